Context: an optimization exercise on an open-source flow, tuned for a short achievable clock period and few clock cycles. The choices shown serve that exercise and are no tape-out recipe. Where RTL was checked, it was by simulation tests only, not by an equivalence proof against the original. Order is by start time. A run may have started before the one above it ended, and the first run may already hold edits. The series may have gaps, and a smaller design here may also do less where the tests do not look. Only the layout flow was run in runs 2 to 4, 7, 9 and 11; the RTL was not checked for function there. Power and IR drop assume default switching activity.

===== run.sh =====
#!/bin/bash
# synth_recipe.tcl (not shown) runs the flow's synth.tcl, then flattens the netlist and writes it again
# the make line also repeats each setting of config.mk as NAME=value (left out here)
make -C /OpenROAD-flow-scripts/flow DESIGN_CONFIG=/design/flow/config.mk WORK_HOME=/design/flow/orfs CLKGATE_MAP_FILE= SYNTH_SCRIPT=/design/flow/synth_recipe.tcl finish

===== config.mk =====
export PLATFORM = sky130hd
export DESIGN_NAME = cpu
export DESIGN_NICKNAME = cpu
export VERILOG_FILES = /design/flow/design.v
export SDC_FILE = /design/flow/constraint.sdc
export NUM_CORES = 4
export LEC_CHECK = 0
export CAP_MARGIN = 20
export CORE_MARGIN = 2
export CORE_UTILIZATION = 40
export SLEW_MARGIN = 20

===== constraint.sdc =====
create_clock -name core_clock -period 4.0 [get_ports {clk}]
set_input_delay 0.8000 -clock core_clock [delete_from_list [all_inputs] [get_ports {clk}]]
set_output_delay 0.8000 -clock core_clock [all_outputs]
set_load 0.01 [all_outputs]

===== design.v =====
`timescale 1ns / 1ps
module cpu
#(
    parameter ADDR_WIDTH = 16,
    parameter DATA_WIDTH = 16
)
(
    input clk,
    input reset_n,
    input [DATA_WIDTH-1:0] data_in,
    output [ADDR_WIDTH-1:0] addr,
    output [DATA_WIDTH-1:0] data_out,
    output we_n
);
reg [15:0] AR, DR, IR, PC, AC;
reg I, E, r_we_n;
reg [7:0] D;
reg [3:0] SC;
reg [15:0] r_data_out;
assign we_n = r_we_n;
assign addr = AR; 
assign data_out = r_data_out;
always @(posedge clk or negedge reset_n)begin
if(!reset_n)begin
    AR <= 16'd0;
    DR <= 16'd0;
    IR <= 16'd0;
    PC <= 16'd0;
    AC <= 16'd0;
    I <= 1'b0;
    E <= 1'b0;
    D <= 4'd0;
    SC <= 4'd0;
    r_we_n <= 1'b1;  
end
else begin
    if(SC == 4'b0000)begin  
        r_we_n <= 1'b1;  
        AR <= PC;
        SC <= SC + 1;
    end
    if(SC == 4'b0001)begin  
        IR <= data_in;
        PC <= PC + 1;
        SC <= SC + 1;
    end
    if(SC == 4'b0010)begin  
        I <= IR[15];
        AR <= IR[11:0];
        case(IR[14:12])  
            3'b000 : D <= 8'b00000001;
            3'b001 : D <= 8'b00000010;
            3'b010 : D <= 8'b00000100;
            3'b011 : D <= 8'b00001000;
            3'b100 : D <= 8'b00010000;
            3'b101 : D <= 8'b00100000;
            3'b110 : D <= 8'b01000000;
            3'b111 : D <= 8'b10000000;
            default : D <= 8'b00000000;
        endcase
        SC <= SC + 1;   
    end
    if(SC == 4'b0011)begin  
        if(D[7] == 1'b0)begin  
            if(I == 1'b0)begin  
                SC <= SC + 1;
            end 
            else if(I == 1'b1)begin
                AR <= data_in;
                SC <= SC + 1;
            end
        end
        else if(D[7] == 1'b1)begin  
            if(I == 1'b0)begin
                case(AR)
                    16'h800 : AC <= 16'd0;         
                    16'h400 : E <= 1'b0;           
                    16'h200 : AC <= ~AC;           
                    16'h100 : E <= ~E;             
                    16'h080 : begin AC <= {E,AC[15:1]}; E <= AC[0]; end   
                    16'h040 : begin AC <= {AC[14:0],E}; E <= AC[15]; end  
                    16'h020 : AC <= AC + 1;        
                    16'h010 : if(AC[15] == 1'b0) PC <= PC + 1;  
                    16'h008 : if(AC[15] == 1'b1) PC <= PC + 1;  
                    16'h004 : if(AC == 16'd0) PC <= PC + 1;     
                    16'h002 : if(E == 1'b0) PC <= PC + 1;       
                endcase
                if(AR != 16'h001)begin  
                    SC <= 0;
                end
            end
            else if(I == 1'b1)begin
            end
        end
    end
    if(SC == 4'b0100)begin  
        if(D[0] == 1'b1)begin  
            DR <= data_in;
            SC <= SC + 1;
        end
        else if(D[1] == 1'b1)begin  
            DR <= data_in;
            SC <= SC + 1;
        end
        else if(D[2] == 1'b1)begin  
            DR <= data_in;
            SC <= SC + 1;
        end
        else if(D[3] == 1'b1)begin  
            r_we_n <= 1'b0;  
            r_data_out <= AC;
            SC <= 0;
        end
        else if(D[4] == 1'b1)begin  
            PC <= AR;
            SC <= 0;
        end
        else if(D[5] == 1'b1)begin  
            r_we_n <= 1'b0;  
            r_data_out <= PC;
            SC <= SC + 1;
        end
        else if(D[6] == 1'b1)begin  
            DR <= data_in;
            SC <= SC + 1;
        end
    end
    if(SC == 4'b0101)begin  
        if(D[0] == 1'b1)begin  
            AC <= AC & DR;
            SC <= 0;
        end
        if(D[1] == 1'b1)begin  
            {E, AC} <= AC + DR;  
            SC <= 0;
        end
        if(D[2] == 1'b1)begin  
            AC <= DR;
            SC <= 0;
        end
        if(D[5] == 1'b1)begin  
            r_we_n <= 1'b1;  
            PC <= AR + 1;
            SC <= 0;
        end
        if(D[6] == 1'b1)begin  
            DR <= DR + 1;
            SC <= SC + 1;
        end
    end
    if(SC == 4'b0110)begin  
        if(D[6] == 1'b1)begin  
            r_we_n <= 1'b0;  
            r_data_out <= DR;
            if(DR == 0)begin
                PC <= PC + 1;
            end
            SC <= 0;
        end
    end
end  
end  
endmodule

==> out/results.tsv, run 1 <==
stage	metric	value	unit
finish	drive_gt1_frac	0.0587	
finish	final_common_cell	nand2_1	
cts	cts_tree	yes	
global_route	grt_overflow	0	
placed_design	portBuffers	50	
placed_design	hpwl	25.4	mm
global_route	grt_antenna_before_repair	0	
detailed_routing	wl_met1	15.1	mm
die	rows	55	
power_and_ir_drop	ir_drop	0.000338	V
setup_path	crit_type	reg2reg	
timing	tns	0	ns
flow_run	drv_cap	0	
setup_path	cp_max_fo	13	
cts	clk_pin_slew	0.08	ns
detailed_routing	vias_per_cell	6.45	
detailed_routing	wl_met3	3.07	mm
synth	synth_area	9130	sq um
run_status	status	finished clean	
finish	syn_to_final_growth	11.1	%
cts	cts_resized	0	
synth	syn_nets	1270	
power_and_ir_drop	leakage	3.81	nW
synth	synth-seq-cells	111	
detailed_routing	vias	9755	
finish	layout_common_cells	nand2_1 (180), nor2_1 (126), o21ai_0 (113)	
detailed_routing	routed-wl-met2	15.1	mm
timing	rsz0062_at_grt	no	
die	num_io_pins	51	
synth	ys_warn_count	1	
timing	fin_skew	0.0101	ns
timing	slew_violations	0	
synth	synth_edf_count	16	
die	die_area	24000	sq um
cts	htree_levels	3	
setup_path	crit_arrival	3.43	ns
detailed_routing	maxUsedRoutingLayer	met4	
hold_path	hp-class	in2async	
timing	setup_viol	0	
finish	layout.nets	1270	
detailed_routing	dr.first_iter.drc_count	1034	
synth	synth_cell_types	80	
timing	finalHoldViolations	0	
cts	cts_buffers	9	
die	initial_core_util	0.406	
detailed_routing	drc	0	
setup_path	worst_setup_path_start_kind	register	
detailed_routing	dr.pass1.iters	5	
timing	max_freq	313	MHz
cts	cts_hold_buf	0	
synth	synthArstFlopShare	0.856	
finish	fin_area	10100	sq um
synth	syn_area_per_cell	7.47	sq um
timing	fin_crit	3.19	ns
cts	clk_latency	0.37	ns
cts	post_cts_buffers	0	
setup_path	endpoint_kind	register	
cts	cts.sinks	111	
timing	relSlewSlack	0.355	
global_route	grt_pass1_vias	8900	
global_route	track_usage	0.284	
placed_design	routabilityCongestion	0.974	
die	die_x	155	microns
detailed_routing	drt-total-wl	34.1	mm
die	core_area	22500	sq um
power_and_ir_drop	power_density	759	nW/um^2
cts	clock_path_buffers	2	
global_route	grt_max_degree	60	
timing	worstMarginPinSlew	0.959	ns
synth	yosysSeqAreaShare	0.313	
power_and_ir_drop	p_total	7.70	mW
synth	synth_cells	1222	
cts	root_buffer	clkbuf_16	
setup_path	crit_required	4.24	ns
synth	synth-main-ff-cell	dfrtp_1	
global_route	grt_pass1_wl	52.9	mm
detailed_routing	wl_per_cell	22.6	microns
die	die-height	155	microns
detailed_routing	ant_nets	0	
timing	fin_crit_sh	0.798	
placed_design	placed_cell_area	9860	sq um
==> critical path: stages (launching register included) <==
cell and delay, ns:
dfrtp_1 0.49, inv_1 0.15, ha_1 0.25, or3b_2 0.53, nor4_4 0.35, nand3_1 0.28, a41oi_1 0.23, buf_4 0.23
o21ai_0 0.11, a211oi_1 0.32, a22oi_1 0.13
==> final timing paths <==
kind / startpoint / end / slack (ns) / depth (start not counted)
setup / recovery: AR[0] / AC[12] / 0.81 / 10
hold / removal: reset_n / IR[10] / 0.44 / 1
setup reg to reg: AR[0] / AC[12] / 0.81 / 10
hold reg to reg: IR[15] / I / 0.48 / 2
max in group asynchronous: reset_n / E / 2.81 / 2
min in group core_clock: IR[15] / I / 0.48 / 2
==> registers in the layout, summed over array words and instances, names as in the netlist <==
signal and flops:
r_we_n 1, DR 16, SC 4, IR 16
D 8, PC 16, AC 16, AR 16
E 1, r_data_out 16, I 1
==> power breakdown <==
part	internal (mW)	switching, mW
Combinational	1.71	2.46
Sequential	1.59	1.03
Clock	0.433	0.476
==> synth_stat cells (all sizes together) (11+ instances only) <==
cell type    n  area share
a211oi      14       0.013
o21ai      114       0.062
a31oi       22       0.017
o31ai       12      0.0099
nand3       46       0.027
clkbuf      79       0.033
a22oi       11      0.0090
nand2b      11      0.0075
inv         34       0.014
edfxtp      16       0.053
o211ai      13       0.011
dfrtp       94        0.26
o22ai       28       0.019
a21oi      107       0.059
nand4       23       0.016
nand2      180       0.074
mux2i       15       0.016
nor4        20       0.018
nor3        27       0.015
ha          29       0.040
and3        15       0.010
nor2       126       0.052
==> metrics by stage <==
step	hold slack [ns]	utilization	setup slack, ns	cells
after floorplan	0.439	-	1.21	1222
after global placement	0.454	0.438	0.921	1496
after detailed placement	0.461	0.438	0.875	1496
after CTS	0.451	0.451	0.852	1511
after global routing	0.470	0.451	0.580	1511
final	0.438	0.451	0.809	1512
==> layer usage <==
metal,GRT usage,vias up
met3,0.0426,58
li1,-,4506
met5,0,-
met4,0.0891,0
met1,0.412,4663
met2,0.434,528
==> cells by family after synthesis <==
family,synth area share
compound gates,0.282
simple gates,0.276
buf+inv,0.0515
flops,0.313
fa+ha+maj,0.0419
mux,0.0189
xor+xnor,0.0163
==> area by class of cell <==
class / instances / area (sq um)
fill: 2278 / 12400
multi-input combinational: 989 / 5810
sequential: 111 / 2860
timing repair buffer: 77 / 713
tap: 285 / 357
clock buffer: 9 / 225
inverter: 34 / 128
clock inverter: 6 / 55.1
antenna: 1 / 2.50
Testbench counts, summed over its fixed seeds: cycles 25,494.
==> inputs of run 2 (changes only) <==
==> design.v (replaced) <==
`timescale 1ns / 1ps
module cpu
#(
    parameter ADDR_WIDTH = 16,
    parameter DATA_WIDTH = 16
)
(
    input clk,
    input reset_n,
    input [DATA_WIDTH-1:0] data_in,
    output [ADDR_WIDTH-1:0] addr,
    output [DATA_WIDTH-1:0] data_out,
    output we_n
);
reg [15:0] A;        
reg [15:0] DO;       
reg        WEN;      
reg [15:0] PC;       
reg [15:0] AC;
reg        E;
reg sF, sI, sR, sW, sH;
reg oAND, oADD, oLDA, oSTA, oBUN, oBSA, oISZ;
reg zskip;           
assign addr = A;
assign data_out = DO;
assign we_n = WEN;
wire [15:0] ir = data_in;
wire [2:0] op = ir[14:12];
wire       ib = ir[15];
wire [11:0] f = ir[11:0];
wire rr = (op == 3'd7) & ~ib;
wire io = (op == 3'd7) & ib;
wire [15:0] pc1 = PC + 16'd1;
wire [15:0] pc2 = PC + 16'd2;
wire acz = (AC == 16'd0);
wire r_cla = rr & (f == 12'h800);
wire r_cle = rr & (f == 12'h400);
wire r_cma = rr & (f == 12'h200);
wire r_cme = rr & (f == 12'h100);
wire r_cir = rr & (f == 12'h080);
wire r_cil = rr & (f == 12'h040);
wire r_inc = rr & (f == 12'h020);
wire r_spa = rr & (f == 12'h010);
wire r_sna = rr & (f == 12'h008);
wire r_sza = rr & (f == 12'h004);
wire r_sze = rr & (f == 12'h002);
wire r_hlt = rr & (f == 12'h001);
wire skip = (r_spa & ~AC[15]) | (r_sna & AC[15]) | (r_sza & acz) | (r_sze & ~E);
wire [16:0] sum = {1'b0, AC} + {1'b0, data_in};
always @(posedge clk or negedge reset_n) begin
    if (!reset_n) begin
        A <= 16'd0;
        DO <= 16'd0;
        WEN <= 1'b1;
        PC <= 16'd0;
        AC <= 16'd0;
        E <= 1'b0;
        sF <= 1'b1; sI <= 1'b0; sR <= 1'b0; sW <= 1'b0; sH <= 1'b0;
        oAND <= 1'b0; oADD <= 1'b0; oLDA <= 1'b0; oSTA <= 1'b0;
        oBUN <= 1'b0; oBSA <= 1'b0; oISZ <= 1'b0;
        zskip <= 1'b0;
    end else begin
        if (sF) begin
            oAND <= (op == 3'd0);
            oADD <= (op == 3'd1);
            oLDA <= (op == 3'd2);
            oSTA <= (op == 3'd3);
            oBUN <= (op == 3'd4);
            oBSA <= (op == 3'd5);
            oISZ <= (op == 3'd6);
            if (io | r_hlt) begin
                sF <= 1'b0;
                sH <= 1'b1;
            end else if (rr) begin
                A <= skip ? pc2 : pc1;
                PC <= skip ? pc2 : pc1;
                if (r_cla) AC <= 16'd0;
                if (r_cle) E <= 1'b0;
                if (r_cma) AC <= ~AC;
                if (r_cme) E <= ~E;
                if (r_cir) begin AC <= {E, AC[15:1]}; E <= AC[0]; end
                if (r_cil) begin AC <= {AC[14:0], E}; E <= AC[15]; end
                if (r_inc) AC <= AC + 16'd1;
            end else if (op == 3'd4 && !ib) begin
                A <= {4'd0, f};
                PC <= {4'd0, f};
            end else begin
                A <= {4'd0, f};
                PC <= pc1;
                sF <= 1'b0;
                if (ib) begin
                    sI <= 1'b1;
                end else if (op == 3'd3 || op == 3'd5) begin
                    sW <= 1'b1;
                    WEN <= 1'b0;
                    DO <= (op == 3'd3) ? AC : pc1;
                end else begin
                    sR <= 1'b1;
                end
            end
        end
        if (sI) begin
            A <= data_in;
            sI <= 1'b0;
            if (oBUN) begin
                PC <= data_in;
                sF <= 1'b1;
            end else if (oSTA | oBSA) begin
                sW <= 1'b1;
                WEN <= 1'b0;
                DO <= oSTA ? AC : PC;
            end else begin
                sR <= 1'b1;
            end
        end
        if (sR) begin
            sR <= 1'b0;
            if (oISZ) begin
                DO <= data_in + 16'd1;
                zskip <= (data_in == 16'hFFFF);
                WEN <= 1'b0;
                sW <= 1'b1;
            end else begin
                if (oAND) AC <= AC & data_in;
                if (oADD) begin AC <= sum[15:0]; E <= sum[16]; end
                if (oLDA) AC <= data_in;
                A <= PC;
                sF <= 1'b1;
            end
        end
        if (sW) begin
            WEN <= 1'b1;
            sW <= 1'b0;
            sF <= 1'b1;
            if (oBSA) begin
                A <= A + 16'd1;
                PC <= A + 16'd1;
            end else if (oISZ & zskip) begin
                A <= pc1;
                PC <= pc1;
            end else begin
                A <= PC;
            end
        end
    end
end
endmodule
==> run 2 against run 1 <==
  * Largest cell class unchanged
  * Still clean
  * Clock power up 6.9%
  * Cell count is 0.40% lower
  * Sequential power fell by 29%
  * First-iteration DRC count up 28%
==> out/results.tsv, run 2 <==
stage	metric	value	unit	change
run_status	status	finished clean		
placed_design	portBuffers	50		unchanged
detailed_routing	drt-total-wl	36.9	mm	+8.1%
timing	fin_crit	3.59	ns	+0.399 ns
placed_design	hpwl	26.9	mm	+6.0%
synth	synth_edf_count	0		-16
detailed_routing	vias_per_cell	6.72		+4.2%
global_route	grt_antenna_before_repair	0		unchanged
timing	tns	0	ns	unchanged
detailed_routing	drc	0		unchanged
setup_path	cp_max_fo	7		-6
power_and_ir_drop	leakage	3.84	nW	+0.68%
timing	setup_viol	0		unchanged
setup_path	r2r_cells	10		unchanged
finish	layout_common_cells	nand2_1 (144), nor2_1 (114), a21oi_1 (99)		
detailed_routing	dr.pass1.iters	8		+3
finish	n_antenna_cell	0		-1
finish	final_cells	1506		-0.40%
setup_path	crit_arrival	3.86	ns	+0.43 ns
synth	synth_most_common_cell	nand2_1		
synth	synth_commonest_cells	nand2_1 (144), nor2_1 (114), a21oi_1 (99), clkbuf_1 (98), o21ai_0 (80)		
cts	cts.sinks	78		-30%
timing	relSlewSlack	0.295		-0.0592
synth	synthArstFlopShare	1.00		+0.144
synth	synth_top_area_share	0.221		-0.0365
global_route	grt_overflow	0		unchanged
timing	whs	0.478	ns	+0.0402 ns
setup_path	crit_required	4.27	ns	+0.03 ns
die	die_x	151	microns	-2.9%
timing	slew_violations	0		unchanged
placed_design	post-place-ws	0.0842	ns	-0.791 ns
cts	cts_tree	yes		
synth	ys_warn_count	1		unchanged
power_and_ir_drop	power_density	688	nW/um^2	-9.3%
synth	synth_area	8600	sq um	-5.8%
placed_design	placed_cell_area	9600	sq um	-2.7%
cts	root_buffer	clkbuf_16		
die	rows	53		-3.6%
cts	clk_pin_slew	0.08	ns	about the same
timing	finalHoldViolations	0		unchanged
timing	setup_ws	0.411	ns	-0.399 ns
cts	clk_latency	0.37	ns	about the same
timing	fin_skew	0.0154	ns	+0.00529 ns
flow_run	drv_cap	0		unchanged
setup_path	endpoint_kind	register		
power_and_ir_drop	pwr-share-clk	0.142		+0.024
finish	final_common_cell	nand2_1		
placed_design	place_inst	1490		-0.40%
cts	post_cts_buffers	0		unchanged
power_and_ir_drop	intPower	3.35	mW	-10%
finish	utilization	0.471		+0.0202
synth	synth_cells	1201		-1.7%
synth	syn_area_per_cell	7.16	sq um	-4.1%
cts	cts_buffers	9		unchanged
synth	synth_cell_types	85		+6.3%
detailed_routing	vias	10100		+3.8%
die	num_io_pins	51		unchanged
setup_path	worst_setup_path_start_kind	input pin		
die	die_area	22700	sq um	-5.7%
detailed_routing	ant_nets	0		unchanged
cts	htree_levels	3		unchanged
global_route	grt_pass1_vias	9567		+7.5%
placed_design	routabilityCongestion	1.05		+7.6%
global_route	grt_max_degree	73		+22%
die	die-height	151	microns	-2.9%
cts	cts_resized	0		unchanged
global_route	track_usage	0.331		+0.0477
synth	yosysSeqAreaShare	0.227		-0.0859
cts	cts_hold_buf	0		unchanged
synth	syn_nets	1245		-2.0%
synth	yosysTopAreaCell	dfrtp_1		
cts	clock_path_buffers	2		unchanged
synth	ys_top_cells_by_area	dfrtp_1 (22%), nand2_1 (6.3%), a21oi_1 (5.8%)		
global_route	grt_pass1_wl	57.1	mm	+7.9%
die	core_area	21100	sq um	-6.3%
timing	worstMarginPinSlew	1.05	ns	+0.0951 ns
die	initial_core_util	0.408		+0.00213
finish	fin_area	9930	sq um	-2.1%
power_and_ir_drop	ir_drop	0.000370	V	+9.7%
hold_path	hp-class	in2async		
finish	syn_to_final_growth	15.5	%	
synth	synth-seq-cells	78		-30%
timing	max_freq	279	MHz	-11%
detailed_routing	dr.first_iter.drc_count	1325		+28%
synth	synth-main-ff-cell	dfrtp_1		
timing	fin_crit_sh	0.897		+0.0996
setup_path	crit_type	in2reg		
power_and_ir_drop	p_sw	3.49	mW	-12%
finish	drive_gt1_frac	0.0950		+0.0363
power_and_ir_drop	p_total	6.84	mW	-11%
power_and_ir_drop	power_switching_share	0.510		-0.00533
finish	layout.nets	1270		unchanged
power_and_ir_drop	pwr-share-seq	0.272		-0.068
power_and_ir_drop	combPwrFrac	0.585		+0.043
detailed_routing	wl_per_cell	24.5	microns	+8.5%
timing	rsz0062_at_grt	no		
## run 2: cell types whose count changed in the layout (fill, tap and decap cells not counted), moves of 10 or more
cell	previous run	this run
buf_4	27	76
nand2_1	180	144
o21ai_0	113	80
xnor2_1	9	41
a211oi_1	13	41
dfrtp_1	94	76
edfxtp_1	16	0
xor2_1	8	23
o221ai_1	3	17
nor2_1	126	114
inv_1	34	24
o21ai_1	1	11
## run 2: power by group through the flow
| stage | clock network [mW] | logic, mW | registers, mW |
|---|---|---|---|
| 2_1_floorplan | 0 | 2.69 | 1.48 |
| 4_1_cts | 0.975 | 3.91 | 1.84 |
| 3_5_place_dp | 0 | 3.89 | 1.85 |
| 3_3_place_gp | 0 | 3.87 | 1.85 |
| 6_report | 0.972 | 4.00 | 1.86 |
| 5_1_grt | 1.01 | 4.33 | 1.92 |
## run 2: per-layer routing
layer,vias to the layer above,part of all wire,track usage
met2,693,0.43,0.487
met5,-,0,0
met1,4755,0.41,0.465
met3,130,0.11,0.0758
li1,4544,-,-
met4,0,0.044,0.141
## run 2: layout make-up
class | count | area (sq um)
multi-input combinational | 984 | 6130
clock buffer | 10 | 239
inverter | 27 | 101
sequential | 78 | 1950
clock inverter | 6 | 91.3
fill | 2165 | 11200
timing repair buffer | 126 | 1070
tap | 275 | 344
## run 2: worst max-delay path, cell delays in order
cell and delay [ns]:
clkdlybuf4s50_1 0.62, ha_1 0.22, inv_1 0.07, fa_1 0.41, nand2b_1 0.19, a21oi_1 0.35
o2111a_1 0.28, o221ai_1 0.18, o21ai_0 0.32, a21o_1 0.17, a21oi_1 0.08, o22ai_1 0.16
## run 2: cell families after synthesis
kind of cell             after synthesis  synth area share
AND/OR/NAND/NOR                      443             0.247
AO/OA/AOI/OAI                        423             0.327
buffers and inverters                139            0.0617
flip-flops                            78             0.227
XOR/XNOR                              64            0.0652
multiplexers                          28            0.0333
adder cells (fa/ha/maj)               26            0.0387
## run 2: final timing paths
| check | start | end | slack (ns) |
|---|---|---|---|
| min reg2reg | WEN | WEN | 0.49 |
| max in group asynchronous | reset_n | DO[7] | 2.87 |
| max | data_in[0] | E | 0.41 |
| max reg2reg | AC[1] | A[8] | 0.84 |
| min | reset_n | PC[15] | 0.48 |
| min in group core_clock | WEN | WEN | 0.49 |
==> inputs of run 3 (changes only) <==
==> design.v (replaced) <==
`timescale 1ns / 1ps
module cpu
#(
    parameter ADDR_WIDTH = 16,
    parameter DATA_WIDTH = 16
)
(
    input clk,
    input reset_n,
    input [DATA_WIDTH-1:0] data_in,
    output [ADDR_WIDTH-1:0] addr,
    output [DATA_WIDTH-1:0] data_out,
    output we_n
);
reg [15:0] A;        
reg [15:0] DO;       
reg        WEN;      
reg [15:0] PC;       
reg [15:0] AC;
reg        E;
reg [15:0] DR;       
reg        pend;     
reg sF, sI, sR, sW, sH;
reg oAND, oADD, oLDA, oSTA, oBUN, oBSA, oISZ;
reg zskip;           
assign addr = A;
assign data_out = DO;
assign we_n = WEN;
wire [15:0] ir = data_in;
wire [2:0] op = ir[14:12];
wire       ib = ir[15];
wire [11:0] f = ir[11:0];
wire rr = (op == 3'd7) & ~ib;
wire io = (op == 3'd7) & ib;
wire [15:0] pc1 = PC + 16'd1;
wire [15:0] pc2 = PC + 16'd2;
wire acz = (AC == 16'd0);
wire r_cla = rr & (f == 12'h800);
wire r_cle = rr & (f == 12'h400);
wire r_cma = rr & (f == 12'h200);
wire r_cme = rr & (f == 12'h100);
wire r_cir = rr & (f == 12'h080);
wire r_cil = rr & (f == 12'h040);
wire r_inc = rr & (f == 12'h020);
wire r_hlt = rr & (f == 12'h001);
wire skipm = (f == 12'h010 & ~AC[15]) | (f == 12'h008 & AC[15]) |
             (f == 12'h004 & acz) | (f == 12'h002 & ~E);
wire [16:0] sum = {1'b0, AC} + {1'b0, DR};
wire [15:0] ac_now = pend ? sum[15:0] : AC;
always @(posedge clk or negedge reset_n) begin
    if (!reset_n) begin
        A <= 16'd0;
        DO <= 16'd0;
        WEN <= 1'b1;
        PC <= 16'd0;
        AC <= 16'd0;
        E <= 1'b0;
        DR <= 16'd0;
        pend <= 1'b0;
        sF <= 1'b1; sI <= 1'b0; sR <= 1'b0; sW <= 1'b0; sH <= 1'b0;
        oAND <= 1'b0; oADD <= 1'b0; oLDA <= 1'b0; oSTA <= 1'b0;
        oBUN <= 1'b0; oBSA <= 1'b0; oISZ <= 1'b0;
        zskip <= 1'b0;
    end else begin
        if (sF) begin
            if (pend) begin
                AC <= sum[15:0];
                E <= sum[16];
                pend <= 1'b0;
            end
            if (!(pend & rr)) begin
                oAND <= (op == 3'd0);
                oADD <= (op == 3'd1);
                oLDA <= (op == 3'd2);
                oSTA <= (op == 3'd3);
                oBUN <= (op == 3'd4);
                oBSA <= (op == 3'd5);
                oISZ <= (op == 3'd6);
                if (io | r_hlt) begin
                    sF <= 1'b0;
                    sH <= 1'b1;
                end else if (rr) begin
                    A <= skipm ? pc2 : pc1;
                    PC <= skipm ? pc2 : pc1;
                    if (r_cla) AC <= 16'd0;
                    if (r_cle) E <= 1'b0;
                    if (r_cma) AC <= ~AC;
                    if (r_cme) E <= ~E;
                    if (r_cir) begin AC <= {E, AC[15:1]}; E <= AC[0]; end
                    if (r_cil) begin AC <= {AC[14:0], E}; E <= AC[15]; end
                    if (r_inc) AC <= AC + 16'd1;
                end else if (op == 3'd4 && !ib) begin
                    A <= {4'd0, f};
                    PC <= {4'd0, f};
                end else begin
                    A <= {4'd0, f};
                    PC <= pc1;
                    sF <= 1'b0;
                    if (ib) begin
                        sI <= 1'b1;
                    end else if (op == 3'd3 || op == 3'd5) begin
                        sW <= 1'b1;
                        WEN <= 1'b0;
                        DO <= (op == 3'd3) ? ac_now : pc1;
                    end else begin
                        sR <= 1'b1;
                    end
                end
            end
        end
        if (sI) begin
            A <= data_in;
            sI <= 1'b0;
            if (oBUN) begin
                PC <= data_in;
                sF <= 1'b1;
            end else if (oSTA | oBSA) begin
                sW <= 1'b1;
                WEN <= 1'b0;
                DO <= oSTA ? AC : PC;
            end else begin
                sR <= 1'b1;
            end
        end
        if (sR) begin
            sR <= 1'b0;
            if (oISZ) begin
                DO <= data_in + 16'd1;
                zskip <= (data_in == 16'hFFFF);
                WEN <= 1'b0;
                sW <= 1'b1;
            end else begin
                if (oAND) AC <= AC & data_in;
                if (oADD) begin DR <= data_in; pend <= 1'b1; end
                if (oLDA) AC <= data_in;
                A <= PC;
                sF <= 1'b1;
            end
        end
        if (sW) begin
            WEN <= 1'b1;
            sW <= 1'b0;
            sF <= 1'b1;
            if (oBSA) begin
                A <= A + 16'd1;
                PC <= A + 16'd1;
            end else if (oISZ & zskip) begin
                A <= pc1;
                PC <= pc1;
            end else begin
                A <= PC;
            end
        end
    end
end
endmodule
--- a/config.mk
+++ b/config.mk
@@ -5,7 +5,9 @@
 export SDC_FILE = /design/flow/constraint.sdc
 export NUM_CORES = 4
 export LEC_CHECK = 0
+export ABC_CLOCK_PERIOD_IN_PS = 2000
 export CAP_MARGIN = 20
 export CORE_MARGIN = 2
-export CORE_UTILIZATION = 40
+export CORE_UTILIZATION = 25
+export SETUP_SLACK_MARGIN = 1.5
 export SLEW_MARGIN = 20
==> run 3 against run 2 <==
  * Total power is 40% higher
  * Fmax is 29% higher
  * Sequential share of layout area is 0.60 points lower
  * Sequential cell count is 17 higher
  * Synthesized cell count is 5.0% higher
  * Cell count is 23% higher
  * Critical path type is now reg2reg
  * Area after synthesis is 11% higher
  * Combinational power is 62% higher
  * Cell area is 26% higher
  * Routed wire length is 13% higher
  * Sequential power is 12% higher
==> out/results.tsv, run 3 <==
stage	metric	value	unit	change
synth	synth-main-ff-cell	dfrtp_1		
synth	synth_edf_count	0		unchanged
synth	synth_commonest_cells	nand2_1 (151), nor2_1 (105), dfrtp_1 (93), a21oi_1 (91), o21ai_0 (85)		
finish	n_antenna_cell	0		unchanged
die	num_io_pins	51		unchanged
power_and_ir_drop	leakage	4.61	nW	+20%
cts	cts_tree	yes		
global_route	grt_pass1_vias	10100		+6.0%
timing	max_freq	360	MHz	+29%
finish	drive_gt1_frac	0.268		+0.172
synth	synth_area	9580	sq um	+11%
timing	relSlewSlack	0.264		-0.0309
synth	synth_most_common_cell	nand2_1		
finish	regArea	2400	sq um	+23%
timing	worstMarginPinSlew	1.10	ns	+0.0462 ns
setup_path	crit_type	reg2reg		
run_status	status	finished clean		
setup_path	endpoint_kind	register		
synth	yosysTopAreaCell	dfrtp_1		
die	die_x	200	microns	+33%
synth	syn_area_per_cell	7.59	sq um	+6.0%
setup_path	cp_slowest_cell	dfrtp_1		
setup_path	worst_setup_path_start_kind	register		
finish	final_common_cell	nand2_1		
cts	root_buffer	clkbuf_16		
finish	syn_to_final_growth	31.2	%	
synth	synthArstFlopShare	1.00		unchanged
die	die_area	39900	sq um	+76%
die	core_area	37700	sq um	+79%
global_route	grt_max_degree	55		-25%
setup_path	crit_path_frequent_cell	a21o_1		
die	initial_core_util	0.254		-0.154
detailed_routing	vias_per_cell	5.94		-12%
finish	layout.nets	1381		+8.7%
finish	multiInputGateArea	7520	sq um	+23%
detailed_routing	ant_nets	0		unchanged
detailed_routing	drt-total-wl	41.6	mm	+13%
global_route	grt_pass1_wl	62.4	mm	+9.3%
finish	utilization	0.333		-0.138
die	die-height	200	microns	+33%
hold_path	hp-class	reg2reg		
power_and_ir_drop	power_density	763	nW/um^2	+11%
setup_path	crit_required	4.21	ns	-0.06 ns
synth	synth-seq-cells	95		+22%
cts	cts_buffers	9		unchanged
placed_design	routabilityCongestion	0.941		-10%
cts	cts.sinks	95		+22%
detailed_routing	drc	0		unchanged
die	rows	71		+34%
detailed_routing	vias	11000		+8.7%
detailed_routing	wl_per_cell	22.5	microns	-8.3%
timing	fin_crit_sh	0.694		-0.204
timing	slew_violations	0		unchanged
timing	rsz0062_at_grt	yes		
timing	fin_crit	2.77	ns	-0.815 ns
cts	clock_path_buffers	2		unchanged
timing	fin_skew	0.0119	ns	-0.00349 ns
placed_design	hpwl	29.0	mm	+7.7%
setup_path	cp_max_fo	2		-5
global_route	track_usage	0.204		-0.128
power_and_ir_drop	ir_drop	0.000281	V	-24%
setup_path	crit_chain	ha_2 -> fa_2 -> a21o_1 -> a221oi_4 -> o21bai_2 -> a311o_1 -> a21o_1 -> a211oi_2 -> a311oi_1		
synth	synth_top_area_share	0.243		+0.0219
cts	cts_hold_buf	0		unchanged
cts	htree_levels	3		unchanged
timing	setup_viol	0		unchanged
global_route	grt_antenna_before_repair	0		unchanged
synth	synth_cell_types	89		+4.7%
timing	tns	0	ns	unchanged
setup_path	cp_top_family	compound AO/OA/AOI/OAI gates		
detailed_routing	dr.first_iter.drc_count	1483		+12%
cts	clk_latency	0.37	ns	about the same
cts	clk_pin_slew	0.07	ns	about the same
setup_path	cpPeakStageDelay	0.39	ns	-0.23 ns
placed_design	portBuffers	50		unchanged
setup_path	crit_arrival	2.99	ns	-0.87 ns
finish	layout_common_cells	nand2_1 (143), buf_4 (113), nor2_1 (101)		
synth	syn_nets	1305		+4.8%
flow_run	drv_cap	0		unchanged
timing	finalHoldViolations	0		unchanged
setup_path	worst-path-buf-inv	0		-2
synth	ys_warn_count	1		unchanged
global_route	grt_overflow	0		unchanged
detailed_routing	dr.pass1.iters	6		-2
finish	fillers	3983		+84%
synth	yosysSeqAreaShare	0.249		+0.0213
synth	synth_cells	1261		+5.0%
synth	ys_top_cells_by_area	dfrtp_1 (24%), nand2_1 (5.9%), a21oi_1 (4.8%)		
-- run 3: cell count changes after synthesis, sizes merged, moves of 9 or more --
cell | previous run | this run
dfrtp | 76 | 93
mux2 | 5 | 18
buf | 14 | 52
a211oi | 43 | 20
nor2b | 3 | 12
xor2 | 23 | 33
clkbuf | 98 | 69
-- run 3: worst register-to-register path, stage by stage, from the launching register on --
cell and delay (ns):
dfrtp_1 0.39, ha_2 0.21, fa_2 0.35, a21o_1 0.22
a221oi_4 0.36, o21bai_2 0.13, a311o_1 0.39, a21o_1 0.21
a211oi_2 0.28, a311oi_1 0.08
-- run 3: final cells by class --
| cell class | count | area share |
|---|---|---|
| tap | 511 | 0.0509 |
| clock buffer | 11 | 0.0193 |
| sequential | 95 | 0.191 |
| timing repair buffer | 185 | 0.127 |
| clock inverter | 5 | 0.00648 |
| inverter | 18 | 0.00677 |
| multi-input combinational | 1028 | 0.598 |
-- run 3: worst paths after layout --
check                      startpoint   end  slack (ns)  depth (start not counted)
setup / recovery                AC[0]     E        1.23                          9
hold / removal                   oADD  oADD        0.48                          2
setup reg to reg                AC[0]     E        1.23                          9
hold reg to reg                  oADD  oADD        0.48                          2
max in group asynchronous     reset_n    sF        2.70                          2
min in group asynchronous     reset_n  A[3]        0.51                          1
-- run 3: cells by family after synthesis --
family          share of synthesized area
flops                               0.249
compound gates                      0.304
fa+ha+maj                          0.0348
simple gates                        0.229
buf+inv                            0.0660
xor+xnor                           0.0677
mux                                0.0498
-- run 3: what timing repair did --
item,in CTS,in global routing
resized for setup,175,118
pin swaps,64,81
buffers inserted,46,21
endpoints found under the setup margin,67,62
cloned,1,0
-- run 3: per-layer routing --
layer	vias to the layer above	global-route usage	part of all wire
met2	657	0.321	0.46
met5	-	0	0
met4	0	0.0664	0.027
met1	5393	0.283	0.42
li1	4854	-	-
met3	96	0.0336	0.092
-- run 3: where the power goes --
group | total (mW) | switching [mW] | internal [mW]
registers | 2.09 | 0.682 | 1.41
clock network | 1.01 | 0.444 | 0.567
logic | 6.47 | 3.60 | 2.88
-- run 3: metrics by stage --
| step | cells | setup slack [ns] | area [sq um] | hold slack [ns] | total power, mW |
|---|---|---|---|---|---|
| 6_report | 1853 | 1.23 | 12600 | 0.484 | 9.58 |
| 5_1_grt | 1853 | 1.17 | 12600 | 0.527 | 10.2 |
| 4_1_cts | 1832 | 1.25 | 11900 | 0.490 | 8.90 |
| 3_5_place_dp | 1769 | 0.317 | 10700 | 0.471 | 7.15 |
| 3_3_place_gp | 1769 | 0.295 | 10700 | 0.465 | 7.09 |
| 2_1_floorplan | 1261 | 1.11 | 9660 | 0.443 | 5.39 |
==> inputs of run 4 (changes only) <==
--- a/config.mk
+++ b/config.mk
@@ -9,5 +9,5 @@
 export CAP_MARGIN = 20
 export CORE_MARGIN = 2
 export CORE_UTILIZATION = 25
-export SETUP_SLACK_MARGIN = 1.5
+export SETUP_SLACK_MARGIN = 2.0
 export SLEW_MARGIN = 20
==> run 4 against run 3 <==
  * Clock power barely moved
  * Sequential share of layout area fell by 1.5 points
  * Cell area is 8.8% higher
  * Global-route usage grew 0.95 points
  * Area after synthesis did not move
  * Worst setup slack worse by 0.034 ns
  * Highest routed layer unchanged
  * Clock skew rose by 0.0049 ns
  * Critical path type unchanged
  * Critical path depth unchanged
  * Non-clock buffer count up 63
  * Synthesized cell count unchanged
  * Cell count increased by 3.7%
  * Total power up 4.1%
==> out/results.tsv, run 4 <==
stage	metric	value	unit	change
global_route	grt_pass1_wl	64.9	mm	+4.0%
detailed_routing	vias_per_cell	5.90		-0.58%
cts	cts_tree	yes		
die	rows	71		unchanged
die	die-height	200	microns	unchanged
hold_path	hp-class	in2async		
synth	yosysTopAreaCell	dfrtp_1		
die	core_area	37700	sq um	unchanged
detailed_routing	vias	11300		+3.1%
timing	rsz0062_at_grt	yes		
global_route	track_usage	0.213		+0.00951
finish	final_common_cell	buf_4		
timing	fin_crit_sh	0.702		+0.00851
setup_path	reg2reg_from	DR[0]		
placed_design	portBuffers	50		unchanged
setup_path	r2r-end	E		
detailed_routing	wl_per_cell	22.6	microns	+0.40%
placed_design	hpwl	29.0	mm	about the same
setup_path	crit_type	reg2reg		
setup_path	r2r_slack	1.19	ns	-0.03 ns
setup_path	worst_setup_path_start_kind	register		
die	die_x	200	microns	unchanged
detailed_routing	dr.first_iter.drc_count	1395		-5.9%
detailed_routing	ant_nets	0		unchanged
synth	syn_area_per_cell	7.59	sq um	unchanged
power_and_ir_drop	power_density	730	nW/um^2	-4.3%
global_route	grt_pass1_vias	10500		+4.0%
timing	fin_crit	2.81	ns	+0.0340 ns
timing	slew_violations	0		unchanged
timing	whs	0.481	ns	-0.00286 ns
finish	fillers	3870		-2.8%
global_route	grt_antenna_before_repair	0		unchanged
setup_path	cp_slowest_cell	a311o_1		
setup_path	crit_required	4.24	ns	+0.03 ns
die	die_area	39900	sq um	unchanged
synth	synth_commonest_cells	nand2_1 (151), nor2_1 (105), dfrtp_1 (93), a21oi_1 (91), o21ai_0 (85)		
synth	synth_top_area_share	0.243		unchanged
setup_path	crit_arrival	3.05	ns	+0.06 ns
power_and_ir_drop	leakage	5.13	nW	+11%
setup_path	endpoint	E		
synth	synth_cells	1261		unchanged
detailed_routing	drc	0		unchanged
timing	worstMarginPinSlew	0.837	ns	-0.264 ns
die	initial_core_util	0.254		unchanged
setup_path	endpoint_kind	register		
synth	yosysSeqAreaShare	0.249		unchanged
detailed_routing	drt-total-wl	43.3	mm	+4.1%
synth	syn_nets	1305		unchanged
synth	synthArstFlopShare	1.00		unchanged
cts	cts_buffers	9		unchanged
setup_path	crit_start	DR[0]		
synth	synth_most_common_cell	nand2_1		
global_route	grt_overflow	0		unchanged
cts	root_buffer	clkbuf_16		
finish	layout.nets	1449		+4.9%
cts	htree_levels	3		unchanged
global_route	grt_max_degree	52		-5.5%
synth	synth-seq-cells	95		unchanged
power_and_ir_drop	ir_drop	0.000293	V	+4.4%
finish	drive_gt1_frac	0.330		+0.0630
timing	setup_viol	0		unchanged
timing	finalHoldViolations	0		unchanged
cts	cts.sinks	95		unchanged
synth	synth_cell_types	89		unchanged
cts	clk_latency	0.38	ns	about the same
setup_path	r2r_cells	9		unchanged
synth	synth_edf_count	0		unchanged
finish	multiInputGateArea	7920	sq um	+5.4%
timing	fin_skew	0.0168	ns	+0.00489 ns
setup_path	crit_chain	ha_2 -> fa_2 -> a21o_4 -> a221oi_4 -> o21bai_2 -> a311o_1 -> a21o_1 -> a211oi_2 -> a311oi_1		
timing	max_freq	356	MHz	-1.2%
cts	clock_path_buffers	2		unchanged
synth	ys_warn_count	1		unchanged
flow_run	drv_cap	0		unchanged
placed_design	routabilityCongestion	0.958		+1.9%
synth	synth-main-ff-cell	dfrtp_1		
finish	layout_common_cells	buf_4 (140), nand2_1 (137), nor2_1 (94)		
timing	relSlewSlack	0.442		+0.178
finish	regArea	2410	sq um	+0.47%
synth	synth_area	9580	sq um	unchanged
cts	clk_pin_slew	0.08	ns	about the same
finish	n_antenna_cell	0		unchanged
die	num_io_pins	51		unchanged
finish	syn_to_final_growth	42.7	%	
synth	ys_top_cells_by_area	dfrtp_1 (24%), nand2_1 (5.9%), a21oi_1 (4.8%)		
setup_path	cpPeakStageDelay	0.40	ns	about the same
timing	tns	0	ns	unchanged
detailed_routing	dr.pass1.iters	5		-1
setup_path	cp_max_fo	3		+1
run_status	status	finished clean		
==> run 4: cell count changes in the layout (fill, tap and decap cells not counted), moves of 9 or more <==
cell and change:
buf_4 +27, buf_6 +24, clkdlybuf4s50_1 -33, dlygate4sd2_1 +31, nor2_4 +9
==> run 4: layout make-up <==
class | count | share of cell area
inverters | 18 | 0.00659
repair buffers | 248 | 0.167
multi-input cells | 1033 | 0.580
well taps | 511 | 0.0468
clock buffers | 9 | 0.0165
clock inverters | 7 | 0.00751
flip-flops and latches | 95 | 0.176
==> run 4: repair_timing <==
action / in CTS / in global routing
buffers inserted: 93 / 32
hold buffers: 0 / 0
pin swaps: 87 / 89
setup endpoints to repair: 126 / 67
resized for setup: 284 / 121
cloned: 9 / 1
endpoints found under the hold margin: 0 / 0
==> run 4: logic make-up (layout without fill, tap and decap cells) <==
group                      count (synthesis)  after routing  share of synthesized area
adders and majority gates                 26             26                     0.0348
and+or+nand+nor                          452            454                      0.229
AOI/OAI and AO/OA                        430            433                      0.304
buffers and inverters                    139            282                     0.0660
muxes                                     45             46                     0.0498
DFF                                       95             95                      0.249
xor gates and xnor gates                  74             74                     0.0677
==> run 4: worst min path at each step <==
stage                 end  startpoint  slack [ns]  cells after the start
floorplan            oADD        oADD        0.44                      2
global placement     oADD        oADD        0.46                      2
detailed placement   oADD        oADD        0.46                      2
CTS                    sW          sW        0.49                      1
global route        DR[8]       DR[8]        0.53                      1
finish              PC[5]     reset_n        0.48                      1
==> run 4: stage by stage <==
stage | setup WS (ns) | std cells | utilization | power (mW) | area [sq um]
floorplan | 1.11 | 1261 | - | 5.60 | 9940
global placement | 0.292 | 1770 | 0.291 | 7.29 | 11000
detailed placement | 0.190 | 1770 | 0.291 | 7.34 | 11000
CTS | 1.23 | 1888 | 0.341 | 9.20 | 12800
global route | 1.17 | 1921 | 0.363 | 10.5 | 13700
finish | 1.19 | 1921 | 0.363 | 9.98 | 13700
==> run 4: where the power goes <==
part | switching, mW | internal [mW]
Sequential | 0.614 | 1.42
Combinational | 3.83 | 3.09
Clock | 0.471 | 0.558
==> run 4: per-layer routing <==
metal,routed length (microns),vias to the layer above,GRT usage
li1,-,5019,-
met1,17800,5499,0.290
met2,19500,694,0.333
met3,4220,126,0.0403
met4,1810,0,0.0829
met5,0,-,0
==> run 4: worst max-delay path: cells and delay by family (launching register included) <==
| kind | cells | cell delay (ns) |
|---|---|---|
| DFF | 1 | 0.39 |
| AOI/OAI and AO/OA | 7 | 1.72 |
| adders and majority gates | 2 | 0.55 |
==> inputs of run 5 (changes only) <==
--- a/design.v
+++ b/design.v
@@ -12,6 +12,35 @@
     output [DATA_WIDTH-1:0] data_out,
     output we_n
 );
+function [15:0] inc16(input [15:0] a);
+    reg [15:0] c;
+    integer i, l;
+    begin
+        c = a;               
+        for (l = 1; l < 16; l = l * 2)
+            for (i = 15; i >= 0; i = i - 1)
+                if (i >= l) c[i] = c[i] & c[i - l];
+        inc16 = a ^ {c[14:0], 1'b1};
+    end
+endfunction
+function [16:0] add16(input [15:0] a, input [15:0] b);
+    reg [15:0] g, p, gn, pn;
+    integer i, l;
+    begin
+        g = a & b;
+        p = a | b;
+        for (l = 1; l < 16; l = l * 2) begin
+            gn = g; pn = p;
+            for (i = 0; i < 16; i = i + 1)
+                if (i >= l) begin
+                    gn[i] = g[i] | (p[i] & g[i - l]);
+                    pn[i] = p[i] & p[i - l];
+                end
+            g = gn; p = pn;
+        end
+        add16 = {g[15], (a ^ b) ^ {g[14:0], 1'b0}};
+    end
+endfunction
 reg [15:0] A;        
 reg [15:0] DO;       
 reg        WEN;      
@@ -32,8 +61,9 @@
 wire [11:0] f = ir[11:0];
 wire rr = (op == 3'd7) & ~ib;
 wire io = (op == 3'd7) & ib;
-wire [15:0] pc1 = PC + 16'd1;
-wire [15:0] pc2 = PC + 16'd2;
+wire [15:0] pc1 = inc16(PC);
+wire [15:0] pc2h = inc16({1'b0, PC[15:1]});
+wire [15:0] pc2 = {pc2h[14:0], PC[0]};
 wire acz = (AC == 16'd0);
 wire r_cla = rr & (f == 12'h800);
 wire r_cle = rr & (f == 12'h400);
@@ -45,7 +75,7 @@
 wire r_hlt = rr & (f == 12'h001);
 wire skipm = (f == 12'h010 & ~AC[15]) | (f == 12'h008 & AC[15]) |
              (f == 12'h004 & acz) | (f == 12'h002 & ~E);
-wire [16:0] sum = {1'b0, AC} + {1'b0, DR};
+wire [16:0] sum = add16(AC, DR);
 wire [15:0] ac_now = pend ? sum[15:0] : AC;
 always @(posedge clk or negedge reset_n) begin
     if (!reset_n) begin
@@ -88,7 +118,7 @@
                     if (r_cme) E <= ~E;
                     if (r_cir) begin AC <= {E, AC[15:1]}; E <= AC[0]; end
                     if (r_cil) begin AC <= {AC[14:0], E}; E <= AC[15]; end
-                    if (r_inc) AC <= AC + 16'd1;
+                    if (r_inc) AC <= inc16(AC);
                 end else if (op == 3'd4 && !ib) begin
                     A <= {4'd0, f};
                     PC <= {4'd0, f};
@@ -125,7 +155,7 @@
         if (sR) begin
             sR <= 1'b0;
             if (oISZ) begin
-                DO <= data_in + 16'd1;
+                DO <= inc16(data_in);
                 zskip <= (data_in == 16'hFFFF);
                 WEN <= 1'b0;
                 sW <= 1'b1;
@@ -142,8 +172,8 @@
             sW <= 1'b0;
             sF <= 1'b1;
             if (oBSA) begin
-                A <= A + 16'd1;
-                PC <= A + 16'd1;
+                A <= inc16(A);
+                PC <= inc16(A);
             end else if (oISZ & zskip) begin
                 A <= pc1;
                 PC <= pc1;
==> config.mk (replaced) <==
export PLATFORM = sky130hd
export DESIGN_NAME = cpu
export DESIGN_NICKNAME = cpu
export VERILOG_FILES = /design/flow/design.v
export SDC_FILE = /design/flow/constraint.sdc
export NUM_CORES = 4
export LEC_CHECK = 0
export ABC_CLOCK_PERIOD_IN_PS = 1400
export CAP_MARGIN = 20
export CORE_MARGIN = 2
export CORE_UTILIZATION = 25
export SETUP_SLACK_MARGIN = 2.6
export SLEW_MARGIN = 20
==> run 5 against run 4 <==
  * Still clean
  * Non-clock buffer count increased by 75
  * Via count is 14% higher
  * Core utilization grew 1.9 points
  * Register-to-register slack gained 0.08 ns
  * Fmax grew 3.0%
  * Die area rose by 5.2%
  * Area after synthesis grew 5.3%
  * First-iteration DRC count grew 43%
  * Clock-buffer cell count up 1
  * Highest routed layer unchanged
==> out/results.tsv, run 5 <==
stage	metric	value	unit	change
run_status	status	finished clean		
timing	fin_crit_sh	0.682		-0.0204
synth	synth_top_area_share	0.231		-0.0122
setup_path	reg2reg_from	AC[0]		
synth	yosys.area_share.xor_xnor	0.0634		-0.00426
die	num_io_pins	51		unchanged
setup_path	r2r_slack	1.27	ns	+0.08 ns
synth	synth_most_common_cell	nand2_1		
die	die_x	205	microns	+2.6%
detailed_routing	wl_per_cell	23.7	microns	+5.1%
setup_path	r2r_cells	13		+4
detailed_routing	dr.first_iter.drc_count	1997		+43%
setup_path	crit_chain	buf_6 -> inv_4 -> ha_4 -> nor4b_4 -> nand4_1 -> buf_6 -> o211ai_4 -> nand2_4 -> buf_6 -> and2_4 -> o32a_1 -> o221ai_2 -> o211ai_1		
global_route	grt_pass1_wl	75.3	mm	+16%
finish	fillers	4004		+3.5%
synth	synthArstFlopShare	1.00		unchanged
flow_run	drv_cap	0		unchanged
placed_design	post-place-ws	0.323	ns	+0.134 ns
setup_path	cp_slowest_cell	dfrtp_1		
detailed_routing	drc	0		unchanged
die	initial_core_util	0.254		-0.000495
synth	synthMuxAreaShare	0.0365		-0.0133
setup_path	worst-path-buf-inv	4		+4
timing	fin_crit	2.73	ns	-0.0816 ns
setup_path	endpoint	A[1]		
placed_design	routabilityCongestion	0.986		+3.0%
detailed_routing	ant_nets	0		unchanged
finish	final_common_cell	buf_4		
power_and_ir_drop	combPwrFrac	0.723		+0.029
timing	max_freq	367	MHz	+3.0%
power_and_ir_drop	intPower	5.48	mW	+8.3%
hold_path	hp-class	in2async		
cts	cts_buffers	9		unchanged
synth	yosysTopAreaCell	dfrtp_1		
timing	fin_skew	0.00886	ns	-0.00793 ns
setup_path	cp_top_family	compound AO/OA/AOI/OAI gates		
synth	synth_fa_ha_area_frac	0.0516		+0.0169
cts	clk_pin_slew	0.08	ns	about the same
synth	synth_edf_count	0		unchanged
cts	clock_path_buffers	2		unchanged
finish	n_antenna_cell	0		unchanged
power_and_ir_drop	pwr-share-seq	0.197		-0.006
timing	whs	0.400	ns	-0.0816 ns
timing	rsz0062_at_grt	yes		
power_and_ir_drop	leakage	5.85	nW	+14%
setup_path	crit_required	4.23	ns	about the same
detailed_routing	drt-total-wl	50.8	mm	+17%
global_route	track_usage	0.235		+0.0216
cts	root_buffer	clkbuf_16		
finish	final_cells	2141		+11%
synth	synth_cell_types	84		-5.6%
setup_path	endpoint_kind	register		
synth	synth_simple_gate_area_frac	0.241		+0.0116
cts	htree_levels	3		unchanged
cts	cts.sinks	95		unchanged
setup_path	r2r-end	A[1]		
global_route	grt_overflow	0		unchanged
finish	syn_to_final_growth	50.6	%	
synth	synth_compound_area_frac	0.298		-0.00592
detailed_routing	vias_per_cell	6.03		+2.1%
setup_path	crit_path_frequent_cell	buf_6		
detailed_routing	dr.pass1.iters	7		+2
synth	ys_top_cells_by_area	dfrtp_1 (23%), a21oi_1 (6.3%), nand2_1 (5.4%)		
power_and_ir_drop	ir_drop	0.000266	V	-9.4%
synth	synth-main-ff-cell	dfrtp_1		
finish	drive_gt1_frac	0.394		+0.0637
synth	synth_commonest_cells	nand2_1 (146), a21oi_1 (127), nor2_1 (119), o21ai_0 (104), clkbuf_1 (102)		
global_route	grt_max_degree	55		+5.8%
synth	synth_area	10100	sq um	+5.3%
synth	ys_warn_count	1		unchanged
timing	setup_ws	1.27	ns	+0.0816 ns
synth	synth_cells	1400		+11%
synth	yosysSeqAreaShare	0.236		-0.0125
finish	layout.nets	1670		+15%
setup_path	cp_max_fo	6		+3
timing	worstMarginPinSlew	1.07	ns	+0.235 ns
setup_path	cp_num_cells	13		+4
finish	layout_common_cells	buf_4 (201), nand2_1 (133), nor2_1 (101)		
setup_path	crit_arrival	2.96	ns	-0.09 ns
placed_design	hpwl	33.3	mm	+15%
synth	synth-seq-cells	95		unchanged
power_and_ir_drop	pwr-share-clk	0.080		-0.023
setup_path	crit_type	reg2reg		
setup_path	cpPeakStageDelay	0.42	ns	+0.02 ns
global_route	grt_pass1_vias	12200		+16%
die	core_area	39700	sq um	+5.5%
setup_path	worst_setup_path_start_kind	register		
die	rows	73		+2.8%
setup_path	crit_start	AC[0]		
die	die_area	41900	sq um	+5.2%
timing	setup_viol	0		unchanged
detailed_routing	vias	12900		+14%
timing	relSlewSlack	0.284		-0.159
synth	syn_area_per_cell	7.20	sq um	-5.2%
cts	cts_tree	yes		
power_and_ir_drop	p_sw	5.52	mW	+12%
synth	synth_top_family_by_area	compound AO/OA/AOI/OAI gates		
placed_design	place_inst	1921		+8.5%
cts	clk_latency	0.38	ns	about the same
timing	tns	0	ns	unchanged
timing	slew_violations	0		unchanged
placed_design	portBuffers	50		unchanged
die	die-height	205	microns	+2.6%
power_and_ir_drop	power_density	724	nW/um^2	-0.77%
global_route	grt_antenna_before_repair	0		unchanged
timing	finalHoldViolations	0		unchanged
synth	syn_nets	1459		+12%
power_and_ir_drop	power_switching_share	0.502		+0.00910
run 5: kinds of logic (layout without fill, tap and decap cells):
kind of cell / count (synthesis) / count (layout)
flip-flops: 95 / 95
AO/OA/AOI/OAI: 465 / 465
multiplexers: 35 / 35
adder cells (fa/ha/maj): 41 / 41
AND/OR/NAND/NOR: 501 / 503
XOR/XNOR: 73 / 73
buffers and inverters: 190 / 404
run 5: power groups by stage:
stage / clock network, mW / logic, mW / registers (mW)
final: 0.879 / 7.95 / 2.16
after floorplan: 0 / 3.90 / 1.75
after CTS: 0.892 / 6.95 / 2.10
after detailed placement: 0 / 5.30 / 2.16
after global routing: 0.924 / 8.41 / 2.22
after global placement: 0 / 5.26 / 2.16
run 5: worst reg2reg max path, cell delays in order (launching register included):
cell and delay (ns):
dfrtp_1 0.42, buf_6 0.15, inv_4 0.05, ha_4 0.13, nor4b_4 0.18, nand4_1 0.14
buf_6 0.16, o211ai_4 0.29, nand2_4 0.18, buf_6 0.16, and2_4 0.13, o32a_1 0.34
o221ai_2 0.14, o211ai_1 0.11
run 5: how the worst min path moves through the flow:
stage          endpoint  depth (start not counted)  slack [ns]
2_1_floorplan     DR[0]                          2        0.45
3_3_place_gp        WEN                          2        0.45
3_5_place_dp        WEN                          2        0.45
4_1_cts            A[3]                          1        0.43
5_1_grt           DO[2]                          1        0.43
6_report          DO[2]                          1        0.40
run 5: timing repair:
item,CTS,global route
hold buffers,0,0
setup endpoints to repair,171,119
gates cloned,4,0
resized for setup,523,114
hold endpoints to repair,0,0
pin swaps,123,89
setup buffers,149,51
run 5: area by class of cell:
type / instances / area, sq um / area share
Sequential cell: 95 / 2420 / 0.159
Inverter: 65 / 307 / 0.0202
Multi-Input combinational cell: 1117 / 8520 / 0.561
Clock inverter: 6 / 36.3 / 0.00239
Timing Repair Buffer: 323 / 3010 / 0.198
Clock buffer: 10 / 239 / 0.0157
Tap cell: 525 / 657 / 0.0433
run 5: metal layers:
metal,share of wire,vias to the layer above,global-route usage
met5,0,-,0
met4,0.048,0,0.0906
met3,0.12,207,0.0558
met2,0.44,943,0.367
met1,0.39,6179,0.312
li1,-,5576,-
run 5: metrics by stage:
stage	area (sq um)	total power, mW	util
2_1_floorplan	10700	5.65	-
3_3_place_gp	11700	7.43	0.294
3_5_place_dp	11700	7.46	0.294
4_1_cts	14300	9.94	0.360
5_1_grt	15200	11.5	0.382
6_report	15200	11.0	0.382
Testbench counts for the RTL of run 5, summed over its fixed seeds: cycles 8,959.
==> inputs of run 6 (changes only) <==
==> config.mk (replaced) <==
export PLATFORM = sky130hd
export DESIGN_NAME = cpu
export DESIGN_NICKNAME = cpu
export VERILOG_FILES = /design/flow/design.v
export SDC_FILE = /design/flow/constraint.sdc
export NUM_CORES = 4
export LEC_CHECK = 0
export ABC_CLOCK_PERIOD_IN_PS = 2000
export CAP_MARGIN = 20
export CORE_MARGIN = 2
export CORE_UTILIZATION = 25
export SETUP_SLACK_MARGIN = 2.0
export SLEW_MARGIN = 20
==> run 6 against run 5 <==
  * Area after synthesis stayed put
  * Global-route usage fell by 0.23 points
  * Cell count fell by 3.1%
  * Critical endpoint is now DO[12]
  * Highest routed layer is now met5
==> out/results.tsv, run 6 <==
stage	metric	value	unit	change
synth	yosysTopAreaCell	dfrtp_1		
timing	max_freq	377	MHz	+2.7%
synth	synth_top_area_share	0.231		unchanged
die	rows	73		unchanged
hold_path	hp-class	in2async		
finish	utilization	0.365		-0.0176
synth	syn_nets	1459		unchanged
synth	ys_warn_count	1		unchanged
cts	clk_pin_slew	0.08	ns	about the same
setup_path	reg2reg_from	AC[0]		
cts	cts_hold_buf	0		unchanged
global_route	grt_pass1_wl	74.1	mm	-1.6%
setup_path	crit_arrival	2.95	ns	about the same
detailed_routing	drt-total-wl	50.6	mm	-0.24%
detailed_routing	dr.pass1.iters	6		-1
flow_run	drv_cap	0		unchanged
setup_path	crit_start	AC[0]		
detailed_routing	vias_per_cell	6.06		+0.59%
finish	final_common_cell	buf_4		
synth	synthArstFlopShare	1.00		unchanged
finish	layout.nets	1605		-3.9%
detailed_routing	wl_per_cell	24.4	microns	+3.0%
global_route	track_usage	0.233		-0.00227
synth	yosysSeqAreaShare	0.236		unchanged
die	die_area	41900	sq um	unchanged
timing	setup_viol	0		unchanged
setup_path	crit_required	4.30	ns	+0.07 ns
synth	synth_most_common_cell	nand2_1		
placed_design	portBuffers	50		unchanged
power_and_ir_drop	power_density	719	nW/um^2	-0.68%
placed_design	routabilityCongestion	0.972		-1.5%
cts	clk_latency	0.38	ns	about the same
timing	slew_violations	0		unchanged
timing	fin_crit_sh	0.664		-0.0178
timing	fin_crit	2.66	ns	-0.0712 ns
synth	syn_area_per_cell	7.20	sq um	unchanged
synth	synth_cell_types	84		unchanged
synth	synth_simple_gate_area_frac	0.241		unchanged
global_route	grt_antenna_before_repair	1		+1
setup_path	cp_max_fo	4		-2
finish	n_antenna_cell	0		unchanged
synth	synthMuxAreaShare	0.0365		unchanged
global_route	grt_overflow	0		unchanged
detailed_routing	dr.first_iter.drc_count	1805		-9.6%
synth	synth-seq-cells	95		unchanged
synth	synth_edf_count	0		unchanged
detailed_routing	drc	0		unchanged
cts	cts_tree	yes		
synth	synth_compound_area_frac	0.298		unchanged
run_status	status	finished clean		
placed_design	hpwl	34.3	mm	+2.9%
synth	ys_top_cells_by_area	dfrtp_1 (23%), a21oi_1 (6.3%), nand2_1 (5.4%)		
die	die-height	205	microns	unchanged
synth	synth-main-ff-cell	dfrtp_1		
detailed_routing	vias	12600		-2.6%
synth	synth_fa_ha_area_frac	0.0516		unchanged
cts	clock_path_buffers	2		unchanged
power_and_ir_drop	leakage	5.52	nW	-5.7%
cts	cts_buffers	9		unchanged
power_and_ir_drop	ir_drop	0.000309	V	+16%
synth	synth_area	10100	sq um	unchanged
timing	rsz0062_at_grt	yes		
finish	syn_to_final_growth	43.7	%	
die	die_x	205	microns	unchanged
synth	synth_cells	1400		unchanged
global_route	grt_pass1_vias	11900		-2.8%
synth	yosys.area_share.xor_xnor	0.0634		unchanged
power_and_ir_drop	p_total	10.4	mW	-5.3%
cts	root_buffer	clkbuf_16		
setup_path	endpoint_kind	register		
timing	finalHoldViolations	0		unchanged
detailed_routing	ant_nets	0		unchanged
timing	tns	0	ns	unchanged
timing	fin_skew	0.0124	ns	+0.00357 ns
die	initial_core_util	0.254		unchanged
setup_path	worst_setup_path_start_kind	register		
timing	relSlewSlack	0.320		+0.0363
die	core_area	39700	sq um	unchanged
synth	synth_top_family_by_area	compound AO/OA/AOI/OAI gates		
die	num_io_pins	51		unchanged
cts	cts.sinks	95		unchanged
timing	worstMarginPinSlew	1.02	ns	-0.0519 ns
global_route	grt_max_degree	49		-11%
finish	layout_common_cells	buf_4 (154), nand2_1 (136), nor2_1 (103)		
synth	synth_commonest_cells	nand2_1 (146), a21oi_1 (127), nor2_1 (119), o21ai_0 (104), clkbuf_1 (102)		
finish	drive_gt1_frac	0.340		-0.0546
setup_path	crit_type	reg2reg		
cts	htree_levels	3		unchanged
## run 6: cell types whose count changed in the layout (fill, tap and decap cells not counted), moves of 5 or more
cell | before | now
dfrtp_1 | 63 | 69
a21oi_2 | 21 | 16
buf_2 | 10 | 4
buf_6 | 87 | 54
dlygate4sd2_1 | 0 | 29
dfrtp_2 | 30 | 24
nor4_2 | 6 | 1
buf_4 | 201 | 154
buf_12 | 14 | 7
o21ai_0 | 73 | 78
## run 6: timing repair
| item | in CTS | in global routing |
|---|---|---|
| setup endpoints to repair | 110 | 71 |
| cloned | 1 | 3 |
| buffers inserted | 93 | 41 |
| pin swaps | 105 | 89 |
| resized for setup | 317 | 153 |
## run 6: critical path: stages, from the launching register on
cell and delay (ns):
dfrtp_1 0.38, ha_2 0.23, inv_2 0.05, fa_2 0.37
o21bai_4 0.17, a21oi_4 0.10, o211ai_1 0.19, buf_4 0.18
o41ai_4 0.07, xor2_1 0.17, buf_4 0.16, a21oi_4 0.18
o211ai_1 0.12, a31oi_1 0.19
## run 6: logic make-up (layout without fill, tap and decap cells)
logic type,after synthesis,after routing
adder cells (fa/ha/maj),41,41
XOR/XNOR,73,73
AO/OA/AOI/OAI,465,465
multiplexers,35,35
flip-flops,95,95
AND/OR/NAND/NOR,501,502
buffers and inverters,190,338
## run 6: final timing paths
check                      endpoint  slack, ns  depth (start not counted)
max                          DO[12]       1.34                         13
min                              sW       0.43                          1
max reg2reg                  DO[12]       1.34                         13
min reg2reg                     WEN       0.46                          2
max in group asynchronous     AC[3]       2.53                          2
min in group core_clock         WEN       0.46                          2
## run 6: where the power goes
part,internal [mW],switching [mW]
clock network,0.498,0.461
registers,1.41,0.664
logic,3.13,4.25
## run 6: routing by layer
layer | global-route usage | wire, microns | share of wire
met5 | 0 | 13 | 0.00026
met4 | 0.103 | 2580 | 0.051
met3 | 0.0509 | 5680 | 0.11
met2 | 0.362 | 22300 | 0.44
met1 | 0.307 | 20000 | 0.40
## run 6: metrics by stage
step	hold WS (ns)	instance area [sq um]	cells	setup WS (ns)
after floorplan	0.443	10600	1400	1.22
after global placement	0.455	11600	1922	0.240
after detailed placement	0.452	11600	1922	0.273
after CTS	0.448	13500	2030	1.33
after global routing	0.461	14500	2074	1.25
final	0.428	14500	2074	1.34
## run 6: final cells by class
class,instances,area (sq um)
timing repair buffer,259,2350
fill,4089,25200
tap,525,657
multi-input combinational,1116,8490
sequential,95,2410
clock inverter,3,45.0
inverter,65,288
clock buffer,11,243
==> inputs of run 7 (changes only) <==
==> design.v (replaced) <==
`timescale 1ns / 1ps
module cpu
#(
    parameter ADDR_WIDTH = 16,
    parameter DATA_WIDTH = 16
)
(
    input clk,
    input reset_n,
    input [DATA_WIDTH-1:0] data_in,
    output [ADDR_WIDTH-1:0] addr,
    output [DATA_WIDTH-1:0] data_out,
    output we_n
);
function [15:0] inc16(input [15:0] a);
    reg [15:0] c;
    integer i, l;
    begin
        c = a;               
        for (l = 1; l < 16; l = l * 2)
            for (i = 15; i >= 0; i = i - 1)
                if (i >= l) c[i] = c[i] & c[i - l];
        inc16 = a ^ {c[14:0], 1'b1};
    end
endfunction
function [16:0] addgt(input [15:0] g0, input [15:0] t0);
    reg [15:0] g, p, gn, pn;
    integer i, l;
    begin
        g = g0;
        p = t0;
        for (l = 1; l < 16; l = l * 2) begin
            gn = g; pn = p;
            for (i = 0; i < 16; i = i + 1)
                if (i >= l) begin
                    gn[i] = g[i] | (p[i] & g[i - l]);
                    pn[i] = p[i] & p[i - l];
                end
            g = gn; p = pn;
        end
        addgt = {g[15], t0 ^ {g[14:0], 1'b0}};
    end
endfunction
reg [15:0] A;        
reg [15:0] DO;       
reg        WEN;      
reg [15:0] PC;       
reg [15:0] AC;
reg        E;
reg [15:0] DG, DT;   
reg        pend;     
reg sF, sI, sR, sW, sH;
reg oAND, oADD, oLDA, oSTA, oBUN, oBSA, oISZ;
reg zskip;           
reg xv;
reg xcla, xcle, xcma, xcme, xcir, xcil, xinc, xspa, xsna, xsza, xsze, xhlt;
assign addr = A;
assign data_out = DO;
assign we_n = WEN;
wire [2:0] op = data_in[14:12];
wire       ib = data_in[15];
wire [11:0] f = data_in[11:0];
wire op7 = (op == 3'd7);
wire rr = op7 & ~ib;
wire zh = ~|f[11:8];
wire zm = ~|f[7:4];
wire zl = ~|f[3:0];
wire [15:0] pc1 = inc16(PC);
wire [16:0] sum = addgt(DG, DT);
wire [15:0] ac_now = pend ? sum[15:0] : AC;
wire acz = ~|AC;
wire xskip = (xspa & ~AC[15]) | (xsna & AC[15]) | (xsza & acz) | (xsze & ~E);
wire [15:0] xac = ({16{xcma}} & ~AC) |
                  ({16{xcir}} & {E, AC[15:1]}) |
                  ({16{xcil}} & {AC[14:0], E}) |
                  ({16{xinc}} & inc16(AC)) |
                  ({16{~(xcla | xcma | xcir | xcil | xinc)}} & AC);
wire xe = (~(xcle | xcme | xcir | xcil) & E) | (xcme & ~E) | (xcir & AC[0]) | (xcil & AC[15]);
wire drop = xv & (xskip | xhlt);
wire [15:0] ac_st = xv ? xac : ac_now;
always @(posedge clk or negedge reset_n) begin
    if (!reset_n) begin
        A <= 16'd0;
        DO <= 16'd0;
        WEN <= 1'b1;
        PC <= 16'd0;
        AC <= 16'd0;
        E <= 1'b0;
        DG <= 16'd0;
        DT <= 16'd0;
        pend <= 1'b0;
        sF <= 1'b1; sI <= 1'b0; sR <= 1'b0; sW <= 1'b0; sH <= 1'b0;
        oAND <= 1'b0; oADD <= 1'b0; oLDA <= 1'b0; oSTA <= 1'b0;
        oBUN <= 1'b0; oBSA <= 1'b0; oISZ <= 1'b0;
        zskip <= 1'b0;
        xv <= 1'b0;
        xcla <= 1'b0; xcle <= 1'b0; xcma <= 1'b0; xcme <= 1'b0; xcir <= 1'b0; xcil <= 1'b0;
        xinc <= 1'b0; xspa <= 1'b0; xsna <= 1'b0; xsza <= 1'b0; xsze <= 1'b0; xhlt <= 1'b0;
    end else begin
        if (pend) begin
            AC <= sum[15:0];
            E <= sum[16];
            pend <= 1'b0;
        end
        if (xv) begin
            AC <= xac;
            E <= xe;
            xv <= 1'b0;
        end
        if (sF) begin
            if (drop) begin
                if (xhlt) begin
                    sF <= 1'b0;
                    sH <= 1'b1;
                end else begin
                    A <= pc1;
                    PC <= pc1;
                end
            end else begin
                oAND <= (op == 3'd0);
                oADD <= (op == 3'd1);
                oLDA <= (op == 3'd2);
                oSTA <= (op == 3'd3);
                oBUN <= (op == 3'd4);
                oBSA <= (op == 3'd5);
                oISZ <= (op == 3'd6);
                if (op7) begin
                    A <= pc1;
                    PC <= pc1;
                    xv <= 1'b1;
                    xcla <= rr & (f[11:8] == 4'h8) & zm & zl;
                    xcle <= rr & (f[11:8] == 4'h4) & zm & zl;
                    xcma <= rr & (f[11:8] == 4'h2) & zm & zl;
                    xcme <= rr & (f[11:8] == 4'h1) & zm & zl;
                    xcir <= rr & zh & (f[7:4] == 4'h8) & zl;
                    xcil <= rr & zh & (f[7:4] == 4'h4) & zl;
                    xinc <= rr & zh & (f[7:4] == 4'h2) & zl;
                    xspa <= rr & zh & (f[7:4] == 4'h1) & zl;
                    xsna <= rr & zh & zm & (f[3:0] == 4'h8);
                    xsza <= rr & zh & zm & (f[3:0] == 4'h4);
                    xsze <= rr & zh & zm & (f[3:0] == 4'h2);
                    xhlt <= ib | (zh & zm & (f[3:0] == 4'h1));
                end else if (op == 3'd4 && !ib) begin
                    A <= {4'd0, f};
                    PC <= {4'd0, f};
                end else begin
                    A <= {4'd0, f};
                    PC <= pc1;
                    sF <= 1'b0;
                    if (ib) begin
                        sI <= 1'b1;
                    end else if (op == 3'd3 || op == 3'd5) begin
                        sW <= 1'b1;
                        WEN <= 1'b0;
                        DO <= (op == 3'd3) ? ac_st : pc1;
                    end else begin
                        sR <= 1'b1;
                    end
                end
            end
        end
        if (sI) begin
            A <= data_in;
            sI <= 1'b0;
            if (oBUN) begin
                PC <= data_in;
                sF <= 1'b1;
            end else if (oSTA | oBSA) begin
                sW <= 1'b1;
                WEN <= 1'b0;
                DO <= oSTA ? AC : PC;
            end else begin
                sR <= 1'b1;
            end
        end
        if (sR) begin
            sR <= 1'b0;
            if (oISZ) begin
                DO <= inc16(data_in);
                zskip <= &data_in;
                WEN <= 1'b0;
                sW <= 1'b1;
            end else begin
                if (oAND) AC <= AC & data_in;
                if (oADD) begin DG <= AC & data_in; DT <= AC ^ data_in; pend <= 1'b1; end
                if (oLDA) AC <= data_in;
                A <= PC;
                sF <= 1'b1;
            end
        end
        if (sW) begin
            WEN <= 1'b1;
            sW <= 1'b0;
            sF <= 1'b1;
            if (oBSA) begin
                A <= inc16(A);
                PC <= inc16(A);
            end else if (oISZ & zskip) begin
                A <= pc1;
                PC <= pc1;
            end else begin
                A <= PC;
            end
        end
    end
end
endmodule
==> run 7 against run 6 <==
  * Worst setup slack worse by 0.0058 ns
  * Die area fell by 1.3%
  * Sequential power rose by 23%
  * Critical endpoint is now A[15]
==> out/results.tsv, run 7 <==
stage	metric	value	unit	change
global_route	grt_pass1_vias	11000		-7.1%
synth	synth-seq-cells	124		+31%
power_and_ir_drop	power_switching_share	0.453		-0.0633
timing	max_freq	376	MHz	-0.22%
die	core_area	39500	sq um	-0.69%
placed_design	hpwl	28.1	mm	-18%
setup_path	cp_max_fo	8		+4
synth	ys_warn_count	1		unchanged
power_and_ir_drop	ir_drop	0.000288	V	-6.9%
setup_path	crit_required	4.37	ns	+0.07 ns
timing	setup_viol	0		unchanged
detailed_routing	dr.first_iter.drc_count	1280		-29%
die	initial_core_util	0.252		-0.00169
setup_path	worst_setup_path_start_kind	register		
synth	syn_area_per_cell	7.81	sq um	+8.5%
synth	synth_most_common_cell	nand2_1		
setup_path	cp_slowest_cell	dfrtp_2		
cts	htree_levels	4		+1
power_and_ir_drop	pwr-share-seq	0.265		+0.066
synth	synth_cell_types	74		-12%
setup_path	crit_chain	nor4_2 -> nand4_1 -> a31oi_4 -> buf_6 -> mux2_4 -> buf_12 -> nor3b_2 -> a21oi_1 -> o211ai_1 -> o21ai_1 -> a21oi_1		
finish	fillers	3994		-2.3%
timing	worstMarginPinSlew	1.12	ns	+0.100 ns
power_and_ir_drop	pwr-share-clk	0.178		+0.086
setup_path	crit_arrival	3.03	ns	+0.08 ns
detailed_routing	wl_per_cell	22.0	microns	-10%
detailed_routing	drt-total-wl	42.6	mm	-16%
finish	final_common_cell	nand2_1		
power_and_ir_drop	p_sw	4.35	mW	-19%
timing	setup_ws	1.34	ns	-0.00582 ns
cts	clock_path_buffers	2		unchanged
cts	cts_hold_buf	0		unchanged
detailed_routing	vias	11300		-11%
detailed_routing	ant_nets	0		unchanged
die	num_io_pins	51		unchanged
setup_path	endpoint_kind	register		
finish	layout_common_cells	nand2_1 (117), buf_4 (114), nor2_1 (96)		
timing	rsz0062_at_grt	yes		
global_route	track_usage	0.202		-0.0306
finish	n_antenna_cell	0		unchanged
global_route	grt_antenna_before_repair	0		-1
power_and_ir_drop	power_density	673	nW/um^2	-6.4%
finish	utilization	0.362		-0.00226
timing	fin_skew	0.00956	ns	-0.00287 ns
finish	regArea	3150	sq um	+31%
power_and_ir_drop	leakage	5.66	nW	+2.6%
synth	ys_top_cells_by_area	dfrtp_1 (31%), a21oi_1 (5.8%), nand2_1 (5.3%)		
setup_path	crit_type	reg2reg		
global_route	grt_max_degree	69		+41%
setup_path	crit_path_frequent_cell	a21oi_1		
synth	synth_cells	1273		-9.1%
synth	synth_commonest_cells	nand2_1 (140), dfrtp_1 (122), a21oi_1 (116), nor2_1 (110), clkbuf_1 (95)		
die	die_area	41400	sq um	-1.3%
cts	root_buffer	clkbuf_16		
detailed_routing	drc	0		unchanged
synth	synth_edf_count	0		unchanged
global_route	grt_pass1_wl	65.3	mm	-12%
timing	fin_crit_sh	0.665		+0.00145
global_route	grt_overflow	0		unchanged
placed_design	post-place-ws	0.514	ns	+0.241 ns
setup_path	cp_top_family	compound AO/OA/AOI/OAI gates		
detailed_routing	vias_per_cell	5.80		-4.3%
timing	relSlewSlack	0.253		-0.0674
timing	finalHoldViolations	0		unchanged
synth	synth_top_area_share	0.307		+0.0761
cts	cts.sinks	124		+31%
setup_path	cpPeakStageDelay	0.50	ns	+0.12 ns
synth	syn_nets	1316		-9.8%
setup_path	worst-path-buf-inv	2		-1
timing	tns	0	ns	unchanged
flow_run	drv_cap	0		unchanged
placed_design	routabilityCongestion	0.932		-4.1%
cts	cts_buffers	17		+8
synth	yosysSeqAreaShare	0.312		+0.0762
cts	cts_tree	yes		
finish	multiInputGateArea	7560	sq um	-11%
synth	synthArstFlopShare	1.00		unchanged
synth	synth-main-ff-cell	dfrtp_1		
synth	yosysTopAreaCell	dfrtp_1		
finish	syn_to_final_growth	43.8	%	about the same
synth	synth_area	9940	sq um	-1.4%
power_and_ir_drop	combPwrFrac	0.557		-0.152
power_and_ir_drop	intPower	5.27	mW	+4.4%
finish	drive_gt1_frac	0.368		+0.0282
die	die_x	203	microns	-0.66%
detailed_routing	dr.pass1.iters	8		+2
timing	slew_violations	0		unchanged
hold_path	hp-class	in2async		
die	die-height	203	microns	-0.66%
run_status	status	finished clean		
cts	clk_latency	0.45	ns	+0.07 ns
placed_design	portBuffers	50		unchanged
cts	clk_pin_slew	0.06	ns	-0.02 ns
timing	fin_crit	2.66	ns	+0.00582 ns
die	rows	73		unchanged
finish	layout.nets	1444		-10%
==> run 7: changes by cell type in the layout (fill, tap and decap cells not counted), sizes merged, moves of 12 or more <==
cell and delta:
dfrtp +29, buf -43, xnor2 -24, nor4 -12, mux2 +28, inv -28, clkdlybuf4s15 +13, ha -15
nand3 -15, nor3 -20, a221o +14
==> run 7: what timing repair did <==
item	CTS	global route
setup endpoints to repair	124	133
pin swaps	104	91
gates cloned	6	0
resized for setup	336	87
buffers inserted	84	36
==> run 7: metrics by stage <==
stage | cell area [sq um] | std cells | total power, mW | hold WS [ns]
floorplan | 10300 | 1273 | 5.16 | 0.435
global placement | 11300 | 1781 | 6.54 | 0.463
detailed placement | 11300 | 1781 | 6.60 | 0.468
CTS | 13600 | 1903 | 9.12 | 0.411
global route | 14300 | 1939 | 10.1 | 0.429
finish | 14300 | 1939 | 9.62 | 0.389
==> run 7: layout make-up <==
type                    count  area share
multi-input cells         997       0.529
inverters                  36     0.00989
repair buffers            225       0.151
well taps                 525      0.0459
flip-flops and latches    124       0.220
clock buffers              18      0.0300
clock inverters            14      0.0137
==> run 7: cell families after synthesis <==
family                     count (synthesis)  synth area share
adders and majority gates                 25            0.0315
buffers and inverters                    154            0.0600
AOI/OAI and AO/OA                        448             0.296
xor gates and xnor gates                  54            0.0476
DFF                                      124             0.312
muxes                                     52            0.0576
and+or+nand+nor                          416             0.196
==> run 7: power by group through the flow <==
stage	registers (mW)	logic, mW	clock network (mW)
global route	2.62	5.75	1.77
CTS	2.51	4.89	1.72
finish	2.55	5.36	1.71
floorplan	2.17	2.99	0
detailed placement	2.57	4.03	0
global placement	2.57	3.97	0
==> run 7: worst paths after layout <==
path                       startpoint     to  slack, ns  cells after the start
setup / recovery               AC[14]  A[15]       1.34                     11
hold / removal                reset_n  DT[9]       0.39                      1
setup reg to reg               AC[14]  A[15]       1.34                     11
hold reg to reg                  xsze   xsze       0.49                      2
max in group asynchronous     reset_n    WEN       2.67                      2
min in group core_clock          xsze   xsze       0.49                      2
==> run 7: per-layer routing <==
| layer | vias up | track usage | part of all wire |
|---|---|---|---|
| li1 | 4973 | - | - |
| met3 | 155 | 0.0304 | 0.071 |
| met2 | 632 | 0.324 | 0.47 |
| met5 | - | 0 | 0 |
| met1 | 5493 | 0.259 | 0.41 |
| met4 | 0 | 0.117 | 0.054 |
==> inputs of run 8 (changes only) <==
==> design.v (replaced) <==
`timescale 1ns / 1ps
module cpu
#(
    parameter ADDR_WIDTH = 16,
    parameter DATA_WIDTH = 16
)
(
    input clk,
    input reset_n,
    input [DATA_WIDTH-1:0] data_in,
    output [ADDR_WIDTH-1:0] addr,
    output [DATA_WIDTH-1:0] data_out,
    output we_n
);
function [15:0] inc16(input [15:0] a);
    reg [15:0] c;
    integer i, l;
    begin
        c = a;               
        for (l = 1; l < 16; l = l * 2)
            for (i = 15; i >= 0; i = i - 1)
                if (i >= l) c[i] = c[i] & c[i - l];
        inc16 = a ^ {c[14:0], 1'b1};
    end
endfunction
function [16:0] addgt(input [15:0] g0, input [15:0] t0);
    reg [15:0] g, p, gn, pn;
    integer i, l;
    begin
        g = g0;
        p = t0;
        for (l = 1; l < 16; l = l * 2) begin
            gn = g; pn = p;
            for (i = 0; i < 16; i = i + 1)
                if (i >= l) begin
                    gn[i] = g[i] | (p[i] & g[i - l]);
                    pn[i] = p[i] & p[i - l];
                end
            g = gn; p = pn;
        end
        addgt = {g[15], t0 ^ {g[14:0], 1'b0}};
    end
endfunction
reg [15:0] A;        
reg [15:0] DO;       
reg        WEN;      
reg [15:0] PC;       
reg [15:0] AC;
reg        E;
reg        ACZ;      
reg [15:0] DG, DT;   
reg        pend;     
reg sF, sI, sR, sW, sH;
reg oAND, oADD, oLDA, oSTA, oBUN, oBSA, oISZ;
reg zskip;           
reg xv;
reg xcla, xcle, xcma, xcme, xcir, xcil, xinc, xspa, xsna, xsza, xsze, xhlt;
assign addr = A;
assign data_out = DO;
assign we_n = WEN;
wire [2:0] op = data_in[14:12];
wire       ib = data_in[15];
wire [11:0] f = data_in[11:0];
wire op7 = (op == 3'd7);
wire rr = op7 & ~ib;
wire zh = ~|f[11:8];
wire zm = ~|f[7:4];
wire zl = ~|f[3:0];
wire [15:0] pc1 = inc16(PC);
wire [16:0] sum = addgt(DG, DT);
wire [15:0] ac_now = pend ? sum[15:0] : AC;
wire xskip = (xspa & ~AC[15]) | (xsna & AC[15]) | (xsza & ACZ) | (xsze & ~E);
wire acones = &AC;
wire xacz = xcla | ((xcma | xinc) & acones) | (xcir & ~E & ~|AC[15:1]) |
            (xcil & ~E & ~|AC[14:0]) | (~(xcla | xcma | xcir | xcil | xinc) & ACZ);
wire sumz = &(~(DT ^ {DG[14:0] | DT[14:0], 1'b0}));
wire [15:0] xac = ({16{xcma}} & ~AC) |
                  ({16{xcir}} & {E, AC[15:1]}) |
                  ({16{xcil}} & {AC[14:0], E}) |
                  ({16{xinc}} & inc16(AC)) |
                  ({16{~(xcla | xcma | xcir | xcil | xinc)}} & AC);
wire xe = (~(xcle | xcme | xcir | xcil) & E) | (xcme & ~E) | (xcir & AC[0]) | (xcil & AC[15]);
wire drop = xv & (xskip | xhlt);
wire [15:0] ac_st = xv ? xac : ac_now;
wire bund = (op == 3'd4) & ~ib;
wire fgo = sF & ~drop;                      
wire [15:0] fz = {4'd0, f};
wire [15:0] a1 = inc16(A);
wire isk = oISZ & zskip;
wire nA_f    = fgo & ~op7;
wire nA_pc1  = (sF & (op7 | drop)) | (sW & isk);
wire nA_pc   = (sR & ~oISZ) | (sW & ~oBSA & ~isk);
wire nA_a1   = sW & oBSA;
wire nA_hold = (sR & oISZ) | sH;
wire [15:0] A_n = ({16{nA_f}} & fz) | ({16{nA_pc1}} & pc1) | ({16{sI}} & data_in) |
                  ({16{nA_pc}} & PC) | ({16{nA_a1}} & a1) | ({16{nA_hold}} & A);
wire nP_f    = fgo & bund;
wire nP_pc1  = (sF & ~(fgo & bund)) | (sW & isk);
wire nP_din  = sI & oBUN;
wire nP_a1   = sW & oBSA;
wire nP_hold = (sI & ~oBUN) | sR | (sW & ~oBSA & ~isk) | sH;
wire [15:0] PC_n = ({16{nP_f}} & fz) | ({16{nP_pc1}} & pc1) | ({16{nP_din}} & data_in) |
                   ({16{nP_a1}} & a1) | ({16{nP_hold}} & PC);
wire opR = ~ib & ((op == 3'd0) | (op == 3'd1) | (op == 3'd2) | (op == 3'd6));
wire opW = ~ib & ((op == 3'd3) | (op == 3'd5));
wire sF_n = (sF & (drop ? ~xhlt : (op7 | bund))) | (sI & oBUN) | (sR & ~oISZ) | sW;
wire sI_n = fgo & ib & ~op7;
wire sR_n = (fgo & opR) | (sI & ~oBUN & ~oSTA & ~oBSA);
wire sW_n = (fgo & opW) | (sI & (oSTA | oBSA)) | (sR & oISZ);
wire sH_n = sH | (sF & drop & xhlt);
wire [15:0] DO_n = sF ? ((op == 3'd3) ? ac_st : pc1) :
                   sI ? (oSTA ? AC : PC) :
                   sR ? inc16(data_in) : DO;
wire ac_and = sR & oAND;
wire ac_lda = sR & oLDA;
wire ac_hold = ~pend & ~xv & ~ac_and & ~ac_lda;
wire [15:0] AC_n = ({16{pend}} & sum[15:0]) | ({16{xv}} & xac) |
                   ({16{ac_and}} & (AC & data_in)) | ({16{ac_lda}} & data_in) |
                   ({16{ac_hold}} & AC);
wire ACZ_n = (pend & sumz) | (xv & xacz) | (ac_and & ~|(AC & data_in)) |
             (ac_lda & ~|data_in) | (ac_hold & ACZ);
wire E_n = (pend & sum[16]) | (xv & xe) | (~pend & ~xv & E);
always @(posedge clk or negedge reset_n) begin
    if (!reset_n) begin
        A <= 16'd0;
        DO <= 16'd0;
        WEN <= 1'b1;
        PC <= 16'd0;
        AC <= 16'd0;
        ACZ <= 1'b1;
        E <= 1'b0;
        DG <= 16'd0;
        DT <= 16'd0;
        pend <= 1'b0;
        sF <= 1'b1; sI <= 1'b0; sR <= 1'b0; sW <= 1'b0; sH <= 1'b0;
        oAND <= 1'b0; oADD <= 1'b0; oLDA <= 1'b0; oSTA <= 1'b0;
        oBUN <= 1'b0; oBSA <= 1'b0; oISZ <= 1'b0;
        zskip <= 1'b0;
        xv <= 1'b0;
        xcla <= 1'b0; xcle <= 1'b0; xcma <= 1'b0; xcme <= 1'b0; xcir <= 1'b0; xcil <= 1'b0;
        xinc <= 1'b0; xspa <= 1'b0; xsna <= 1'b0; xsza <= 1'b0; xsze <= 1'b0; xhlt <= 1'b0;
    end else begin
        A <= A_n;
        PC <= PC_n;
        DO <= DO_n;
        WEN <= ~sW_n;
        sF <= sF_n; sI <= sI_n; sR <= sR_n; sW <= sW_n; sH <= sH_n;
        if (sF) begin
            oAND <= (op == 3'd0);
            oADD <= (op == 3'd1);
            oLDA <= (op == 3'd2);
            oSTA <= (op == 3'd3);
            oBUN <= (op == 3'd4);
            oBSA <= (op == 3'd5);
            oISZ <= (op == 3'd6);
        end
        AC <= AC_n;
        ACZ <= ACZ_n;
        E <= E_n;
        pend <= sR & oADD;
        if (sR) begin
            DG <= AC & data_in;
            DT <= AC ^ data_in;
            zskip <= &data_in;
        end
        xv <= fgo & op7;
        xcla <= rr & (f[11:8] == 4'h8) & zm & zl;
        xcle <= rr & (f[11:8] == 4'h4) & zm & zl;
        xcma <= rr & (f[11:8] == 4'h2) & zm & zl;
        xcme <= rr & (f[11:8] == 4'h1) & zm & zl;
        xcir <= rr & zh & (f[7:4] == 4'h8) & zl;
        xcil <= rr & zh & (f[7:4] == 4'h4) & zl;
        xinc <= rr & zh & (f[7:4] == 4'h2) & zl;
        xspa <= rr & zh & (f[7:4] == 4'h1) & zl;
        xsna <= rr & zh & zm & (f[3:0] == 4'h8);
        xsza <= rr & zh & zm & (f[3:0] == 4'h4);
        xsze <= rr & zh & zm & (f[3:0] == 4'h2);
        xhlt <= ib | (zh & zm & (f[3:0] == 4'h1));
    end
end
endmodule
==> run 8 against run 7 <==
  * Still clean on timing, DRC and antenna
  * Register-to-register slack improved by 0.36 ns
  * Sequential share of layout area is 3.3 points higher
  * Area after synthesis shrank 5.3%
  * Routed wire length shrank 10%
  * Worst setup slack better by 0.36 ns
  * Cell area fell by 11%
  * Clock-buffer cell count is 2 higher
  * Sequential power increased by 2%
  * Total power shrank 11%
  * Sequential cell count grew 2
  * Synthesized cell count shrank 11%
  * Critical endpoint is now DO[8]
  * Largest power group unchanged
  * Highest routed layer unchanged
==> out/results.tsv, run 8 <==
stage	metric	value	unit	change
die	num_io_pins	51		unchanged
power_and_ir_drop	ir_drop	0.000303	V	+5.2%
timing	fin_crit_sh	0.575		-0.0903
setup_path	r2r_cells	7		-4
cts	cts.sinks	126		+1.6%
setup_path	reg2reg_from	xcil		
detailed_routing	vias	10100		-9.9%
detailed_routing	drc	0		unchanged
detailed_routing	drt-total-wl	38.3	mm	-10%
global_route	grt_antenna_before_repair	0		unchanged
power_and_ir_drop	leakage	5.07	nW	-10%
placed_design	routabilityCongestion	0.912		-2.2%
synth	synth_top_area_share	0.327		+0.0197
synth	synth_cells	1129		-11%
synth	yosysTopAreaCell	dfrtp_1		
timing	relSlewSlack	0.398		+0.146
synth	synth_most_common_cell	nand2_1		
die	initial_core_util	0.252		about the same
finish	layout.nets	1262		-13%
power_and_ir_drop	power_density	671	nW/um^2	-0.37%
cts	cts_hold_buf	0		unchanged
placed_design	portBuffers	50		unchanged
synth	synth_area	9420	sq um	-5.3%
cts	clk_pin_slew	0.06	ns	about the same
synth	synth_fa_ha_area_frac	0.0332		+0.00175
die	die_area	39300	sq um	-5.2%
die	die_x	198	microns	-2.6%
placed_design	hpwl	25.5	mm	-9.6%
detailed_routing	dr.first_iter.drc_count	1482		+16%
finish	final_common_cell	nand2_1		
timing	whs	0.470	ns	+0.0809 ns
global_route	grt_max_degree	91		+32%
synth	synth_simple_gate_area_frac	0.213		+0.0176
timing	finalHoldViolations	0		unchanged
setup_path	endpoint_kind	register		
timing	slew_violations	0		unchanged
setup_path	cp_max_fo	4		-4
finish	fin_area	12700	sq um	-11%
timing	tns	0	ns	unchanged
detailed_routing	vias_per_cell	5.81		+0.15%
finish	fillers	3788		-5.2%
finish	utilization	0.340		-0.0225
cts	htree_levels	4		unchanged
die	core_area	37400	sq um	-5.2%
timing	rsz0062_at_grt	yes		
synth	synth-main-ff-cell	dfrtp_1		
detailed_routing	ant_nets	0		unchanged
setup_path	worst_setup_path_start_kind	register		
synth	synth_edf_count	0		unchanged
synth	ys_top_cells_by_area	dfrtp_1 (33%), nand2_1 (5.3%), mux2_2 (4.9%)		
cts	clock_path_buffers	2		unchanged
setup_path	r2r_slack	1.70	ns	+0.36 ns
timing	max_freq	435	MHz	+16%
timing	setup_viol	0		unchanged
detailed_routing	wl_per_cell	21.9	microns	-0.16%
synth	syn_nets	1172		-11%
synth	synthMuxAreaShare	0.0596		+0.00200
timing	worstMarginPinSlew	0.902	ns	-0.218 ns
timing	fin_crit	2.30	ns	-0.361 ns
placed_design	placed_cell_area	10500	sq um	-7.1%
cts	clk_latency	0.43	ns	-0.02 ns
synth	synthArstFlopShare	1.00		unchanged
setup_path	endpoint	DO[8]		
timing	setup_ws	1.70	ns	+0.361 ns
synth	synth_commonest_cells	nand2_1 (133), dfrtp_1 (123), clkbuf_1 (88), nor2_1 (60)		
setup_path	crit_required	4.35	ns	-0.02 ns
run_status	status	finished clean		
detailed_routing	dr.pass1.iters	9		+1
finish	drive_gt1_frac	0.327		-0.0406
global_route	track_usage	0.192		-0.0103
die	rows	71		-2.7%
placed_design	post-place-ws	0.683	ns	+0.169 ns
synth	synth-seq-cells	126		+1.6%
cts	cts_buffers	17		unchanged
die	die-height	198	microns	-2.6%
cts	root_buffer	clkbuf_16		
finish	layout_common_cells	nand2_1 (127), buf_4 (101), dfrtp_1 (79)		
synth	syn_area_per_cell	8.35	sq um	+6.8%
hold_path	hp-class	in2async		
flow_run	drv_cap	0		unchanged
synth	synth_top_family_by_area	compound AO/OA/AOI/OAI gates		
setup_path	crit_type	reg2reg		
finish	syn_to_final_growth	34.9	%	
setup_path	r2r-end	DO[8]		
synth	yosysSeqAreaShare	0.335		+0.0228
synth	synth_compound_area_frac	0.259		-0.0361
synth	synth_cell_types	70		-5.4%
cts	cts_tree	yes		
setup_path	crit_arrival	2.65	ns	-0.38 ns
synth	ys_warn_count	1		unchanged
global_route	grt_overflow	0		unchanged
global_route	grt_pass1_vias	9455		-14%
global_route	grt_pass1_wl	57.9	mm	-11%
synth	yosys.area_share.xor_xnor	0.0446		-0.00294
setup_path	crit_start	xcil		
timing	fin_skew	0.00801	ns	-0.00155 ns
## run 8: cell count changes after synthesis, sizes merged, moves of 15 or more
cell	before	now
a21oi	116	57
a222oi	5	27
a22oi	8	27
nor2	111	60
nor4	7	22
o21ai	106	59
o22ai	25	6
## run 8: cell families after synthesis
family,Yosys count
and+or+nand+nor,402
muxes,51
xor gates and xnor gates,48
buffers and inverters,136
AOI/OAI and AO/OA,341
adders and majority gates,25
DFF,126
## run 8: report_power, final
group          internal [mW]  switching (mW)  leakage (nW)  total [mW]
clock network          0.970           0.638         0.289        1.61
logic                   1.96            2.36          3.21        4.32
registers               1.77           0.824          1.57        2.59
total                   4.70            3.83          5.07        8.52
## run 8: area by class of cell
class	instances	area, sq um	share of cell area
Timing Repair Buffer	175	1570	0.124
Clock inverter	12	136	0.0107
Sequential cell	126	3220	0.253
Antenna cell	1	2.50	0.000197
Inverter	32	153	0.0120
Tap cell	511	639	0.0503
Multi-Input combinational cell	867	6520	0.513
Clock buffer	20	467	0.0367
## run 8: worst min path at each step
stage	start	endpoint	slack [ns]	depth (start not counted)
5_1_grt	reset_n	DG[12]	0.53	1
3_3_place_gp	oADD	pend	0.47	1
2_1_floorplan	sH	sH	0.46	1
3_5_place_dp	oADD	pend	0.47	1
6_report	reset_n	DG[12]	0.47	1
4_1_cts	oADD	pend	0.49	1
## run 8: critical path: stages (launching register included)
cell      delay [ns]
dfrtp_1         0.40
buf_12          0.14
or4_4           0.53
o211ai_2        0.19
or3b_4          0.41
a31oi_4         0.17
and4b_1         0.24
a211oi_2        0.14
## run 8: what timing repair did
action,CTS,global route
gates cloned,2,0
pin swaps,40,42
resized for setup,252,119
setup buffers,80,16
endpoints found under the hold margin,0,0
endpoints found under the setup margin,119,76
## run 8: metrics by stage
step | std cells | power [mW]
after detailed placement | 1613 | 5.93
final | 1744 | 8.52
after floorplan | 1129 | 4.68
after global placement | 1613 | 5.90
after CTS | 1727 | 8.13
after global routing | 1743 | 9.02
## run 8: layer usage
layer / wire (microns) / vias up / GRT usage
met5: 0 / - / 0
met4: 1610 / 0 / 0.0774
met3: 3760 / 99 / 0.0443
met2: 16900 / 598 / 0.295
met1: 16000 / 4962 / 0.258
li1: - / 4478 / -
Testbench counts for the RTL of run 8, summed over its fixed seeds: cycles 9,108.
==> inputs of run 9 (changes only) <==
--- a/design.v
+++ b/design.v
@@ -23,22 +23,28 @@
         inc16 = a ^ {c[14:0], 1'b1};
     end
 endfunction
-function [16:0] addgt(input [15:0] g0, input [15:0] t0);
-    reg [15:0] g, p, gn, pn;
-    integer i, l;
+function [31:0] grp_pg(input [15:0] a, input [15:0] b);
+    reg [15:0] g, t, gp, pp;
+    integer i;
     begin
-        g = g0;
-        p = t0;
-        for (l = 1; l < 16; l = l * 2) begin
-            gn = g; pn = p;
-            for (i = 0; i < 16; i = i + 1)
-                if (i >= l) begin
-                    gn[i] = g[i] | (p[i] & g[i - l]);
-                    pn[i] = p[i] & p[i - l];
-                end
-            g = gn; p = pn;
-        end
-        addgt = {g[15], t0 ^ {g[14:0], 1'b0}};
+        g = a & b;
+        t = a ^ b;
+        for (i = 0; i < 16; i = i + 1)
+            if (i % 4 == 0) begin
+                gp[i] = g[i];
+                pp[i] = t[i];
+            end else if (i % 4 == 1) begin
+                gp[i] = g[i] | (t[i] & g[i - 1]);
+                pp[i] = t[i] & t[i - 1];
+            end else if (i % 4 == 2) begin
+                gp[i] = g[i] | (t[i] & g[i - 1]) | (t[i] & t[i - 1] & g[i - 2]);
+                pp[i] = t[i] & t[i - 1] & t[i - 2];
+            end else begin
+                gp[i] = g[i] | (t[i] & g[i - 1]) | (t[i] & t[i - 1] & g[i - 2]) |
+                        (t[i] & t[i - 1] & t[i - 2] & g[i - 3]);
+                pp[i] = t[i] & t[i - 1] & t[i - 2] & t[i - 3];
+            end
+        grp_pg = {gp, pp};
     end
 endfunction
 reg [15:0] A;        
@@ -48,9 +54,9 @@
 reg [15:0] AC;
 reg        E;
 reg        ACZ;      
-reg [15:0] DG, DT;   
+reg [15:0] DT, DOR, GP, PP;   
 reg        pend;     
-reg sF, sI, sR, sW, sH;
+reg sZ, sF, sI, sR, sW, sH;    
 reg oAND, oADD, oLDA, oSTA, oBUN, oBSA, oISZ;
 reg zskip;           
 reg xv;
@@ -67,13 +73,26 @@
 wire zm = ~|f[7:4];
 wire zl = ~|f[3:0];
 wire [15:0] pc1 = inc16(PC);
-wire [16:0] sum = addgt(DG, DT);
+wire c1 = GP[3];
+wire c2 = GP[7] | (PP[7] & GP[3]);
+wire c3 = GP[11] | (PP[11] & GP[7]) | (PP[11] & PP[7] & GP[3]);
+wire c4 = GP[15] | (PP[15] & GP[11]) | (PP[15] & PP[11] & GP[7]) |
+          (PP[15] & PP[11] & PP[7] & GP[3]);
+wire [3:0] cg = {c3, c2, c1, 1'b0};
+reg [15:0] cin;
+integer ci;
+always @(*) begin
+    for (ci = 0; ci < 16; ci = ci + 1)
+        if (ci % 4 == 0) cin[ci] = cg[ci / 4];
+        else             cin[ci] = GP[ci - 1] | (PP[ci - 1] & cg[ci / 4]);
+end
+wire [16:0] sum = {c4, DT ^ cin};
 wire [15:0] ac_now = pend ? sum[15:0] : AC;
 wire xskip = (xspa & ~AC[15]) | (xsna & AC[15]) | (xsza & ACZ) | (xsze & ~E);
 wire acones = &AC;
 wire xacz = xcla | ((xcma | xinc) & acones) | (xcir & ~E & ~|AC[15:1]) |
             (xcil & ~E & ~|AC[14:0]) | (~(xcla | xcma | xcir | xcil | xinc) & ACZ);
-wire sumz = &(~(DT ^ {DG[14:0] | DT[14:0], 1'b0}));
+wire sumz = &(~(DT ^ {DOR[14:0], 1'b0}));
 wire [15:0] xac = ({16{xcma}} & ~AC) |
                   ({16{xcir}} & {E, AC[15:1]}) |
                   ({16{xcil}} & {AC[14:0], E}) |
@@ -88,27 +107,24 @@
 wire [15:0] a1 = inc16(A);
 wire isk = oISZ & zskip;
 wire nA_f    = fgo & ~op7;
-wire nA_pc1  = (sF & (op7 | drop)) | (sW & isk);
+wire nA_pc1  = sW & isk;
 wire nA_pc   = (sR & ~oISZ) | (sW & ~oBSA & ~isk);
-wire nA_a1   = sW & oBSA;
+wire nA_a1   = (sF & (op7 | drop)) | (sW & oBSA);
 wire nA_hold = (sR & oISZ) | sH;
 wire [15:0] A_n = ({16{nA_f}} & fz) | ({16{nA_pc1}} & pc1) | ({16{sI}} & data_in) |
                   ({16{nA_pc}} & PC) | ({16{nA_a1}} & a1) | ({16{nA_hold}} & A);
-wire nP_f    = fgo & bund;
-wire nP_pc1  = (sF & ~(fgo & bund)) | (sW & isk);
-wire nP_din  = sI & oBUN;
-wire nP_a1   = sW & oBSA;
-wire nP_hold = (sI & ~oBUN) | sR | (sW & ~oBSA & ~isk) | sH;
-wire [15:0] PC_n = ({16{nP_f}} & fz) | ({16{nP_pc1}} & pc1) | ({16{nP_din}} & data_in) |
-                   ({16{nP_a1}} & a1) | ({16{nP_hold}} & PC);
+wire nP_pc1  = sW & isk;
+wire nP_a1   = sF | (sW & oBSA);
+wire nP_hold = sI | sR | (sW & ~oBSA & ~isk) | sH;
+wire [15:0] PC_n = ({16{nP_pc1}} & pc1) | ({16{nP_a1}} & a1) | ({16{nP_hold}} & PC);
 wire opR = ~ib & ((op == 3'd0) | (op == 3'd1) | (op == 3'd2) | (op == 3'd6));
 wire opW = ~ib & ((op == 3'd3) | (op == 3'd5));
-wire sF_n = (sF & (drop ? ~xhlt : (op7 | bund))) | (sI & oBUN) | (sR & ~oISZ) | sW;
+wire sF_n = (sF & (drop ? ~xhlt : (op7 | bund))) | (sI & oBUN) | (sR & ~oISZ) | sW | sZ;
 wire sI_n = fgo & ib & ~op7;
 wire sR_n = (fgo & opR) | (sI & ~oBUN & ~oSTA & ~oBSA);
 wire sW_n = (fgo & opW) | (sI & (oSTA | oBSA)) | (sR & oISZ);
 wire sH_n = sH | (sF & drop & xhlt);
-wire [15:0] DO_n = sF ? ((op == 3'd3) ? ac_st : pc1) :
+wire [15:0] DO_n = sF ? ((op == 3'd3) ? ac_st : a1) :
                    sI ? (oSTA ? AC : PC) :
                    sR ? inc16(data_in) : DO;
 wire ac_and = sR & oAND;
@@ -122,17 +138,17 @@
 wire E_n = (pend & sum[16]) | (xv & xe) | (~pend & ~xv & E);
 always @(posedge clk or negedge reset_n) begin
     if (!reset_n) begin
-        A <= 16'd0;
-        DO <= 16'd0;
         WEN <= 1'b1;
         PC <= 16'd0;
         AC <= 16'd0;
         ACZ <= 1'b1;
         E <= 1'b0;
-        DG <= 16'd0;
         DT <= 16'd0;
+        DOR <= 16'd0;
+        GP <= 16'd0;
+        PP <= 16'd0;
         pend <= 1'b0;
-        sF <= 1'b1; sI <= 1'b0; sR <= 1'b0; sW <= 1'b0; sH <= 1'b0;
+        sZ <= 1'b1; sF <= 1'b0; sI <= 1'b0; sR <= 1'b0; sW <= 1'b0; sH <= 1'b0;
         oAND <= 1'b0; oADD <= 1'b0; oLDA <= 1'b0; oSTA <= 1'b0;
         oBUN <= 1'b0; oBSA <= 1'b0; oISZ <= 1'b0;
         zskip <= 1'b0;
@@ -140,11 +156,9 @@
         xcla <= 1'b0; xcle <= 1'b0; xcma <= 1'b0; xcme <= 1'b0; xcir <= 1'b0; xcil <= 1'b0;
         xinc <= 1'b0; xspa <= 1'b0; xsna <= 1'b0; xsza <= 1'b0; xsze <= 1'b0; xhlt <= 1'b0;
     end else begin
-        A <= A_n;
         PC <= PC_n;
-        DO <= DO_n;
         WEN <= ~sW_n;
-        sF <= sF_n; sI <= sI_n; sR <= sR_n; sW <= sW_n; sH <= sH_n;
+        sZ <= 1'b0; sF <= sF_n; sI <= sI_n; sR <= sR_n; sW <= sW_n; sH <= sH_n;
         if (sF) begin
             oAND <= (op == 3'd0);
             oADD <= (op == 3'd1);
@@ -159,8 +173,9 @@
         E <= E_n;
         pend <= sR & oADD;
         if (sR) begin
-            DG <= AC & data_in;
             DT <= AC ^ data_in;
+            DOR <= AC | data_in;
+            {GP, PP} <= grp_pg(AC, data_in);
             zskip <= &data_in;
         end
         xv <= fgo & op7;
@@ -178,4 +193,8 @@
         xhlt <= ib | (zh & zm & (f[3:0] == 4'h1));
     end
 end
+always @(posedge clk) begin
+    A <= A_n;
+    DO <= DO_n;
+end
 endmodule
==> run 9 against run 8 <==
  * First-iteration DRC count is 23% lower
  * Routed wire length is 5.7% lower
  * Clock power is 4% higher
  * Clock-buffer cell count stayed put
  * Non-clock buffer count is 15 lower
==> out/results.tsv, run 9 <==
stage	metric	value	unit	change
run_status	status	finished clean		
finish	fillers	3985		+5.2%
synth	synth_top_area_share	0.298		-0.0282
finish	final_cells	1701		-2.5%
detailed_routing	drt-total-wl	36.1	mm	-5.7%
flow_run	drv_cap	0		unchanged
cts	cts_tree	yes		
cts	cts.sinks	151		+20%
setup_path	r2r_cells	7		unchanged
die	num_io_pins	51		unchanged
setup_path	crit_required	4.27	ns	-0.08 ns
placed_design	routabilityCongestion	0.923		+1.1%
timing	worstMarginPinSlew	0.725	ns	-0.177 ns
die	die_area	40500	sq um	+3.2%
synth	ys_top_cells_by_area	dfrtp_1 (30%), ha_1 (5.4%), edfxtp_1 (4.9%)		
setup_path	crit_arrival	2.36	ns	-0.29 ns
finish	drive_gt1_frac	0.272		-0.0549
detailed_routing	drc	0		unchanged
cts	clock_path_buffers	2		unchanged
placed_design	portBuffers	50		unchanged
power_and_ir_drop	leakage	5.09	nW	+0.45%
power_and_ir_drop	power_density	682	nW/um^2	+1.8%
die	core_area	38600	sq um	+3.1%
synth	ys_warn_count	1		unchanged
timing	finalHoldViolations	0		unchanged
setup_path	worst_setup_path_start_kind	register		
placed_design	hpwl	24.0	mm	-5.7%
cts	cts_hold_buf	0		unchanged
finish	layout.nets	1230		-2.5%
synth	synth_cells	1074		-4.9%
timing	slew_violations	0		unchanged
cts	clk_pin_slew	0.07	ns	about the same
global_route	grt_overflow	0		unchanged
placed_design	placed_cell_area	10700	sq um	+2.6%
die	rows	72		+1.4%
finish	fin_area	12600	sq um	-1.2%
cts	clk_latency	0.44	ns	about the same
detailed_routing	vias	9361		-7.7%
global_route	grt_pass1_vias	9055		-4.2%
power_and_ir_drop	ir_drop	0.000283	V	-6.7%
die	die_x	201	microns	+1.6%
setup_path	cp_max_fo	6		+2
timing	max_freq	478	MHz	+9.9%
die	die-height	201	microns	+1.6%
synth	synth_most_common_cell	dfrtp_1		
finish	regArea	3830	sq um	+19%
finish	layout_common_cells	nand2_1 (103), dfrtp_1 (93), buf_4 (85)		
finish	final_common_cell	nand2_1		
synth	synth_edf_count	16		+16
cts	cts_buffers	17		unchanged
timing	relSlewSlack	0.517		+0.118
synth	syn_area_per_cell	9.06	sq um	+8.5%
setup_path	crit_type	reg2reg		
global_route	grt_pass1_wl	54.3	mm	-6.3%
detailed_routing	dr.first_iter.drc_count	1143		-23%
synth	synth-seq-cells	151		+20%
timing	rsz0062_at_grt	yes		
timing	setup_viol	0		unchanged
synth	synth_area	9730	sq um	+3.2%
global_route	grt_antenna_before_repair	2		+2
synth	synthArstFlopShare	0.788		-0.212
detailed_routing	vias_per_cell	5.50		-5.3%
synth	synth_commonest_cells	dfrtp_1 (116), nand2_1 (110), o21ai_0 (89), a21oi_1 (54), inv_1 (52)		
global_route	grt_max_degree	120		+32%
timing	fin_crit_sh	0.523		-0.0518
detailed_routing	wl_per_cell	21.2	microns	-3.3%
finish	syn_to_final_growth	29.1	%	
die	initial_core_util	0.252		+0.000324
synth	synth-main-ff-cell	dfrtp_1		
synth	yosysTopAreaCell	dfrtp_1		
timing	fin_skew	0.00956	ns	+0.00155 ns
detailed_routing	dr.pass1.iters	7		-2
hold_path	hp-class	in2async		
timing	tns	0	ns	unchanged
global_route	track_usage	0.172		-0.0198
synth	yosysSeqAreaShare	0.389		+0.0539
timing	fin_crit	2.09	ns	-0.207 ns
finish	n_antenna_cell	0		-1
synth	syn_nets	1134		-3.2%
detailed_routing	ant_nets	0		unchanged
finish	multiInputGateArea	5840	sq um	-10%
setup_path	endpoint_kind	register		
placed_design	place_inst	1579		-2.1%
cts	htree_levels	4		unchanged
power_and_ir_drop	p_total	8.57	mW	+0.54%
synth	synth_cell_types	78		+11%
cts	root_buffer	clkbuf_16		
[run 9: cell types whose count changed after synthesis, moves of 17 or more]
cell / previous run / this run
o21ai_0: 57 / 89
buf_2: 5 / 26
nand2_1: 133 / 110
inv_1: 31 / 52
a211oi_1: 21 / 4
clkbuf_1: 88 / 38
ha_1: 25 / 42
[run 9: final timing paths]
path                       startpoint      to  slack (ns)
setup / recovery                 xcir   DO[8]        1.91
hold / removal                reset_n    oBUN        0.46
setup reg to reg                 xcir   DO[8]        1.91
hold reg to reg                PP[10]  PP[10]        0.50
max in group asynchronous     reset_n   PC[1]        2.94
min in group core_clock        PP[10]  PP[10]        0.50
[run 9: cells by family after synthesis]
group | Yosys count | synth area share
other cells | 1 | 0.000386
buf+inv | 139 | 0.0648
xor+xnor | 62 | 0.0558
mux | 44 | 0.0488
fa+ha+maj | 42 | 0.0540
compound gates | 312 | 0.217
simple gates | 323 | 0.170
flops | 151 | 0.389
[run 9: power breakdown]
| part | switching (mW) | total (mW) | internal (mW) |
|---|---|---|---|
| Combinational | 2.34 | 4.09 | 1.75 |
| Clock | 0.728 | 1.67 | 0.938 |
| Sequential | 0.643 | 2.81 | 2.17 |
[run 9: routing by layer]
layer | global-route usage | routed length (microns) | vias up
met5 | 0 | 27 | -
met4 | 0.0696 | 1490 | 4
met3 | 0.0296 | 3230 | 120
met2 | 0.276 | 16400 | 549
met1 | 0.229 | 14900 | 4523
li1 | - | - | 4165
[run 9: area by class of cell]
| cell class | instances | share of cell area |
|---|---|---|
| well taps | 518 | 0.0516 |
| repair buffers | 160 | 0.113 |
| clock buffers | 20 | 0.0382 |
| multi-input cells | 786 | 0.465 |
| inverters | 54 | 0.0182 |
| clock inverters | 12 | 0.00897 |
| flip-flops and latches | 151 | 0.305 |
[run 9: repair_timing]
item | CTS | global route
setup buffers | 69 | 18
endpoints found under the setup margin | 146 | 60
resized for setup | 173 | 80
pin swaps | 26 | 28
gates cloned | 2 | 1
[run 9: stage by stage]
stage,setup slack [ns],util,hold slack (ns)
after detailed placement,0.824,0.278,0.482
after CTS,1.84,0.316,0.498
after global placement,0.889,0.278,0.470
after floorplan,1.95,-,0.442
after global routing,1.84,0.326,0.511
final,1.91,0.326,0.459
[run 9: critical path, cell delays in order (launching register included)]
cell and delay [ns]:
dfrtp_1 0.42, buf_12 0.15, nor4_4 0.41, nand2b_2 0.24, a31o_1 0.28, a21oi_2 0.15
a21oi_2 0.07, o211ai_1 0.21
==> inputs of run 10 (changes only) <==
--- a/design.v
+++ b/design.v
@@ -56,7 +56,7 @@
 reg        ACZ;      
 reg [15:0] DT, DOR, GP, PP;   
 reg        pend;     
-reg sZ, sF, sI, sR, sW, sH;    
+reg sF, sI, sR, sW, sH;
 reg oAND, oADD, oLDA, oSTA, oBUN, oBSA, oISZ;
 reg zskip;           
 reg xv;
@@ -119,7 +119,7 @@
 wire [15:0] PC_n = ({16{nP_pc1}} & pc1) | ({16{nP_a1}} & a1) | ({16{nP_hold}} & PC);
 wire opR = ~ib & ((op == 3'd0) | (op == 3'd1) | (op == 3'd2) | (op == 3'd6));
 wire opW = ~ib & ((op == 3'd3) | (op == 3'd5));
-wire sF_n = (sF & (drop ? ~xhlt : (op7 | bund))) | (sI & oBUN) | (sR & ~oISZ) | sW | sZ;
+wire sF_n = (sF & (drop ? ~xhlt : (op7 | bund))) | (sI & oBUN) | (sR & ~oISZ) | sW;
 wire sI_n = fgo & ib & ~op7;
 wire sR_n = (fgo & opR) | (sI & ~oBUN & ~oSTA & ~oBSA);
 wire sW_n = (fgo & opW) | (sI & (oSTA | oBSA)) | (sR & oISZ);
@@ -138,6 +138,8 @@
 wire E_n = (pend & sum[16]) | (xv & xe) | (~pend & ~xv & E);
 always @(posedge clk or negedge reset_n) begin
     if (!reset_n) begin
+        A <= 16'd0;
+        DO <= 16'd0;
         WEN <= 1'b1;
         PC <= 16'd0;
         AC <= 16'd0;
@@ -148,7 +150,7 @@
         GP <= 16'd0;
         PP <= 16'd0;
         pend <= 1'b0;
-        sZ <= 1'b1; sF <= 1'b0; sI <= 1'b0; sR <= 1'b0; sW <= 1'b0; sH <= 1'b0;
+        sF <= 1'b1; sI <= 1'b0; sR <= 1'b0; sW <= 1'b0; sH <= 1'b0;
         oAND <= 1'b0; oADD <= 1'b0; oLDA <= 1'b0; oSTA <= 1'b0;
         oBUN <= 1'b0; oBSA <= 1'b0; oISZ <= 1'b0;
         zskip <= 1'b0;
@@ -156,9 +158,11 @@
         xcla <= 1'b0; xcle <= 1'b0; xcma <= 1'b0; xcme <= 1'b0; xcir <= 1'b0; xcil <= 1'b0;
         xinc <= 1'b0; xspa <= 1'b0; xsna <= 1'b0; xsza <= 1'b0; xsze <= 1'b0; xhlt <= 1'b0;
     end else begin
+        A <= A_n;
         PC <= PC_n;
+        DO <= DO_n;
         WEN <= ~sW_n;
-        sZ <= 1'b0; sF <= sF_n; sI <= sI_n; sR <= sR_n; sW <= sW_n; sH <= sH_n;
+        sF <= sF_n; sI <= sI_n; sR <= sR_n; sW <= sW_n; sH <= sH_n;
         if (sF) begin
             oAND <= (op == 3'd0);
             oADD <= (op == 3'd1);
@@ -193,8 +197,4 @@
         xhlt <= ib | (zh & zm & (f[3:0] == 4'h1));
     end
 end
-always @(posedge clk) begin
-    A <= A_n;
-    DO <= DO_n;
-end
 endmodule
==> run 10 against run 9 <==
  * Area after synthesis grew 3.2%
  * Worst setup slack gained 0.036 ns
  * Critical path depth shrank 1
  * Core utilization shrank 0.63 points
  * Global-route usage grew 1.3 points
  * Worst hold slack lost 0.17 ns
  * Synthesized cell count grew 4.8%
  * Sequential cell count shrank 1
  * Routed wire length grew 8.8%
==> out/results.tsv, run 10 <==
stage	metric	value	unit	change
run_status	status	finished clean		
cts	cts.sinks	150		-0.66%
finish	layout.nets	1279		+4.0%
timing	setup_ws	1.94	ns	+0.0360 ns
die	rows	73		+1.4%
finish	fillers	4134		+3.7%
die	core_area	39700	sq um	+3.0%
timing	worstMarginPinSlew	0.821	ns	+0.0959 ns
timing	tns	0	ns	unchanged
synth	synth-main-ff-cell	dfrtp_1		
setup_path	r2r_slack	1.98	ns	+0.07 ns
power_and_ir_drop	power_density	672	nW/um^2	-1.6%
cts	htree_levels	4		unchanged
setup_path	reg2reg_from	AC[6]		
placed_design	hpwl	26.7	mm	+11%
setup_path	worst_setup_path_start_kind	input pin		
synth	synth_top_area_share	0.366		+0.0679
synth	syn_area_per_cell	8.92	sq um	-1.5%
power_and_ir_drop	leakage	5.32	nW	+4.4%
setup_path	cp_top_family	simple AND/OR/NAND/NOR gates		
setup_path	endpoint_kind	register		
synth	synth_area	10000	sq um	+3.2%
setup_path	cp_max_fo	8		+2
placed_design	routabilityCongestion	0.969		+5.0%
setup_path	worst-path-buf-inv	1		unchanged
finish	n_antenna_cell	0		unchanged
timing	fin_crit	2.06	ns	-0.0360 ns
die	die_x	204	microns	+1.6%
finish	drive_gt1_frac	0.242		-0.0301
setup_path	endpoint	DO[14]		
flow_run	drv_cap	0		unchanged
die	die-height	204	microns	+1.6%
cts	clk_pin_slew	0.07	ns	about the same
global_route	grt_pass1_wl	59.4	mm	+9.5%
finish	final_common_cell	dfrtp_1		
synth	synth_edf_count	0		-16
setup_path	crit_arrival	2.41	ns	+0.05 ns
setup_path	crit_start	data_in[4]		
timing	rsz0062_at_grt	yes		
cts	cts_buffers	17		unchanged
synth	synth_most_common_cell	dfrtp_1		
timing	relSlewSlack	0.453		-0.0639
synth	yosysSeqAreaShare	0.374		-0.0147
timing	fin_crit_sh	0.514		-0.00900
global_route	grt_pass1_vias	9446		+4.3%
detailed_routing	drt-total-wl	39.2	mm	+8.8%
detailed_routing	drc	0		unchanged
detailed_routing	vias	10000		+6.9%
synth	synth_cell_types	76		-2.6%
synth	yosysTopAreaCell	dfrtp_1		
global_route	grt_max_degree	89		-26%
cts	clock_path_buffers	2		unchanged
hold_path	hp-class	in2async		
setup_path	r2r_cells	7		unchanged
detailed_routing	ant_nets	0		unchanged
timing	setup_viol	0		unchanged
setup_path	cp_slowest_cell	or4_4		
finish	layout_common_cells	dfrtp_1 (112), buf_4 (100), nand2_1 (86)		
synth	synthArstFlopShare	1.00		+0.212
detailed_routing	dr.first_iter.drc_count	1526		+34%
cts	cts_tree	yes		
synth	ys_top_cells_by_area	dfrtp_1 (37%), ha_1 (5.2%), mux2_2 (3.5%)		
detailed_routing	vias_per_cell	5.70		+3.5%
setup_path	crit_required	4.35	ns	+0.08 ns
placed_design	post-place-ws	0.778	ns	-0.0462 ns
synth	syn_nets	1186		+4.6%
cts	clk_latency	0.43	ns	about the same
die	die_area	41800	sq um	+3.2%
timing	slew_violations	0		unchanged
timing	finalHoldViolations	0		unchanged
die	num_io_pins	51		unchanged
setup_path	crit_chain	clkbuf_4 -> nand4_4 -> or4_4 -> or4_1 -> and3_4 -> a211oi_2		
global_route	grt_antenna_before_repair	1		-1
placed_design	portBuffers	50		unchanged
detailed_routing	dr.pass1.iters	10		+3
setup_path	crit_type	in2reg		
cts	root_buffer	clkbuf_16		
power_and_ir_drop	ir_drop	0.000244	V	-14%
global_route	grt_overflow	0		unchanged
setup_path	r2r-end	AC[10]		
global_route	track_usage	0.185		+0.0131
synth	synth-seq-cells	150		-0.66%
synth	ys_warn_count	1		unchanged
timing	fin_skew	0.0159	ns	+0.00630 ns
setup_path	cpPeakStageDelay	0.52	ns	+0.10 ns
timing	max_freq	486	MHz	+1.7%
synth	synth_cells	1126		+4.8%
die	initial_core_util	0.253		+0.000477
detailed_routing	wl_per_cell	22.3	microns	+5.3%
setup_path	cp_num_cells	6		-1
finish	syn_to_final_growth	26.4	%	
synth	synth_commonest_cells	dfrtp_1 (147), nand2_1 (88), inv_1 (79), clkbuf_1 (63), o21ai_0 (59)		
==> run 10: changes by cell type in the layout (fill, tap and decap cells not counted), sizes merged, moves of 9 or more <==
cell / change
nor3: +14
inv: +24
mux2i: +16
nand2: -21
xnor2: -9
dfrtp: +31
dfxtp: -16
edfxtp: -16
o21ai: -36
==> run 10: layout make-up <==
| class | instances | area (sq um) | area share |
|---|---|---|---|
| Clock buffer | 20 | 447 | 0.0352 |
| Clock inverter | 11 | 148 | 0.0116 |
| Inverter | 80 | 318 | 0.0250 |
| Multi-Input combinational cell | 809 | 5970 | 0.471 |
| Sequential cell | 150 | 3810 | 0.300 |
| Tap cell | 525 | 657 | 0.0518 |
| Timing Repair Buffer | 161 | 1340 | 0.106 |
==> run 10: logic make-up (layout without fill, tap and decap cells) <==
group	after synthesis	after routing	synth area share
AND/OR/NAND/NOR	339	339	0.171
AO/OA/AOI/OAI	310	311	0.216
buffers and inverters	168	272	0.0718
flip-flops	150	150	0.374
multiplexers	64	64	0.0677
XOR/XNOR	53	53	0.0462
adder cells (fa/ha/maj)	42	42	0.0523
==> run 10: through the flow <==
stage	util	hold WS, ns	total power [mW]	cells	instance area (sq um)
finish	0.319	0.293	8.52	1756	12700
global route	0.319	0.284	8.97	1756	12700
CTS	0.310	0.287	8.21	1735	12300
detailed placement	0.279	0.469	6.20	1644	11100
global placement	0.279	0.466	6.15	1644	11100
floorplan	-	0.442	4.85	1126	10100
==> run 10: report_power, final <==
| group | switching [mW] | internal [mW] | total, mW |
|---|---|---|---|
| clock | 0.688 | 0.999 | 1.69 |
| sequential | 0.680 | 2.11 | 2.79 |
| combinational | 2.32 | 1.72 | 4.04 |
| total | 3.69 | 4.83 | 8.52 |
==> run 10: timing repair <==
action	4_1_cts	5_1_grt
buffers inserted	60	20
pin swaps	19	16
gates resized for setup	187	57
setup endpoints to repair	145	52
hold buffers	0	0
gates cloned	0	1
==> run 10: worst min-delay path by stage <==
stage | startpoint | to | slack, ns | depth (start not counted)
after floorplan | oAND | oAND | 0.44 | 2
after global placement | oAND | oAND | 0.47 | 2
after detailed placement | oAND | oAND | 0.47 | 2
after CTS | reset_n | WEN | 0.29 | 1
after global routing | reset_n | WEN | 0.28 | 1
final | reset_n | WEN | 0.29 | 1
==> run 10: metal layers <==
metal	track usage	part of all wire	vias to the layer above	wire, microns
met5	0	0	-	0
met4	0.0631	0.038	0	1500
met3	0.0384	0.10	95	4030
met2	0.282	0.44	648	17300
met1	0.258	0.42	4882	16400
li1	-	-	4378	-
Testbench counts for the RTL of run 10, summed over its fixed seeds: cycles 9,108.
==> inputs of run 11 (changes only) <==
--- a/design.v
+++ b/design.v
@@ -56,7 +56,7 @@
 reg        ACZ;      
 reg [15:0] DT, DOR, GP, PP;   
 reg        pend;     
-reg sF, sI, sR, sW, sH;
+reg sZ, sF, sI, sR, sW, sH;    
 reg oAND, oADD, oLDA, oSTA, oBUN, oBSA, oISZ;
 reg zskip;           
 reg xv;
@@ -119,7 +119,7 @@
 wire [15:0] PC_n = ({16{nP_pc1}} & pc1) | ({16{nP_a1}} & a1) | ({16{nP_hold}} & PC);
 wire opR = ~ib & ((op == 3'd0) | (op == 3'd1) | (op == 3'd2) | (op == 3'd6));
 wire opW = ~ib & ((op == 3'd3) | (op == 3'd5));
-wire sF_n = (sF & (drop ? ~xhlt : (op7 | bund))) | (sI & oBUN) | (sR & ~oISZ) | sW;
+wire sF_n = (sF & (drop ? ~xhlt : (op7 | bund))) | (sI & oBUN) | (sR & ~oISZ) | sW | sZ;
 wire sI_n = fgo & ib & ~op7;
 wire sR_n = (fgo & opR) | (sI & ~oBUN & ~oSTA & ~oBSA);
 wire sW_n = (fgo & opW) | (sI & (oSTA | oBSA)) | (sR & oISZ);
@@ -138,8 +138,6 @@
 wire E_n = (pend & sum[16]) | (xv & xe) | (~pend & ~xv & E);
 always @(posedge clk or negedge reset_n) begin
     if (!reset_n) begin
-        A <= 16'd0;
-        DO <= 16'd0;
         WEN <= 1'b1;
         PC <= 16'd0;
         AC <= 16'd0;
@@ -150,7 +148,7 @@
         GP <= 16'd0;
         PP <= 16'd0;
         pend <= 1'b0;
-        sF <= 1'b1; sI <= 1'b0; sR <= 1'b0; sW <= 1'b0; sH <= 1'b0;
+        sZ <= 1'b1; sF <= 1'b0; sI <= 1'b0; sR <= 1'b0; sW <= 1'b0; sH <= 1'b0;
         oAND <= 1'b0; oADD <= 1'b0; oLDA <= 1'b0; oSTA <= 1'b0;
         oBUN <= 1'b0; oBSA <= 1'b0; oISZ <= 1'b0;
         zskip <= 1'b0;
@@ -158,11 +156,9 @@
         xcla <= 1'b0; xcle <= 1'b0; xcma <= 1'b0; xcme <= 1'b0; xcir <= 1'b0; xcil <= 1'b0;
         xinc <= 1'b0; xspa <= 1'b0; xsna <= 1'b0; xsza <= 1'b0; xsze <= 1'b0; xhlt <= 1'b0;
     end else begin
-        A <= A_n;
         PC <= PC_n;
-        DO <= DO_n;
         WEN <= ~sW_n;
-        sF <= sF_n; sI <= sI_n; sR <= sR_n; sW <= sW_n; sH <= sH_n;
+        sZ <= 1'b0; sF <= sF_n; sI <= sI_n; sR <= sR_n; sW <= sW_n; sH <= sH_n;
         if (sF) begin
             oAND <= (op == 3'd0);
             oADD <= (op == 3'd1);
@@ -197,4 +193,8 @@
         xhlt <= ib | (zh & zm & (f[3:0] == 4'h1));
     end
 end
+always @(posedge clk) begin
+    A <= A_n;
+    DO <= DO_n;
+end
 endmodule
--- a/config.mk
+++ b/config.mk
@@ -9,5 +9,5 @@
 export CAP_MARGIN = 20
 export CORE_MARGIN = 2
 export CORE_UTILIZATION = 25
-export SETUP_SLACK_MARGIN = 2.0
+export SETUP_SLACK_MARGIN = 2.5
 export SLEW_MARGIN = 20
==> run 11 against run 10 <==
  * Cell count rose by 3.9%
  * Worst hold slack improved by 0.10 ns
  * Non-clock buffer count increased by 120
  * Synthesized cell count down 4.6%
  * Worst setup slack lost 0.16 ns
  * Clock-buffer cell count unchanged
  * Routed wire length is 9.6% higher
  * Sequential power increased by 4%
==> out/results.tsv, run 11 <==
stage	metric	value	unit	change
placed_design	portBuffers	50		unchanged
timing	finalHoldViolations	0		unchanged
setup_path	crit_required	4.18	ns	-0.17 ns
setup_path	cp_slowest_cell	dfrtp_2		
power_and_ir_drop	leakage	6.14	nW	+15%
finish	utilization	0.392		+0.0725
detailed_routing	dr.pass1.iters	14		+4
power_and_ir_drop	intPower	5.78	mW	+20%
finish	layout.nets	1353		+5.8%
cts	cts_buffers	17		unchanged
cts	clk_pin_slew	0.07	ns	about the same
timing	fin_crit_sh	0.555		+0.0411
power_and_ir_drop	power_switching_share	0.430		-0.00347
timing	tns	0	ns	unchanged
setup_path	endpoint_kind	register		
synth	synth_commonest_cells	dfrtp_1 (116), nand2_1 (110), o21ai_0 (89), a21oi_1 (54), inv_1 (52)		
placed_design	routabilityCongestion	0.940		-3.0%
synth	syn_nets	1134		-4.4%
power_and_ir_drop	combPwrFrac	0.549		+0.075
global_route	grt_pass1_vias	10100		+6.9%
cts	clock_path_buffers	2		unchanged
power_and_ir_drop	p_total	10.1	mW	+19%
finish	fillers	3638		-12%
flow_run	drv_cap	0		unchanged
detailed_routing	wl_per_cell	23.6	microns	+5.5%
cts	cts_tree	yes		
setup_path	cpPeakStageDelay	0.43	ns	-0.09 ns
finish	n_antenna_cell	0		unchanged
global_route	grt_antenna_before_repair	1		unchanged
synth	synth_top_area_share	0.298		-0.0679
placed_design	post-place-ws	0.808	ns	+0.0305 ns
synth	synthArstFlopShare	0.788		-0.212
synth	syn_area_per_cell	9.06	sq um	+1.5%
finish	syn_to_final_growth	55.4	%	
global_route	track_usage	0.202		+0.0167
detailed_routing	dr.first_iter.drc_count	1794		+18%
setup_path	crit_chain	a21o_1 -> a21o_4 -> ha_4 -> or3_4 -> nand3_4 -> o21ai_2 -> a211oi_2 -> o21ai_1		
timing	setup_ws	1.78	ns	-0.164 ns
hold_path	hp-class	in2async		
global_route	grt_pass1_wl	62.7	mm	+5.5%
finish	drive_gt1_frac	0.480		+0.238
cts	htree_levels	4		unchanged
synth	synth_area	9730	sq um	-3.1%
setup_path	worst_setup_path_start_kind	register		
timing	fin_crit	2.22	ns	+0.164 ns
placed_design	place_inst	1577		-4.1%
synth	synth_cells	1074		-4.6%
power_and_ir_drop	ir_drop	0.000305	V	+25%
finish	final_cells	1824		+3.9%
global_route	grt_max_degree	69		-22%
die	num_io_pins	51		unchanged
run_status	status	finished clean		
power_and_ir_drop	p_sw	4.35	mW	+18%
synth	yosysSeqAreaShare	0.389		+0.0147
timing	fin_skew	0.00731	ns	-0.00855 ns
synth	synth-seq-cells	151		+0.67%
die	die_x	201	microns	-1.6%
cts	cts_hold_buf	0		unchanged
setup_path	crit_type	reg2reg		
power_and_ir_drop	power_density	671	nW/um^2	-0.15%
cts	cts.sinks	151		+0.67%
setup_path	cp_max_fo	2		-6
die	core_area	38600	sq um	-3.0%
timing	setup_viol	0		unchanged
synth	yosysTopAreaCell	dfrtp_1		
timing	worstMarginPinSlew	0.713	ns	-0.108 ns
synth	synth_most_common_cell	dfrtp_1		
cts	clk_latency	0.44	ns	about the same
detailed_routing	drc	0		unchanged
power_and_ir_drop	pwr-share-seq	0.285		-0.043
detailed_routing	vias_per_cell	5.81		+2.0%
detailed_routing	ant_nets	0		unchanged
detailed_routing	vias	10600		+6.0%
timing	relSlewSlack	0.525		+0.0722
die	rows	72		-1.4%
placed_design	hpwl	24.6	mm	-8.1%
synth	ys_top_cells_by_area	dfrtp_1 (30%), ha_1 (5.4%), edfxtp_1 (4.9%)		
finish	final_common_cell	buf_4		
detailed_routing	drt-total-wl	43.0	mm	+9.6%
synth	synth-main-ff-cell	dfrtp_1		
synth	ys_warn_count	1		unchanged
global_route	grt_overflow	0		unchanged
finish	fin_area	15100	sq um	+19%
timing	rsz0062_at_grt	yes		
finish	layout_common_cells	buf_4 (153), nand2_1 (95), dfrtp_1 (83)		
synth	synth_edf_count	16		+16
power_and_ir_drop	pwr-share-clk	0.167		-0.031
setup_path	crit_arrival	2.40	ns	about the same
timing	slew_violations	0		unchanged
die	die-height	201	microns	-1.6%
cts	root_buffer	clkbuf_16		
timing	max_freq	450	MHz	-7.4%
placed_design	placed_cell_area	11200	sq um	+0.78%
die	die_area	40500	sq um	-3.1%
timing	whs	0.395	ns	+0.103 ns
die	initial_core_util	0.252		-0.000477
synth	synth_cell_types	78		+2.6%
==> run 11: cell types whose count changed after synthesis, sizes merged, moves of 21 or more <==
cell and change:
dfrtp -31, clkbuf -25, buf +22, nand2 +21, o21ai +36, inv -28
==> run 11: kinds of logic (layout without fill, tap and decap cells) <==
family,count (synthesis),in the layout,synth area share
AOI/OAI and AO/OA,312,313,0.217
other,1,1,0.000386
xor gates and xnor gates,62,62,0.0558
adders and majority gates,42,42,0.0540
DFF,151,151,0.389
and+or+nand+nor,323,326,0.170
muxes,44,44,0.0488
buffers and inverters,139,367,0.0648
==> run 11: per-layer routing <==
metal	up-vias	GRT usage	wire length (microns)	share of wire
met3	216	0.0525	4590	0.11
met5	-	0	0	0
met2	764	0.315	19400	0.45
li1	4432	-	-	-
met1	5188	0.258	16500	0.38
met4	0	0.0998	2450	0.057
==> run 11: final timing paths <==
path | from | end | slack [ns] | depth (start not counted)
setup / recovery | GP[3] | DO[13] | 1.78 | 8
hold / removal | reset_n | sF | 0.40 | 1
setup reg to reg | GP[3] | DO[13] | 1.78 | 8
hold reg to reg | PP[6] | PP[6] | 0.49 | 2
max in group asynchronous | reset_n | AC[1] | 2.68 | 2
min in group core_clock | PP[6] | PP[6] | 0.49 | 2
==> run 11: cell type report <==
type / count / area, sq um / share of cell area
multi-input cells: 788 / 6890 / 0.456
flip-flops and latches: 151 / 3890 / 0.258
repair buffers: 281 / 2790 / 0.184
well taps: 518 / 648 / 0.0429
clock buffers: 20 / 478 / 0.0316
inverters: 54 / 303 / 0.0200
clock inverters: 12 / 119 / 0.00787
==> run 11: power by group through the flow <==
stage               logic [mW]  registers, mW  clock network, mW
finish                    5.56           2.89               1.69
global route              5.90           2.95               1.75
CTS                       4.89           2.86               1.68
detailed placement        3.60           2.97                  0
global placement          3.54           2.97                  0
floorplan                 2.72           2.60                  0
==> run 11: worst max-delay path, delay by kind of cell, from the launching register on <==
kind / cells / cell delay, ns
compound gates: 5 / 0.92
fa+ha+maj: 1 / 0.16
flops: 1 / 0.43
simple gates: 2 / 0.45
==> run 11: repair_timing <==
action,in CTS,in global routing
endpoints found under the setup margin,197,144
gates cloned,8,2
setup buffers,164,41
pin swaps,76,81
resized for setup,525,98
==> inputs of run 12 (changes only) <==
--- a/design.v
+++ b/design.v
@@ -56,7 +56,7 @@
 reg        ACZ;      
 reg [15:0] DT, DOR, GP, PP;   
 reg        pend;     
-reg sZ, sF, sI, sR, sW, sH;    
+reg sF, sI, sR, sW, sH;
 reg oAND, oADD, oLDA, oSTA, oBUN, oBSA, oISZ;
 reg zskip;           
 reg xv;
@@ -119,7 +119,7 @@
 wire [15:0] PC_n = ({16{nP_pc1}} & pc1) | ({16{nP_a1}} & a1) | ({16{nP_hold}} & PC);
 wire opR = ~ib & ((op == 3'd0) | (op == 3'd1) | (op == 3'd2) | (op == 3'd6));
 wire opW = ~ib & ((op == 3'd3) | (op == 3'd5));
-wire sF_n = (sF & (drop ? ~xhlt : (op7 | bund))) | (sI & oBUN) | (sR & ~oISZ) | sW | sZ;
+wire sF_n = (sF & (drop ? ~xhlt : (op7 | bund))) | (sI & oBUN) | (sR & ~oISZ) | sW;
 wire sI_n = fgo & ib & ~op7;
 wire sR_n = (fgo & opR) | (sI & ~oBUN & ~oSTA & ~oBSA);
 wire sW_n = (fgo & opW) | (sI & (oSTA | oBSA)) | (sR & oISZ);
@@ -138,6 +138,8 @@
 wire E_n = (pend & sum[16]) | (xv & xe) | (~pend & ~xv & E);
 always @(posedge clk or negedge reset_n) begin
     if (!reset_n) begin
+        A <= 16'd0;
+        DO <= 16'd0;
         WEN <= 1'b1;
         PC <= 16'd0;
         AC <= 16'd0;
@@ -148,7 +150,7 @@
         GP <= 16'd0;
         PP <= 16'd0;
         pend <= 1'b0;
-        sZ <= 1'b1; sF <= 1'b0; sI <= 1'b0; sR <= 1'b0; sW <= 1'b0; sH <= 1'b0;
+        sF <= 1'b1; sI <= 1'b0; sR <= 1'b0; sW <= 1'b0; sH <= 1'b0;
         oAND <= 1'b0; oADD <= 1'b0; oLDA <= 1'b0; oSTA <= 1'b0;
         oBUN <= 1'b0; oBSA <= 1'b0; oISZ <= 1'b0;
         zskip <= 1'b0;
@@ -156,9 +158,11 @@
         xcla <= 1'b0; xcle <= 1'b0; xcma <= 1'b0; xcme <= 1'b0; xcir <= 1'b0; xcil <= 1'b0;
         xinc <= 1'b0; xspa <= 1'b0; xsna <= 1'b0; xsza <= 1'b0; xsze <= 1'b0; xhlt <= 1'b0;
     end else begin
+        A <= A_n;
         PC <= PC_n;
+        DO <= DO_n;
         WEN <= ~sW_n;
-        sZ <= 1'b0; sF <= sF_n; sI <= sI_n; sR <= sR_n; sW <= sW_n; sH <= sH_n;
+        sF <= sF_n; sI <= sI_n; sR <= sR_n; sW <= sW_n; sH <= sH_n;
         if (sF) begin
             oAND <= (op == 3'd0);
             oADD <= (op == 3'd1);
@@ -193,8 +197,4 @@
         xhlt <= ib | (zh & zm & (f[3:0] == 4'h1));
     end
 end
-always @(posedge clk) begin
-    A <= A_n;
-    DO <= DO_n;
-end
 endmodule
--- a/config.mk
+++ b/config.mk
@@ -8,6 +8,6 @@
 export ABC_CLOCK_PERIOD_IN_PS = 2000
 export CAP_MARGIN = 20
 export CORE_MARGIN = 2
-export CORE_UTILIZATION = 25
-export SETUP_SLACK_MARGIN = 2.5
+export CORE_UTILIZATION = 40
+export SETUP_SLACK_MARGIN = 2.0
 export SLEW_MARGIN = 20
==> run 12 against run 11 <==
  * Global-route usage up 8.5 points
  * Fmax up 5.5%
  * Sequential share of layout area up 4.7 points
  * Routed wire length down 12%
  * Clock power down 4%
  * Cell area down 18%
  * Total power down 19%
  * Core utilization up 12 points
  * Critical path depth down 1
  * Area after synthesis up 3.2%
  * Cell count down 14%
  * Critical endpoint is now DO[14]
  * Largest power group unchanged
==> out/results.tsv, run 12 <==
stage	metric	value	unit	change
setup_path	crit_type	in2reg		
cts	clk_pin_slew	0.07	ns	about the same
die	num_io_pins	51		unchanged
die	core_area	24500	sq um	-37%
cts	cts.sinks	150		-0.66%
timing	setup_viol	0		unchanged
synth	synth_top_family_by_area	compound AO/OA/AOI/OAI gates		
synth	ys_top_cells_by_area	dfrtp_1 (37%), ha_1 (5.2%), mux2_2 (3.5%)		
setup_path	cp_max_fo	3		+1
detailed_routing	drc	0		unchanged
power_and_ir_drop	power_density	663	nW/um^2	-1.2%
hold_path	hp-class	in2async		
setup_path	worst-path-buf-inv	1		+1
detailed_routing	vias_per_cell	6.33		+8.9%
global_route	grt_pass1_vias	9366		-7.2%
timing	fin_skew	0.0110	ns	+0.00372 ns
synth	synth_compound_area_frac	0.216		-0.000842
die	rows	57		-21%
run_status	status	finished clean		
finish	layout.nets	1290		-4.7%
cts	clk_latency	0.44	ns	about the same
timing	rsz0062_at_grt	yes		
detailed_routing	dr.first_iter.drc_count	1289		-28%
timing	finalHoldViolations	0		unchanged
die	die_x	162	microns	-19%
finish	syn_to_final_growth	24.1	%	
synth	yosysTopAreaCell	dfrtp_1		
synth	synth_commonest_cells	dfrtp_1 (147), nand2_1 (88), inv_1 (79), clkbuf_1 (63), o21ai_0 (59)		
detailed_routing	wl_per_cell	24.0	microns	+1.9%
cts	root_buffer	clkbuf_16		
synth	synth_cell_types	76		-2.6%
setup_path	cp_top_family	simple AND/OR/NAND/NOR gates		
timing	slew_violations	0		unchanged
synth	synth_fa_ha_area_frac	0.0523		-0.00170
synth	ys_warn_count	1		unchanged
timing	tns	0	ns	unchanged
setup_path	crit_arrival	2.46	ns	+0.06 ns
finish	n_antenna_cell	0		unchanged
global_route	grt_pass1_wl	57.5	mm	-8.3%
synth	synth_top_area_share	0.366		+0.0679
setup_path	crit_chain	buf_12 -> ha_4 -> nand4_4 -> or4_4 -> or4_1 -> and3_4 -> a211oi_2		
finish	fin_area	12500	sq um	-18%
cts	clock_path_buffers	2		unchanged
synth	synth_edf_count	0		-16
synth	synth_most_common_cell	dfrtp_1		
synth	yosys.area_share.xor_xnor	0.0462		-0.00960
setup_path	endpoint_kind	register		
global_route	track_usage	0.286		+0.0847
cts	cts_hold_buf	0		unchanged
synth	synthMuxAreaShare	0.0677		+0.0189
setup_path	worst_setup_path_start_kind	input pin		
setup_path	cp_slowest_cell	or4_4		
synth	synth_cells	1126		+4.8%
placed_design	placed_cell_area	10900	sq um	-2.6%
placed_design	routabilityCongestion	0.986		+4.9%
power_and_ir_drop	leakage	5.36	nW	-13%
global_route	grt_overflow	0		unchanged
placed_design	hpwl	26.1	mm	+6.1%
timing	fin_crit_sh	0.527		-0.0288
synth	synth-seq-cells	150		-0.66%
synth	syn_nets	1186		+4.6%
flow_run	drv_cap	0		unchanged
timing	relSlewSlack	0.459		-0.0659
setup_path	cpPeakStageDelay	0.58	ns	+0.15 ns
timing	fin_crit	2.11	ns	-0.115 ns
detailed_routing	drt-total-wl	37.6	mm	-12%
global_route	grt_antenna_before_repair	0		-1
die	die-height	162	microns	-19%
timing	max_freq	475	MHz	+5.5%
global_route	grt_max_degree	79		+14%
die	die_area	26400	sq um	-35%
setup_path	crit_required	4.35	ns	+0.17 ns
synth	synth_area	10000	sq um	+3.2%
power_and_ir_drop	ir_drop	0.000316	V	+3.7%
placed_design	portBuffers	50		unchanged
synth	synth-main-ff-cell	dfrtp_1		
finish	layout_common_cells	dfrtp_1 (116), buf_4 (107), nand2_1 (87)		
synth	synth_simple_gate_area_frac	0.171		+0.00139
timing	worstMarginPinSlew	0.812	ns	+0.0989 ns
cts	cts_tree	yes		
synth	yosysSeqAreaShare	0.374		-0.0147
cts	htree_levels	4		unchanged
finish	drive_gt1_frac	0.241		-0.239
finish	final_common_cell	dfrtp_1		
synth	syn_area_per_cell	8.92	sq um	-1.5%
detailed_routing	ant_nets	0		unchanged
cts	cts_buffers	17		unchanged
detailed_routing	vias	9914		-6.5%
die	initial_core_util	0.410		+0.158
synth	synthArstFlopShare	1.00		+0.212
detailed_routing	dr.pass1.iters	7		-7
[run 12: cell count changes after synthesis, sizes merged, moves of 14 or more]
cell / before / now
o21ai: 95 / 59
clkbuf: 41 / 66
dfxtp: 16 / 0
mux2i: 17 / 33
inv: 52 / 80
nand2: 110 / 89
dfrtp: 116 / 147
nor3: 18 / 32
buf: 44 / 22
edfxtp: 16 / 0
[run 12: layer usage]
| layer | up-vias | global-route usage | wire, microns |
|---|---|---|---|
| met3 | 104 | 0.0578 | 3850 |
| met1 | 4784 | 0.397 | 15700 |
| met2 | 627 | 0.448 | 16700 |
| met5 | - | 0 | 0 |
| met4 | 0 | 0.0977 | 1430 |
| li1 | 4399 | - | - |
[run 12: logic make-up (layout without fill, tap and decap cells)]
group           after synthesis  in the layout
buf+inv                     168            283
xor+xnor                     53             53
compound gates              310            310
fa+ha+maj                    42             42
flops                       150            150
simple gates                339            340
mux                          64             64
[run 12: per-stage QoR]
| stage | cells | power (mW) | hold WS (ns) | util | worst slack (ns) |
|---|---|---|---|---|---|
| floorplan | 1126 | 4.85 | 0.442 | - | 1.62 |
| global placement | 1450 | 6.13 | 0.457 | 0.445 | 0.802 |
| detailed placement | 1450 | 6.15 | 0.475 | 0.445 | 0.783 |
| CTS | 1541 | 8.04 | 0.445 | 0.494 | 1.87 |
| global route | 1566 | 8.73 | 0.472 | 0.509 | 1.86 |
| finish | 1566 | 8.26 | 0.415 | 0.509 | 1.89 |
[run 12: worst register-to-register path: stages, from the launching register on]
cell	delay (ns)
dfrtp_1	0.37
buf_6	0.18
nor4_4	0.44
nand2b_2	0.26
buf_4	0.20
a31oi_1	0.20
o31ai_1	0.14
o22ai_1	0.17
[run 12: area by class of cell]
cell class	count	area [sq um]
fill	2286	12000
multi-input combinational	809	5940
sequential	150	3800
timing repair buffer	171	1430
clock buffer	19	443
tap	324	405
inverter	80	308
clock inverter	12	130
timing repair inverter	1	5.00
[run 12: path summary, 6_finish.rpt]
check,from,endpoint,slack (ns),cells past startpoint
worst max-delay path,data_in[1],DO[14],1.89,7
worst min-delay path,reset_n,sW,0.41,1
worst max register to register,xcir,DO[6],1.96,7
worst min register to register,sH,sH,0.49,1
max in group asynchronous,reset_n,ACZ,2.73,2
min in group core_clock,sH,sH,0.49,1
[run 12: power breakdown]
part	internal (mW)	switching (mW)	leakage, nW	total [mW]
clock	0.931	0.685	0.279	1.62
combinational	1.66	2.26	3.22	3.91
sequential	2.11	0.616	1.86	2.73
total	4.70	3.56	5.36	8.26
[run 12: repair_timing]
item	4_1_cts	5_1_grt
pin swaps	21	15
buffers inserted	59	23
endpoints found under the hold margin	0	0
gates cloned	1	2
resized for setup	166	54
setup endpoints to repair	129	46
Testbench counts for the RTL of run 12, summed over its fixed seeds: cycles 9,108.
==> inputs of run 13 (changes only) <==
--- a/config.mk
+++ b/config.mk
@@ -8,6 +8,7 @@
 export ABC_CLOCK_PERIOD_IN_PS = 2000
 export CAP_MARGIN = 20
 export CORE_MARGIN = 2
-export CORE_UTILIZATION = 40
-export SETUP_SLACK_MARGIN = 2.0
+export CORE_UTILIZATION = 25
+export SETUP_SLACK_MARGIN = 2.2
 export SLEW_MARGIN = 20
+export TNS_END_PERCENT = 100
==> run 13 against run 12 <==
  * Largest cell class unchanged
  * Still clean
  * Core utilization decreased by 15 points
  * Non-clock buffer count grew 67
  * Clock skew hardly changed
  * Via count up 6.4%
  * Register-to-register slack is essentially flat
  * Fmax fell by 1.8%
  * Worst setup slack worse by 0.038 ns
  * Sequential cell count unchanged
==> out/results.tsv, run 13 <==
stage	metric	value	unit	change
finish	final_common_cell	buf_4		
setup_path	cp_max_fo	3		unchanged
die	core_area	39700	sq um	+62%
placed_design	placed_cell_area	11200	sq um	+3.2%
timing	worstMarginPinSlew	0.928	ns	+0.116 ns
cts	clk_latency	0.44	ns	about the same
timing	fin_skew	0.0106	ns	-0.000413 ns
flow_run	drv_cap	0		unchanged
synth	ys_top_cells_by_area	dfrtp_1 (37%), ha_1 (5.2%), mux2_2 (3.5%)		
setup_path	crit_type	in2reg		
timing	relSlewSlack	0.382		-0.0773
die	initial_core_util	0.253		-0.158
global_route	track_usage	0.194		-0.0920
setup_path	crit_required	4.35	ns	about the same
detailed_routing	wl_per_cell	22.7	microns	-5.5%
detailed_routing	ant_nets	0		unchanged
die	die_area	41800	sq um	+58%
setup_path	r2r_cells	9		+2
synth	synth_top_area_share	0.366		unchanged
placed_design	hpwl	27.8	mm	+6.7%
setup_path	worst_setup_path_start_kind	input pin		
timing	setup_viol	0		unchanged
synth	synthArstFlopShare	1.00		unchanged
synth	synth-seq-cells	150		unchanged
synth	synth-main-ff-cell	dfrtp_1		
power_and_ir_drop	leakage	5.85	nW	+9.1%
die	die-height	204	microns	+26%
detailed_routing	drc	0		unchanged
timing	fin_crit_sh	0.536		+0.00946
power_and_ir_drop	p_sw	4.00	mW	+12%
setup_path	cp_top_family	simple AND/OR/NAND/NOR gates		
global_route	grt_pass1_wl	62.0	mm	+7.8%
finish	multiInputGateArea	6570	sq um	+11%
global_route	grt_max_degree	90		+14%
detailed_routing	drt-total-wl	41.7	mm	+11%
finish	final_cells	1837		+17%
synth	synth_most_common_cell	dfrtp_1		
setup_path	crit_start	data_in[1]		
finish	layout.nets	1358		+5.3%
detailed_routing	vias	10500		+6.4%
setup_path	r2r-end	DO[13]		
setup_path	endpoint_kind	register		
setup_path	cp_slowest_cell	or4_4		
global_route	grt_antenna_before_repair	1		+1
finish	fillers	3950		+73%
global_route	grt_pass1_vias	9912		+5.8%
finish	utilization	0.354		-0.155
synth	syn_area_per_cell	8.92	sq um	unchanged
cts	clk_pin_slew	0.07	ns	about the same
setup_path	worst-path-buf-inv	1		unchanged
cts	cts_tree	yes		
finish	drive_gt1_frac	0.377		+0.136
timing	max_freq	466	MHz	-1.8%
detailed_routing	dr.first_iter.drc_count	1395		+8.2%
power_and_ir_drop	power_density	661	nW/um^2	-0.29%
synth	synth_edf_count	0		unchanged
synth	syn_nets	1186		unchanged
power_and_ir_drop	intPower	5.31	mW	+13%
finish	regArea	3820	sq um	+0.46%
cts	root_buffer	clkbuf_16		
finish	syn_to_final_growth	40.3	%	
timing	finalHoldViolations	0		unchanged
synth	synth_cells	1126		unchanged
finish	fin_area	14100	sq um	+13%
placed_design	portBuffers	50		unchanged
die	num_io_pins	51		unchanged
hold_path	hp-class	in2async		
timing	fin_crit	2.14	ns	+0.0378 ns
cts	cts.sinks	150		unchanged
setup_path	crit_arrival	2.50	ns	+0.04 ns
run_status	status	finished clean		
cts	cts_hold_buf	0		unchanged
synth	yosysSeqAreaShare	0.374		unchanged
cts	htree_levels	4		unchanged
timing	tns	0	ns	unchanged
timing	whs	0.452	ns	+0.0366 ns
timing	slew_violations	0		unchanged
timing	rsz0062_at_grt	yes		
placed_design	place_inst	1648		+14%
cts	cts_buffers	17		unchanged
synth	synth_commonest_cells	dfrtp_1 (147), nand2_1 (88), inv_1 (79), clkbuf_1 (63), o21ai_0 (59)		
synth	yosysTopAreaCell	dfrtp_1		
cts	clock_path_buffers	2		unchanged
die	die_x	204	microns	+26%
power_and_ir_drop	combPwrFrac	0.503		+0.029
synth	synth_cell_types	76		unchanged
setup_path	crit_chain	buf_8 -> ha_4 -> nand4_4 -> or4_4 -> or4_1 -> and3_4 -> a211oi_2		
die	rows	73		+28%
synth	ys_warn_count	1		unchanged
detailed_routing	vias_per_cell	5.74		-9.3%
setup_path	cpPeakStageDelay	0.53	ns	-0.05 ns
power_and_ir_drop	pwr-share-clk	0.187		-0.009
setup_path	r2r_slack	1.96	ns	about the same
power_and_ir_drop	pwr-share-seq	0.310		-0.020
detailed_routing	dr.pass1.iters	7		unchanged
placed_design	routabilityCongestion	0.970		-1.6%
finish	layout_common_cells	buf_4 (148), dfrtp_1 (104), nand2_1 (80)		
setup_path	reg2reg_from	GP[3]		
power_and_ir_drop	ir_drop	0.000320	V	+1.2%
global_route	grt_overflow	0		unchanged
power_and_ir_drop	power_switching_share	0.429		-0.00140
synth	synth_area	10000	sq um	unchanged
-- run 13: cell counts after synthesis --
Identical to the previous run, type by type.
-- run 13: metal layers --
metal / vias up / part of all wire / track usage
met5: - / 0.00031 / 0
met1: 5180 / 0.42 / 0.268
met3: 113 / 0.10 / 0.0466
met2: 700 / 0.45 / 0.289
li1: 4554 / - / -
met4: 2 / 0.034 / 0.0836
-- run 13: how the worst max path moves through the flow --
stage                   to  slack, ns  cells past startpoint
finish              DO[14]       1.86                      7
floorplan           DO[14]       1.62                      6
CTS                 DO[14]       1.87                      7
global placement    DO[14]       0.84                      6
global route        DO[14]       1.83                      7
detailed placement  DO[14]       0.81                      6
-- run 13: what timing repair did --
action                                 4_1_cts  5_1_grt
gates cloned                                 3        1
setup endpoints to repair                  158       98
setup buffers                              100       52
gates resized for setup                    380      121
endpoints found under the hold margin        0        0
pin swaps                                   50       63
-- run 13: power groups by stage --
| stage | logic, mW | clock network (mW) | registers, mW |
|---|---|---|---|
| after floorplan | 2.37 | 0 | 2.56 |
| after global placement | 3.31 | 0 | 2.96 |
| after detailed placement | 3.32 | 0 | 2.98 |
| after CTS | 4.05 | 1.75 | 2.86 |
| after global routing | 5.00 | 1.81 | 2.95 |
| final | 4.68 | 1.74 | 2.88 |
-- run 13: stage by stage --
stage / power [mW] / setup slack, ns
after floorplan: 4.93 / 1.62
after global placement: 6.27 / 0.840
after detailed placement: 6.31 / 0.806
after CTS: 8.67 / 1.87
after global routing: 9.77 / 1.83
final: 9.31 / 1.86
-- run 13: layout make-up --
type | count | area share
multi-input cells | 811 | 0.466
flip-flops and latches | 150 | 0.271
repair buffers | 238 | 0.148
well taps | 525 | 0.0466
clock buffers | 24 | 0.0349
inverters | 80 | 0.0245
clock inverters | 8 | 0.00871
diodes | 1 | 0.000178
-- run 13: cell families after synthesis --
logic type / count (synthesis) / synth area share
simple gates: 339 / 0.171
xor+xnor: 53 / 0.0462
fa+ha+maj: 42 / 0.0523
mux: 64 / 0.0677
buf+inv: 168 / 0.0718
flops: 150 / 0.374
compound gates: 310 / 0.216
-- run 13: worst reg2reg max path, delay by kind of cell (launching register included) --
| kind | cells | cell delay (ns) |
|---|---|---|
| AOI/OAI and AO/OA | 5 | 0.80 |
| adders and majority gates | 1 | 0.16 |
| DFF | 1 | 0.43 |
| and+or+nand+nor | 2 | 0.47 |
| buffers and inverters | 1 | 0.07 |

-- separate check: timing with driven ports --
How much do the figures lean on ideal ports? The routed layouts below were timed once more, with nothing changed but the port constraints. Step 1, drivers: a clkbuf_16 drives clk and a buf_2 each remaining input, both assumed. Step 2 adds t to the input delays and takes it off the output delays; t is the mean of the earliest and latest rising clock arrival at the registers after step 1. Input paths then give back, and output paths get back, about the clock's delay inside the block. a / b / c = ideal ports / drivers / drivers and shift; a / b = the first two.
run	t, ns	slack for setup (ns)	hold slack, ns
run 1	0.411	0.809 / 0.809 / 0.809	0.438 / 0.412 / 0.476
run 2	0.412	0.411 / 0.440 / 0.028	0.478 / 0.466 / 0.490
run 3	0.413	1.226 / 1.226 / 0.921	0.484 / 0.484 / 0.484
run 4	0.426	1.192 / 1.192 / 0.852	0.481 / 0.458 / 0.488
run 5	0.422	1.273 / 1.273 / 0.975	0.400 / 0.389 / 0.475
run 6	0.424	1.344 / 1.344 / 0.941	0.428 / 0.403 / 0.463
run 7	0.488	1.339 / 1.339 / 1.099	0.389 / 0.384 / 0.494
run 8	0.474	1.700 / 1.700 / 1.375	0.470 / 0.461 / 0.490
run 9	0.484	1.907 / 1.907 / 1.505	0.459 / 0.441 / 0.498
run 10	0.479	1.943 / 1.946 / 1.467	0.293 / 0.294 / 0.493
run 11	0.487	1.778 / 1.778 / 1.547	0.395 / 0.378 / 0.494
run 12	0.483	1.893 / 1.880 / 1.396	0.415 / 0.402 / 0.494
run 13	0.487	1.856 / 1.847 / 1.360	0.452 / 0.447 / 0.489
After both steps every run listed still meets setup and hold. For run 12, which loses most, drivers alone change the setup slack by -0.013 ns; drivers and shift together by -0.497 ns.
